Source: an optimization exercise on an open RTL-to-GDS flow (aim: small area). Production flows keep margins and buffers that such runs may drop. Where RTL was checked, it was by simulation tests only, not by an equivalence proof against the original. The runs stand in the order in which they began. Some may have run side by side, so a run need not build on the results above it, and the first need not be the original design. The series may have gaps, and a smaller design here may also do less where the tests do not look. The RTL of runs 1 to 4, 7 and 9 was laid out without a check of its function. Power and IR drop assume default switching activity.

<file path="run.sh">
#!/bin/bash
# synth_recipe.tcl (not shown) runs the flow's synth.tcl, then flattens the netlist and writes it again
# the make line also repeats each setting of config.mk as NAME=value (left out here)
make -C /OpenROAD-flow-scripts/flow DESIGN_CONFIG=/design/flow/config.mk WORK_HOME=/design/flow/orfs CLKGATE_MAP_FILE= SYNTH_SCRIPT=/design/flow/synth_recipe.tcl finish
</file>
<file path="config.mk">
export PLATFORM = sky130hd
export DESIGN_NAME = usb_cdl
export DESIGN_NICKNAME = usb_cdl
export VERILOG_FILES = /design/flow/design.v
export SDC_FILE = /design/flow/constraint.sdc
export NUM_CORES = 4
export LEC_CHECK = 0
export CAP_MARGIN = 20
export CORE_MARGIN = 2
export CORE_UTILIZATION = 40
export SLEW_MARGIN = 20
</file>
<file path="constraint.sdc">
create_clock -name core_clock -period 10.0 [get_ports {clk}]
set_input_delay 2.0000 -clock core_clock [delete_from_list [all_inputs] [get_ports {clk}]]
set_output_delay 2.0000 -clock core_clock [all_outputs]
set_load 0.01 [all_outputs]
</file>
<file path="design.v">
module sync_high(input logic clk, input logic n_rst, input logic async_in, output logic sync_out);
logic intermediate;
always_ff @ (posedge clk, negedge n_rst) begin
	if(n_rst == 1'b0) begin
		sync_out <= 1'b1;
		intermediate <= 1'b1;
	end
	else begin
		intermediate <= async_in;
		sync_out <= intermediate;
	end
end
endmodule
module sync_low(input logic clk, input logic n_rst, input logic async_in, output logic sync_out);
logic intermediate;
	always_ff @ (posedge clk, negedge n_rst) begin
		if(n_rst == 1'b0) begin
			sync_out <= 1'b0;
			intermediate <= 1'b0;
		end
		else begin
			intermediate <= async_in;
			sync_out <= intermediate;
		end
	end
endmodule
module edge_detector(
    input logic clk,
    input logic n_rst,
    input logic dplus_in_sync,
    output logic d_edge
);
logic dplus_in_prev;
always_ff @(posedge clk, negedge n_rst) begin
    if(n_rst == 1'b0) begin
        dplus_in_prev <= 0;
    end
    else begin
        dplus_in_prev <= dplus_in_sync;
    end
end
assign d_edge = dplus_in_prev & !dplus_in_sync;
endmodule
module eop(
    input logic clk,
    input logic n_rst,
    input logic dminus_in_sync,
    input logic dplus_in_sync,
    output logic eop
);
assign eop = !dminus_in_sync && !dplus_in_sync;
endmodule
module decode(
    input logic clk,
    input logic n_rst,
    input logic shift_enable,
    input logic clear,
    input logic dplus_in_sync,
    output logic d_orig
);
logic dplus_in_nxt, dplus_in_prev;
always_ff @ (posedge clk, negedge n_rst) begin
    if(n_rst == 0) begin
        dplus_in_prev <= 1;
    end
    else begin
        dplus_in_prev <= dplus_in_nxt;
    end
end
always_comb begin
    dplus_in_nxt = dplus_in_prev;
    if(clear) begin
        dplus_in_nxt = 1;
    end
    else if(shift_enable) begin
        dplus_in_nxt = dplus_in_sync;
    end
end
assign d_orig = !(dplus_in_sync ^ dplus_in_prev);
endmodule
module flex_counter#(parameter NUM_CNT_BITS = 4)
(
	input logic clk, 
	input logic n_rst, 
	input logic clear, 
	input logic count_enable, 
	input logic [2:0] reset_val,
	input logic [NUM_CNT_BITS-1:0]rollover_val, 
	output logic [NUM_CNT_BITS-1:0]count_out, 
	output logic rollover_flag
);
logic [(NUM_CNT_BITS-1):0]cout;
logic flag;
always_ff @ (posedge clk, negedge n_rst) begin
	if (n_rst == 1'b0) begin
		count_out <= 0;
		rollover_flag <= 0;
	end
	else begin
		count_out <= cout;
		rollover_flag <= flag;
	end
end
always_comb begin 
	cout = count_out;
	flag = 0;
	if (clear == 1'b1) begin
		cout = reset_val;
		flag = 0;
	end
	else if(count_enable == 1'b1) begin
		if(count_out == rollover_val - 1) begin
			flag = 1;
			cout = count_out + 1;
		end
		else if (count_out == rollover_val) begin
			cout = 1;
		end
		else begin
			cout = count_out + 1;
		end
	end
	else begin
		flag = rollover_flag;
		cout = count_out;
	end
end
endmodule
module timer(
    input logic clk,
    input logic n_rst,
    input logic addr_en,
    input logic rx_transfer_active,
    input logic eop_en,
    output logic shift_en,
    output logic eop_1_comp,
    output logic eop_comp,
    output logic byte_received,
    output logic address_comp
);
    logic addr_byte_en;
    flex_counter #(.NUM_CNT_BITS(4)) f1(.clk(clk), .n_rst(n_rst), .clear(!rx_transfer_active), 
    .count_enable(rx_transfer_active), .rollover_val(4'd8), .reset_val(3'd4),.rollover_flag(shift_en));
    flex_counter #(.NUM_CNT_BITS(4)) f2(.clk(clk), .n_rst(n_rst), .clear(!rx_transfer_active), 
    .count_enable(shift_en), .rollover_val(4'd8), .reset_val(3'd0), .rollover_flag(byte_received));
    flex_counter #(.NUM_CNT_BITS(4)) f3(.clk(clk), .n_rst(n_rst), .clear(!rx_transfer_active), 
    .count_enable(eop_en), .rollover_val(4'd8), .reset_val(3'd0),.rollover_flag(eop_1_comp));
    flex_counter #(.NUM_CNT_BITS(5)) f4(.clk(clk), .n_rst(n_rst), .clear(!rx_transfer_active), 
    .count_enable(eop_en), .rollover_val(5'd16), .reset_val(3'd0), .rollover_flag(eop_comp));
    flex_counter #(.NUM_CNT_BITS(4)) f5(.clk(clk), .n_rst(n_rst), .clear(!rx_transfer_active), 
    .count_enable(addr_en), .rollover_val(4'd8),.reset_val(3'd4), .rollover_flag(addr_byte_en));
    flex_counter #(.NUM_CNT_BITS(5)) f6(.clk(clk), .n_rst(n_rst), .clear(!rx_transfer_active), 
    .count_enable(addr_byte_en), .rollover_val(5'd16),.reset_val(3'd0), .rollover_flag(address_comp));
endmodule
module flex_stp_sr#(parameter NUM_BITS = 4, parameter SHIFT_MSB = 1)
                    (input logic clk,
                    input logic n_rst,
                    input logic shift_enable,
                    input logic serial_in,
                    output logic [NUM_BITS-1:0] parallel_out);
    logic [NUM_BITS-1:0] out;
    always_ff @(posedge clk, negedge n_rst) begin
        if(n_rst == 0) begin
            parallel_out <= '1;
        end
        else begin
            parallel_out <= out;
        end
    end 
    always_comb begin
        if(SHIFT_MSB)begin
            if(shift_enable == 1) begin
                out[0] = serial_in;
                out[NUM_BITS-1:1] = parallel_out[NUM_BITS-2:0];
            end
            else begin
                out = parallel_out;
            end
        end
        else begin
            if(shift_enable == 1) begin
                out[NUM_BITS-1] = serial_in;
                out[NUM_BITS-2:0] = parallel_out[NUM_BITS-1:1];
            end
            else begin
                out = parallel_out;
            end
        end
    end
endmodule
module sr_9bit(
    input logic clk,
    input logic n_rst,
    input logic shift_strobe,
    input logic addr_en,
    input logic serial_in,
    output logic [7:0] packet_data,
    output logic [15:0] address
    );
    flex_stp_sr #(.NUM_BITS(8), .SHIFT_MSB(1)) shift_register(.clk(clk), .n_rst(n_rst), 
    .shift_enable(shift_strobe), .serial_in(serial_in), .parallel_out(packet_data));
    flex_stp_sr #(.NUM_BITS(16), .SHIFT_MSB(1)) address_reg (.clk(clk), .n_rst(n_rst), 
    .shift_enable(addr_en), .serial_in(serial_in), .parallel_out(address));
endmodule
module rcu(
    input logic clk,
    input logic n_rst,
    input logic shift_enable,
    input logic [7:0] rcv_data,
    input logic d_edge,
    input logic eop,
    input logic address_comp,
    input logic byte_received,
    input logic [6:0] buffer_occupancy,
    input logic [15:0] address,
    input logic eop_1_comp,
    input logic eop_comp,
    output logic store_rx_packet_data,
    output logic byte_en,
    output logic flush,
    output logic addr_en,
    output logic rcving,
    output logic r_error,
    output logic [2:0] pid,
    output logic rx_data_ready,
    output logic eop_en
);
logic [2:0] nxt_pid;
typedef enum {idle, token, match, match_err, eop1, eop2,
DATA, IN,OUT,store,eop_error,DATA_wait,sync_wait,token_wait,
ACK, NAK, STALL,error,pack,EOP, EOP_wait} state_type;
state_type nxt_state;
state_type state;
always_ff @ (posedge clk, negedge n_rst) begin
    if(n_rst == 0) begin
        state <= idle;
        pid <= '0;
    end
    else begin
        state <= nxt_state;
        pid <= nxt_pid;
    end
end
always_comb begin
    nxt_state = state;
    store_rx_packet_data = 0;
    r_error = 0;
    rcving = 1;
    flush = 0;
    addr_en = 0;
    byte_en = 0;
    nxt_pid = 0;
    rx_data_ready = 0;
    eop_en = 0;
    case(state)
        idle: begin
            rcving = 0;
            if(d_edge) begin
                nxt_state = sync_wait;
            end
            else begin
                nxt_state = idle;
            end
        end
        sync_wait: begin
            rcving = 1;
            flush = 1;
            nxt_pid = 0;
            if(eop) begin
                nxt_state = error;
            end
            if(byte_received) begin
                nxt_state = match;
            end
        end
        match: begin
            rcving = 1;
            if(rcv_data == 8'b00000001) begin
                nxt_state = token;
            end
            else if(rcv_data != 8'b00000001)begin
                r_error = 1;
                nxt_state = match_err;
            end
        end
        token_wait: begin
            rcving = 1;
            if(eop) begin
                nxt_state = error;
            end
            else begin
                nxt_state = token;
            end
        end
        token: begin
            rcving = 1;
            byte_en = 1;
            if(rcv_data == 8'b00011110) begin
                nxt_state = OUT;
                nxt_pid = 3'b010;
            end
            else if(rcv_data == 8'b10010110) begin
                nxt_state = IN;
                nxt_pid = 3'b001;
            end
            else if(rcv_data == 8'b00111100) begin 
                nxt_state = DATA;
                nxt_pid = 3'b011;
            end
            else if(rcv_data == 8'b10110100) begin 
                nxt_state = DATA;
                nxt_pid = 3'b100;
            end
            else if(rcv_data == 8'b00101101) begin
                nxt_state = ACK;
                nxt_pid = 3'b101;
            end
            else if(rcv_data == 8'b10100101) begin
                nxt_state = NAK;
                nxt_pid = 3'b111;
            end
            else if(rcv_data == 8'b11100001) begin
                nxt_state = STALL;
                nxt_pid = 3'b000;
            end
            else if(eop && !byte_received)begin
                r_error = 1;
                nxt_state = error;
            end
            else if(eop)begin
                nxt_state = eop1;
            end
        end
        match_err: begin
            rcving = 1;
            r_error = 1;
            if(eop) begin
                nxt_state = eop1;
            end
            else begin
                nxt_state = match_err;
            end
        end
        ACK, NAK, STALL: begin
            nxt_state = eop1;
        end
        DATA: begin
            rcving = 1;
            if(eop) begin
                nxt_state = error;
            end
            else if(buffer_occupancy == 7'd64) begin
                nxt_state = error;
            end
            else if(byte_received)begin
                nxt_state = store;
            end
        end
        IN, OUT: begin
            rcving = 1;
            addr_en = 1;
            if(eop) begin
                nxt_state = error;
            end
            if(address_comp) begin
                nxt_state = eop1;
            end
        end
        store: begin
            store_rx_packet_data = 1;
            rcving = 1;
            byte_en = 1;
            if(eop) begin
                nxt_state = eop1;
            end
            else if(buffer_occupancy == 7'd64) begin
                nxt_state = error;
            end
            else begin
                nxt_state = DATA_wait;
            end
        end
        DATA_wait: begin
            rcving = 1;
            if(byte_received) begin
                nxt_state = store;
            end
            else if(eop)begin
                nxt_state = eop1;
            end
        end
        eop1: begin
            eop_en = 1;
            rcving = 1;
            r_error = 0;
            if(eop_1_comp == 1)begin
                if (eop == 1) begin
                    nxt_state = eop2;
                end
                else begin
                    nxt_state = eop_error;
                end
            end
        end
        eop2: begin
            eop_en = 1;
            rcving = 1;
            r_error = 0;
            if(eop_comp == 1) begin
                if(eop) begin
                    nxt_state = pack;
                end
                else if(eop_comp != 1)begin
                    nxt_state = eop_error;
                end
            end
        end
        pack: begin
            rcving = 1;
            rx_data_ready = 1;
            nxt_state = idle;
        end
        eop_error: begin
            r_error = 1;
            rcving = 0;
            if(!d_edge) begin
                nxt_state = eop_error;
            end
            else begin
                nxt_state = match;
            end
        end
        error: begin
            r_error = 1;
            rcving = 0;
            flush = 1;
            if(d_edge) begin
                nxt_state = match;
            end
            else begin
                nxt_state = error;
            end
        end
    endcase
end
endmodule
module usb_rx (
    input logic clk,
    input logic n_rst,
    input logic dplus_in,
    input logic dminus_in,
    input logic [6:0] buffer_occupancy,
    output logic [2:0] rx_packet,
    output logic rx_data_ready,
    output logic rx_transfer_active,
    output logic rx_error,
    output logic flush,
    output logic store_rx_packet_data,
    output logic [7:0] rx_packet_data
);
    logic d_edge;
    logic byte_en;
    logic byte_received;
    logic d_orig;
    logic address_comp;
    logic addr_en;
    logic eop;
    logic eop_en;
    logic eop_comp;
    logic eop_1_comp;
    logic [15:0] address;
    logic shift_enable;
    sync_high sh (.clk(clk), .n_rst(n_rst), .async_in(dplus_in), .sync_out(dplus_in_sync));
    sync_low sl (.clk(clk), .n_rst(n_rst), .async_in(dminus_in), .sync_out(dminus_in_sync));
    edge_detector edge_1(.clk(clk), .n_rst(n_rst), 
    .dplus_in_sync(dplus_in_sync), .d_edge(d_edge));
    timer timer1(.clk(clk), .n_rst(n_rst),
    .addr_en(addr_en), .rx_transfer_active(rx_transfer_active),
    .shift_en(shift_enable), .eop_en(eop_en),
    .byte_received(byte_received), .address_comp(address_comp), .eop_comp(eop_comp), .eop_1_comp(eop_1_comp));
    decode decoder(.clk(clk), .n_rst(n_rst), .shift_enable(shift_enable), .clear(!rx_transfer_active),
    .dplus_in_sync(dplus_in_sync), .d_orig(d_orig)); 
    eop end_of_packet(.clk(clk), .n_rst(n_rst), .dminus_in_sync(dminus_in_sync), 
    .dplus_in_sync(dplus_in_sync), .eop(eop));
    sr_9bit shift_register(.clk(clk), .n_rst(n_rst), .shift_strobe(shift_enable), 
    .serial_in(d_orig),.addr_en(addr_en), .packet_data(rx_packet_data), .address(address));
    rcu controller(.clk(clk),.n_rst(n_rst),.shift_enable(shift_enable), .addr_en(addr_en),
    .rcv_data(rx_packet_data), .d_edge(d_edge), .eop(eop), .eop_comp(eop_comp), .eop_1_comp(eop_1_comp), .byte_en(byte_en),.address_comp(address_comp),
    .byte_received(byte_received),.address(address), .rcving(rx_transfer_active), 
    .buffer_occupancy(buffer_occupancy),
    .r_error(rx_error), .store_rx_packet_data(store_rx_packet_data), 
    .rx_data_ready(rx_data_ready),.pid(rx_packet),.flush(flush),.eop_en(eop_en));
endmodule
module flex_counter_tx
#(
parameter NUM_CNT_BITS = 4
)
(
	input logic clk,
	input logic n_rst,
	input logic clear,
	input logic count_enable,
	input logic [NUM_CNT_BITS - 1:0]rollover_val,
	output logic [NUM_CNT_BITS - 1:0]count_out,
	output logic rollover_flag
);
logic [NUM_CNT_BITS - 1:0]count;
logic flag;
always_ff @ (posedge clk, negedge n_rst) begin
if (!n_rst) begin
	count_out <= 0;
	rollover_flag <= 0;
end
else begin
	count_out <= count;
	rollover_flag <= flag;	
end
end
always_comb begin
if (clear) begin
	flag = 0;
end
else if (count_out == (rollover_val - 1) && count_enable) begin
	flag = 1;
end
else if (count_enable == 1'b0) begin
	flag = rollover_flag;
end
else begin
	flag = 0;
end
end
always_comb begin
if (clear) begin
	count = 0;
end
else if (count_enable == 1'b0) begin
	count = count_out;
end
else if (count_out == rollover_val) begin
	count = 1;
end
else begin
	count = count_out + 1;
end
end
endmodule
module timer_tx
(
	input logic clk,
	input logic n_rst,
	input logic enable_timer,
	output logic shift_strobe,
	output logic packet_done
);
typedef enum logic [1:0] {IDLE, SHORT1, SHORT2, LONG} period_type;
period_type state, next_state;
logic temp_packet_done, enable_timer_reg;
logic [3:0] bit_period;
flex_counter_tx #(.NUM_CNT_BITS(4)) c1 (
	.clk(clk), .n_rst(n_rst),
	.clear(!enable_timer),
	.count_enable(enable_timer),
	.rollover_val(bit_period),
	.rollover_flag(shift_strobe)
	);
flex_counter_tx #(.NUM_CNT_BITS(4)) c2 (
	.clk(clk), .n_rst(n_rst),
	.clear(!enable_timer),
	.count_enable(shift_strobe || (enable_timer && (!enable_timer_reg))),
	.rollover_val(4'd8),
	.rollover_flag(temp_packet_done)
	);
always_ff @ (posedge clk, negedge n_rst) begin
	if (!n_rst) begin
		state <= IDLE;
		enable_timer_reg <= 1'b0;
	end
	else begin
		state <= next_state;
		enable_timer_reg <= enable_timer;
	end
end
always_comb begin : next_state_logic
	next_state = state;
	bit_period = 4'd8;
	case (state)
	IDLE: begin
		if (enable_timer) begin
			next_state = SHORT1;
		end
	end
	SHORT1: begin
		if (enable_timer && shift_strobe) begin
			next_state = SHORT2;
		end
		else if (enable_timer == 1'b0) begin
			next_state = IDLE;
		end
	end
	SHORT2: begin
		if (enable_timer && shift_strobe) begin
			next_state = LONG;
		end
		else if (enable_timer == 1'b0) begin
			next_state = IDLE;
		end
	end
	LONG: begin
		bit_period = 4'd9;
		if (enable_timer && shift_strobe) begin
			next_state = SHORT1;
		end
		else if (enable_timer == 1'b0) begin
			next_state = IDLE;
		end
	end
	endcase
end
assign packet_done = temp_packet_done && shift_strobe;
endmodule
module flex_pts_sr_tx
#(
	parameter NUM_BITS = 4,
	parameter SHIFT_MSB = 1'b1
)
(
	input logic clk,
	input logic n_rst,
	input logic load_enable,
	input logic shift_enable,
	input logic [NUM_BITS - 1:0] parallel_in,
	output logic serial_out
);
logic [NUM_BITS - 1:0] out;
logic [NUM_BITS - 1:0] next_out;
always_ff @ (posedge clk, negedge n_rst) begin
if (n_rst == 1'b0) begin
	out <= '1;
end
else begin
	out <= next_out;
end
end
always_comb begin
if (SHIFT_MSB) begin
	serial_out <= out[NUM_BITS - 1];
end
else begin
	serial_out <= out[0];
end
end
always_comb begin
if (load_enable == 1'b1) begin
	next_out = parallel_in;
end
else if (shift_enable == 1'b1) begin
	next_out = SHIFT_MSB ? {out[NUM_BITS - 2:0], 1'b1} : {1'b1, out[NUM_BITS - 1:1]};
end
else begin
	next_out = out;
end
end
endmodule
module encoder (
    input logic clk,
    input logic n_rst,
    input logic enable,
    input logic shift,
    input logic eop,
    input logic d_orig,
    output logic d_plus,
    output logic d_minus
);
logic next_d_plus;
always_ff @ (posedge clk, negedge n_rst) begin
    if (!n_rst) begin
        d_plus <= 1'b1;
        d_minus <= 1'b0;
    end
    else if (eop) begin
        d_plus <= 1'b0;
        d_minus <= 1'b0;
    end
    else begin
        d_plus <= next_d_plus;
        d_minus <= !next_d_plus;
    end
end
always_comb begin
    if (enable) begin
        next_d_plus = d_plus;
        if (shift) begin
            if (d_orig) begin
                next_d_plus = d_plus;
            end
            else begin
                next_d_plus = !d_plus;
            end
        end
    end
    else begin
        next_d_plus = 1'b1;
    end
end
endmodule
module usb_tx (
    input logic clk,
    input logic n_rst,
    input logic [2:0] tx_packet,
    input logic [7:0] tx_packet_data,
    input logic [6:0] buffer_occupancy,
    output logic tx_transfer_active,
    output logic tx_error,
    output logic get_tx_packet_data,
    output logic dplus_out,
    output logic dminus_out
);
logic load_enable, enable_timer, enable_encoder, shift_encoder, d_orig, eop, next_eop, packet_done, next_load_enable, next_load_enable_reg, get_packet;
logic [2:0] tx_packet_reg, tx_packet_sync;
logic [7:0] parallel_data;
encoder DUT1 (
    .clk(clk), .n_rst(n_rst),
    .eop(next_eop),
    .enable(enable_encoder),
    .shift(shift_encoder),
    .d_orig(d_orig),
    .d_plus(dplus_out),
    .d_minus(dminus_out)
    );
flex_pts_sr_tx #(.NUM_BITS(8), .SHIFT_MSB(0)) 
    DUT2 (
    .clk(clk), .n_rst(n_rst),
    .load_enable(load_enable || packet_done),
    .shift_enable(shift_strobe),
    .parallel_in(parallel_data),
    .serial_out(d_orig)
    );
timer_tx DUT3 (
    .clk(clk), .n_rst(n_rst),
	.enable_timer(enable_timer),
	.shift_strobe(shift_strobe),
    .packet_done(packet_done)
    );
typedef enum logic [3:0] {IDLE, SYNC, ID, DATA, CRC1, CRC2, EOP1, EOP2, WAIT, EEOP1, EEOP2, EWAIT, EIDLE} state_type;
state_type state, next_state, packet_data;
always_ff @ (posedge clk, negedge n_rst) begin
    if (!n_rst) begin
	    next_load_enable_reg <= 1'b0;
	    shift_encoder <= 1'b0;
        tx_packet_reg <= 3'b0;
        state <= IDLE;
    end
    else begin
	    next_load_enable_reg <= next_load_enable;
	    shift_encoder <= (shift_strobe || load_enable);
        tx_packet_reg <= tx_packet_sync;
        state <= next_state;
    end
end
assign next_load_enable = tx_packet == 3'd1 || tx_packet == 3'd2 || tx_packet == 3'd3 || tx_packet == 3'd4;
assign load_enable = next_load_enable && ~next_load_enable_reg && ~tx_transfer_active;
assign tx_packet_sync = tx_transfer_active ? (tx_packet_reg) : (tx_packet);
assign get_tx_packet_data = packet_done && get_packet;
always_comb begin : fsm
    next_state = state;
    case(state)
    IDLE: begin
        if (tx_packet != 0) begin
            next_state = SYNC;
        end
    end
    SYNC: begin
        if (packet_done) begin
            next_state = ID;
        end
    end
    ID: begin
	    if (packet_done) begin
            if (tx_packet_sync == 3'd1) begin
                if (buffer_occupancy != 7'b0) begin
                    next_state = DATA;
                end
                else begin
                    next_state = EEOP1;
                end
            end
            else begin
                next_state = EOP1;
            end
        end
    end
    DATA: begin
        if (packet_done && buffer_occupancy == 0) begin
            next_state = CRC1;
        end
    end
    CRC1: begin
        if (packet_done) begin
            next_state = CRC2;
        end
    end
    CRC2: begin
        if (packet_done) begin
            next_state = EOP1;
        end
    end
    EOP1: begin
        if (shift_strobe) begin
            next_state = EOP2;
        end
    end
    EOP2: begin
        if (shift_strobe) begin
            next_state = IDLE;
        end
    end
    EEOP1: begin
        if (shift_strobe) begin
            next_state = EOP2;
        end
    end
    EEOP2: begin
        if (shift_strobe) begin
            next_state = EIDLE;
        end
    end
    EIDLE: begin
        if (tx_packet_sync != 0) begin
            next_state = SYNC;
        end
    end
    endcase
end
always_comb begin : signal_logic
    packet_data = IDLE;
    get_packet = 1'b0;
    tx_transfer_active = 1'b1;
    enable_encoder = 1'b1;
    enable_timer = 1'b1;
    tx_error = 1'b0;
    next_eop = 1'b0;
    case(state)
    IDLE: begin
        packet_data = SYNC;
        tx_transfer_active = 1'b0;
        enable_encoder = 1'b0;
        enable_timer = 1'b0;
    end
    SYNC: begin
        packet_data = ID;
    end
    ID: begin
        packet_data = DATA;
        get_packet = tx_packet_sync == 3'd1;
    end
    DATA: begin
        if(buffer_occupancy == 7'd0) begin
            packet_data = CRC1;
            get_packet = 1'b0;
        end
        else begin
            packet_data = DATA;
            get_packet = 1'b1;
        end
    end
    CRC1: begin
        packet_data = CRC2;
    end
    CRC2: begin
    end
    EOP1: begin
        next_eop = 1'b1;
    end
    EOP2: begin
        next_eop = 1'b1;
    end
    EEOP1: begin
        tx_error = 1'b1;
        next_eop = 1'b1;
    end
    EEOP2: begin
        tx_error = 1'b1;
        next_eop = 1'b1;
    end
    EIDLE: begin
        packet_data = SYNC;
        tx_transfer_active = 1'b0;
        enable_encoder = 1'b0;
        enable_timer = 1'b0;
        tx_error = 1'b1;
    end
    endcase
end
always_comb begin : parallel_data_logic
    parallel_data = 8'b11111111;
    if (packet_data == SYNC) begin
        parallel_data = 8'b10000000;
    end
    else if (packet_data == ID) begin
        case (tx_packet_sync)
        3'd1: parallel_data = 8'b11000011;
        3'd2: parallel_data = 8'b11010010;
        3'd3: parallel_data = 8'b01011010;
        3'd4: parallel_data = 8'b00011110;
        endcase
    end
    else if (packet_data == DATA) begin
        parallel_data = tx_packet_data;
    end
    else if(packet_data == CRC1) begin
        parallel_data = 8'b10011111;
    end
    else if(packet_data == CRC2) begin
        parallel_data = 8'b00100010;
    end
end
endmodule
module data_buffer (
    input logic clk,
    input logic n_rst,
    input logic get_rx_data,
    input logic store_tx_data,
    input logic [7:0] tx_data,
    input logic clear,
    input logic get_tx_packet_data,
    input logic [7:0] rx_packet_data,
    input logic store_rx_packet_data,
    input logic flush,
    output logic [6:0] buffer_occupancy,
    output logic [7:0] rx_data,
    output logic [7:0] tx_packet_data
);
logic [63:0][7:0]fifo_storage;
logic [63:0][7:0] nxt_fifo_storage;
logic [6:0] nxt_occupancy;
logic [5:0] w_addr, r_addr, nxt_w_addr, nxt_r_addr;
always_ff@(posedge clk, negedge n_rst) begin
    if(n_rst == 0) begin
        fifo_storage <= 0;
        buffer_occupancy <= 7'b0;
        w_addr <= 6'b0;
        r_addr <= 6'b0;
    end
    else begin
        fifo_storage <= nxt_fifo_storage;
        buffer_occupancy <= nxt_occupancy;
        w_addr <= nxt_w_addr;
        r_addr <= nxt_r_addr;
    end
end
always_comb begin
    nxt_occupancy = buffer_occupancy;
    if(store_rx_packet_data || store_tx_data)begin
        if(nxt_occupancy != 7'd64) begin
            nxt_occupancy = nxt_occupancy + 7'd1;
        end
        else begin
            nxt_occupancy = buffer_occupancy;
        end
    end
    else if(get_rx_data || get_tx_packet_data) begin
        if(nxt_occupancy != 7'd0) begin
            nxt_occupancy = nxt_occupancy - 7'd1;
        end
        else begin
            nxt_occupancy = buffer_occupancy;
        end
    end
    else if(flush || clear) begin
        nxt_occupancy = 7'd0;
    end
end
always_comb begin
    nxt_fifo_storage = fifo_storage;
    rx_data = 8'b0;
    tx_packet_data = 8'b0;
    nxt_w_addr = w_addr;
    nxt_r_addr = r_addr;
    if(store_rx_packet_data)begin
        if(nxt_occupancy != 7'd64) begin
            if(nxt_w_addr != 7'd63)begin
                nxt_fifo_storage[nxt_w_addr][7:0] = rx_packet_data[7:0];
                nxt_w_addr = nxt_w_addr + 7'd1;
            end
            else begin
                nxt_w_addr = 6'd0;
                    nxt_fifo_storage[nxt_w_addr][7:0] = rx_packet_data[7:0];
                    nxt_w_addr = nxt_w_addr + 6'd1;
            end
        end
    end
    else if(store_tx_data)begin
       if(nxt_occupancy != 7'd64) begin
            if(nxt_w_addr != 7'd63)begin
                nxt_fifo_storage[nxt_w_addr][7:0] = tx_data[7:0];
                nxt_w_addr = nxt_w_addr + 7'd1;
            end
            else begin
                nxt_w_addr = 6'd0;
                if(nxt_r_addr != nxt_w_addr)begin
                    nxt_fifo_storage[0][7:0] = tx_data[7:0];
                    nxt_w_addr = 6'd1;
                end
            end
        end
    end
    else if(get_tx_packet_data) begin
        if(nxt_occupancy != 6'd0) begin
            if(nxt_r_addr != 6'd63) begin
                tx_packet_data[7:0] = nxt_fifo_storage[nxt_r_addr][7:0];
                nxt_r_addr = nxt_r_addr + 7'd1;
            end
            else begin
                nxt_r_addr = 6'd0;
                if(nxt_r_addr != nxt_w_addr)begin
                    tx_packet_data[7:0] = nxt_fifo_storage[nxt_r_addr][7:0];
                    nxt_r_addr = nxt_r_addr + 7'd1;
                end
            end
        end
    end
    else if(get_rx_data)begin
        if(nxt_occupancy != 6'd0) begin
            if(nxt_r_addr != nxt_w_addr) begin
                if(nxt_r_addr != 6'd63) begin
                    rx_data[7:0] = nxt_fifo_storage[nxt_r_addr][7:0];
                    nxt_r_addr = nxt_r_addr + 6'd1;
                end
                else begin
                    nxt_r_addr = 6'd0;
                        rx_data[7:0] = nxt_fifo_storage[nxt_r_addr][7:0];
                        nxt_r_addr = nxt_r_addr + 6'd1;
                end
            end
        end
    end
    else if(flush || clear) begin
        nxt_fifo_storage[63:0] = 8'b0;
        nxt_r_addr = 6'b0;
        nxt_w_addr = 6'b0;
    end
end
endmodule
module ahb_lite_slave_cdl (
    input logic clk,
    input logic n_rst,
    input logic [2:0] rx_packet,
    input logic rx_data_ready,
    input logic rx_transfer_active,
    input logic rx_error,
    input logic [6:0] buffer_occupancy,
    input logic tx_transfer_active,
    input logic tx_error,
    input logic [7:0] rx_data,
    output logic get_rx_data,
    output logic store_tx_data,
    output logic [7:0] tx_data,
    output logic clear,
    output logic [2:0] tx_packet,
    output logic d_mode,
    input logic hsel,
    input logic [7:0] haddr,
    input logic [1:0] hsize,
    input logic [1:0] htrans,
    input logic [2:0] hburst,
    input logic hwrite,
    input logic [31:0] hwdata,
    output logic [31:0] hrdata,
    output logic hresp,
    output logic hready
);  
    logic write;
    logic [3:0]addr;
    logic [1:0]size;
    logic [31:0]db;
    logic [31:0]n_hrdata;
    logic [31:0]n_data_buffer;
    logic [7:0] n_tx_packet;
    logic [31:0]n_db;
    logic [31:0]db1;
    logic [31:0]n_db1;
    logic n_clear;
    logic [1:0]ssize;
    typedef enum logic [3:0] {idle, load1, load2, load3, load4, done,hold, store1, store2, store3, store4} slog;
    slog state;
    slog nstate;
    always_ff @ (posedge clk, negedge n_rst) begin
        if (!n_rst) begin
            hrdata <= 32'd0;
            addr <= 4'd0;
            write <= 0;
            size <= 2'b0;
            db <= 32'b0;
            state <= idle;
            tx_packet <= 0;
            clear <= 0;
            db1 <= 32'b0;
        end
        else begin
            hrdata <= n_hrdata;
            addr <= haddr;
            size <= (haddr == 0 & htrans == 2) ? hsize: size;
            write <= hwrite;
            db <= n_db;
            state <= nstate;
            tx_packet <= n_tx_packet[2:0];
            clear <= n_clear;
            db1 <= n_db1;
        end
    end
    always_comb begin
        hresp = ((hwrite == 1 && (haddr == 4 || haddr == 5 || haddr == 6 || haddr == 7 || haddr == 8)) || (haddr == 9 || haddr == 10 || haddr == 11 || haddr > 13));
    end
    always_comb begin
        hready = 1;
        ssize = hsize;
        nstate = state;
        n_db = db;
        tx_data = 0;
        store_tx_data = 0;
        get_rx_data = 0;
        case(state)
        idle:  begin
            if(hwrite == 0 && hsel == 1 && htrans == 2) begin
                if(hsize == 0) begin
                    case(haddr)
                        0: begin nstate = done; n_db [7:0] = rx_data;get_rx_data = 1; hready = 0; end
                        1: begin nstate = done; n_db [15:8] = rx_data;get_rx_data = 1;hready = 0; end
                        2: begin nstate = done; n_db [23:16] = rx_data;get_rx_data = 1;hready = 0;end
                        3: begin nstate = done; n_db [31:24] = rx_data;get_rx_data = 1;hready = 0;end
                    endcase
                end
                if(hsize == 1) begin
                    case(haddr)
                        0, 1: begin nstate = load2; n_db [7:0] = rx_data;get_rx_data = 1;hready = 0;  end
                        2, 3: begin nstate = load4; n_db [23:16] = rx_data;get_rx_data = 1;hready = 0;end
                    endcase
                end
                if(hsize == 2) begin
                    case(haddr)
                        0,1,2,3: begin nstate = load2; n_db [7:0] = rx_data;get_rx_data = 1;hready = 0;end
                    endcase
                end
            end
            if(write == 1 && hsel == 1) begin
                ssize = hsize;
                if (size == 0) begin
                    case(addr) 
                    0: nstate = store1;
                    1: nstate = store2;
                    2: nstate = store3;
                    3: nstate = store4;
                    endcase
                end
                if (size == 1) begin
                    case(addr)
                    0,1: nstate = store1;
                    2,3: nstate = store3;
                    endcase
                end
                if (size == 2) begin
                    case(addr)
                    0,1,2,3: nstate = store1;
                    endcase
                end
            end
        end
        load2: begin
            hready = 0;
            get_rx_data = 1;
            n_db[15:8] = rx_data;
            if (size == 2) begin
                nstate = load3;
            end
            else
                nstate = done;
        end
        load3: begin
            hready = 0;
            get_rx_data = 1;
            n_db[23:16] = rx_data;
            nstate = load4;
        end
        load4: begin
            hready = 0;
            get_rx_data = 1;
            n_db[31:24] = rx_data;
            nstate = done;
        end
        done: begin
            nstate = hold;
            hready = 1;
        end
        hold: begin 
            hready = 1;
            nstate = idle;
        end
        store1: begin
            hready = 0;
            store_tx_data = 1;
            tx_data = db1[7:0];
            if ((size == 1) || (size == 2)) begin
                nstate = store2;
                ssize = size;
            end
            else 
                nstate = idle;
        end
        store2: begin
            hready = 0;
            store_tx_data = 1;
            tx_data = db1[15:8];
            if (size == 2) begin
                nstate = store3;
                ssize = size;
            end
            else
                nstate = idle;
        end
        store3: begin
            hready = 0;
            store_tx_data = 1;
            tx_data = db1[23:16];
            if ((size == 1) || (size == 2)) begin
                nstate = store4;
                ssize = size;
            end
            else 
                nstate = idle;
        end
        store4: begin
            hready = 0;
            store_tx_data = 1;
            tx_data = db1[31:24];
            nstate = idle;
        end
        endcase
    end
    always_comb begin
        n_hrdata = hrdata;
        n_clear = 0;
        n_tx_packet = tx_transfer_active ? 0 : tx_packet;
        n_db1 = db1;
        if(hsel == 1) begin
            if(hwrite == 0) begin
                if (hsize == 0) begin
                            case(haddr)
                            0: n_hrdata[7:0] = db[7:0];
                            1: n_hrdata[15:8] = db[15:8];
                            2: n_hrdata[23:16] = db[23:16];
                            3: n_hrdata[31:24] = db[31:24];
                            4: begin
                                n_hrdata[0] = rx_data_ready;
                                if (rx_packet == 3'b001)
                                    n_hrdata[1] = 1;
                                else if (rx_packet == 3'b010)
                                    n_hrdata[2] = 1;
                                else if (rx_packet == 3'b110)
                                    n_hrdata[3] = 1;
                                else if (rx_packet == 3'b111)
                                    n_hrdata[4] = 1;
                            end
                            5: begin
                                n_hrdata[8] = rx_transfer_active;
                                n_hrdata[9] = tx_transfer_active;
                            end
                            6: n_hrdata[0] = rx_error;
                            7: n_hrdata[8] = tx_error;
                            8: n_hrdata = buffer_occupancy;
                            12: n_hrdata = tx_packet;
                            13: n_hrdata = clear;
                            endcase
                        end
                else if (hsize == 1) begin
                            case(haddr)
                            0,1: n_hrdata[15:0] = db[15:0];
                            2,3: n_hrdata[31:16] = db[31:16];
                            4,5:begin
                                n_hrdata[0] = rx_data_ready;
                                if (rx_packet == 3'b001)
                                    n_hrdata[1] = 1;
                                else if (rx_packet == 3'b010)
                                    n_hrdata[2] = 1;
                                else if (rx_packet == 3'b110)
                                    n_hrdata[3] = 1;
                                else if (rx_packet == 3'b111)
                                    n_hrdata[4] = 1;
                                n_hrdata[8] = rx_transfer_active;
                                n_hrdata[9] = tx_transfer_active;
                            end
                            6, 7: n_hrdata = {23'b0, tx_error, 7'b0, rx_error};
                            8: n_hrdata = buffer_occupancy;
                            12,13: n_hrdata = {23'b0, clear, 5'b0, tx_packet};
                            endcase
                        end
                else if (hsize == 2) begin
                            case(haddr)
                            0,1,2,3: n_hrdata[31:0] = db[31:0];
                            4,5,6,7: begin
                                n_hrdata[15:0] = {6'b0, tx_transfer_active, rx_transfer_active, 3'b0, rx_packet == 3'b111, rx_packet == 3'b110, rx_packet == 3'b010, rx_packet == 3'b001, rx_data_ready};
                                n_hrdata[31:16] = {7'b0, tx_error, 7'b0, rx_error};
                            end
                            8: n_hrdata = buffer_occupancy;
                            12: n_hrdata = {23'b0, clear, 5'b0, tx_packet};
                            13: n_hrdata = {23'b0, clear, 5'b0, tx_packet};
                            endcase
                        end
            end
            if (write == 1) begin
                if (size == 0) begin    
                            case(addr)
                            0: n_db1[7:0] = hwdata[7:0];
                            1: n_db1[15:8] = hwdata[15:8];
                            2: n_db1[23:16] = hwdata[23:16];
                            3: n_db1[31:24] = hwdata[31:24];
                            12: begin
                                if (hwdata <= 4) begin
                                    n_tx_packet = hwdata[7:0];
                                end
                            end
                            13: n_clear = hwdata[0];
                            endcase
                    end
                else if (size == 1) begin
                            case(addr)
                            0: n_db1[15:0] = hwdata[15:0];
                            1: n_db1[15:0] = hwdata[15:0];
                            2: n_db1[31:16] = hwdata[31:16];
                            3: n_db1[31:16] = hwdata[31:16];
                            12: begin
                                if (hwdata <= 4) begin
                                    n_tx_packet = hwdata[7:0];
                                end
                            end
                            13: n_clear = hwdata[0];
                            endcase
                end
                else if (size == 2) begin
                            case(addr)
                            0: n_db1[31:0] = hwdata[31:0];
                            1: n_db1[31:0] = hwdata[31:0];
                            2: n_db1[31:0] = hwdata[31:0];
                            3: n_db1[31:0] = hwdata[31:0];
                            12: begin
                                if (hwdata <= 4) begin
                                    n_tx_packet = hwdata[7:0];
                                end
                            end
                            13: n_clear = hwdata[0];
                            endcase
                end
            end
        end
    end
    always_comb begin
        d_mode = 0;
        if (tx_transfer_active)
            d_mode = 1;
    end
endmodule
module usb_cdl(
    input logic clk,
    input logic n_rst,
    input logic hsel,
    input logic [7:0] haddr,
    input logic [1:0] hsize,
    input logic [1:0] htrans,
    input logic [2:0] hburst,
    input logic hwrite,
    input logic [31:0] hwdata,
    output logic [31:0] hrdata,
    output logic hresp,
    output logic hready,
    input logic dplus_in,
    input logic dminus_in,
    output logic dplus_out,
    output logic dminus_out,
    output logic d_mode
);
    logic [2:0] rx_packet;
    logic rx_data_ready, rx_transfer_active, rx_error, flush, store_rx_packet_data;
    logic [2:0] tx_packet;
    logic tx_data_ready, tx_transfer_active, tx_error, get_tx_packet_data;
    logic get_rx_data, store_rx_data, get_tx_data, store_tx_data, clear;
    logic [6:0] buffer_occupancy;
    logic [7:0] rx_data, tx_data, tx_packet_data, rx_packet_data;
    ahb_lite_slave_cdl DUT1(
		.clk(clk), .n_rst(n_rst),
        .rx_packet(rx_packet),
        .rx_data_ready(rx_data_ready),
        .rx_transfer_active(rx_transfer_active),
        .rx_error(rx_error),
        .buffer_occupancy(buffer_occupancy),
        .tx_transfer_active(tx_transfer_active),
        .tx_error(tx_error),
        .rx_data(rx_data),
        .get_rx_data(get_rx_data),
        .store_tx_data(store_tx_data),
        .tx_data(tx_data),
        .clear(clear),
        .tx_packet(tx_packet),
        .d_mode(d_mode),
        .hsel(hsel),
        .haddr(haddr),
        .hsize(hsize),
        .htrans(htrans),
        .hburst(hburst),
        .hwrite(hwrite),
        .hwdata(hwdata),
        .hrdata(hrdata),
        .hresp(hresp),
        .hready(hready)
    );
    usb_rx DUT2 (
		.clk(clk), .n_rst(n_rst),
        .dplus_in(dplus_in),
        .dminus_in(dminus_in),
        .buffer_occupancy(buffer_occupancy),
        .rx_packet(rx_packet),
        .rx_data_ready(rx_data_ready),
        .rx_transfer_active(rx_transfer_active),
        .rx_error(rx_error),
        .flush(flush),
        .store_rx_packet_data(store_rx_packet_data),
        .rx_packet_data(rx_packet_data)
    );
    usb_tx DUT3 (
		.clk(clk), .n_rst(n_rst),
        .tx_packet(tx_packet),
        .tx_packet_data(tx_packet_data),
        .buffer_occupancy(buffer_occupancy),
        .tx_transfer_active(tx_transfer_active),
        .tx_error(tx_error),
        .get_tx_packet_data(get_tx_packet_data),
        .dplus_out(dplus_out),
        .dminus_out(dminus_out)
    );
    data_buffer DUT4 (
		.clk(clk), .n_rst(n_rst),
        .buffer_occupancy(buffer_occupancy),
        .rx_data(rx_data),
        .get_rx_data(get_rx_data),
        .store_tx_data(store_tx_data),
        .tx_data(tx_data),
        .clear(clear),
        .tx_packet_data(tx_packet_data),
        .get_tx_packet_data(get_tx_packet_data),
        .rx_packet_data(rx_packet_data),
        .store_rx_packet_data(store_rx_packet_data),
        .flush(flush)
    );
endmodule
</file>
==> impl_metrics.tcl, run 1 <==
set metrics [dict create \
    status "timing/DRC/antenna clean" \
    start_kind "input port" \
    worst-path-buf-inv 2 \
    reg2reg_to "DUT4.fifo_storage[464]$_DFFE_PN0P_" \
    synth_top_area_share_pct 47.6 \
    area.growth.synth_to_final_pct 13.0 \
    crit_path_max_fanout 11 \
    maxSlewViolCount 0 \
    num-nets-final 3532 \
    syn_area_um2 38600 \
    finalHoldViolations 0 \
    drtAntennaViolNets 0 \
    arrival_ns 4.53 \
    initial_core_util_pct 40.5 \
    grt.overflow.total 0 \
    top_register "DUT4.fifo_storage" \
    path_cells "clkdlybuf4s50_1 > or4_1 > nor3_1 > and4_1 > nor2_1 > clkdlybuf4s50_1" \
    critPathSlowestCell "or4_1" \
    fmax_mhz 153 \
    gr-usage-all-layers_pct 21.6 \
    crit_path_frequent_cell "clkdlybuf4s50_1" \
    hpwlAfterDp_um 67500 \
    hold_depth 0 \
    most-common-layout-cells "731 x dfrtp_1, 413 x nand2_1, 262 x mux2i_1" \
    cts_tree "yes" \
    cp.depth 6 \
    io_pins 90 \
    ir_drop_uv 124 \
    syn_inst 3520 \
    wl_per_cell_um 22.3 \
    cts_sinks 755 \
    yosysWarnings 19 \
    fin_skew_ns 0.0265 \
    first_global_vias 27884 \
    synth.largest_area_cell "dfrtp_1" \
    drt_iter0_drc 2719 \
    synth-seq-cells 755 \
    cp.required_ns 8.00 \
    cts_setup_buffers 0 \
    drc_errors 0 \
    yosysSeqAreaShare_pct 49.0 \
    htreeDepth 3 \
    yosys-top-cells-area "dfrtp_1 48%, mux4_2 9.4%, mux2i_1 6.8%" \
    num-fill-cells 8711 \
    grt_pass1_wl_um 169000 \
    maxCapViolations 0 \
    die_width_um 315 \
    n_antenna_cell 0 \
    final_layout_size_suffix_gt1_share_pct 15.7 \
    synth_ff_type "dfrtp_1" \
    critPathKind "input port to primary output" \
    root_buffer "clkbuf_16" \
    synthArstFlopShare_pct 100 \
    rsz0062_at_grt "false" \
    synth_edf_count 0 \
    min-delay-start "DUT2.sl.intermediate$_DFF_PN0_" \
    leakagePower_nw 17.9 \
    fp.dieH_um 315 \
    setup_viol 0 \
    dieArea_um2 99100 \
    vias 28134 \
    relSlewSlack_pct 26.0 \
    synth.distinct_cells 96 \
    largest_reg_flops 512 \
    antenna_found_initial 0 \
    firstDrtPassIters 6 \
    r2r_slack_ns 4.92 \
    clockBufferDepth 3 \
    holdBufCountCts 0 \
    finalCritPeriodShare_pct 65.3 \
    placeableCoreArea_um2 95300 \
    worstRegToRegCells 9 \
    endpoint_kind "primary output" \
    fin_crit_ns 6.53 \
    final_common_cell "dfrtp_1" \
    viasPerCell 5.88 \
    clock_latency_ns 0.65 \
    max_stage_delay_ns 0.76 \
    rows 113 \
    cts_buffers 83 \
    fin_tns_setup_ns 0 \
    power_density_nw_per_um2 198 \
    worst_pin_slew_ns 1.10 \
    clkSlewWorstSetupHoldPaths_ns 0.06 \
    finalHoldWorstSlack_ns 0.348 \
    worstReg2RegStart "DUT1.state[1]$_DFFE_PN0P_" \
    synth_area_per_cell_um2 11.0 \
    hp-class "flop to flop" \
    hold_end "DUT2.sl.sync_out$_DFF_PN0_" \
    wl_um 107000 \
    gp_congestion 0.924 \
    grt_max_degree 212 \
    cts_resized 0 \
    io_buffers 86 \
    cp_top_family "simple AND/OR/NAND/NOR gates" \
]
==> layout make-up <==
cell class / count / area [µm²] / share of cell area [%]
Clock buffer: 110 / 2370 / 5.43
Tap cell: 1265 / 1580 / 3.63
Sequential cell: 755 / 18900 / 43.4
Timing Repair Buffer: 146 / 1400 / 3.20
Clock inverter: 42 / 703 / 1.61
Multi-Input combinational cell: 2400 / 18400 / 42.2
Inverter: 65 / 244 / 0.559
==> synthesized netlist by cell type, types with 13 or more instances <==
cell type,n
dfrtp_1,735
nand2_1,414
mux2i_1,262
o21ai_0,256
clkbuf_1,245
nor2_1,176
mux4_2,161
nand3_1,136
a22o_1,135
a21oi_1,123
o211ai_1,86
mux2_2,70
inv_1,64
nor3_1,49
buf_1,32
o21ai_1,32
a31oi_1,30
nor4_1,30
ha_1,28
o22ai_1,24
o31ai_1,23
nor2b_1,21
dfstp_2,20
nand2b_1,20
and2_1,19
or2_2,19
o21bai_1,18
a211oi_1,15
and3_1,15
nor3_4,15
or3_1,15
xor2_1,15
nor3b_1,14
a22oi_1,13
buf_2,13
==> metrics by stage <==
stage	instance area, µm²	setup WS (ns)	std cells	power [mW]	utilization, %
finish	43700	3.47	4783	8.66	45.8
global route	43700	3.32	4783	9.03	45.8
CTS	43600	3.50	4782	8.71	45.8
detailed placement	40600	3.12	4630	5.26	42.6
global placement	40500	3.20	4629	5.25	42.5
floorplan	38600	4.64	3520	4.69	-
==> per-layer routing <==
metal  global-route usage (%)  part of all wire (%)  up-vias
li1                         -                     -    12781
met1                     31.7                    46    14335
met2                     33.6                    46      862
met3                     2.93                   5.5      156
met4                     5.88                   2.5        0
met5                        0                     0        -
==> how the worst max path moves through the flow <==
stage                   from                                 end  slack [ns]
floorplan           haddr[5]                              hready        4.64
global placement    haddr[5]  DUT4.fifo_storage[471]$_DFFE_PN0P_        3.20
detailed placement  haddr[5]  DUT4.fifo_storage[471]$_DFFE_PN0P_        3.12
CTS                 haddr[5]                              hready        3.50
global route        haddr[5]                              hready        3.32
finish              haddr[5]                              hready        3.47
==> logic make-up (layout without fill, tap and decap cells) <==
kind of cell | count (synthesis) | in the layout | synth area share, %
simple gates | 1016 | 1016 | 13.3
xor+xnor | 28 | 28 | 0.654
mux | 493 | 493 | 18.2
flops | 755 | 755 | 49.0
compound gates | 835 | 835 | 14.2
buf+inv | 365 | 363 | 3.72
fa+ha+maj | 28 | 28 | 0.907
==> report_power, final <==
| group | switching (mW) | internal (mW) |
|---|---|---|
| Combinational | 1.18 | 0.630 |
| Sequential | 0.240 | 3.17 |
| Clock | 1.34 | 2.10 |
| Total | 2.76 | 5.90 |
==> inputs of run 2 (changes only) <==
==> design.v (replaced) <==
module usb_rx (
    input logic clk,
    input logic n_rst,
    input logic dplus_in,
    input logic dminus_in,
    input logic [6:0] buffer_occupancy,
    output logic [2:0] rx_packet,
    output logic rx_data_ready,
    output logic rx_transfer_active,
    output logic rx_error,
    output logic flush,
    output logic store_rx_packet_data,
    output logic [7:0] rx_packet_data
);
    localparam logic [3:0] S_IDLE = 4'd0, S_SYNC_WAIT = 4'd1, S_MATCH = 4'd2, S_TOKEN = 4'd3,
                           S_MATCH_ERR = 4'd4, S_HS = 4'd5, S_DATA = 4'd6, S_INOUT = 4'd7,
                           S_STORE = 4'd8, S_DATA_WAIT = 4'd9, S_EOP1 = 4'd10, S_EOP2 = 4'd11,
                           S_PACK = 4'd12, S_EOP_ERROR = 4'd13, S_ERROR = 4'd14;
    logic dp_meta, dp_s, dm_meta, dm_s, dp_prev, dec_prev;
    logic [2:0] q1;
    logic [3:0] c2;
    logic [6:0] cc;
    logic [3:0] state, nxt_state;
    logic [2:0] nxt_pid;
    logic active, shift_en, byte_received, d_edge, eop, d_orig;
    logic addr_en, eop_en, address_comp, eop_1_comp, eop_comp;
    assign shift_en = q1 == 3'd4;
    assign byte_received = c2[3];
    assign d_edge = dp_prev & !dp_s;
    assign eop = !dm_s & !dp_s;
    assign d_orig = !(dp_s ^ dec_prev);
    assign address_comp = cc == 7'd125;
    assign eop_1_comp = cc == 7'd8;
    assign eop_comp = cc[3:0] == 4'd0;
    always_ff @(posedge clk, negedge n_rst) begin
        if (!n_rst) begin
            dp_meta <= 1'b1;
            dp_s <= 1'b1;
            dm_meta <= 1'b0;
            dm_s <= 1'b0;
            dp_prev <= 1'b0;
            dec_prev <= 1'b1;
            rx_packet_data <= 8'hff;
            q1 <= 3'd0;
            c2 <= 4'd0;
            cc <= 7'd0;
            state <= S_IDLE;
            rx_packet <= 3'd0;
        end else begin
            dp_meta <= dplus_in;
            dp_s <= dp_meta;
            dm_meta <= dminus_in;
            dm_s <= dm_meta;
            dp_prev <= dp_s;
            if (!active) dec_prev <= 1'b1;
            else if (shift_en) dec_prev <= dp_s;
            if (shift_en) rx_packet_data <= {rx_packet_data[6:0], d_orig};
            q1 <= active ? q1 + 3'd1 : 3'd0;
            if (!active) c2 <= 4'd0;
            else if (shift_en) c2 <= c2[3] ? 4'd1 : c2 + 4'd1;
            if (!active || (addr_en && address_comp)) cc <= 7'd0;
            else if (addr_en || eop_en) cc <= cc + 7'd1;
            state <= nxt_state;
            rx_packet <= nxt_pid;
        end
    end
    always_comb begin
        nxt_state = state;
        nxt_pid = 3'd0;
        active = 1'b1;
        flush = 1'b0;
        rx_error = 1'b0;
        store_rx_packet_data = 1'b0;
        rx_data_ready = 1'b0;
        addr_en = 1'b0;
        eop_en = 1'b0;
        case (state)
            S_IDLE: begin
                active = 1'b0;
                if (d_edge) nxt_state = S_SYNC_WAIT;
            end
            S_SYNC_WAIT: begin
                flush = 1'b1;
                if (byte_received) nxt_state = S_MATCH;
                else if (eop) nxt_state = S_ERROR;
            end
            S_MATCH: begin
                if (rx_packet_data == 8'b00000001) nxt_state = S_TOKEN;
                else begin
                    rx_error = 1'b1;
                    nxt_state = S_MATCH_ERR;
                end
            end
            S_TOKEN: begin
                case (rx_packet_data)
                    8'b00011110: begin nxt_state = S_INOUT; nxt_pid = 3'b010; end
                    8'b10010110: begin nxt_state = S_INOUT; nxt_pid = 3'b001; end
                    8'b00111100: begin nxt_state = S_DATA; nxt_pid = 3'b011; end
                    8'b10110100: begin nxt_state = S_DATA; nxt_pid = 3'b100; end
                    8'b00101101: begin nxt_state = S_HS; nxt_pid = 3'b101; end
                    8'b10100101: begin nxt_state = S_HS; nxt_pid = 3'b111; end
                    8'b11100001: begin nxt_state = S_HS; nxt_pid = 3'b000; end
                    default: begin
                        if (eop && !byte_received) begin
                            rx_error = 1'b1;
                            nxt_state = S_ERROR;
                        end else if (eop) nxt_state = S_EOP1;
                    end
                endcase
            end
            S_MATCH_ERR: begin
                rx_error = 1'b1;
                if (eop) nxt_state = S_EOP1;
            end
            S_HS: nxt_state = S_EOP1;
            S_DATA: begin
                if (eop || buffer_occupancy == 7'd64) nxt_state = S_ERROR;
                else if (byte_received) nxt_state = S_STORE;
            end
            S_INOUT: begin
                addr_en = 1'b1;
                if (address_comp) nxt_state = S_EOP1;
                else if (eop) nxt_state = S_ERROR;
            end
            S_STORE: begin
                store_rx_packet_data = 1'b1;
                if (eop) nxt_state = S_EOP1;
                else if (buffer_occupancy == 7'd64) nxt_state = S_ERROR;
                else nxt_state = S_DATA_WAIT;
            end
            S_DATA_WAIT: begin
                if (byte_received) nxt_state = S_STORE;
                else if (eop) nxt_state = S_EOP1;
            end
            S_EOP1: begin
                eop_en = 1'b1;
                if (eop_1_comp) nxt_state = eop ? S_EOP2 : S_EOP_ERROR;
            end
            S_EOP2: begin
                eop_en = 1'b1;
                if (eop_comp && eop) nxt_state = S_PACK;
            end
            S_PACK: begin
                rx_data_ready = 1'b1;
                nxt_state = S_IDLE;
            end
            S_EOP_ERROR: begin
                active = 1'b0;
                rx_error = 1'b1;
                if (d_edge) nxt_state = S_MATCH;
            end
            S_ERROR: begin
                active = 1'b0;
                rx_error = 1'b1;
                flush = 1'b1;
                if (d_edge) nxt_state = S_MATCH;
            end
            default: ;
        endcase
    end
    assign rx_transfer_active = active;
endmodule
module usb_tx (
    input logic clk,
    input logic n_rst,
    input logic [2:0] tx_packet,
    input logic [7:0] tx_packet_data,
    input logic [6:0] buffer_occupancy,
    output logic tx_transfer_active,
    output logic tx_error,
    output logic get_tx_packet_data,
    output logic dplus_out,
    output logic dminus_out
);
    localparam logic [3:0] IDLE = 4'd0, SYNC = 4'd1, ID = 4'd2, DATA = 4'd3, CRC1 = 4'd4,
                           CRC2 = 4'd5, EOP1 = 4'd6, EOP2 = 4'd7, EEOP1 = 4'd8;
    localparam logic [1:0] T_IDLE = 2'd0, T_SHORT1 = 2'd1, T_SHORT2 = 2'd2, T_LONG = 2'd3;
    logic [3:0] state, next_state;
    logic [1:0] tstate;
    logic [3:0] c1, c2;
    logic en_reg, next_load_enable_reg, shift_encoder;
    logic [2:0] tx_packet_reg, tx_packet_sync;
    logic [7:0] sr, parallel_data;
    logic active, shift_strobe, packet_done, next_load_enable, load_enable, next_eop;
    logic occ0, next_d_plus;
    assign occ0 = buffer_occupancy == 7'd0;
    assign active = state != IDLE;
    assign tx_transfer_active = active;
    assign tx_error = state == EEOP1;
    assign next_eop = state == EOP1 || state == EOP2 || state == EEOP1;
    assign shift_strobe = c1[3] && (c1[0] == (tstate == T_LONG));
    assign packet_done = c2[3] && shift_strobe;
    assign next_load_enable = tx_packet == 3'd1 || tx_packet == 3'd2 || tx_packet == 3'd3 || tx_packet == 3'd4;
    assign load_enable = next_load_enable && !next_load_enable_reg && !active;
    assign tx_packet_sync = active ? tx_packet_reg : tx_packet;
    assign get_tx_packet_data = packet_done &&
        ((state == ID && tx_packet_sync == 3'd1) || (state == DATA && !occ0));
    assign next_d_plus = !active ? 1'b1 : (shift_encoder && !sr[0]) ? !dplus_out : dplus_out;
    always_ff @(posedge clk, negedge n_rst) begin
        if (!n_rst) begin
            state <= IDLE;
            tstate <= T_IDLE;
            c1 <= 4'd0;
            c2 <= 4'd0;
            en_reg <= 1'b0;
            next_load_enable_reg <= 1'b0;
            shift_encoder <= 1'b0;
            tx_packet_reg <= 3'd0;
            sr <= 8'hff;
            dplus_out <= 1'b1;
            dminus_out <= 1'b0;
        end else begin
            state <= next_state;
            en_reg <= active;
            next_load_enable_reg <= next_load_enable;
            shift_encoder <= shift_strobe || load_enable;
            tx_packet_reg <= tx_packet_sync;
            if (!active) begin
                tstate <= T_IDLE;
                c1 <= 4'd0;
                c2 <= 4'd0;
            end else begin
                case (tstate)
                    T_IDLE: tstate <= T_SHORT1;
                    T_SHORT1: if (shift_strobe) tstate <= T_SHORT2;
                    T_SHORT2: if (shift_strobe) tstate <= T_LONG;
                    default: if (shift_strobe) tstate <= T_SHORT1;
                endcase
                c1 <= shift_strobe ? 4'd1 : c1 + 4'd1;
                if (shift_strobe || !en_reg) c2 <= c2[3] ? 4'd1 : c2 + 4'd1;
            end
            if (load_enable || packet_done) sr <= parallel_data;
            else if (shift_strobe) sr <= {1'b1, sr[7:1]};
            if (next_eop) begin
                dplus_out <= 1'b0;
                dminus_out <= 1'b0;
            end else begin
                dplus_out <= next_d_plus;
                dminus_out <= !next_d_plus;
            end
        end
    end
    always_comb begin
        next_state = state;
        case (state)
            IDLE: if (tx_packet != 3'd0) next_state = SYNC;
            SYNC: if (packet_done) next_state = ID;
            ID: if (packet_done) begin
                    if (tx_packet_sync == 3'd1) next_state = occ0 ? EEOP1 : DATA;
                    else next_state = EOP1;
                end
            DATA: if (packet_done && occ0) next_state = CRC1;
            CRC1: if (packet_done) next_state = CRC2;
            CRC2: if (packet_done) next_state = EOP1;
            EOP1: if (shift_strobe) next_state = EOP2;
            EOP2: if (shift_strobe) next_state = IDLE;
            EEOP1: if (shift_strobe) next_state = EOP2;
            default: ;
        endcase
    end
    always_comb begin
        parallel_data = 8'hff;
        case (state)
            IDLE: parallel_data = 8'b10000000;
            SYNC: case (tx_packet_sync)
                    3'd1: parallel_data = 8'b11000011;
                    3'd2: parallel_data = 8'b11010010;
                    3'd3: parallel_data = 8'b01011010;
                    3'd4: parallel_data = 8'b00011110;
                    default: ;
                endcase
            ID: parallel_data = tx_packet_data;
            DATA: parallel_data = occ0 ? 8'b10011111 : tx_packet_data;
            CRC1: parallel_data = 8'b00100010;
            default: ;
        endcase
    end
endmodule
module data_buffer (
    input logic clk,
    input logic n_rst,
    input logic get_rx_data,
    input logic store_tx_data,
    input logic [7:0] tx_data,
    input logic clear,
    input logic get_tx_packet_data,
    input logic [7:0] rx_packet_data,
    input logic store_rx_packet_data,
    input logic flush,
    output logic [6:0] buffer_occupancy,
    output logic [7:0] rx_data,
    output logic [7:0] tx_packet_data
);
logic [7:0] mem [0:62];
logic [5:0] w_addr, r_addr;
logic wrapped;
logic st, gt, occ64, occ0, wr_ok, rd_ok, w63, r63, w0, r0;
logic [5:0] wslot, rslot;
logic do_write, do_read_tx, do_read_rx, wr_any, rd_clr, fl;
logic [7:0] wd, rd;
logic [62:0] wsel, rsel;
assign st = store_rx_packet_data | store_tx_data;
assign gt = get_rx_data | get_tx_packet_data;
assign occ64 = buffer_occupancy[6];
assign occ0 = buffer_occupancy == 7'd0;
assign wr_ok = !occ64 && buffer_occupancy[5:0] != 6'd63;
assign rd_ok = buffer_occupancy[6:1] != 6'd0;
assign w63 = w_addr == 6'd63;
assign r63 = r_addr == 6'd63;
assign w0 = w_addr == 6'd0;
assign r0 = r_addr == 6'd0;
assign wslot = w63 ? 6'd0 : w_addr;
assign rslot = r63 ? 6'd0 : r_addr;
assign wr_any = st && wr_ok;
assign do_write = wr_any && (store_rx_packet_data || !w63 || !r0);
assign do_read_tx = !st && get_tx_packet_data && rd_ok && !(r63 && w0);
assign rd_clr = !st && get_tx_packet_data && rd_ok && r63 && w0;
assign do_read_rx = !st && !get_tx_packet_data && get_rx_data && rd_ok && (r_addr != w_addr);
assign fl = !st && !gt && (flush || clear);
assign wd = store_rx_packet_data ? rx_packet_data : tx_data;
always_ff @(posedge clk, negedge n_rst) begin
    if (!n_rst) begin
        buffer_occupancy <= 7'd0;
        w_addr <= 6'd0;
        r_addr <= 6'd0;
        wrapped <= 1'b0;
    end else begin
        if (st) begin
            if (!occ64) buffer_occupancy <= buffer_occupancy + 7'd1;
        end else if (gt) begin
            if (!occ0) buffer_occupancy <= buffer_occupancy - 7'd1;
        end else if (flush || clear) begin
            buffer_occupancy <= 7'd0;
        end
        if (fl) begin
            w_addr <= 6'd0;
            r_addr <= 6'd0;
            wrapped <= 1'b0;
        end else begin
            if (wr_any) w_addr <= do_write ? wslot + 6'd1 : 6'd0;
            if (do_read_tx || do_read_rx) r_addr <= rslot + 6'd1;
            else if (rd_clr) r_addr <= 6'd0;
            if (w63) wrapped <= 1'b1;
        end
    end
end
fifo_dec wdec (.en(do_write), .a(w_addr), .sel(wsel));
fifo_dec rdec (.en(1'b1), .a(r_addr), .sel(rsel));
genvar s, b;
generate
    for (s = 0; s < 63; s = s + 1) begin : g_slot
        always_ff @(posedge clk) begin
            if (wsel[s]) mem[s] <= wd;
        end
    end
    for (b = 0; b < 8; b = b + 1) begin : g_bit
        logic [62:0] col;
        for (s = 0; s < 63; s = s + 1) begin : g_col
            assign col[s] = mem[s][b];
        end
        fifo_rdbit rb (.sel(rsel), .d(col), .y(rd[b]));
    end
endgenerate
logic valid;
assign valid = wrapped || rslot < w_addr;
assign tx_packet_data = (do_read_tx && valid) ? rd : 8'd0;
assign rx_data = (do_read_rx && valid) ? rd : 8'd0;
endmodule
module fifo_dec (
    input logic en,
    input logic [5:0] a,
    output logic [62:0] sel
);
logic [7:0] hi_n, lo_n;
fifo_predec ph (.en(en), .a(a[5:3]), .y_n(hi_n));
fifo_predec pl (.en(1'b1), .a(a[2:0]), .y_n(lo_n));
always_comb begin
    for (int k = 0; k < 63; k++) sel[k] = !(hi_n[k / 8] | lo_n[k % 8]);
    sel[0] = !((hi_n[0] | lo_n[0]) & (hi_n[7] | lo_n[7]));
end
endmodule
module fifo_predec (
    input logic en,
    input logic [2:0] a,
    output logic [7:0] y_n
);
always_comb
    for (int k = 0; k < 8; k++) y_n[k] = !(en && a == k);
endmodule
module fifo_rdbit (
    input logic [62:0] sel,
    input logic [62:0] d,
    output logic y
);
logic [20:0] part_n;
genvar g;
generate
    for (g = 0; g < 21; g = g + 1) begin : g_aoi
        fifo_aoi3 u (.a(sel[3 * g +: 3]), .b(d[3 * g +: 3]), .y(part_n[g]));
    end
endgenerate
assign y = !(&part_n);
endmodule
module fifo_aoi3 (
    input logic [2:0] a,
    input logic [2:0] b,
    output logic y
);
assign y = !((a[0] & b[0]) | (a[1] & b[1]) | (a[2] & b[2]));
endmodule
module ahb_lite_slave_cdl (
    input logic clk,
    input logic n_rst,
    input logic [2:0] rx_packet,
    input logic rx_data_ready,
    input logic rx_transfer_active,
    input logic rx_error,
    input logic [6:0] buffer_occupancy,
    input logic tx_transfer_active,
    input logic tx_error,
    input logic [7:0] rx_data,
    output logic get_rx_data,
    output logic store_tx_data,
    output logic [7:0] tx_data,
    output logic clear,
    output logic [2:0] tx_packet,
    output logic d_mode,
    input logic hsel,
    input logic [7:0] haddr,
    input logic [1:0] hsize,
    input logic [1:0] htrans,
    input logic [2:0] hburst,
    input logic hwrite,
    input logic [31:0] hwdata,
    output logic [31:0] hrdata,
    output logic hresp,
    output logic hready
);  
    logic write;
    logic [3:0]addr;
    logic [1:0]size;
    logic [31:0]db;
    logic [31:0]n_hrdata;
    logic [31:0]n_data_buffer;
    logic [7:0] n_tx_packet;
    logic [31:0]n_db;
    logic [31:0]db1;
    logic [31:0]n_db1;
    logic n_clear;
    logic [1:0]ssize;
    typedef enum logic [3:0] {idle, load1, load2, load3, load4, done,hold, store1, store2, store3, store4} slog;
    slog state;
    slog nstate;
    always_ff @ (posedge clk, negedge n_rst) begin
        if (!n_rst) begin
            hrdata <= 32'd0;
            addr <= 4'd0;
            write <= 0;
            size <= 2'b0;
            db <= 32'b0;
            state <= idle;
            tx_packet <= 0;
            clear <= 0;
            db1 <= 32'b0;
        end
        else begin
            hrdata <= n_hrdata;
            addr <= haddr;
            size <= (haddr == 0 & htrans == 2) ? hsize: size;
            write <= hwrite;
            db <= n_db;
            state <= nstate;
            tx_packet <= n_tx_packet[2:0];
            clear <= n_clear;
            db1 <= n_db1;
        end
    end
    always_comb begin
        hresp = ((hwrite == 1 && (haddr == 4 || haddr == 5 || haddr == 6 || haddr == 7 || haddr == 8)) || (haddr == 9 || haddr == 10 || haddr == 11 || haddr > 13));
    end
    always_comb begin
        hready = 1;
        ssize = hsize;
        nstate = state;
        n_db = db;
        tx_data = 0;
        store_tx_data = 0;
        get_rx_data = 0;
        case(state)
        idle:  begin
            if(hwrite == 0 && hsel == 1 && htrans == 2) begin
                if(hsize == 0) begin
                    case(haddr)
                        0: begin nstate = done; n_db [7:0] = rx_data;get_rx_data = 1; hready = 0; end
                        1: begin nstate = done; n_db [15:8] = rx_data;get_rx_data = 1;hready = 0; end
                        2: begin nstate = done; n_db [23:16] = rx_data;get_rx_data = 1;hready = 0;end
                        3: begin nstate = done; n_db [31:24] = rx_data;get_rx_data = 1;hready = 0;end
                    endcase
                end
                if(hsize == 1) begin
                    case(haddr)
                        0, 1: begin nstate = load2; n_db [7:0] = rx_data;get_rx_data = 1;hready = 0;  end
                        2, 3: begin nstate = load4; n_db [23:16] = rx_data;get_rx_data = 1;hready = 0;end
                    endcase
                end
                if(hsize == 2) begin
                    case(haddr)
                        0,1,2,3: begin nstate = load2; n_db [7:0] = rx_data;get_rx_data = 1;hready = 0;end
                    endcase
                end
            end
            if(write == 1 && hsel == 1) begin
                ssize = hsize;
                if (size == 0) begin
                    case(addr) 
                    0: nstate = store1;
                    1: nstate = store2;
                    2: nstate = store3;
                    3: nstate = store4;
                    endcase
                end
                if (size == 1) begin
                    case(addr)
                    0,1: nstate = store1;
                    2,3: nstate = store3;
                    endcase
                end
                if (size == 2) begin
                    case(addr)
                    0,1,2,3: nstate = store1;
                    endcase
                end
            end
        end
        load2: begin
            hready = 0;
            get_rx_data = 1;
            n_db[15:8] = rx_data;
            if (size == 2) begin
                nstate = load3;
            end
            else
                nstate = done;
        end
        load3: begin
            hready = 0;
            get_rx_data = 1;
            n_db[23:16] = rx_data;
            nstate = load4;
        end
        load4: begin
            hready = 0;
            get_rx_data = 1;
            n_db[31:24] = rx_data;
            nstate = done;
        end
        done: begin
            nstate = hold;
            hready = 1;
        end
        hold: begin 
            hready = 1;
            nstate = idle;
        end
        store1: begin
            hready = 0;
            store_tx_data = 1;
            tx_data = db1[7:0];
            if ((size == 1) || (size == 2)) begin
                nstate = store2;
                ssize = size;
            end
            else 
                nstate = idle;
        end
        store2: begin
            hready = 0;
            store_tx_data = 1;
            tx_data = db1[15:8];
            if (size == 2) begin
                nstate = store3;
                ssize = size;
            end
            else
                nstate = idle;
        end
        store3: begin
            hready = 0;
            store_tx_data = 1;
            tx_data = db1[23:16];
            if ((size == 1) || (size == 2)) begin
                nstate = store4;
                ssize = size;
            end
            else 
                nstate = idle;
        end
        store4: begin
            hready = 0;
            store_tx_data = 1;
            tx_data = db1[31:24];
            nstate = idle;
        end
        endcase
    end
    always_comb begin
        n_hrdata = hrdata;
        n_clear = 0;
        n_tx_packet = tx_transfer_active ? 0 : tx_packet;
        n_db1 = db1;
        if(hsel == 1) begin
            if(hwrite == 0) begin
                if (hsize == 0) begin
                            case(haddr)
                            0: n_hrdata[7:0] = db[7:0];
                            1: n_hrdata[15:8] = db[15:8];
                            2: n_hrdata[23:16] = db[23:16];
                            3: n_hrdata[31:24] = db[31:24];
                            4: begin
                                n_hrdata[0] = rx_data_ready;
                                if (rx_packet == 3'b001)
                                    n_hrdata[1] = 1;
                                else if (rx_packet == 3'b010)
                                    n_hrdata[2] = 1;
                                else if (rx_packet == 3'b110)
                                    n_hrdata[3] = 1;
                                else if (rx_packet == 3'b111)
                                    n_hrdata[4] = 1;
                            end
                            5: begin
                                n_hrdata[8] = rx_transfer_active;
                                n_hrdata[9] = tx_transfer_active;
                            end
                            6: n_hrdata[0] = rx_error;
                            7: n_hrdata[8] = tx_error;
                            8: n_hrdata = buffer_occupancy;
                            12: n_hrdata = tx_packet;
                            13: n_hrdata = clear;
                            endcase
                        end
                else if (hsize == 1) begin
                            case(haddr)
                            0,1: n_hrdata[15:0] = db[15:0];
                            2,3: n_hrdata[31:16] = db[31:16];
                            4,5:begin
                                n_hrdata[0] = rx_data_ready;
                                if (rx_packet == 3'b001)
                                    n_hrdata[1] = 1;
                                else if (rx_packet == 3'b010)
                                    n_hrdata[2] = 1;
                                else if (rx_packet == 3'b110)
                                    n_hrdata[3] = 1;
                                else if (rx_packet == 3'b111)
                                    n_hrdata[4] = 1;
                                n_hrdata[8] = rx_transfer_active;
                                n_hrdata[9] = tx_transfer_active;
                            end
                            6, 7: n_hrdata = {23'b0, tx_error, 7'b0, rx_error};
                            8: n_hrdata = buffer_occupancy;
                            12,13: n_hrdata = {23'b0, clear, 5'b0, tx_packet};
                            endcase
                        end
                else if (hsize == 2) begin
                            case(haddr)
                            0,1,2,3: n_hrdata[31:0] = db[31:0];
                            4,5,6,7: begin
                                n_hrdata[15:0] = {6'b0, tx_transfer_active, rx_transfer_active, 3'b0, rx_packet == 3'b111, rx_packet == 3'b110, rx_packet == 3'b010, rx_packet == 3'b001, rx_data_ready};
                                n_hrdata[31:16] = {7'b0, tx_error, 7'b0, rx_error};
                            end
                            8: n_hrdata = buffer_occupancy;
                            12: n_hrdata = {23'b0, clear, 5'b0, tx_packet};
                            13: n_hrdata = {23'b0, clear, 5'b0, tx_packet};
                            endcase
                        end
            end
            if (write == 1) begin
                if (size == 0) begin    
                            case(addr)
                            0: n_db1[7:0] = hwdata[7:0];
                            1: n_db1[15:8] = hwdata[15:8];
                            2: n_db1[23:16] = hwdata[23:16];
                            3: n_db1[31:24] = hwdata[31:24];
                            12: begin
                                if (hwdata <= 4) begin
                                    n_tx_packet = hwdata[7:0];
                                end
                            end
                            13: n_clear = hwdata[0];
                            endcase
                    end
                else if (size == 1) begin
                            case(addr)
                            0: n_db1[15:0] = hwdata[15:0];
                            1: n_db1[15:0] = hwdata[15:0];
                            2: n_db1[31:16] = hwdata[31:16];
                            3: n_db1[31:16] = hwdata[31:16];
                            12: begin
                                if (hwdata <= 4) begin
                                    n_tx_packet = hwdata[7:0];
                                end
                            end
                            13: n_clear = hwdata[0];
                            endcase
                end
                else if (size == 2) begin
                            case(addr)
                            0: n_db1[31:0] = hwdata[31:0];
                            1: n_db1[31:0] = hwdata[31:0];
                            2: n_db1[31:0] = hwdata[31:0];
                            3: n_db1[31:0] = hwdata[31:0];
                            12: begin
                                if (hwdata <= 4) begin
                                    n_tx_packet = hwdata[7:0];
                                end
                            end
                            13: n_clear = hwdata[0];
                            endcase
                end
            end
        end
    end
    always_comb begin
        d_mode = 0;
        if (tx_transfer_active)
            d_mode = 1;
    end
endmodule
module usb_cdl(
    input logic clk,
    input logic n_rst,
    input logic hsel,
    input logic [7:0] haddr,
    input logic [1:0] hsize,
    input logic [1:0] htrans,
    input logic [2:0] hburst,
    input logic hwrite,
    input logic [31:0] hwdata,
    output logic [31:0] hrdata,
    output logic hresp,
    output logic hready,
    input logic dplus_in,
    input logic dminus_in,
    output logic dplus_out,
    output logic dminus_out,
    output logic d_mode
);
    logic [2:0] rx_packet;
    logic rx_data_ready, rx_transfer_active, rx_error, flush, store_rx_packet_data;
    logic [2:0] tx_packet;
    logic tx_data_ready, tx_transfer_active, tx_error, get_tx_packet_data;
    logic get_rx_data, store_rx_data, get_tx_data, store_tx_data, clear;
    logic [6:0] buffer_occupancy;
    logic [7:0] rx_data, tx_data, tx_packet_data, rx_packet_data;
    ahb_lite_slave_cdl DUT1(
		.clk(clk), .n_rst(n_rst),
        .rx_packet(rx_packet),
        .rx_data_ready(rx_data_ready),
        .rx_transfer_active(rx_transfer_active),
        .rx_error(rx_error),
        .buffer_occupancy(buffer_occupancy),
        .tx_transfer_active(tx_transfer_active),
        .tx_error(tx_error),
        .rx_data(rx_data),
        .get_rx_data(get_rx_data),
        .store_tx_data(store_tx_data),
        .tx_data(tx_data),
        .clear(clear),
        .tx_packet(tx_packet),
        .d_mode(d_mode),
        .hsel(hsel),
        .haddr(haddr),
        .hsize(hsize),
        .htrans(htrans),
        .hburst(hburst),
        .hwrite(hwrite),
        .hwdata(hwdata),
        .hrdata(hrdata),
        .hresp(hresp),
        .hready(hready)
    );
    usb_rx DUT2 (
		.clk(clk), .n_rst(n_rst),
        .dplus_in(dplus_in),
        .dminus_in(dminus_in),
        .buffer_occupancy(buffer_occupancy),
        .rx_packet(rx_packet),
        .rx_data_ready(rx_data_ready),
        .rx_transfer_active(rx_transfer_active),
        .rx_error(rx_error),
        .flush(flush),
        .store_rx_packet_data(store_rx_packet_data),
        .rx_packet_data(rx_packet_data)
    );
    usb_tx DUT3 (
		.clk(clk), .n_rst(n_rst),
        .tx_packet(tx_packet),
        .tx_packet_data(tx_packet_data),
        .buffer_occupancy(buffer_occupancy),
        .tx_transfer_active(tx_transfer_active),
        .tx_error(tx_error),
        .get_tx_packet_data(get_tx_packet_data),
        .dplus_out(dplus_out),
        .dminus_out(dminus_out)
    );
    data_buffer DUT4 (
		.clk(clk), .n_rst(n_rst),
        .buffer_occupancy(buffer_occupancy),
        .rx_data(rx_data),
        .get_rx_data(get_rx_data),
        .store_tx_data(store_tx_data),
        .tx_data(tx_data),
        .clear(clear),
        .tx_packet_data(tx_packet_data),
        .get_tx_packet_data(get_tx_packet_data),
        .rx_packet_data(rx_packet_data),
        .store_rx_packet_data(store_rx_packet_data),
        .flush(flush)
    );
endmodule
--- a/config.mk
+++ b/config.mk
@@ -10,2 +10,3 @@
 export CORE_UTILIZATION = 40
 export SLEW_MARGIN = 20
+export SYNTH_HIERARCHICAL = 1
==> run 2 against run 1 <==
Critical path type unchanged. Sequential power decreased by 1%. Power decreased by 20%. Highest routed layer unchanged. Still clean. Largest cell class unchanged. Setup slack got worse by 0.058 ns. Critical endpoint unchanged. Non-clock buffer count decreased by 42. Register-to-register slack improved by 0.49 ns. Hold slack improved by 0.0097 ns. Final cell count decreased by 29%. Via count decreased by 28%.
==> impl_metrics.tcl, run 2 <==
set metrics [dict create \
    power_density_nw_per_um2 199 \
    cts_sinks 700 \
    dieArea_um2 78200 \
    clockBufferDepth 3 \
    viasPerCell 5.98 \
    fin_skew_ns 0.0354 \
    critPathKind "input port to primary output" \
    initial_core_util_pct 40.2 \
    synthArstFlopShare_pct 28.0 \
    yosys-top-cells-area "edfxtp_1 50%, dfrtp_1 14%, a222oi_1 5.6%" \
    ir_drop_uv 118 \
    finalCoreUtilization_pct 46.0 \
    worstRegToRegCells 7 \
    gr-usage-all-layers_pct 20.1 \
    cts_buffers 75 \
    cp-endpoint "hready" \
    synth_ff_type "edfxtp_1" \
    finalHoldWorstSlack_ns 0.358 \
    rsz0062_at_grt "false" \
    crit_path_max_fanout 20 \
    htreeDepth 3 \
    cts_resized 0 \
    grt_max_degree 91 \
    grt.overflow.total 0 \
    reg2reg_to "DUT4.mem[15][3]$_DFFE_PP_" \
    cts_setup_buffers 0 \
    leakagePower_nw 12.3 \
    cts_tree "yes" \
    maxCapViolations 0 \
    crit_path_frequent_cell "clkdlybuf4s50_1" \
    synth_top_area_share_pct 49.8 \
    setup_slack_ns 3.42 \
    io_pins 90 \
    synth_edf_count 504 \
    status "timing/DRC/antenna clean" \
    gp_congestion 0.916 \
    fin_crit_ns 6.58 \
    finalPower_mw 6.92 \
    n_antenna_cell 0 \
    die_width_um 280 \
    grt_pass1_wl_um 121000 \
    min-delay-start "DUT2.dp_meta$_DFF_PN1_" \
    vias 20227 \
    most-common-layout-cells "504 x edfxtp_1, 234 x nor2_1, 176 x dfrtp_1" \
    synth_most_common_cell "edfxtp_1" \
    fmax_mhz 152 \
    area.growth.synth_to_final_pct 14.3 \
    setup_viol 0 \
    finalHoldViolations 0 \
    yosysWarnings 13 \
    syn_area_um2 30400 \
    top_register "DUT4.mem" \
    hp-class "flop to flop" \
    drt_iter0_drc 2628 \
    yosysSeqAreaShare_pct 66.0 \
    first_global_vias 20306 \
    synth_common_cells "504 x edfxtp_1, 234 x nor2_1, 176 x dfrtp_1" \
    final_common_cell "edfxtp_1" \
    worst_pin_slew_ns 0.994 \
    holdBufCountCts 0 \
    endpoint_kind "primary output" \
    synth.largest_area_cell "edfxtp_1" \
    synth-seq-cells 700 \
    relSlewSlack_pct 33.3 \
    arrival_ns 4.58 \
    antenna_found_initial 0 \
    synth_area_per_cell_um2 13.6 \
    num-nets-final 2427 \
    path_cells "clkdlybuf4s50_1 > nor2_1 > nand3_1 > a21oi_1 > o211ai_1 > clkdlybuf4s50_1" \
    maxSlewViolCount 0 \
    drtAntennaViolNets 0 \
    fin_tns_setup_ns 0 \
    start_kind "input port" \
    firstDrtPassIters 9 \
    drc_errors 0 \
    fp.dieH_um 280 \
    finalCritPeriodShare_pct 65.8 \
    cp.required_ns 8.00 \
    clock_latency_ns 0.64 \
    rows 101 \
    wl_um 79100 \
    critPathSlowestCell "clkdlybuf4s50_1" \
    r2r_slack_ns 5.41 \
    worstReg2RegStart "DUT1.state[3]$_DFFE_PN0P_" \
    root_buffer "clkbuf_16" \
    final_layout_size_suffix_gt1_share_pct 12.2 \
    placeableCoreArea_um2 75600 \
    io_buffers 86 \
    post-place-ws_ns 3.42 \
    clkSlewWorstSetupHoldPaths_ns 0.06 \
    wl_per_cell_um 23.4 \
    hpwlAfterDp_um 51800 \
    cp-startpoint "haddr[2]" \
    synth.distinct_cells 114 \
    largest_reg_flops 504 \
    syn_inst 2240 \
    max_stage_delay_ns 0.80 \
]
## run 2: cell count changes in the layout (fill, tap and decap cells not counted), sizes merged, moves of 44 or more
cell / previous run / this run
edfxtp: 0 / 504
a222oi: 1 / 170
nand2: 414 / 160
nand4: 9 / 53
a21oi: 124 / 69
o211ai: 87 / 13
mux2i: 262 / 35
o21ai: 290 / 86
nor3: 65 / 20
nor2: 187 / 237
mux4: 161 / 0
dfrtp: 735 / 176
nand3: 137 / 42
a22o: 135 / 18
## run 2: worst max-delay path, delay by kind of cell
family | cells | cell delay (ns)
AO/OA/AOI/OAI | 2 | 0.57
buffers and inverters | 2 | 1.30
AND/OR/NAND/NOR | 2 | 0.70
## run 2: how the worst min path moves through the flow
stage	slack, ns	cells past startpoint	endpoint
global route	0.37	0	DUT2.dp_s$_DFF_PN1_
finish	0.36	0	DUT2.dp_s$_DFF_PN1_
global placement	0.35	0	DUT2.dp_s$_DFF_PN1_
floorplan	0.33	0	DUT2.dm_s$_DFF_PN0_
detailed placement	0.35	0	DUT2.dp_s$_DFF_PN1_
CTS	0.36	0	DUT2.dp_s$_DFF_PN1_
## run 2: stage by stage
| step | instances | area, µm² |
|---|---|---|
| after floorplan | 2261 | 30500 |
| after global placement | 3248 | 32200 |
| after detailed placement | 3248 | 32200 |
| after CTS | 3384 | 34800 |
| after global routing | 3384 | 34800 |
| final | 3384 | 34800 |
## run 2: metal layers
| metal | share of wire [%] | GRT usage [%] | up-vias |
|---|---|---|---|
| li1 | - | - | 9112 |
| met1 | 41 | 26.2 | 10161 |
| met2 | 49 | 33.9 | 810 |
| met3 | 6.6 | 3.21 | 144 |
| met4 | 2.9 | 7.23 | 0 |
| met5 | 0 | 0 | - |
## run 2: cell families after synthesis
logic type | count (synthesis) | synth area share [%]
flip-flops | 700 | 66.0
XOR/XNOR | 26 | 0.749
AND/OR/NAND/NOR | 703 | 11.9
multiplexers | 115 | 4.11
AO/OA/AOI/OAI | 507 | 13.7
other | 3 | 0.0370
adder cells (fa/ha/maj) | 28 | 1.15
buffers and inverters | 158 | 2.36
## run 2: cell type report
cell class / count / area, µm²
fill: 6704 / 40800
multi-input combinational: 1403 / 9700
timing repair buffer: 104 / 1000
clock inverter: 44 / 531
inverter: 63 / 236
clock buffer: 92 / 2000
tap: 978 / 1220
sequential: 700 / 20100
## run 2: power breakdown
| part | switching (mW) | total (mW) | internal, mW |
|---|---|---|---|
| logic | 0.467 | 0.748 | 0.281 |
| clock network | 1.18 | 2.81 | 1.63 |
| registers | 0.134 | 3.36 | 3.23 |
## run 2: modules after synthesis, one instance, submodules excluded, excerpt
module | cells | times used | cell area [µm²] | flops+latches
ahb_lite_slave_cdl | 615 | 1 | 6170 | 111
fifo_aoi3 | 1 | 168 | 10.0 | 0
fifo_rdbit | 9 | 8 | 47.5 | 0
fifo_predec | 8 | 4 | 76.3 | 0
fifo_dec | 80 | 2 | 345 | 0
usb_tx | 214 | 1 | 1850 | 30
usb_rx | 259 | 1 | 2270 | 35
data_buffer | 720 | 1 | 17100 | 524
==> inputs of run 3 (changes only) <==
--- a/design.v
+++ b/design.v
@@ -20,5 +20,5 @@
     logic [2:0] q1;
     logic [3:0] c2;
-    logic [6:0] cc;
+    logic [3:0] cc;
     logic [3:0] state, nxt_state;
     logic [2:0] nxt_pid;
@@ -30,7 +30,7 @@
     assign eop = !dm_s & !dp_s;
     assign d_orig = !(dp_s ^ dec_prev);
-    assign address_comp = cc == 7'd125;
-    assign eop_1_comp = cc == 7'd8;
-    assign eop_comp = cc[3:0] == 4'd0;
+    assign address_comp = cc == 4'd15 && q1 == 3'd3;
+    assign eop_1_comp = cc == 4'd8;
+    assign eop_comp = cc == 4'd0;
     always_ff @(posedge clk, negedge n_rst) begin
         if (!n_rst) begin
@@ -44,5 +44,5 @@
             q1 <= 3'd0;
             c2 <= 4'd0;
-            cc <= 7'd0;
+            cc <= 4'd0;
             state <= S_IDLE;
             rx_packet <= 3'd0;
@@ -59,6 +59,6 @@
             if (!active) c2 <= 4'd0;
             else if (shift_en) c2 <= c2[3] ? 4'd1 : c2 + 4'd1;
-            if (!active || (addr_en && address_comp)) cc <= 7'd0;
-            else if (addr_en || eop_en) cc <= cc + 7'd1;
+            if (!active || (addr_en && address_comp)) cc <= 4'd0;
+            else if ((addr_en && shift_en) || eop_en) cc <= cc + 4'd1;
             state <= nxt_state;
             rx_packet <= nxt_pid;
@@ -436,293 +436,215 @@
     output logic hresp,
     output logic hready
-);  
+);
+    localparam logic [3:0] IDLE = 4'd0, LOAD2 = 4'd1, LOAD3 = 4'd2, LOAD4 = 4'd3, DONE = 4'd4,
+                           HOLD = 4'd5, STORE1 = 4'd6, STORE2 = 4'd7, STORE3 = 4'd8, STORE4 = 4'd9;
     logic write;
-    logic [3:0]addr;
-    logic [1:0]size;
-    logic [31:0]db;
-    logic [31:0]n_hrdata;
-    logic [31:0]n_data_buffer;
-    logic [7:0] n_tx_packet;
-    logic [31:0]n_db;
-    logic [31:0]db1;
-    logic [31:0]n_db1;
-    logic n_clear;
-    logic [1:0]ssize;
-    typedef enum logic [3:0] {idle, load1, load2, load3, load4, done,hold, store1, store2, store3, store4} slog;
-    slog state;
-    slog nstate;
-    always_ff @ (posedge clk, negedge n_rst) begin
+    logic [3:0] addr;
+    logic [1:0] size;
+    logic [31:0] db, db1;
+    logic [3:0] state, nstate;
+    logic [31:0] n_hrdata;
+    logic [3:0] db_we;       
+    logic [3:0] db1_we;      
+    logic n_clear, tp_we;
+    logic a_lo, a0, a1, a2, a3, rd, rd_start;
+    assign a_lo = haddr[7:2] == 6'd0;
+    assign a0 = a_lo && haddr[1:0] == 2'd0;
+    assign a1 = a_lo && haddr[1:0] == 2'd1;
+    assign a2 = a_lo && haddr[1:0] == 2'd2;
+    assign a3 = a_lo && haddr[1:0] == 2'd3;
+    assign rd = hsel && !hwrite;
+    assign rd_start = rd && htrans == 2'd2 && a_lo && hsize != 2'd3;
+    assign hresp = (hwrite && (haddr == 8'd4 || haddr == 8'd5 || haddr == 8'd6 || haddr == 8'd7 || haddr == 8'd8)) ||
+                   haddr == 8'd9 || haddr == 8'd10 || haddr == 8'd11 || haddr > 8'd13;
+    assign d_mode = tx_transfer_active;
+    always_ff @(posedge clk, negedge n_rst) begin
         if (!n_rst) begin
             hrdata <= 32'd0;
             addr <= 4'd0;
-            write <= 0;
-            size <= 2'b0;
-            db <= 32'b0;
-            state <= idle;
-            tx_packet <= 0;
-            clear <= 0;
-            db1 <= 32'b0;
-        end
-        else begin
+            write <= 1'b0;
+            size <= 2'd0;
+            db <= 32'd0;
+            state <= IDLE;
+            tx_packet <= 3'd0;
+            clear <= 1'b0;
+            db1 <= 32'd0;
+        end else begin
             hrdata <= n_hrdata;
-            addr <= haddr;
-            size <= (haddr == 0 & htrans == 2) ? hsize: size;
+            addr <= haddr[3:0];
+            if (a0 && htrans == 2'd2) size <= hsize;
             write <= hwrite;
-            db <= n_db;
+            for (int k = 0; k < 4; k++) begin
+                if (db_we[k]) db[8 * k +: 8] <= rx_data;
+                if (db1_we[k]) db1[8 * k +: 8] <= hwdata[8 * k +: 8];
+            end
             state <= nstate;
-            tx_packet <= n_tx_packet[2:0];
+            if (tp_we) tx_packet <= hwdata[2:0];
+            else if (tx_transfer_active) tx_packet <= 3'd0;
             clear <= n_clear;
-            db1 <= n_db1;
         end
     end
+    logic wr_go;
+    assign wr_go = write && hsel && addr[3:2] == 2'b00 && size != 2'd3;
     always_comb begin
-        hresp = ((hwrite == 1 && (haddr == 4 || haddr == 5 || haddr == 6 || haddr == 7 || haddr == 8)) || (haddr == 9 || haddr == 10 || haddr == 11 || haddr > 13));
-    end
-    always_comb begin
-        hready = 1;
-        ssize = hsize;
         nstate = state;
-        n_db = db;
-        tx_data = 0;
-        store_tx_data = 0;
-        get_rx_data = 0;
-        case(state)
-        idle:  begin
-            if(hwrite == 0 && hsel == 1 && htrans == 2) begin
-                if(hsize == 0) begin
-                    case(haddr)
-                        0: begin nstate = done; n_db [7:0] = rx_data;get_rx_data = 1; hready = 0; end
-                        1: begin nstate = done; n_db [15:8] = rx_data;get_rx_data = 1;hready = 0; end
-                        2: begin nstate = done; n_db [23:16] = rx_data;get_rx_data = 1;hready = 0;end
-                        3: begin nstate = done; n_db [31:24] = rx_data;get_rx_data = 1;hready = 0;end
-                    endcase
-                end
-                if(hsize == 1) begin
-                    case(haddr)
-                        0, 1: begin nstate = load2; n_db [7:0] = rx_data;get_rx_data = 1;hready = 0;  end
-                        2, 3: begin nstate = load4; n_db [23:16] = rx_data;get_rx_data = 1;hready = 0;end
-                    endcase
-                end
-                if(hsize == 2) begin
-                    case(haddr)
-                        0,1,2,3: begin nstate = load2; n_db [7:0] = rx_data;get_rx_data = 1;hready = 0;end
-                    endcase
-                end
-            end
-            if(write == 1 && hsel == 1) begin
-                ssize = hsize;
-                if (size == 0) begin
-                    case(addr) 
-                    0: nstate = store1;
-                    1: nstate = store2;
-                    2: nstate = store3;
-                    3: nstate = store4;
-                    endcase
-                end
-                if (size == 1) begin
-                    case(addr)
-                    0,1: nstate = store1;
-                    2,3: nstate = store3;
+        hready = 1'b1;
+        get_rx_data = 1'b0;
+        store_tx_data = 1'b0;
+        db_we = 4'd0;
+        tx_data = 8'd0;
+        case (state)
+            IDLE: begin
+                if (rd_start) begin
+                    hready = 1'b0;
+                    get_rx_data = 1'b1;
+                    case (hsize)
+                        2'd0: begin
+                            nstate = DONE;
+                            db_we[haddr[1:0]] = 1'b1;
+                        end
+                        2'd1: begin
+                            nstate = haddr[1] ? LOAD4 : LOAD2;
+                            db_we = haddr[1] ? 4'b0100 : 4'b0001;
+                        end
+                        default: begin
+                            nstate = LOAD2;
+                            db_we = 4'b0001;
+                        end
                     endcase
                 end
-                if (size == 2) begin
-                    case(addr)
-                    0,1,2,3: nstate = store1;
+                if (wr_go) begin
+                    case (size)
+                        2'd0: case (addr[1:0])
+                                2'd0: nstate = STORE1;
+                                2'd1: nstate = STORE2;
+                                2'd2: nstate = STORE3;
+                                default: nstate = STORE4;
+                            endcase
+                        2'd1: nstate = addr[1] ? STORE3 : STORE1;
+                        default: nstate = STORE1;
                     endcase
                 end
             end
-        end
-        load2: begin
-            hready = 0;
-            get_rx_data = 1;
-            n_db[15:8] = rx_data;
-            if (size == 2) begin
-                nstate = load3;
+            LOAD2: begin
+                hready = 1'b0;
+                get_rx_data = 1'b1;
+                db_we = 4'b0010;
+                nstate = size == 2'd2 ? LOAD3 : DONE;
+            end
+            LOAD3: begin
+                hready = 1'b0;
+                get_rx_data = 1'b1;
+                db_we = 4'b0100;
+                nstate = LOAD4;
+            end
+            LOAD4: begin
+                hready = 1'b0;
+                get_rx_data = 1'b1;
+                db_we = 4'b1000;
+                nstate = DONE;
+            end
+            DONE: nstate = HOLD;
+            HOLD: nstate = IDLE;
+            STORE1: begin
+                hready = 1'b0;
+                store_tx_data = 1'b1;
+                tx_data = db1[7:0];
+                nstate = (size == 2'd1 || size == 2'd2) ? STORE2 : IDLE;
+            end
+            STORE2: begin
+                hready = 1'b0;
+                store_tx_data = 1'b1;
+                tx_data = db1[15:8];
+                nstate = size == 2'd2 ? STORE3 : IDLE;
+            end
+            STORE3: begin
+                hready = 1'b0;
+                store_tx_data = 1'b1;
+                tx_data = db1[23:16];
+                nstate = (size == 2'd1 || size == 2'd2) ? STORE4 : IDLE;
+            end
+            STORE4: begin
+                hready = 1'b0;
+                store_tx_data = 1'b1;
+                tx_data = db1[31:24];
+                nstate = IDLE;
             end
-            else
-                nstate = done;
-        end
-        load3: begin
-            hready = 0;
-            get_rx_data = 1;
-            n_db[23:16] = rx_data;
-            nstate = load4;
-        end
-        load4: begin
-            hready = 0;
-            get_rx_data = 1;
-            n_db[31:24] = rx_data;
-            nstate = done;
-        end
-        done: begin
-            nstate = hold;
-            hready = 1;
-        end
-        hold: begin 
-            hready = 1;
-            nstate = idle;
-        end
-        store1: begin
-            hready = 0;
-            store_tx_data = 1;
-            tx_data = db1[7:0];
-            if ((size == 1) || (size == 2)) begin
-                nstate = store2;
-                ssize = size;
-            end
-            else 
-                nstate = idle;
-        end
-        store2: begin
-            hready = 0;
-            store_tx_data = 1;
-            tx_data = db1[15:8];
-            if (size == 2) begin
-                nstate = store3;
-                ssize = size;
-            end
-            else
-                nstate = idle;
-        end
-        store3: begin
-            hready = 0;
-            store_tx_data = 1;
-            tx_data = db1[23:16];
-            if ((size == 1) || (size == 2)) begin
-                nstate = store4;
-                ssize = size;
+            default: ;
+        endcase
+    end
+    logic wdp;
+    assign wdp = hsel && write;
+    always_comb begin
+        db1_we = 4'd0;
+        n_clear = 1'b0;
+        tp_we = 1'b0;
+        if (wdp && size != 2'd3) begin
+            if (addr[3:2] == 2'b00) begin
+                case (size)
+                    2'd0: db1_we[addr[1:0]] = 1'b1;
+                    2'd1: db1_we = addr[1] ? 4'b1100 : 4'b0011;
+                    default: db1_we = 4'b1111;
+                endcase
             end
-            else 
-                nstate = idle;
+            if (addr == 4'd12) tp_we = hwdata <= 32'd4;
+            if (addr == 4'd13) n_clear = hwdata[0];
         end
-        store4: begin
-            hready = 0;
-            store_tx_data = 1;
-            tx_data = db1[31:24];
-            nstate = idle;
-        end
-        endcase
     end
+    logic [4:0] pid_bits;
+    assign pid_bits = {rx_packet == 3'b111, rx_packet == 3'b110, rx_packet == 3'b010, rx_packet == 3'b001, rx_data_ready};
     always_comb begin
         n_hrdata = hrdata;
-        n_clear = 0;
-        n_tx_packet = tx_transfer_active ? 0 : tx_packet;
-        n_db1 = db1;
-        if(hsel == 1) begin
-            if(hwrite == 0) begin
-                if (hsize == 0) begin
-                            case(haddr)
-                            0: n_hrdata[7:0] = db[7:0];
-                            1: n_hrdata[15:8] = db[15:8];
-                            2: n_hrdata[23:16] = db[23:16];
-                            3: n_hrdata[31:24] = db[31:24];
-                            4: begin
-                                n_hrdata[0] = rx_data_ready;
-                                if (rx_packet == 3'b001)
-                                    n_hrdata[1] = 1;
-                                else if (rx_packet == 3'b010)
-                                    n_hrdata[2] = 1;
-                                else if (rx_packet == 3'b110)
-                                    n_hrdata[3] = 1;
-                                else if (rx_packet == 3'b111)
-                                    n_hrdata[4] = 1;
-                            end
-                            5: begin
-                                n_hrdata[8] = rx_transfer_active;
-                                n_hrdata[9] = tx_transfer_active;
-                            end
-                            6: n_hrdata[0] = rx_error;
-                            7: n_hrdata[8] = tx_error;
-                            8: n_hrdata = buffer_occupancy;
-                            12: n_hrdata = tx_packet;
-                            13: n_hrdata = clear;
-                            endcase
-                        end
-                else if (hsize == 1) begin
-                            case(haddr)
-                            0,1: n_hrdata[15:0] = db[15:0];
-                            2,3: n_hrdata[31:16] = db[31:16];
-                            4,5:begin
-                                n_hrdata[0] = rx_data_ready;
-                                if (rx_packet == 3'b001)
-                                    n_hrdata[1] = 1;
-                                else if (rx_packet == 3'b010)
-                                    n_hrdata[2] = 1;
-                                else if (rx_packet == 3'b110)
-                                    n_hrdata[3] = 1;
-                                else if (rx_packet == 3'b111)
-                                    n_hrdata[4] = 1;
-                                n_hrdata[8] = rx_transfer_active;
-                                n_hrdata[9] = tx_transfer_active;
-                            end
-                            6, 7: n_hrdata = {23'b0, tx_error, 7'b0, rx_error};
-                            8: n_hrdata = buffer_occupancy;
-                            12,13: n_hrdata = {23'b0, clear, 5'b0, tx_packet};
-                            endcase
+        if (rd) begin
+            case (hsize)
+                2'd0: begin
+                    if (a0) n_hrdata[7:0] = db[7:0];
+                    if (a1) n_hrdata[15:8] = db[15:8];
+                    if (a2) n_hrdata[23:16] = db[23:16];
+                    if (a3) n_hrdata[31:24] = db[31:24];
+                    case (haddr)
+                        8'd4: begin
+                            n_hrdata[0] = rx_data_ready;
+                            n_hrdata[4:1] = hrdata[4:1] | pid_bits[4:1];
                         end
-                else if (hsize == 2) begin
-                            case(haddr)
-                            0,1,2,3: n_hrdata[31:0] = db[31:0];
-                            4,5,6,7: begin
-                                n_hrdata[15:0] = {6'b0, tx_transfer_active, rx_transfer_active, 3'b0, rx_packet == 3'b111, rx_packet == 3'b110, rx_packet == 3'b010, rx_packet == 3'b001, rx_data_ready};
-                                n_hrdata[31:16] = {7'b0, tx_error, 7'b0, rx_error};
-                            end
-                            8: n_hrdata = buffer_occupancy;
-                            12: n_hrdata = {23'b0, clear, 5'b0, tx_packet};
-                            13: n_hrdata = {23'b0, clear, 5'b0, tx_packet};
-                            endcase
+                        8'd5: n_hrdata[9:8] = {tx_transfer_active, rx_transfer_active};
+                        8'd6: n_hrdata[0] = rx_error;
+                        8'd7: n_hrdata[8] = tx_error;
+                        8'd8: n_hrdata = {25'd0, buffer_occupancy};
+                        8'd12: n_hrdata = {29'd0, tx_packet};
+                        8'd13: n_hrdata = {31'd0, clear};
+                        default: ;
+                    endcase
+                end
+                2'd1: begin
+                    if (a0 || a1) n_hrdata[15:0] = db[15:0];
+                    if (a2 || a3) n_hrdata[31:16] = db[31:16];
+                    case (haddr)
+                        8'd4, 8'd5: begin
+                            n_hrdata[0] = rx_data_ready;
+                            n_hrdata[4:1] = hrdata[4:1] | pid_bits[4:1];
+                            n_hrdata[9:8] = {tx_transfer_active, rx_transfer_active};
                         end
-            end
-            if (write == 1) begin
-                if (size == 0) begin    
-                            case(addr)
-                            0: n_db1[7:0] = hwdata[7:0];
-                            1: n_db1[15:8] = hwdata[15:8];
-                            2: n_db1[23:16] = hwdata[23:16];
-                            3: n_db1[31:24] = hwdata[31:24];
-                            12: begin
-                                if (hwdata <= 4) begin
-                                    n_tx_packet = hwdata[7:0];
-                                end
-                            end
-                            13: n_clear = hwdata[0];
-                            endcase
-                    end
-                else if (size == 1) begin
-                            case(addr)
-                            0: n_db1[15:0] = hwdata[15:0];
-                            1: n_db1[15:0] = hwdata[15:0];
-                            2: n_db1[31:16] = hwdata[31:16];
-                            3: n_db1[31:16] = hwdata[31:16];
-                            12: begin
-                                if (hwdata <= 4) begin
-                                    n_tx_packet = hwdata[7:0];
-                                end
-                            end
-                            13: n_clear = hwdata[0];
-                            endcase
+                        8'd6, 8'd7: n_hrdata = {23'd0, tx_error, 7'd0, rx_error};
+                        8'd8: n_hrdata = {25'd0, buffer_occupancy};
+                        8'd12, 8'd13: n_hrdata = {23'd0, clear, 5'd0, tx_packet};
+                        default: ;
+                    endcase
                 end
-                else if (size == 2) begin
-                            case(addr)
-                            0: n_db1[31:0] = hwdata[31:0];
-                            1: n_db1[31:0] = hwdata[31:0];
-                            2: n_db1[31:0] = hwdata[31:0];
-                            3: n_db1[31:0] = hwdata[31:0];
-                            12: begin
-                                if (hwdata <= 4) begin
-                                    n_tx_packet = hwdata[7:0];
-                                end
-                            end
-                            13: n_clear = hwdata[0];
-                            endcase
+                2'd2: begin
+                    if (a_lo) n_hrdata = db;
+                    case (haddr)
+                        8'd4, 8'd5, 8'd6, 8'd7:
+                            n_hrdata = {7'd0, tx_error, 7'd0, rx_error,
+                                        6'd0, tx_transfer_active, rx_transfer_active, 3'd0, pid_bits};
+                        8'd8: n_hrdata = {25'd0, buffer_occupancy};
+                        8'd12, 8'd13: n_hrdata = {23'd0, clear, 5'd0, tx_packet};
+                        default: ;
+                    endcase
                 end
-            end
+                default: ;
+            endcase
         end
     end
-    always_comb begin
-        d_mode = 0;
-        if (tx_transfer_active)
-            d_mode = 1;
-    end
 endmodule
 module usb_cdl(
--- a/config.mk
+++ b/config.mk
@@ -8,5 +8,6 @@
 export CAP_MARGIN = 20
 export CORE_MARGIN = 2
-export CORE_UTILIZATION = 40
+export CORE_UTILIZATION = 65
+export CTS_BUF_LIST = sky130_fd_sc_hd__clkbuf_4 sky130_fd_sc_hd__clkbuf_8
 export SLEW_MARGIN = 20
 export SYNTH_HIERARCHICAL = 1
==> run 3 against run 2 <==
Still clean on timing, DRC and antenna. Hold slack got worse by 0.0012 ns. Power decreased by 5.7%. Fmax decreased by 1.7%. Utilization increased by 27 points. Synthesized cell count decreased by 2.5%. Global-route usage increased by 12 points. Clock skew about the same. First-iteration DRC count increased by 19%. Critical path depth increased by 1. Sequential power about the same. Critical path type unchanged.
==> impl_metrics.tcl, run 3 <==
set metrics [dict create \
    critPathKind "input port to primary output" \
    yosys-top-cells-area "edfxtp_1 50%, dfrtp_1 14%, a222oi_1 5.6%" \
    largest_reg_flops 504 \
    clockBufferDepth 3 \
    endpoint_kind "primary output" \
    synth_common_cells "504 x edfxtp_1, 216 x nor2_1, 173 x dfrtp_1" \
    syn_inst 2183 \
    gp_congestion 0.892 \
    most-common-layout-cells "504 x edfxtp_1, 216 x nor2_1, 173 x dfrtp_1" \
    synthArstFlopShare_pct 27.7 \
    grt_use_met1_pct 42.6 \
    cp.required_ns 8.00 \
    synth_edf_count 504 \
    arrival_ns 4.70 \
    n_antenna_cell 0 \
    worstRegToRegCells 11 \
    ir_drop_uv 164 \
    fin_tns_setup_ns 0 \
    reg2reg_to "DUT3.sr[3]$_DFFE_PN1P_" \
    num-nets-final 2405 \
    syn_area_um2 30200 \
    grt_busiest_layer "met2" \
    placeableCoreArea_um2 46300 \
    dieArea_um2 48300 \
    finalCritPeriodShare_pct 67.0 \
    wl_um 77000 \
    cts_tree "yes" \
    final_common_cell "edfxtp_1" \
    io_pins 90 \
    use_met2_pct 51.4 \
    yosysSeqAreaShare_pct 66.1 \
    htreeDepth 3 \
    grt_max_degree 118 \
    final_layout_size_suffix_gt1_share_pct 15.1 \
    clkSlewWorstSetupHoldPaths_ns 0.06 \
    cp_top_family "simple AND/OR/NAND/NOR gates" \
    worstReg2RegStart "DUT4.r_addr[1]$_DFFE_PN0P_" \
    fin_skew_ns 0.0353 \
    min-delay-start "DUT2.dp_meta$_DFF_PN1_" \
    gr-usage-all-layers_pct 32.0 \
    grt_pass1_wl_um 116000 \
    viasPerCell 6.74 \
    crit_path_frequent_cell "clkdlybuf4s50_1" \
    synth-seq-cells 697 \
    wl_per_cell_um 25.6 \
    first_global_vias 19779 \
    synth.largest_area_cell "edfxtp_1" \
    worst_pin_slew_ns 1.07 \
    cts_sinks 697 \
    maxSlewViolCount 0 \
    relSlewSlack_pct 28.0 \
    top_register "DUT4.mem" \
    leakagePower_nw 12.4 \
    hp-class "flop to flop" \
    drc_errors 0 \
    start_kind "input port" \
    status "timing/DRC/antenna clean" \
    hold_depth 0 \
    die_width_um 220 \
    vias 20280 \
    io_buffers 86 \
    holdBufCountCts 0 \
    drt_iter0_drc 3133 \
    synth.distinct_cells 115 \
    power_density_nw_per_um2 193 \
    clock_latency_ns 0.72 \
    final_cell_count_no_fill 3010 \
    maxCapViolations 0 \
    path_cells "clkdlybuf4s50_1 > or4_4 > nor3_4 > and3_4 > o31a_1 > nor2_1 > clkdlybuf4s50_1" \
    cts_resized 0 \
    worst-path-buf-inv 2 \
    synth_ff_type "edfxtp_1" \
    drtAntennaViolNets 0 \
    rsz0062_at_grt "false" \
    hold_end "DUT2.dp_s$_DFF_PN1_" \
    r2r_slack_ns 5.49 \
    fp.dieH_um 220 \
    grt.overflow.total 0 \
    cts_buffers 107 \
    synth_top_area_share_pct 50.0 \
    antenna_found_initial 0 \
    dp_cells 2816 \
    use_met3_pct 6.05 \
    synth_area_per_cell_um2 13.9 \
    rows 79 \
    cts_setup_buffers 0 \
    finalHoldViolations 0 \
    setup_viol 0 \
    firstDrtPassIters 9 \
    hpwlAfterDp_um 49800 \
    cp.depth 7 \
    dpl-instance-area_um2 31600 \
    initial_core_util_pct 65.4 \
    fin_crit_ns 6.70 \
    fmax_mhz 149 \
    fin_area_um2 33800 \
    area.growth.synth_to_final_pct 11.7 \
    critPathSlowestCell "or4_4" \
    root_buffer "clkbuf_8" \
    max_stage_delay_ns 0.65 \
    crit_path_max_fanout 9 \
    synth_most_common_cell "edfxtp_1" \
    yosysWarnings 13 \
]
run 3: cell types whose count changed after synthesis, moves of 12 or more:
cell and delta:
nand2_1 -28, nor2_1 -18, o21ai_0 -29, o21ai_1 +12
run 3: final cells by class:
| type | instances | area, µm² |
|---|---|---|
| clock buffer | 156 | 1900 |
| clock inverter | 36 | 287 |
| sequential | 697 | 20000 |
| tap | 607 | 759 |
| multi-input combinational | 1348 | 9610 |
| timing repair buffer | 105 | 1030 |
| fill | 3024 | 12500 |
| inverter | 61 | 229 |
run 3: power by group:
group | switching [mW] | internal (mW)
Clock | 1.10 | 1.32
Combinational | 0.469 | 0.292
Sequential | 0.125 | 3.23
run 3: Yosys stat by module (local to each module, per instance), excerpt:
module	cells	cell area, µm²	copies in the design
data_buffer	720	17100	1
ahb_lite_slave_cdl	587	6130	1
usb_rx	234	2130	1
usb_tx	210	1830	1
fifo_dec	80	345	2
fifo_predec	8	76.3	4
fifo_rdbit	9	47.5	8
fifo_aoi3	1	10.0	168
run 3: layer usage:
layer | wire [µm] | up-vias
li1 | - | 8985
met1 | 29900 | 9995
met2 | 36900 | 1094
met3 | 6790 | 206
met4 | 3380 | 0
met5 | 0 | -
run 3: cell families (layout without fill, tap and decap cells):
group	count (synthesis)	after routing	synth area share, %
buffers and inverters	159	358	2.44
AOI/OAI and AO/OA	478	478	13.1
and+or+nand+nor	657	657	11.4
adders and majority gates	33	33	1.36
xor gates and xnor gates	20	20	0.604
other	3	24	0.0372
muxes	136	136	5.00
DFF	697	697	66.1
run 3: how the worst max path moves through the flow:
stage / startpoint / end / slack (ns)
floorplan: haddr[6] / hready / 4.58
global placement: haddr[6] / hready / 3.36
detailed placement: haddr[6] / hready / 3.28
CTS: haddr[6] / hready / 3.27
global route: haddr[2] / hready / 3.17
finish: haddr[6] / hready / 3.30
run 3: per-stage QoR:
stage	setup WS [ns]	utilization, %	power (mW)	hold WS, ns
floorplan	4.58	-	3.92	0.331
global placement	3.36	68.3	4.13	0.349
detailed placement	3.28	68.3	4.15	0.352
CTS	3.27	73.0	6.54	0.357
global route	3.17	73.1	6.75	0.359
finish	3.30	73.1	6.53	0.356
==> inputs of run 4 (changes only) <==
--- a/config.mk
+++ b/config.mk
@@ -8,5 +8,5 @@
 export CAP_MARGIN = 20
 export CORE_MARGIN = 2
-export CORE_UTILIZATION = 65
+export CORE_UTILIZATION = 40
 export CTS_BUF_LIST = sky130_fd_sc_hd__clkbuf_4 sky130_fd_sc_hd__clkbuf_8
 export SLEW_MARGIN = 20
==> run 4 against run 3 <==
Sequential share of layout area is 1.1 points lower. Utilization is 27 points lower. Synthesized cell count stayed put. Clock-buffer cell count is 5 higher. Setup slack better by 0.031 ns. Clock power is 7% higher. Largest cell class unchanged.
==> impl_metrics.tcl, run 4 <==
set metrics [dict create \
    wl_per_cell_um 23.2 \
    crit_path_frequent_cell "clkdlybuf4s50_1" \
    finalHoldViolations 0 \
    cts_setup_buffers 0 \
    gr-usage-all-layers_pct 19.9 \
    firstDrtPassIters 6 \
    fin_crit_ns 6.67 \
    cp_top_family "simple AND/OR/NAND/NOR gates" \
    synth_ff_type "edfxtp_1" \
    cts_sinks 697 \
    critPathKind "input port to primary output" \
    synth_most_common_cell "edfxtp_1" \
    synth-seq-cells 697 \
    finalCritPeriodShare_pct 66.7 \
    synth_common_cells "504 x edfxtp_1, 216 x nor2_1, 173 x dfrtp_1" \
    io_buffers 86 \
    gp_congestion 0.900 \
    synth_edf_count 504 \
    drc_errors 0 \
    worst-path-buf-inv 2 \
    worstRegToRegCells 7 \
    post-place-ws_ns 3.34 \
    num-nets-final 2413 \
    grt_max_degree 124 \
    top_register "DUT4.mem" \
    r2r_slack_ns 5.64 \
    dieArea_um2 77800 \
    drt_iter0_drc 2098 \
    cts_buffers 115 \
    status "timing/DRC/antenna clean" \
    crit_path_max_fanout 9 \
    maxSlewViolCount 0 \
    fp.dieH_um 279 \
    setup_viol 0 \
    synthArstFlopShare_pct 27.7 \
    clockBufferDepth 3 \
    path_cells "clkdlybuf4s50_1 > or4_4 > nor3_4 > and3_4 > o31a_1 > nor2_1 > clkdlybuf4s50_1" \
    clock_latency_ns 0.77 \
    worst_pin_slew_ns 1.13 \
    most-common-layout-cells "504 x edfxtp_1, 216 x nor2_1, 173 x dfrtp_1" \
    synth_top_area_share_pct 50.0 \
    synth_area_per_cell_um2 13.9 \
    syn_area_um2 30200 \
    synth.largest_area_cell "edfxtp_1" \
    cts_tree "yes" \
    grt_pass1_wl_um 119000 \
    io_pins 90 \
    initial_core_util_pct 40.5 \
    die_width_um 279 \
    yosys-top-cells-area "edfxtp_1 50%, dfrtp_1 14%, a222oi_1 5.6%" \
    dp_cells 3179 \
    syn_inst 2183 \
    fin_skew_ns 0.0551 \
    cp.depth 7 \
    finalHoldWorstSlack_ns 0.365 \
    fmax_mhz 150 \
    viasPerCell 5.89 \
    placeableCoreArea_um2 74700 \
    arrival_ns 4.67 \
    drtAntennaViolNets 0 \
    hpwlAfterDp_um 50800 \
    holdBufCountCts 0 \
    yosysSeqAreaShare_pct 66.1 \
    cp.required_ns 8.00 \
    setup_slack_ns 3.33 \
    root_buffer "clkbuf_8" \
    rsz0062_at_grt "false" \
    clkSlewWorstSetupHoldPaths_ns 0.06 \
    reg2reg_to "DUT4.mem[57][7]$_DFFE_PP_" \
    area.growth.synth_to_final_pct 14.0 \
    wl_um 78500 \
    critPathSlowestCell "or4_4" \
    finalCoreUtilization_pct 46.1 \
    final_common_cell "edfxtp_1" \
    worstReg2RegStart "DUT1.state[3]$_DFFE_PN0P_" \
    yosysWarnings 13 \
    synth.distinct_cells 115 \
    vias 19924 \
    relSlewSlack_pct 24.8 \
    power_density_nw_per_um2 195 \
    endpoint_kind "primary output" \
    cts_resized 0 \
    htreeDepth 3 \
    final_cell_count_no_fill 3385 \
    min-delay-start "DUT2.dp_meta$_DFF_PN1_" \
    cp-startpoint "haddr[6]" \
    max_stage_delay_ns 0.65 \
    fin_tns_setup_ns 0 \
    grt.overflow.total 0 \
    antenna_found_initial 1 \
    final_layout_size_suffix_gt1_share_pct 15.6 \
    first_global_vias 19563 \
    largest_reg_flops 504 \
    maxCapViolations 0 \
    cp-endpoint "hready" \
    start_kind "input port" \
    ir_drop_uv 151 \
    hp-class "flop to flop" \
    rows 100 \
    leakagePower_nw 12.5 \
]
[run 4: cell types whose count changed in the layout (fill, tap and decap cells not counted), moves of 2 or more]
cell	previous run	this run
clkinv_2	8	13
clkinvlp_4	3	1
clkbuf_8	117	128
inv_12	0	3
clkbuf_4	40	34
[run 4: area by class of cell]
cell class                      count  area [µm²]
Clock inverter                     43         392
Timing Repair Buffer              105        1030
Sequential cell                   697       20000
Multi-Input combinational cell   1348        9610
Inverter                           61         229
Clock buffer                      161        2000
Fill cell                        6604       40200
Antenna cell                        1        2.50
Tap cell                          969        1210
[run 4: per-module statistics from Yosys, one instance, submodules excluded, a selection]
module,copies in the design,flops+latches
ahb_lite_slave_cdl,1,111
fifo_rdbit,8,0
fifo_aoi3,168,0
usb_tx,1,30
fifo_predec,4,0
data_buffer,1,524
usb_rx,1,32
fifo_dec,2,0
[run 4: metal layers]
layer / up-vias / global-route usage, % / wire (µm)
li1: 8983 / - / -
met1: 10046 / 26.6 / 33100
met2: 756 / 33.0 / 38300
met3: 139 / 3.44 / 5000
met4: 0 / 6.18 / 2080
met5: - / 0 / 0
[run 4: how the worst min path moves through the flow]
stage	cells past startpoint	slack [ns]	to
after floorplan	0	0.33	DUT2.dm_s$_DFF_PN0_
after global placement	0	0.34	DUT2.dm_s$_DFF_PN0_
after detailed placement	0	0.34	DUT2.dm_s$_DFF_PN0_
after CTS	0	0.37	DUT2.dm_s$_DFF_PN0_
after global routing	0	0.37	DUT2.dp_s$_DFF_PN1_
final	0	0.36	DUT2.dp_s$_DFF_PN1_
[run 4: kinds of logic after synthesis]
kind of cell	share of synthesized area (%)
AOI/OAI and AO/OA	13.1
xor gates and xnor gates	0.604
adders and majority gates	1.36
buffers and inverters	2.44
DFF	66.1
muxes	5.00
other	0.0372
and+or+nand+nor	11.4
[run 4: report_power, final]
group,switching (mW),leakage (nW),internal (mW)
clock,1.15,1.27,1.43
sequential,0.126,7.29,3.23
combinational,0.475,3.96,0.292
[run 4: worst register-to-register path, delay by kind of cell (launching register included)]
kind             cells  cell delay [ns]
AND/OR/NAND/NOR      4             2.40
flip-flops           1             0.46
AO/OA/AOI/OAI        3             1.13
[run 4: metrics by stage]
step                cell area (µm²)  total power [mW]
floorplan                     30300              3.92
global placement              32000              4.14
finish                        34500              6.70
detailed placement            32000              4.17
CTS                           34400              6.75
global route                  34500              6.96
==> inputs of run 5 (changes only) <==
--- a/design.v
+++ b/design.v
@@ -294,5 +294,4 @@
 logic [7:0] mem [0:62];
 logic [5:0] w_addr, r_addr;
-logic wrapped;
 logic st, gt, occ64, occ0, wr_ok, rd_ok, w63, r63, w0, r0;
 logic [5:0] wslot, rslot;
@@ -324,5 +323,4 @@
         w_addr <= 6'd0;
         r_addr <= 6'd0;
-        wrapped <= 1'b0;
     end else begin
         if (st) begin
@@ -336,10 +334,8 @@
             w_addr <= 6'd0;
             r_addr <= 6'd0;
-            wrapped <= 1'b0;
-        end else begin
+            end else begin
             if (wr_any) w_addr <= do_write ? wslot + 6'd1 : 6'd0;
             if (do_read_tx || do_read_rx) r_addr <= rslot + 6'd1;
             else if (rd_clr) r_addr <= 6'd0;
-            if (w63) wrapped <= 1'b1;
         end
     end
@@ -362,8 +358,6 @@
     end
 endgenerate
-logic valid;
-assign valid = wrapped || rslot < w_addr;
-assign tx_packet_data = (do_read_tx && valid) ? rd : 8'd0;
-assign rx_data = (do_read_rx && valid) ? rd : 8'd0;
+assign tx_packet_data = do_read_tx ? rd : 8'd0;
+assign rx_data = do_read_rx ? rd : 8'd0;
 endmodule
 module fifo_dec (
--- a/config.mk
+++ b/config.mk
@@ -8,6 +8,8 @@
 export CAP_MARGIN = 20
 export CORE_MARGIN = 2
-export CORE_UTILIZATION = 40
-export CTS_BUF_LIST = sky130_fd_sc_hd__clkbuf_4 sky130_fd_sc_hd__clkbuf_8
+export CORE_UTILIZATION = 65
+export CTS_BUF_LIST = sky130_fd_sc_hd__clkbuf_8
+export CTS_CLUSTER_DIAMETER = 50
+export CTS_CLUSTER_SIZE = 16
 export SLEW_MARGIN = 20
 export SYNTH_HIERARCHICAL = 1
==> run 5 against run 4 <==
Clock skew shrank 0.020 ns. Die area shrank 39%. Final area shrank 5.8%. Clock power shrank 36%. Synthesized area shrank 0.89%. Synthesized cell count shrank 1.3%. Via count shrank 1.8%. Largest power group unchanged.
==> impl_metrics.tcl, run 5 <==
set metrics [dict create \
    largest_reg_flops 504 \
    path_cells "clkdlybuf4s50_1 > or4_4 > nor3_4 > and3_4 > o31a_1 > nor2_1 > clkdlybuf4s50_1" \
    holdBufCountCts 0 \
    synthArstFlopShare_pct 27.6 \
    status "timing/DRC/antenna clean" \
    crit_path_frequent_cell "clkdlybuf4s50_1" \
    num-fill-cells 3074 \
    wl_per_cell_um 25.0 \
    maxCapViolations 0 \
    setup_viol 0 \
    wl_um 71900 \
    worst_pin_slew_ns 0.972 \
    grt_max_degree 135 \
    post-place-ws_ns 3.52 \
    synth.distinct_cells 110 \
    clockBufferDepth 3 \
    htreeDepth 2 \
    synth_area_per_cell_um2 13.9 \
    area.growth.synth_to_final_pct 8.36 \
    initial_core_util_pct 65.9 \
    finalHoldWorstSlack_ns 0.344 \
    antenna_found_initial 1 \
    clock_latency_ns 0.72 \
    final_layout_size_suffix_gt1_share_pct 11.5 \
    yosysSeqAreaShare_pct 66.6 \
    grt_pass1_wl_um 109000 \
    clkSlewWorstSetupHoldPaths_ns 0.08 \
    synth.largest_area_cell "edfxtp_1" \
    max_stage_delay_ns 0.64 \
    p_clk_share_pct 28.5 \
    critPathKind "input port to primary output" \
    syn_inst 2154 \
    first_global_vias 18613 \
    dieArea_um2 47800 \
    root_buffer "clkbuf_8" \
    drtAntennaViolNets 0 \
    fin_crit_ns 6.52 \
    final-seq-area_um2 20000 \
    grt.overflow.total 0 \
    finalCoreUtilization_pct 71.4 \
    final_cell_count_no_fill 2871 \
    leakagePower_nw 11.6 \
    syn_area_um2 30000 \
    ir_drop_uv 143 \
    gr-usage-all-layers_pct 30.1 \
    rows 78 \
    rsz0062_at_grt "false" \
    combPwrFrac_pct 13.4 \
    cts_sinks 696 \
    finalHoldViolations 0 \
    arrival_ns 4.52 \
    io_buffers 86 \
    synth_common_cells "504 x edfxtp_1, 217 x nor2_1, 172 x dfrtp_1" \
    maxSlewViolCount 0 \
    worst-path-buf-inv 2 \
    most-common-layout-cells "504 x edfxtp_1, 217 x nor2_1, 172 x dfrtp_1" \
    firstDrtPassIters 8 \
    drc_errors 0 \
    relSlewSlack_pct 35.1 \
    num-nets-final 2320 \
    cts_setup_buffers 0 \
    top_register "DUT4.mem" \
    fp.dieH_um 219 \
    gp_congestion 0.955 \
    n_antenna_cell 0 \
    placeableCoreArea_um2 45500 \
    cp.required_ns 8.00 \
    intPower_mw 4.16 \
    synth-seq-cells 696 \
    synth_ff_type "edfxtp_1" \
    drt_iter0_drc 2843 \
    critPathSlowestCell "or4_4" \
    cts_buffers 59 \
    endpoint_kind "primary output" \
    yosysWarnings 13 \
    cp_top_family "simple AND/OR/NAND/NOR gates" \
    start_kind "input port" \
    cts_resized 0 \
    power_density_nw_per_um2 177 \
    io_pins 90 \
    power_switching_mw 1.60 \
    synth_edf_count 504 \
    setup_slack_ns 3.48 \
    vias 19568 \
    die_width_um 219 \
    synth_top_area_share_pct 50.5 \
    viasPerCell 6.82 \
    fin_skew_ns 0.0354 \
    final_common_cell "edfxtp_1" \
    multi_input_area_um2 9390 \
    sw_frac_of_total_pct 27.8 \
    dp_cells 2778 \
    hp-class "flop to flop" \
    crit_path_max_fanout 9 \
    synth_most_common_cell "edfxtp_1" \
    fmax_mhz 153 \
    hpwlAfterDp_um 47300 \
    finalCritPeriodShare_pct 65.2 \
    cts_tree "yes" \
    p_seq_share_pct 58.1 \
    yosys-top-cells-area "edfxtp_1 50%, dfrtp_1 14%, a222oi_1 5.6%" \
    fin_tns_setup_ns 0 \
]
run 5: changes by cell type after synthesis, moves of 3 or more:
cell and change:
inv_1 -5, nand4_1 -4, a21o_1 -3, ha_1 -5, nand3_1 -5
run 5: Yosys stat by module, one instance, submodules excluded, excerpt:
module              flip-flops and latches  area, µm²  cells
fifo_dec                                 0        345     80
fifo_aoi3                                0       10.0      1
ahb_lite_slave_cdl                     111       6130    587
usb_rx                                  32       2130    234
fifo_predec                              0       76.3      8
data_buffer                            523      16800    691
usb_tx                                  30       1830    210
fifo_rdbit                               0       47.5      9
run 5: area by class of cell:
type / instances / share of cell area, %
Tap cell: 600 / 2.31
Sequential cell: 696 / 61.5
Clock buffer: 61 / 2.58
Timing Repair Buffer: 102 / 3.10
Inverter: 56 / 0.647
Clock inverter: 31 / 0.975
Multi-Input combinational cell: 1325 / 28.9
run 5: cells by family after synthesis:
group	share of synthesized area, %
other cells	0.0376
compound gates	12.7
mux	5.08
fa+ha+maj	1.16
simple gates	11.4
xor+xnor	0.609
buf+inv	2.38
flops	66.6
run 5: worst reg2reg max path, delay by kind of cell, from the launching register on:
family | cells | cell delay [ns]
compound gates | 3 | 0.97
buf+inv | 2 | 0.55
simple gates | 4 | 2.06
flops | 1 | 0.63
run 5: power by group through the flow:
stage	Sequential, mW	Clock [mW]	Combinational, mW
global route	3.36	1.76	0.840
floorplan	3.34	0	0.567
detailed placement	3.41	0	0.759
CTS	3.34	1.66	0.763
global placement	3.40	0	0.736
finish	3.35	1.64	0.773
run 5: worst paths after layout:
check	from	to	slack [ns]	cells past startpoint
max	haddr[6]	hready	3.48	7
min	DUT2.dm_meta$_DFF_PN0_	DUT2.dm_s$_DFF_PN0_	0.34	0
max reg2reg	DUT2.state[0]$_DFFE_PN0P_	DUT4.mem[13][6]$_DFFE_PP_	5.43	9
min reg2reg	DUT2.dm_meta$_DFF_PN0_	DUT2.dm_s$_DFF_PN0_	0.34	0
max in group asynchronous	n_rst	DUT3.c1[1]$_DFF_PN0_	7.36	3
min in group asynchronous	n_rst	DUT1.hrdata[6]$_DFFE_PN0P_	1.16	1
run 5: per-layer routing:
layer	global-route usage (%)	vias up	share of wire, %
met1	43.3	9704	41
met5	0	-	0.018
met4	10.7	2	3.6
met3	4.01	150	8.3
met2	47.9	998	47
li1	-	8714	-
run 5: through the flow:
stage	cell area (µm²)	power (mW)
final	32500	5.76
after global routing	32500	5.96
after CTS	32500	5.77
after detailed placement	31300	4.17
after global placement	31300	4.13
after floorplan	30100	3.91
==> inputs of run 6 (changes only) <==
==> flow/run.sh (new file) <==
#!/bin/bash
# Own layout flow: the standard flow with a smaller clock tree (no dummy
# loads), minimum-size port buffers and power recovery (downsizing).
set -e
cat >> config.mk <<'EOC'
export CTS_ARGS = -sink_clustering_enable -repair_clock_nets -sink_clustering_size 16 -sink_clustering_max_diameter 50 -buf_list sky130_fd_sc_hd__clkbuf_8 -dont_use_dummy_load
export BUFFER_PORTS_ARGS = -buffer_cell sky130_fd_sc_hd__buf_1
export RECOVER_POWER = 100
EOC
bash standard.sh > standard.log 2>&1
==> standard.sh (new file) <==
#!/bin/bash
# synth_recipe.tcl (not shown) runs the flow's synth.tcl, then flattens the netlist and writes it again
# the make line also repeats each setting of config.mk as NAME=value (left out here)
make -C /OpenROAD-flow-scripts/flow DESIGN_CONFIG=/design/flow/config.mk WORK_HOME=/design/flow/orfs CLKGATE_MAP_FILE= SYNTH_SCRIPT=/design/flow/synth_recipe.tcl "${@:-finish}"
--- a/config.mk
+++ b/config.mk
@@ -14,2 +14,5 @@
 export SLEW_MARGIN = 20
 export SYNTH_HIERARCHICAL = 1
+export CTS_ARGS = -sink_clustering_enable -repair_clock_nets -sink_clustering_size 16 -sink_clustering_max_diameter 50 -buf_list sky130_fd_sc_hd__clkbuf_8 -dont_use_dummy_load
+export BUFFER_PORTS_ARGS = -buffer_cell sky130_fd_sc_hd__buf_1
+export RECOVER_POWER = 100
removed: run.sh
==> run 6 against run 5 <==
The layout now fails its checks (max-capacitance violations, max-slew violations). Non-clock buffer count increased by 2. First-iteration DRC count down 2.3%. Synthesized cell count did not move. Critical endpoint unchanged. Setup slack better by 0.25 ns. Fmax is 3.9% higher.
==> impl_metrics.tcl, run 6 <==
set metrics [dict create \
    die_width_um 219 \
    num-nets-final 2320 \
    p_seq_share_pct 61.7 \
    setup_viol 0 \
    cts_tree "yes" \
    yosysWarnings 13 \
    antenna_found_initial 0 \
    io_buffers 86 \
    placeableCoreArea_um2 45500 \
    synth_ff_type "edfxtp_1" \
    initial_core_util_pct 65.9 \
    syn_inst 2154 \
    fmax_mhz 159 \
    largest_reg_flops 504 \
    yosys.area_share.simple_pct 11.4 \
    failed_checks "max-capacitance violations, max-slew violations" \
    viasPerCell 6.87 \
    use_met3_pct 3.87 \
    grt.overflow.total 0 \
    grt_use_met1_pct 42.9 \
    endpoint_kind "primary output" \
    ir_drop_uv 158 \
    max_stage_delay_ns 0.70 \
    clockBufferDepth 3 \
    grt_pass1_wl_um 109000 \
    synth-xor-area-share_pct 0.609 \
    n_antenna_cell 0 \
    yosysSeqAreaShare_pct 66.6 \
    dieArea_um2 47800 \
    finalCritPeriodShare_pct 62.7 \
    cts_sinks 696 \
    dpl-instance-area_um2 30800 \
    final_common_cell "edfxtp_1" \
    arrival_ns 4.27 \
    drc_errors 0 \
    wl_um 71700 \
    synth_top_area_share_pct 50.5 \
    sw_frac_of_total_pct 26.7 \
    synth_top_family_by_area "compound AO/OA/AOI/OAI gates" \
    fin_crit_ns 6.27 \
    top_register "DUT4.mem" \
    area.growth.synth_to_final_pct 4.75 \
    worst-path-buf-inv 2 \
    synthMuxAreaShare_pct 5.08 \
    final_cell_count_no_fill 2838 \
    grt_busiest_layer "met2" \
    synth_common_cells "504 x edfxtp_1, 217 x nor2_1, 172 x dfrtp_1" \
    io_pins 90 \
    gp_congestion 0.927 \
    start_kind "input port" \
    crit_path_max_fanout 9 \
    cp_top_family "simple AND/OR/NAND/NOR gates" \
    synth-seq-cells 696 \
    grt_max_degree 193 \
    dp_cells 2780 \
    syn_area_um2 30000 \
    synth_area_per_cell_um2 13.9 \
    first_global_vias 18693 \
    wl_per_cell_um 25.3 \
    drt_iter0_drc 2777 \
    cp.required_ns 8.00 \
    synth.largest_area_cell "edfxtp_1" \
    hpwlAfterDp_um 47500 \
    gr-usage-all-layers_pct 30.0 \
    synth.distinct_cells 110 \
    clock_latency_ns 0.74 \
    cts_setup_buffers 0 \
    worst_pin_slew_ns 4.53 \
    root_buffer "clkbuf_8" \
    combPwrFrac_pct 13.3 \
    fin_skew_ns 0.142 \
    leakagePower_nw 11.1 \
    most-common-layout-cells "504 x edfxtp_1, 218 x nor2_1, 172 x dfrtp_1" \
    drtAntennaViolNets 0 \
    firstDrtPassIters 7 \
    cts_resized 0 \
    maxSlewViolCount 622 \
    cts_buffers 57 \
    synth_edf_count 504 \
    holdBufCountCts 0 \
    intPower_mw 3.99 \
    use_met2_pct 47.6 \
    final_layout_size_suffix_gt1_share_pct 8.80 \
    synth_compound_area_share_pct 12.7 \
    critPathKind "input port to primary output" \
    hp-class "flop to flop" \
    synthArstFlopShare_pct 27.6 \
    htreeDepth 2 \
    path_cells "buf_1 > or4_1 > nor3_1 > and3_1 > o31a_1 > nor2_1 > buf_1" \
    power_switching_mw 1.45 \
    vias 19489 \
    power_density_nw_per_um2 173 \
    fp.dieH_um 219 \
    rsz0062_at_grt "false" \
    synthAdderAreaFrac_pct 1.16 \
    rows 78 \
    clkSlewWorstSetupHoldPaths_ns 0.07 \
    relSlewSlack_pct -202 \
    status "failed layout checks" \
    finalHoldViolations 0 \
    yosys-top-cells-area "edfxtp_1 50%, dfrtp_1 14%, a222oi_1 5.6%" \
    p_clk_share_pct 25.0 \
    critPathSlowestCell "or4_1" \
    fin_tns_setup_ns 0 \
    fin_area_um2 31400 \
    synth_most_common_cell "edfxtp_1" \
    maxCapViolations 10 \
    crit_path_frequent_cell "buf_1" \
]
-- run 6: cell counts after synthesis --
No cell type changed its count.
-- run 6: power groups by stage --
stage	clock, mW	combinational, mW	sequential, mW
after floorplan	0	0.567	3.34
after global placement	0	0.716	3.40
after detailed placement	0	0.739	3.41
after CTS	1.38	0.743	3.34
after global routing	1.48	0.793	3.37
final	1.36	0.723	3.36
-- run 6: final timing paths --
path,end,start,slack [ns],cells past startpoint
setup / recovery,hready,haddr[6],3.73,7
hold / removal,DUT2.dp_s$_DFF_PN1_,DUT2.dp_meta$_DFF_PN1_,0.36,0
setup reg to reg,DUT4.mem[0][5]$_DFFE_PP_,DUT2.state[0]$_DFFE_PN0P_,4.62,9
hold reg to reg,DUT2.dp_s$_DFF_PN1_,DUT2.dp_meta$_DFF_PN1_,0.36,0
max in group asynchronous,DUT4.r_addr[0]$_DFFE_PN0P_,n_rst,4.32,2
min in group asynchronous,DUT3.tstate[0]$_DFFE_PN0P_,n_rst,3.08,2
-- run 6: layout make-up --
class | instances | area [µm²]
clock buffers | 57 | 785
fillers | 3196 | 14100
inverters | 56 | 210
multi-input cells | 1325 | 9260
flip-flops and latches | 696 | 20000
well taps | 600 | 751
repair buffers | 104 | 429
-- run 6: per-layer routing --
| metal | share of wire (%) | up-vias |
|---|---|---|
| li1 | - | 8679 |
| met1 | 41 | 9739 |
| met2 | 47 | 920 |
| met3 | 8.4 | 151 |
| met4 | 3.8 | 0 |
| met5 | 0 | - |
-- run 6: stage by stage --
step                setup slack (ns)  util [%]  power (mW)  hold WS, ns
global placement                4.26      67.7        4.12        0.334
detailed placement              4.25      67.7        4.15        0.339
CTS                             4.25      69.4        5.46        0.361
finish                          3.73      69.0        5.44        0.364
floorplan                       4.69         -        3.91        0.331
global route                    3.26      69.0        5.65        0.372
-- run 6: worst reg2reg max path, delay by kind of cell (launching register included) --
kind                   cells  cell delay (ns)
buffers and inverters      2             0.92
flip-flops                 1             0.64
AND/OR/NAND/NOR            3             1.32
AO/OA/AOI/OAI              4             2.09
-- run 6: cell families (layout without fill, tap and decap cells) --
kind of cell | after synthesis | after routing
multiplexers | 137 | 137
flip-flops | 696 | 696
XOR/XNOR | 20 | 20
buffers and inverters | 154 | 217
other | 3 | 24
AO/OA/AOI/OAI | 467 | 467
AND/OR/NAND/NOR | 649 | 649
adder cells (fa/ha/maj) | 28 | 28
-- run 6: per-module statistics from Yosys, one instance, submodules excluded, a selection --
module,flops+latches,cells inside
fifo_predec,0,8
fifo_aoi3,0,1
fifo_dec,0,80
ahb_lite_slave_cdl,111,587
usb_rx,32,234
usb_tx,30,210
data_buffer,523,691
fifo_rdbit,0,9
==> inputs of run 7 (changes only) <==
--- a/design.v
+++ b/design.v
@@ -206,6 +206,4 @@
             next_load_enable_reg <= 1'b0;
             shift_encoder <= 1'b0;
-            tx_packet_reg <= 3'd0;
-            sr <= 8'hff;
             dplus_out <= 1'b1;
             dminus_out <= 1'b0;
@@ -215,5 +213,4 @@
             next_load_enable_reg <= next_load_enable;
             shift_encoder <= shift_strobe || load_enable;
-            tx_packet_reg <= tx_packet_sync;
             if (!active) begin
                 tstate <= T_IDLE;
@@ -230,6 +227,4 @@
                 if (shift_strobe || !en_reg) c2 <= c2[3] ? 4'd1 : c2 + 4'd1;
             end
-            if (load_enable || packet_done) sr <= parallel_data;
-            else if (shift_strobe) sr <= {1'b1, sr[7:1]};
             if (next_eop) begin
                 dplus_out <= 1'b0;
@@ -241,4 +236,9 @@
         end
     end
+    always_ff @(posedge clk) begin
+        tx_packet_reg <= tx_packet_sync;
+        if (load_enable || packet_done) sr <= parallel_data;
+        else if (shift_strobe) sr <= {1'b1, sr[7:1]};
+    end
     always_comb begin
         next_state = state;
@@ -456,5 +456,4 @@
         if (!n_rst) begin
             hrdata <= 32'd0;
-            addr <= 4'd0;
             write <= 1'b0;
             size <= 2'd0;
@@ -466,5 +465,4 @@
         end else begin
             hrdata <= n_hrdata;
-            addr <= haddr[3:0];
             if (a0 && htrans == 2'd2) size <= hsize;
             write <= hwrite;
@@ -479,4 +477,5 @@
         end
     end
+    always_ff @(posedge clk) addr <= haddr[3:0];
     logic wr_go;
     assign wr_go = write && hsel && addr[3:2] == 2'b00 && size != 2'd3;
==> flow/run.sh (replaced) <==
#!/bin/bash
# Own layout flow: the standard flow (standard.sh) with a smaller clock
# tree (sink clusters of up to 14 flip-flops under clkbuf_8 leaf buffers, no
# dummy loads) and minimum-size port buffers. Each tool's log stays under
# orfs/logs; standard.sh's own output goes to standard.log.
set -e
cat >> config.mk <<'EOC'
export CTS_ARGS = -sink_clustering_enable -repair_clock_nets -sink_clustering_size 14 -sink_clustering_max_diameter 50 -buf_list sky130_fd_sc_hd__clkbuf_8 -dont_use_dummy_load
export BUFFER_PORTS_ARGS = -buffer_cell sky130_fd_sc_hd__buf_1
EOC
bash standard.sh > standard.log 2>&1
--- a/config.mk
+++ b/config.mk
@@ -14,5 +14,4 @@
 export SLEW_MARGIN = 20
 export SYNTH_HIERARCHICAL = 1
-export CTS_ARGS = -sink_clustering_enable -repair_clock_nets -sink_clustering_size 16 -sink_clustering_max_diameter 50 -buf_list sky130_fd_sc_hd__clkbuf_8 -dont_use_dummy_load
+export CTS_ARGS = -sink_clustering_enable -repair_clock_nets -sink_clustering_size 14 -sink_clustering_max_diameter 50 -buf_list sky130_fd_sc_hd__clkbuf_8 -dont_use_dummy_load
 export BUFFER_PORTS_ARGS = -buffer_cell sky130_fd_sc_hd__buf_1
-export RECOVER_POWER = 100
==> run 7 against run 6 <==
The run now finishes clean. Power grew 18%. Sequential cell count unchanged. Utilization grew 0.53 points. Synthesized area decreased by 0.51%. Clock skew is 0.037 ns lower. Fmax up 3.9%. Global-route usage up 1.6 points. Clock-buffer cell count grew 4. Clock power is 4% higher. Combinational power increased by 91%.
==> impl_metrics.tcl, run 7 <==
set metrics [dict create \
    status "timing/DRC/antenna clean" \
    rows 78 \
    cts_sinks 696 \
    gp_congestion 0.935 \
    wl_per_cell_um 26.3 \
    start_kind "input port" \
    synth_most_common_cell "edfxtp_1" \
    crit_path_max_fanout 13 \
    area.growth.synth_to_final_pct 5.87 \
    yosysSeqAreaShare_pct 66.9 \
    hpwlAfterDp_um 48700 \
    ir_drop_uv 193 \
    cp.required_ns 8.00 \
    synth_ff_type "edfxtp_1" \
    synthArstFlopShare_pct 25.4 \
    power_density_nw_per_um2 203 \
    clockBufferDepth 3 \
    io_buffers 86 \
    dieArea_um2 47600 \
    synth.largest_area_cell "edfxtp_1" \
    cts_buffers 61 \
    gr-usage-all-layers_pct 31.6 \
    viasPerCell 6.93 \
    hold_depth 0 \
    wl_um 74600 \
    endpoint_kind "primary output" \
    fin_tns_setup_ns 0 \
    antenna_found_initial 0 \
    synth_top_area_share_pct 51.6 \
    top_register "DUT4.mem" \
    finalCoreUtilization_pct 69.6 \
    grt_use_met1_pct 44.4 \
    synth-xor-area-share_pct 0.554 \
    worst_pin_slew_ns 1.15 \
    syn_inst 2134 \
    cts_setup_buffers 0 \
    yosys.area_share.simple_pct 11.6 \
    io_pins 90 \
    synth_area_per_cell_um2 14.0 \
    worstRegToRegCells 10 \
    htreeDepth 2 \
    num-fill-cells 3109 \
    cts_resized 0 \
    relSlewSlack_pct 22.6 \
    leakagePower_nw 11.1 \
    drt_iter0_drc 2929 \
    first_global_vias 18941 \
    use_met3_pct 5.97 \
    arrival_ns 4.03 \
    n_antenna_cell 0 \
    drtAntennaViolNets 0 \
    grt_max_degree 70 \
    maxCapViolations 0 \
    synthAdderAreaFrac_pct 1.17 \
    yosys-top-cells-area "edfxtp_1 52%, dfrtp_1 14%, a222oi_1 5.6%" \
    maxSlewViolCount 0 \
    critPathKind "input port to primary output" \
    cts_tree "yes" \
    clock_latency_ns 0.74 \
    placeableCoreArea_um2 45400 \
    multi_input_area_um2 9310 \
    grt.overflow.total 0 \
    fin_crit_ns 6.03 \
    grt_busiest_layer "met2" \
    final_cell_count_no_fill 2836 \
    root_buffer "clkbuf_8" \
    most-common-layout-cells "512 x edfxtp_1, 220 x nor2_1, 168 x a222oi_1" \
    initial_core_util_pct 65.7 \
    synth.distinct_cells 112 \
    final-seq-area_um2 20000 \
    rsz0062_at_grt "false" \
    vias 19650 \
    synth_compound_area_share_pct 12.5 \
    synthMuxAreaShare_pct 5.02 \
    yosysWarnings 13 \
    finalPower_mw 6.42 \
    finalHoldViolations 0 \
    hp-class "flop to flop" \
    fin_skew_ns 0.104 \
    clkSlewWorstSetupHoldPaths_ns 0.06 \
    fp.dieH_um 218 \
    holdBufCountCts 0 \
    synth_edf_count 512 \
    synth-seq-cells 696 \
    largest_reg_flops 504 \
    syn_area_um2 29800 \
    drc_errors 0 \
    finalCritPeriodShare_pct 60.3 \
    final_common_cell "edfxtp_1" \
    use_met2_pct 49.3 \
    grt_pass1_wl_um 113000 \
    final_layout_size_suffix_gt1_share_pct 11.3 \
    firstDrtPassIters 9 \
    fmax_mhz 166 \
    setup_viol 0 \
    synth_top_family_by_area "compound AO/OA/AOI/OAI gates" \
    dp_cells 2774 \
    synth_common_cells "512 x edfxtp_1, 220 x nor2_1, 168 x a222oi_1" \
    die_width_um 218 \
    num-nets-final 2318 \
]
[run 7: changes by cell type after synthesis, moves of 9 or more]
cell,previous run,this run
a22oi_1,15,6
nor3_1,16,28
buf_2,52,43
mux2_4,10,0
nand3_1,46,35
mux2_2,79,91
[run 7: cell type report]
cell class / instances / area share, %
tap: 600 / 2.38
multi-input combinational: 1315 / 29.5
timing repair buffer: 109 / 1.62
sequential: 696 / 63.2
clock buffer: 61 / 2.66
inverter: 55 / 0.654
[run 7: worst paths after layout]
kind	end	slack [ns]	start
setup / recovery	hready	3.97	haddr[6]
hold / removal	DUT2.dp_s$_DFF_PN1_	0.36	DUT2.dp_meta$_DFF_PN1_
setup reg to reg	DUT3.sr[0]$_DFFE_PP_	5.28	DUT4.r_addr[2]$_DFFE_PN0P_
hold reg to reg	DUT2.dp_s$_DFF_PN1_	0.36	DUT2.dp_meta$_DFF_PN1_
max in group asynchronous	DUT1.size[0]$_DFFE_PN0P_	7.23	n_rst
min in group asynchronous	DUT1.db1[8]$_DFFE_PN0P_	1.29	n_rst
[run 7: per-module statistics from Yosys (local to each module, per instance), excerpt]
module	flip-flops and latches	cell area, µm²	cells	times used
fifo_dec	0	345	80	2
fifo_aoi3	0	10.0	1	168
fifo_predec	0	76.3	8	4
fifo_rdbit	0	47.5	9	8
data_buffer	523	16800	692	1
usb_tx	30	1870	195	1
ahb_lite_slave_cdl	111	5990	581	1
usb_rx	32	2130	234	1
[run 7: critical path: stages]
cell and delay, ns:
buf_1 0.09, or4_4 0.66, nor4_4 0.50, nor3_1 0.10, nor2_1 0.38, nor2_1 0.14
buf_1 0.16
[run 7: cell families (layout without fill, tap and decap cells)]
| logic type | after synthesis | after routing |
|---|---|---|
| AOI/OAI and AO/OA | 451 | 451 |
| xor gates and xnor gates | 18 | 18 |
| adders and majority gates | 28 | 28 |
| buffers and inverters | 144 | 225 |
| DFF | 696 | 696 |
| muxes | 138 | 138 |
| other | 3 | 24 |
| and+or+nand+nor | 656 | 656 |
[run 7: report_power, final]
| group | switching (mW) | leakage, nW | internal, mW |
|---|---|---|---|
| registers | 0.213 | 7.13 | 3.42 |
| logic | 0.921 | 3.49 | 0.461 |
| clock network | 0.872 | 0.439 | 0.540 |
| total | 2.01 | 11.1 | 4.42 |
[run 7: metal layers]
layer / vias to the layer above / share of wire [%]
li1: 8689 / -
met1: 9716 / 40
met2: 1084 / 47
met3: 161 / 9.2
met4: 0 / 4.2
met5: - / 0
[run 7: stage by stage]
step,hold slack [ns],instance area (µm²),setup slack (ns)
2_1_floorplan,0.331,29900,4.70
3_3_place_gp,0.338,30700,4.04
3_5_place_dp,0.347,30700,4.03
4_1_cts,0.356,31500,4.02
5_1_grt,0.365,31600,3.87
6_report,0.355,31600,3.97
==> inputs of run 8 (changes only) <==
--- a/design.v
+++ b/design.v
@@ -13,8 +13,19 @@
     output logic [7:0] rx_packet_data
 );
-    localparam logic [3:0] S_IDLE = 4'd0, S_SYNC_WAIT = 4'd1, S_MATCH = 4'd2, S_TOKEN = 4'd3,
-                           S_MATCH_ERR = 4'd4, S_HS = 4'd5, S_DATA = 4'd6, S_INOUT = 4'd7,
-                           S_STORE = 4'd8, S_DATA_WAIT = 4'd9, S_EOP1 = 4'd10, S_EOP2 = 4'd11,
-                           S_PACK = 4'd12, S_EOP_ERROR = 4'd13, S_ERROR = 4'd14;
+    localparam logic [3:0] S_IDLE = 4'd0,
+                           S_SYNC_WAIT = 4'd14,
+                           S_MATCH = 4'd6,
+                           S_TOKEN = 4'd10,
+                           S_MATCH_ERR = 4'd9,
+                           S_HS = 4'd4,
+                           S_DATA = 4'd12,
+                           S_INOUT = 4'd7,
+                           S_STORE = 4'd8,
+                           S_DATA_WAIT = 4'd13,
+                           S_EOP1 = 4'd3,
+                           S_EOP2 = 4'd11,
+                           S_PACK = 4'd15,
+                           S_EOP_ERROR = 4'd1,
+                           S_ERROR = 4'd2;
     logic dp_meta, dp_s, dm_meta, dm_s, dp_prev, dec_prev;
     logic [2:0] q1;
==> run 8 against run 7 <==
Still clean. Via count is 0.16% higher. Register-to-register slack better by 0.07 ns. Synthesized cell count decreased by 0.33%. Critical path depth stayed put. Power is 0.19% lower. Sequential power is essentially flat. Highest routed layer unchanged.
==> impl_metrics.tcl, run 8 <==
set metrics [dict create \
    leakagePower_nw 11.1 \
    clkSlewWorstSetupHoldPaths_ns 0.09 \
    wl_per_cell_um 26.1 \
    cp.required_ns 8.00 \
    path_cells "buf_1 > or4_4 > nor4_4 > nor3_1 > nor2_1 > nor2_1 > buf_1" \
    wl_um 73800 \
    gr-usage-all-layers_pct 31.2 \
    fmax_mhz 168 \
    most-common-layout-cells "512 x edfxtp_1, 222 x nor2_1, 168 x a222oi_1" \
    io_pins 90 \
    top_register "DUT4.mem" \
    drtAntennaViolNets 0 \
    yosys-top-cells-area "edfxtp_1 52%, dfrtp_1 14%, a222oi_1 5.7%" \
    sw_frac_of_total_pct 31.5 \
    fin_skew_ns 0.109 \
    ir_drop_uv 155 \
    cts_resized 0 \
    maxCapViolations 0 \
    initial_core_util_pct 65.7 \
    hp-class "flop to flop" \
    num-nets-final 2310 \
    relSlewSlack_pct 31.0 \
    drt_iter0_drc 3004 \
    status "timing/DRC/antenna clean" \
    worst-path-buf-inv 2 \
    first_global_vias 18926 \
    synth_ff_type "edfxtp_1" \
    critPathSlowestCell "or4_4" \
    dpl-instance-area_um2 30600 \
    grt_pass1_wl_um 112000 \
    root_buffer "clkbuf_8" \
    finalCritPeriodShare_pct 59.4 \
    fp.dieH_um 218 \
    syn_area_um2 29700 \
    cts_sinks 696 \
    setup_viol 0 \
    start_kind "input port" \
    holdBufCountCts 0 \
    max_stage_delay_ns 0.65 \
    finalPower_mw 6.41 \
    synth_common_cells "512 x edfxtp_1, 222 x nor2_1, 168 x a222oi_1" \
    power_density_nw_per_um2 204 \
    rsz0062_at_grt "false" \
    cts_tree "yes" \
    die_width_um 218 \
    htreeDepth 2 \
    cts_buffers 61 \
    grt.overflow.total 0 \
    dieArea_um2 47500 \
    clockBufferDepth 3 \
    yosysWarnings 13 \
    syn_inst 2127 \
    num-fill-cells 3146 \
    synth_area_per_cell_um2 14.0 \
    cp_top_family "simple AND/OR/NAND/NOR gates" \
    placeableCoreArea_um2 45300 \
    synthArstFlopShare_pct 25.4 \
    setup_slack_ns 4.06 \
    drc_errors 0 \
    synth_edf_count 512 \
    p_seq_share_pct 56.3 \
    p_clk_share_pct 22.0 \
    arrival_ns 3.94 \
    fin_tns_setup_ns 0 \
    synth_top_area_share_pct 51.7 \
    intPower_mw 4.39 \
    hpwlAfterDp_um 48400 \
    antenna_found_initial 0 \
    grt_max_degree 69 \
    combPwrFrac_pct 21.7 \
    cts_setup_buffers 0 \
    final_common_cell "edfxtp_1" \
    synth_most_common_cell "edfxtp_1" \
    rows 78 \
    critPathKind "input port to primary output" \
    post-place-ws_ns 4.11 \
    finalHoldViolations 0 \
    yosysSeqAreaShare_pct 67.1 \
    fin_area_um2 31500 \
    synth.distinct_cells 109 \
    finalHoldWorstSlack_ns 0.366 \
    crit_path_max_fanout 13 \
    clock_latency_ns 0.74 \
    power_switching_mw 2.02 \
    n_antenna_cell 0 \
    endpoint_kind "primary output" \
    firstDrtPassIters 7 \
    viasPerCell 6.96 \
    synth.largest_area_cell "edfxtp_1" \
    vias 19681 \
    maxSlewViolCount 0 \
    io_buffers 86 \
    fin_crit_ns 5.94 \
    area.growth.synth_to_final_pct 5.85 \
    synth-seq-cells 696 \
    final_layout_size_suffix_gt1_share_pct 10.9 \
    worst_pin_slew_ns 1.03 \
    r2r_slack_ns 5.35 \
    gp_congestion 0.954 \
    largest_reg_flops 504 \
]
==> run 8: per-layer routing <==
| layer | share of wire (%) | up-vias | global-route usage (%) |
|---|---|---|---|
| li1 | - | 8638 | - |
| met1 | 39 | 9751 | 41.8 |
| met5 | 0 | - | 0 |
| met3 | 8.5 | 204 | 4.59 |
| met2 | 48 | 1088 | 50.4 |
| met4 | 5.1 | 0 | 15.4 |
==> run 8: cells by family after synthesis <==
family	after synthesis	synth area share, %
buf+inv	144	2.17
xor+xnor	19	0.559
other cells	3	0.0379
flops	696	67.1
mux	138	5.03
compound gates	443	12.4
simple gates	657	11.6
fa+ha+maj	27	1.14
==> run 8: worst register-to-register path: stages, from the launching register on <==
cell	delay [ns]
dfrtp_1	0.63
nand4bb_1	0.81
nor2_1	0.35
a222oi_1	0.50
nand4_1	0.38
nor4_1	0.68
nand2_1	0.30
and2_1	0.24
a22o_1	0.23
nand2_1	0.07
a41oi_1	0.14
==> run 8: cell type report <==
type | instances | area (µm²) | share of cell area (%)
Inverter | 56 | 210 | 0.668
Clock buffer | 61 | 840 | 2.67
Timing Repair Buffer | 107 | 484 | 1.54
Multi-Input combinational cell | 1308 | 9240 | 29.4
Tap cell | 600 | 751 | 2.38
Sequential cell | 696 | 20000 | 63.4
==> run 8: worst paths after layout <==
kind                                       startpoint                    endpoint  cells after the start
max                                          haddr[6]                      hready                      7
min                            DUT2.dp_meta$_DFF_PN1_         DUT2.dp_s$_DFF_PN1_                      0
max reg2reg                DUT4.r_addr[1]$_DFFE_PN0P_        DUT3.sr[0]$_DFFE_PP_                     10
min reg2reg                    DUT2.dp_meta$_DFF_PN1_         DUT2.dp_s$_DFF_PN1_                      0
max in group asynchronous                       n_rst      DUT1.db[8]$_DFFE_PN0P_                      3
min in group asynchronous                       n_rst  DUT4.w_addr[2]$_DFFE_PN0P_                      1
==> run 8: through the flow <==
| step | util, % | instances |
|---|---|---|
| floorplan | - | 2148 |
| global placement | 67.7 | 2767 |
| detailed placement | 67.7 | 2767 |
| CTS | 69.5 | 2828 |
| global route | 69.5 | 2828 |
| finish | 69.5 | 2828 |
==> run 8: power groups by stage <==
stage	clock network (mW)	registers (mW)	logic [mW]
4_1_cts	1.43	3.60	1.37
3_3_place_gp	0	3.66	1.33
6_report	1.41	3.61	1.39
3_5_place_dp	0	3.67	1.37
2_1_floorplan	0	3.57	0.985
5_1_grt	1.51	3.63	1.51
==> run 8: Yosys stat by module, one instance, submodules excluded, a selection <==
module / area [µm²] / times used
ahb_lite_slave_cdl: 5990 / 1
data_buffer: 16800 / 1
fifo_aoi3: 10.0 / 168
fifo_dec: 345 / 2
fifo_predec: 76.3 / 4
fifo_rdbit: 47.5 / 8
usb_rx: 2050 / 1
usb_tx: 1870 / 1
==> inputs of run 9 (changes only) <==
--- a/design.v
+++ b/design.v
@@ -596,59 +596,93 @@
         end
     end
+    logic s0, s1, s2, a4, a5, a6, a7, a8, a12, a13;
+    logic [3:0] ld_db;
+    logic f_occ, f_tp0, f_clr0, f_tpc, f_err1, f_st2, full;
+    logic p0_4, p0_5, p0_6, p0_7, p1_45;
+    logic [31:0] fv, n_simple;
     logic [4:0] pid_bits;
     assign pid_bits = {rx_packet == 3'b111, rx_packet == 3'b110, rx_packet == 3'b010, rx_packet == 3'b001, rx_data_ready};
+    assign s0 = rd && hsize == 2'd0;
+    assign s1 = rd && hsize == 2'd1;
+    assign s2 = rd && hsize == 2'd2;
+    assign a4 = haddr == 8'd4;
+    assign a5 = haddr == 8'd5;
+    assign a6 = haddr == 8'd6;
+    assign a7 = haddr == 8'd7;
+    assign a8 = haddr == 8'd8;
+    assign a12 = haddr == 8'd12;
+    assign a13 = haddr == 8'd13;
+    assign ld_db[0] = (s0 && a0) || (s1 && (a0 || a1)) || (s2 && a_lo);
+    assign ld_db[1] = (s0 && a1) || (s1 && (a0 || a1)) || (s2 && a_lo);
+    assign ld_db[2] = (s0 && a2) || (s1 && (a2 || a3)) || (s2 && a_lo);
+    assign ld_db[3] = (s0 && a3) || (s1 && (a2 || a3)) || (s2 && a_lo);
+    assign f_occ = (s0 || s1 || s2) && a8;
+    assign f_tp0 = s0 && a12;
+    assign f_clr0 = s0 && a13;
+    assign f_tpc = (s1 || s2) && (a12 || a13);
+    assign f_err1 = s1 && (a6 || a7);
+    assign f_st2 = s2 && (a4 || a5 || a6 || a7);
+    assign full = f_occ || f_tp0 || f_clr0 || f_tpc || f_err1 || f_st2;
+    assign p0_4 = s0 && a4;
+    assign p0_5 = s0 && a5;
+    assign p0_6 = s0 && a6;
+    assign p0_7 = s0 && a7;
+    assign p1_45 = s1 && (a4 || a5);
     always_comb begin
-        n_hrdata = hrdata;
-        if (rd) begin
-            case (hsize)
-                2'd0: begin
-                    if (a0) n_hrdata[7:0] = db[7:0];
-                    if (a1) n_hrdata[15:8] = db[15:8];
-                    if (a2) n_hrdata[23:16] = db[23:16];
-                    if (a3) n_hrdata[31:24] = db[31:24];
-                    case (haddr)
-                        8'd4: begin
-                            n_hrdata[0] = rx_data_ready;
-                            n_hrdata[4:1] = hrdata[4:1] | pid_bits[4:1];
-                        end
-                        8'd5: n_hrdata[9:8] = {tx_transfer_active, rx_transfer_active};
-                        8'd6: n_hrdata[0] = rx_error;
-                        8'd7: n_hrdata[8] = tx_error;
-                        8'd8: n_hrdata = {25'd0, buffer_occupancy};
-                        8'd12: n_hrdata = {29'd0, tx_packet};
-                        8'd13: n_hrdata = {31'd0, clear};
-                        default: ;
-                    endcase
-                end
-                2'd1: begin
-                    if (a0 || a1) n_hrdata[15:0] = db[15:0];
-                    if (a2 || a3) n_hrdata[31:16] = db[31:16];
-                    case (haddr)
-                        8'd4, 8'd5: begin
-                            n_hrdata[0] = rx_data_ready;
-                            n_hrdata[4:1] = hrdata[4:1] | pid_bits[4:1];
-                            n_hrdata[9:8] = {tx_transfer_active, rx_transfer_active};
-                        end
-                        8'd6, 8'd7: n_hrdata = {23'd0, tx_error, 7'd0, rx_error};
-                        8'd8: n_hrdata = {25'd0, buffer_occupancy};
-                        8'd12, 8'd13: n_hrdata = {23'd0, clear, 5'd0, tx_packet};
-                        default: ;
-                    endcase
-                end
-                2'd2: begin
-                    if (a_lo) n_hrdata = db;
-                    case (haddr)
-                        8'd4, 8'd5, 8'd6, 8'd7:
-                            n_hrdata = {7'd0, tx_error, 7'd0, rx_error,
-                                        6'd0, tx_transfer_active, rx_transfer_active, 3'd0, pid_bits};
-                        8'd8: n_hrdata = {25'd0, buffer_occupancy};
-                        8'd12, 8'd13: n_hrdata = {23'd0, clear, 5'd0, tx_packet};
-                        default: ;
-                    endcase
-                end
-                default: ;
-            endcase
+        fv = 32'd0;
+        if (f_occ) fv[6:0] = buffer_occupancy;
+        if (f_tp0 || f_tpc) fv[2:0] = tx_packet;
+        if (f_clr0) fv[0] = clear;
+        if (f_tpc) fv[8] = clear;
+        if (f_err1 || f_st2) begin
+            fv[0] = f_err1 ? rx_error : pid_bits[0];
+            fv[8] = f_err1 ? tx_error : rx_transfer_active;
+        end
+        if (f_st2) begin
+            fv[4:1] = pid_bits[4:1];
+            fv[9] = tx_transfer_active;
+            fv[16] = rx_error;
+            fv[24] = tx_error;
         end
     end
+    genvar b;
+    generate
+        for (b = 0; b < 32; b = b + 1) begin : g_hr
+            if (b <= 6 || b == 8 || b == 9 || b == 16 || b == 24) begin : g_v
+                ahb_hr_bit u (.ld(ld_db[b / 8]), .d(db[b]), .full(full), .fv(fv[b]), .hold(hrdata[b]), .y(n_simple[b]));
+            end else begin : g_z
+                ahb_hr_bitz u (.ld(ld_db[b / 8]), .d(db[b]), .full_n(!full), .hold(hrdata[b]), .y(n_simple[b]));
+            end
+        end
+    endgenerate
+    always_comb begin
+        n_hrdata = n_simple;
+        if (p0_4 || p1_45) begin
+            n_hrdata[0] = rx_data_ready;
+            n_hrdata[4:1] = hrdata[4:1] | pid_bits[4:1];
+        end
+        if (p0_5 || p1_45) n_hrdata[9:8] = {tx_transfer_active, rx_transfer_active};
+        if (p0_6) n_hrdata[0] = rx_error;
+        if (p0_7) n_hrdata[8] = tx_error;
+    end
+endmodule
+module ahb_hr_bit (
+    input logic ld,
+    input logic d,
+    input logic full,
+    input logic fv,
+    input logic hold,
+    output logic y
+);
+    assign y = ld ? d : full ? fv : hold;
+endmodule
+module ahb_hr_bitz (
+    input logic ld,
+    input logic d,
+    input logic full_n,
+    input logic hold,
+    output logic y
+);
+    assign y = ld ? d : hold & full_n;
 endmodule
 module usb_cdl(
==> run 9 against run 8 <==
Still clean. Clock skew shrank 0.030 ns. Sequential cell count stayed put. Via count fell by 3.5%. Combinational power down 22%. Routed wire length down 4.0%. Final area fell by 1.3%. Largest cell class unchanged. Largest power group unchanged.
==> impl_metrics.tcl, run 9 <==
set metrics [dict create \
    status "timing/DRC/antenna clean" \
    clockBufferDepth 3 \
    synthArstFlopShare_pct 25.4 \
    rows 77 \
    fin_tns_setup_ns 0 \
    area.growth.synth_to_final_pct 5.66 \
    wl_um 70900 \
    synth_most_common_cell "edfxtp_1" \
    rsz0062_at_grt "false" \
    fin_crit_ns 5.84 \
    critPathKind "input port to primary output" \
    max_stage_delay_ns 0.61 \
    multi_input_area_um2 8990 \
    worstRegToRegCells 8 \
    io_pins 90 \
    worst_pin_slew_ns 1.08 \
    first_global_vias 18345 \
    yosys-top-cells-area "edfxtp_1 52%, dfrtp_1 14%, a222oi_1 5.7%" \
    maxSlewViolCount 0 \
    worst-path-buf-inv 2 \
    syn_inst 2065 \
    leakagePower_nw 11.1 \
    gr-usage-all-layers_pct 30.4 \
    htreeDepth 2 \
    endpoint_kind "primary output" \
    fin_skew_ns 0.0788 \
    num-nets-final 2241 \
    cp_top_family "simple AND/OR/NAND/NOR gates" \
    r2r_slack_ns 5.12 \
    worstReg2RegStart "DUT2.state[3]$_DFFE_PN0P_" \
    drc_errors 0 \
    antenna_found_initial 1 \
    synth_top_area_share_pct 52.3 \
    gp_congestion 0.917 \
    synth-seq-cells 696 \
    cts_tree "yes" \
    syn_area_um2 29400 \
    final_common_cell "edfxtp_1" \
    yosysSeqAreaShare_pct 67.9 \
    cts_sinks 696 \
    wl_per_cell_um 25.7 \
    synth_ff_type "edfxtp_1" \
    firstDrtPassIters 8 \
    final_layout_size_suffix_gt1_share_pct 10.8 \
    arrival_ns 3.84 \
    top_register "DUT4.mem" \
    fp.dieH_um 217 \
    die_width_um 217 \
    clkSlewWorstSetupHoldPaths_ns 0.08 \
    root_buffer "clkbuf_8" \
    cp-startpoint "haddr[2]" \
    cp-endpoint "hready" \
    hp-class "flop to flop" \
    ir_drop_uv 174 \
    vias 18999 \
    most-common-layout-cells "512 x edfxtp_1, 215 x nor2_1, 168 x a222oi_1" \
    grt_pass1_wl_um 108000 \
    grt.overflow.total 0 \
    initial_core_util_pct 66.2 \
    io_buffers 86 \
    finalCritPeriodShare_pct 58.4 \
    largest_reg_flops 504 \
    finalPower_mw 5.97 \
    power_density_nw_per_um2 192 \
    cp.required_ns 8.00 \
    cts_buffers 59 \
    viasPerCell 6.89 \
    crit_path_max_fanout 7 \
    drtAntennaViolNets 0 \
    synth_common_cells "512 x edfxtp_1, 216 x nor2_1, 168 x a222oi_1" \
    finalHoldViolations 0 \
    final-seq-area_um2 20000 \
    holdBufCountCts 0 \
    clock_latency_ns 0.72 \
    placeableCoreArea_um2 44400 \
    num-fill-cells 3115 \
    yosysWarnings 13 \
    synth.largest_area_cell "edfxtp_1" \
    relSlewSlack_pct 28.3 \
    fmax_mhz 171 \
    start_kind "input port" \
    grt_max_degree 83 \
    hpwlAfterDp_um 46000 \
    synth.distinct_cells 115 \
    maxCapViolations 0 \
    path_cells "buf_1 > or4b_4 > or4_4 > a21oi_1 > a21oi_1 > buf_1" \
    synth_edf_count 512 \
    cts_resized 0 \
    reg2reg_to "DUT4.mem[3][3]$_DFFE_PP_" \
    dieArea_um2 46900 \
    drt_iter0_drc 2885 \
    setup_viol 0 \
    critPathSlowestCell "or4_4" \
    cts_setup_buffers 0 \
    cp.depth 6 \
    synth_area_per_cell_um2 14.2 \
]
## run 9: final cells by class
class / instances / share of cell area (%)
inverters: 33 / 0.399
multi-input cells: 1276 / 28.9
flip-flops and latches: 696 / 64.3
clock buffers: 59 / 2.61
diodes: 1 / 0.00806
well taps: 592 / 2.38
repair buffers: 100 / 1.40
## run 9: Yosys stat by module, one instance, submodules excluded, a selection
module	flip-flops and latches	cells inside
fifo_predec	0	8
ahb_lite_slave_cdl	111	428
fifo_rdbit	0	9
fifo_dec	0	80
ahb_hr_bitz	0	3
usb_rx	32	223
## run 9: worst min path at each step
stage / depth (start not counted) / to / start
floorplan: 0 / DUT2.dm_s$_DFF_PN0_ / DUT2.dm_meta$_DFF_PN0_
global placement: 0 / DUT2.dm_s$_DFF_PN0_ / DUT2.dm_meta$_DFF_PN0_
detailed placement: 0 / DUT2.dm_s$_DFF_PN0_ / DUT2.dm_meta$_DFF_PN0_
CTS: 0 / DUT2.dm_s$_DFF_PN0_ / DUT2.dm_meta$_DFF_PN0_
global route: 0 / DUT2.dm_s$_DFF_PN0_ / DUT2.dm_meta$_DFF_PN0_
finish: 0 / DUT2.dm_s$_DFF_PN0_ / DUT2.dm_meta$_DFF_PN0_
## run 9: where the power goes
group          switching [mW]  total, mW  leakage [nW]  internal (mW)
clock network           0.863       1.39         0.424          0.524
logic                   0.683       1.09          3.12          0.410
registers               0.213       3.49          7.59           3.28
total                    1.76       5.97          11.1           4.21
## run 9: kinds of logic (layout without fill, tap and decap cells)
group           count (synthesis)  count (layout)  share of synthesized area (%)
flops                         696             696                           67.9
simple gates                  658             658                           12.0
compound gates                439             439                           12.4
mux                           114             114                           4.31
buf+inv                       114             192                           1.87
fa+ha+maj                      22              22                          0.936
xor+xnor                       19              19                          0.592
other cells                     3              25                         0.0383
## run 9: worst register-to-register path, delay by kind of cell (launching register included)
family,cells,cell delay [ns]
compound gates,3,1.03
flops,1,0.71
simple gates,3,2.17
buf+inv,2,0.60
## run 9: stage by stage
| step | cells | hold WS (ns) | utilization, % | worst slack, ns | cell area (µm²) |
|---|---|---|---|---|---|
| 2_1_floorplan | 2086 | 0.331 | - | 4.62 | 29500 |
| 3_3_place_gp | 2696 | 0.336 | 68.0 | 4.23 | 30200 |
| 3_5_place_dp | 2696 | 0.340 | 68.0 | 4.20 | 30200 |
| 4_1_cts | 2755 | 0.359 | 69.9 | 4.20 | 31000 |
| 5_1_grt | 2757 | 0.367 | 69.9 | 4.14 | 31100 |
| 6_report | 2757 | 0.356 | 69.9 | 4.16 | 31100 |
## run 9: per-layer routing
layer / wire, µm / vias up / track usage (%)
met5: 0 / - / 0
met4: 2980 / 0 / 12.2
met3: 6520 / 167 / 5.15
met2: 33300 / 1021 / 48.9
met1: 28000 / 9365 / 41.9
li1: - / 8446 / -
==> inputs of run 10 (changes only) <==
--- a/design.v
+++ b/design.v
@@ -30,6 +30,5 @@
     logic dp_meta, dp_s, dm_meta, dm_s, dp_prev, dec_prev;
     logic [2:0] q1;
-    logic [3:0] c2;
-    logic [3:0] cc;
+    logic [3:0] cnt;
     logic [3:0] state, nxt_state;
     logic [2:0] nxt_pid;
@@ -37,11 +36,11 @@
     logic addr_en, eop_en, address_comp, eop_1_comp, eop_comp;
     assign shift_en = q1 == 3'd4;
-    assign byte_received = c2[3];
+    assign byte_received = cnt[3];
     assign d_edge = dp_prev & !dp_s;
     assign eop = !dm_s & !dp_s;
     assign d_orig = !(dp_s ^ dec_prev);
-    assign address_comp = cc == 4'd15 && q1 == 3'd3;
-    assign eop_1_comp = cc == 4'd8;
-    assign eop_comp = cc == 4'd0;
+    assign address_comp = cnt == 4'd15 && q1 == 3'd3;
+    assign eop_1_comp = cnt == 4'd8;
+    assign eop_comp = cnt == 4'd0;
     always_ff @(posedge clk, negedge n_rst) begin
         if (!n_rst) begin
@@ -54,6 +53,5 @@
             rx_packet_data <= 8'hff;
             q1 <= 3'd0;
-            c2 <= 4'd0;
-            cc <= 4'd0;
+            cnt <= 4'd0;
             state <= S_IDLE;
             rx_packet <= 3'd0;
@@ -68,8 +66,10 @@
             if (shift_en) rx_packet_data <= {rx_packet_data[6:0], d_orig};
             q1 <= active ? q1 + 3'd1 : 3'd0;
-            if (!active) c2 <= 4'd0;
-            else if (shift_en) c2 <= c2[3] ? 4'd1 : c2 + 4'd1;
-            if (!active || (addr_en && address_comp)) cc <= 4'd0;
-            else if ((addr_en && shift_en) || eop_en) cc <= cc + 4'd1;
+            if (!active || (nxt_state == S_INOUT && !addr_en) || (nxt_state == S_EOP1 && state != S_EOP1))
+                cnt <= 4'd0;
+            else if (addr_en) begin
+                if (shift_en) cnt <= cnt + 4'd1;
+            end else if (eop_en) cnt <= cnt + 4'd1;
+            else if (shift_en) cnt <= cnt[3] ? 4'd1 : cnt + 4'd1;
             state <= nxt_state;
             rx_packet <= nxt_pid;
@@ -186,9 +186,9 @@
     localparam logic [3:0] IDLE = 4'd0, SYNC = 4'd1, ID = 4'd2, DATA = 4'd3, CRC1 = 4'd4,
                            CRC2 = 4'd5, EOP1 = 4'd6, EOP2 = 4'd7, EEOP1 = 4'd8;
-    localparam logic [1:0] T_IDLE = 2'd0, T_SHORT1 = 2'd1, T_SHORT2 = 2'd2, T_LONG = 2'd3;
+    localparam logic [1:0] T_SHORT1 = 2'd0, T_SHORT2 = 2'd1, T_LONG = 2'd2;
     logic [3:0] state, next_state;
     logic [1:0] tstate;
     logic [3:0] c1, c2;
-    logic en_reg, next_load_enable_reg, shift_encoder;
+    logic next_load_enable_reg, shift_encoder;
     logic [2:0] tx_packet_reg, tx_packet_sync;
     logic [7:0] sr, parallel_data;
@@ -211,8 +211,7 @@
         if (!n_rst) begin
             state <= IDLE;
-            tstate <= T_IDLE;
+            tstate <= T_SHORT1;
             c1 <= 4'd0;
             c2 <= 4'd0;
-            en_reg <= 1'b0;
             next_load_enable_reg <= 1'b0;
             shift_encoder <= 1'b0;
@@ -221,20 +220,20 @@
         end else begin
             state <= next_state;
-            en_reg <= active;
             next_load_enable_reg <= next_load_enable;
             shift_encoder <= shift_strobe || load_enable;
             if (!active) begin
-                tstate <= T_IDLE;
+                tstate <= T_SHORT1;
                 c1 <= 4'd0;
                 c2 <= 4'd0;
             end else begin
-                case (tstate)
-                    T_IDLE: tstate <= T_SHORT1;
-                    T_SHORT1: if (shift_strobe) tstate <= T_SHORT2;
-                    T_SHORT2: if (shift_strobe) tstate <= T_LONG;
-                    default: if (shift_strobe) tstate <= T_SHORT1;
-                endcase
+                if (shift_strobe) begin
+                    case (tstate)
+                        T_SHORT1: tstate <= T_SHORT2;
+                        T_SHORT2: tstate <= T_LONG;
+                        default: tstate <= T_SHORT1;
+                    endcase
+                end
                 c1 <= shift_strobe ? 4'd1 : c1 + 4'd1;
-                if (shift_strobe || !en_reg) c2 <= c2[3] ? 4'd1 : c2 + 4'd1;
+                if (shift_strobe || c1 == 4'd0) c2 <= c2[3] ? 4'd1 : c2 + 4'd1;
             end
             if (next_eop) begin
@@ -352,6 +351,11 @@
     end
 end
-fifo_dec wdec (.en(do_write), .a(w_addr), .sel(wsel));
-fifo_dec rdec (.en(1'b1), .a(r_addr), .sel(rsel));
+logic [7:0] whi_n, wlo_n, rhi_n, rlo_n;
+fifo_predec_en pwh (.en(do_write), .a(w_addr[5:3]), .y_n(whi_n));
+fifo_predec pwl (.a(w_addr[2:0]), .y_n(wlo_n));
+fifo_predec prh (.a(r_addr[5:3]), .y_n(rhi_n));
+fifo_predec prl (.a(r_addr[2:0]), .y_n(rlo_n));
+fifo_sel wdec (.hi_n(whi_n), .lo_n(wlo_n), .sel(wsel));
+fifo_sel rdec (.hi_n(rhi_n), .lo_n(rlo_n), .sel(rsel));
 genvar s, b;
 generate
@@ -372,12 +376,9 @@
 assign rx_data = do_read_rx ? rd : 8'd0;
 endmodule
-module fifo_dec (
-    input logic en,
-    input logic [5:0] a,
+module fifo_sel (
+    input logic [7:0] hi_n,
+    input logic [7:0] lo_n,
     output logic [62:0] sel
 );
-logic [7:0] hi_n, lo_n;
-fifo_predec ph (.en(en), .a(a[5:3]), .y_n(hi_n));
-fifo_predec pl (.en(1'b1), .a(a[2:0]), .y_n(lo_n));
 always_comb begin
     for (int k = 0; k < 63; k++) sel[k] = !(hi_n[k / 8] | lo_n[k % 8]);
@@ -386,4 +387,11 @@
 endmodule
 module fifo_predec (
+    input logic [2:0] a,
+    output logic [7:0] y_n
+);
+always_comb
+    for (int k = 0; k < 8; k++) y_n[k] = a != k;
+endmodule
+module fifo_predec_en (
     input logic en,
     input logic [2:0] a,
==> run 10 against run 9 <==
Die area shrank 1.2%. Critical endpoint unchanged. Critical path depth is the same. Utilization shrank 0.47 points. Register-to-register slack gained 0.37 ns. Clock power is essentially flat. Fmax grew 1.0%. Non-clock buffer count is the same. Final cell count shrank 1.8%.
==> impl_metrics.tcl, run 10 <==
set metrics [dict create \
    setup_viol 0 \
    final_layout_size_suffix_gt1_share_pct 10.6 \
    cts_sinks 691 \
    dieArea_um2 46400 \
    num-nets-final 2189 \
    fin_skew_ns 0.106 \
    clock_latency_ns 0.73 \
    fin_tns_setup_ns 0 \
    first_global_vias 18148 \
    n_antenna_cell 0 \
    hpwlAfterDp_um 45500 \
    clockBufferDepth 3 \
    io_buffers 86 \
    crit_path_max_fanout 7 \
    synth_common_cells "512 x edfxtp_1, 202 x nor2_1, 168 x a222oi_1" \
    io_pins 90 \
    final_cell_count_no_fill 2708 \
    die_width_um 215 \
    cts_setup_buffers 0 \
    relSlewSlack_pct 34.6 \
    gr-usage-all-layers_pct 30.3 \
    synth_most_common_cell "edfxtp_1" \
    gp_congestion 0.881 \
    yosysWarnings 14 \
    synth_ff_type "edfxtp_1" \
    holdBufCountCts 0 \
    endpoint_kind "primary output" \
    root_buffer "clkbuf_8" \
    grt_max_degree 72 \
    hp-class "flop to flop" \
    grt.overflow.total 0 \
    dp_cells 2646 \
    clkSlewWorstSetupHoldPaths_ns 0.08 \
    yosysSeqAreaShare_pct 68.3 \
    start_kind "input port" \
    cp.required_ns 8.00 \
    fmax_mhz 173 \
    initial_core_util_pct 65.8 \
    maxSlewViolCount 0 \
    leakagePower_nw 10.1 \
    path_cells "buf_1 > or4b_4 > or4_4 > a21oi_1 > a21oi_1 > buf_1" \
    max_stage_delay_ns 0.60 \
    ir_drop_uv 147 \
    num-fill-cells 3108 \
    synth_area_per_cell_um2 14.3 \
    rsz0062_at_grt "false" \
    power_density_nw_per_um2 198 \
    most-common-layout-cells "512 x edfxtp_1, 201 x nor2_1, 168 x a222oi_1" \
    drtAntennaViolNets 0 \
    vias 18689 \
    area.growth.synth_to_final_pct 5.54 \
    critPathKind "input port to primary output" \
    finalCritPeriodShare_pct 57.8 \
    final_common_cell "edfxtp_1" \
    wl_per_cell_um 25.9 \
    drt_iter0_drc 2680 \
    syn_area_um2 29000 \
    status "timing/DRC/antenna clean" \
    synth.distinct_cells 116 \
    synth_top_area_share_pct 52.9 \
    synth-seq-cells 691 \
    drc_errors 0 \
    syn_inst 2032 \
    worst_pin_slew_ns 0.967 \
    cts_tree "yes" \
    htreeDepth 2 \
    viasPerCell 6.90 \
    grt_pass1_wl_um 107000 \
    synthArstFlopShare_pct 24.9 \
    yosys-top-cells-area "edfxtp_1 53%, dfrtp_1 14%, a222oi_1 5.8%" \
    cts_resized 0 \
    arrival_ns 3.78 \
    fp.dieH_um 215 \
    critPathSlowestCell "or4_4" \
    wl_um 70100 \
    synth.largest_area_cell "edfxtp_1" \
    top_register "DUT4.mem" \
    finalHoldViolations 0 \
    rows 77 \
    maxCapViolations 0 \
    firstDrtPassIters 9 \
    antenna_found_initial 0 \
    cts_buffers 60 \
    fin_crit_ns 5.78 \
    placeableCoreArea_um2 44100 \
    largest_reg_flops 504 \
    synth_edf_count 512 \
]
## run 10: path summary, 6_finish.rpt
kind | from | end | slack, ns | depth (start not counted)
hold reg to reg | DUT2.dm_meta$_DFF_PN0_ | DUT2.dm_s$_DFF_PN0_ | 0.35 | 0
hold / removal | DUT2.dm_meta$_DFF_PN0_ | DUT2.dm_s$_DFF_PN0_ | 0.35 | 0
max in group asynchronous | n_rst | DUT4.w_addr[0]$_DFFE_PN0P_ | 6.56 | 3
min in group asynchronous | n_rst | DUT1.db1[9]$_DFFE_PN0P_ | 1.47 | 1
setup / recovery | haddr[2] | hready | 4.22 | 6
setup reg to reg | DUT1.state[3]$_DFFE_PN0P_ | DUT4.mem[14][4]$_DFFE_PP_ | 5.49 | 8
## run 10: where the power goes
part	internal [mW]	leakage, nW	switching, mW	total [mW]
combinational	0.432	3.14	0.806	1.24
sequential	3.26	6.51	0.187	3.45
clock	0.531	0.431	0.856	1.39
## run 10: per-module statistics from Yosys, one instance, submodules excluded, a selection
module	copies in the design	flip-flops and latches
data_buffer	1	523
ahb_lite_slave_cdl	1	111
usb_rx	1	28
usb_tx	1	29
fifo_sel	2	0
fifo_predec_en	1	0
fifo_predec	3	0
fifo_rdbit	8	0
ahb_hr_bit	11	0
ahb_hr_bitz	21	0
fifo_aoi3	168	0
## run 10: routing by layer
metal,wire length [µm],part of all wire (%),GRT usage (%),vias up
met3,6000,8.6,4.57,162
li1,-,-,-,8277
met4,2680,3.8,11.3,0
met1,27900,40,42.3,9335
met2,33500,48,49.1,915
met5,0,0,0,-
## run 10: final cells by class
type	count	area, µm²	share of cell area (%)
Timing Repair Buffer	100	429	1.40
Clock buffer	60	826	2.69
Multi-Input combinational cell	1228	8690	28.3
Inverter	37	139	0.453
Tap cell	592	741	2.42
Sequential cell	691	19800	64.7
## run 10: through the flow
step	hold WS (ns)	setup slack, ns	power (mW)	util, %	cell area, µm²
final	0.355	4.22	6.07	69.5	30700
after global routing	0.363	4.15	6.30	69.5	30700
after CTS	0.359	4.21	6.07	69.4	30600
after detailed placement	0.339	4.21	4.72	67.6	29800
after global placement	0.336	4.27	4.69	67.6	29800
after floorplan	0.331	4.62	4.32	-	29000
## run 10: cell families after synthesis
| logic type | share of synthesized area, % |
|---|---|
| buffers and inverters | 1.84 |
| adders and majority gates | 0.775 |
| and+or+nand+nor | 11.6 |
| AOI/OAI and AO/OA | 12.7 |
| muxes | 4.22 |
| DFF | 68.3 |
| xor gates and xnor gates | 0.513 |
## run 10: critical path, delay by kind of cell
| family | cells | cell delay [ns] |
|---|---|---|
| buffers and inverters | 2 | 0.29 |
| AND/OR/NAND/NOR | 2 | 1.18 |
| AO/OA/AOI/OAI | 2 | 0.30 |
==> inputs of run 11 (changes only) <==
--- a/design.v
+++ b/design.v
@@ -450,6 +450,14 @@
     output logic hready
 );
-    localparam logic [3:0] IDLE = 4'd0, LOAD2 = 4'd1, LOAD3 = 4'd2, LOAD4 = 4'd3, DONE = 4'd4,
-                           HOLD = 4'd5, STORE1 = 4'd6, STORE2 = 4'd7, STORE3 = 4'd8, STORE4 = 4'd9;
+    localparam logic [3:0] IDLE = 4'd0,
+                           LOAD2 = 4'd11,
+                           LOAD3 = 4'd10,
+                           LOAD4 = 4'd1,
+                           DONE = 4'd14,
+                           HOLD = 4'd12,
+                           STORE1 = 4'd7,
+                           STORE2 = 4'd13,
+                           STORE3 = 4'd4,
+                           STORE4 = 4'd9;
     logic write;
     logic [3:0] addr;
==> flow/run.sh (replaced) <==
#!/bin/bash
# Own layout flow: the standard flow (standard.sh) with
# - synthesis by flow/area_synth.tcl: the standard flow's synthesis script with an
#   area-oriented ABC mapping script (flow/area.abc);
# - a smaller clock tree: sink clusters of up to 14 flip-flops under clkbuf_8
#   leaf buffers, no dummy loads;
# - minimum-size (buf_1) port buffers.
# Each step's log is under orfs/logs/; standard.sh's output is in standard.log.
set -e
cat >> config.mk <<EOC
export AREA_ABC_SCRIPT = $PWD/flow/area.abc
export CTS_ARGS = -sink_clustering_enable -repair_clock_nets -sink_clustering_size 14 -sink_clustering_max_diameter 50 -buf_list sky130_fd_sc_hd__clkbuf_8 -dont_use_dummy_load
export BUFFER_PORTS_ARGS = -buffer_cell sky130_fd_sc_hd__buf_1
EOC
bash standard.sh SYNTH_SCRIPT=$PWD/flow/area_synth.tcl finish > standard.log 2>&1
==> flow/area.abc (new file) <==
strash
&get -n
&fraig -x
&put
scorr
dc2
strash
&get -n
&dch -f
&nf -R 1000 -p -F 8 -A 4
&put
==> flow/area_synth.tcl (new file) <==
# The standard flow's synthesis script (synth_recipe.tcl) with one change: ABC maps the
# logic with an area-oriented script (flow/area.abc, given by AREA_ABC_SCRIPT)
# instead of ORFS's delay-oriented one. Registers are mapped before ABC runs,
# so they are the same as in the standard synthesis.
proc synth {args} { yosys synth -nofsm -noshare {*}$args }
proc abc {args} {
  set i [lsearch -exact $args -script]
  if {$i >= 0} { set args [lreplace $args $i [expr {$i + 1}] -script $::env(AREA_ABC_SCRIPT)] }
  yosys abc {*}$args
}
source $::env(SCRIPTS_DIR)/synth.tcl
# left out here: clear keep_hierarchy, flatten, clean up, hide names made inside functions, write 1_2_yosys.v
--- a/config.mk
+++ b/config.mk
@@ -14,4 +14,5 @@
 export SLEW_MARGIN = 20
 export SYNTH_HIERARCHICAL = 1
+export AREA_ABC_SCRIPT = /design/flow/flow/area.abc
 export CTS_ARGS = -sink_clustering_enable -repair_clock_nets -sink_clustering_size 14 -sink_clustering_max_diameter 50 -buf_list sky130_fd_sc_hd__clkbuf_8 -dont_use_dummy_load
 export BUFFER_PORTS_ARGS = -buffer_cell sky130_fd_sc_hd__buf_1
==> run 11 against run 10 <==
Non-clock buffer count rose by 4. Synthesized area fell by 4.7%. Still clean. Synthesized cell count fell by 5.6%. Combinational power rose by 9%. Critical endpoint unchanged. Final cell count fell by 3.3%. Register-to-register slack got worse by 0.75 ns. Global-route usage rose by 0.21 points. Hold slack got worse by 0.0023 ns. Routed wire length fell by 3.8%. Largest power group unchanged. Sequential cell count did not move.
==> impl_metrics.tcl, run 11 <==
set metrics [dict create \
    syn_area_um2 27700 \
    synth_area_per_cell_um2 14.4 \
    gr-usage-all-layers_pct 30.5 \
    final_common_cell "edfxtp_1" \
    root_buffer "clkbuf_8" \
    final_layout_size_suffix_gt1_share_pct 4.71 \
    finalHoldWorstSlack_ns 0.352 \
    vias 18150 \
    worstRegToRegCells 15 \
    post-place-ws_ns 3.88 \
    n_antenna_cell 0 \
    cp.required_ns 8.00 \
    synth.largest_area_cell "edfxtp_1" \
    relSlewSlack_pct 31.3 \
    first_global_vias 17330 \
    path_cells "buf_1 > nor4_1 > nor2b_1 > nand2b_1 > nor3b_1 > nand3_1 > nand3_1 > nor2_1 > buf_1" \
    worst-path-buf-inv 2 \
    synth_most_common_cell "edfxtp_1" \
    max_stage_delay_ns 0.55 \
    hold_depth 0 \
    initial_core_util_pct 66.0 \
    holdBufCountCts 0 \
    synthMuxAreaShare_pct 3.80 \
    clock_latency_ns 0.73 \
    min-delay-start "DUT2.dm_meta$_DFF_PN0_" \
    drtAntennaViolNets 0 \
    grt.overflow.total 0 \
    fin_area_um2 29600 \
    synth_edf_count 512 \
    yosys.area_share.simple_pct 11.5 \
    cts_resized 0 \
    reg2reg_to "DUT4.buffer_occupancy[1]$_DFFE_PN0P_" \
    maxCapViolations 0 \
    placeableCoreArea_um2 41900 \
    cp.depth 9 \
    dp_cells 2559 \
    grt_max_degree 66 \
    arrival_ns 4.19 \
    ir_drop_uv 135 \
    firstDrtPassIters 9 \
    finalPower_mw 6.34 \
    finalCritPeriodShare_pct 61.9 \
    crit_path_max_fanout 5 \
    synth.distinct_cells 54 \
    critPathSlowestCell "nor4_1" \
    final_cell_count_no_fill 2619 \
    grt_pass1_wl_um 101000 \
    cts_setup_buffers 0 \
    critPathKind "input port to primary output" \
    syn_inst 1919 \
    cp_top_family "simple AND/OR/NAND/NOR gates" \
    io_buffers 86 \
    yosysSeqAreaShare_pct 71.7 \
    top_register "DUT4.mem" \
    status "timing/DRC/antenna clean" \
    setup_viol 0 \
    cts_buffers 59 \
    wl_um 67400 \
    rsz0062_at_grt "false" \
    viasPerCell 6.93 \
    fp.dieH_um 210 \
    num-fill-cells 2879 \
    clockBufferDepth 3 \
    endpoint_kind "primary output" \
    synth-xor-area-share_pct 0.633 \
    cts_sinks 691 \
    synth_top_family_by_area "simple AND/OR/NAND/NOR gates" \
    dpl-instance-area_um2 28800 \
    synthArstFlopShare_pct 24.9 \
    area.growth.synth_to_final_pct 6.99 \
    synth_compound_area_share_pct 11.1 \
    cts_tree "yes" \
    antenna_found_initial 0 \
    io_pins 90 \
    dieArea_um2 44200 \
    wl_per_cell_um 25.7 \
    synth_common_cells "512 x edfxtp_1, 221 x nor2_1, 169 x a222oi_1" \
    setup_slack_ns 3.81 \
    die_width_um 210 \
    synthAdderAreaFrac_pct 0.814 \
    drt_iter0_drc 3064 \
    maxSlewViolCount 0 \
    leakagePower_nw 10.1 \
    largest_reg_flops 504 \
    yosysWarnings 14 \
    htreeDepth 2 \
    synth_top_area_share_pct 55.6 \
    clkSlewWorstSetupHoldPaths_ns 0.07 \
    r2r_slack_ns 4.74 \
    most-common-layout-cells "512 x edfxtp_1, 221 x nor2_1, 169 x a222oi_1" \
    finalHoldViolations 0 \
    finalCoreUtilization_pct 70.6 \
    power_density_nw_per_um2 214 \
    start_kind "input port" \
    num-nets-final 2153 \
    yosys-top-cells-area "edfxtp_1 56%, dfrtp_1 14%, a222oi_1 6.1%" \
    fin_tns_setup_ns 0 \
    hp-class "flop to flop" \
    drc_errors 0 \
    synth-seq-cells 691 \
    fin_crit_ns 6.19 \
    fmax_mhz 162 \
    synth_ff_type "edfxtp_1" \
    worstReg2RegStart "DUT3.state[1]$_DFFE_PN0P_" \
    hpwlAfterDp_um 43300 \
    gp_congestion 0.900 \
    fin_skew_ns 0.0964 \
    hold_end "DUT2.dm_s$_DFF_PN0_" \
    rows 75 \
    worst_pin_slew_ns 1.03 \
]
-- run 11: layout make-up --
cell class                 count  area (µm²)  share of cell area [%]
clock buffer                  59         812                    2.74
timing repair buffer         104         462                    1.56
tap                          539         674                    2.28
inverter                      31         116                   0.393
multi-input combinational   1195        7710                    26.0
sequential                   691       19800                    67.0
-- run 11: per-module statistics from Yosys (local to each module, per instance), excerpt --
module              copies in the design  area [µm²]  cells inside  flip-flops and latches
fifo_sel                               2         239            63                       0
fifo_rdbit                             8        45.0             7                       0
usb_rx                                 1        1630           190                      28
data_buffer                            1       16600           681                     523
fifo_predec_en                         1        60.1            12                       0
ahb_hr_bit                            11        18.8             3                       0
ahb_lite_slave_cdl                     1        4730           395                     111
fifo_aoi3                            168        10.0             1                       0
ahb_hr_bitz                           21        12.5             3                       0
fifo_predec                            3        58.8             9                       0
usb_tx                                 1        1500           168                      29
-- run 11: logic make-up after synthesis --
logic type | Yosys count
AOI/OAI and AO/OA | 395
xor gates and xnor gates | 20
adders and majority gates | 18
buffers and inverters | 33
DFF | 691
muxes | 95
and+or+nand+nor | 667
-- run 11: worst max path at each step --
stage / start / end / slack, ns
finish: haddr[5] / hready / 3.81
global route: haddr[5] / hready / 3.61
CTS: haddr[5] / hready / 3.86
detailed placement: haddr[5] / hready / 3.88
global placement: haddr[5] / hready / 3.99
floorplan: haddr[5] / hready / 4.55
-- run 11: per-layer routing --
layer  global-route usage, %  share of wire, %  vias to the layer above  wire length (µm)
li1                        -                 -                     8065                 -
met1                    42.1                39                     8947             26500
met2                    49.5                48                     1000             32400
met3                    5.10               9.2                      138              6190
met4                    12.0               3.5                        0              2380
met5                       0                 0                        -                 0
-- run 11: power by group --
part	total [mW]	switching [mW]	internal [mW]
registers	3.62	0.172	3.45
logic	1.35	0.967	0.387
clock network	1.37	0.846	0.523
==> inputs of run 12 (changes only) <==
--- a/design.v
+++ b/design.v
@@ -50,8 +50,6 @@
             dm_s <= 1'b0;
             dp_prev <= 1'b0;
-            dec_prev <= 1'b1;
             rx_packet_data <= 8'hff;
             q1 <= 3'd0;
-            cnt <= 4'd0;
             state <= S_IDLE;
             rx_packet <= 3'd0;
@@ -62,18 +60,20 @@
             dm_s <= dm_meta;
             dp_prev <= dp_s;
-            if (!active) dec_prev <= 1'b1;
-            else if (shift_en) dec_prev <= dp_s;
             if (shift_en) rx_packet_data <= {rx_packet_data[6:0], d_orig};
             q1 <= active ? q1 + 3'd1 : 3'd0;
-            if (!active || (nxt_state == S_INOUT && !addr_en) || (nxt_state == S_EOP1 && state != S_EOP1))
-                cnt <= 4'd0;
-            else if (addr_en) begin
-                if (shift_en) cnt <= cnt + 4'd1;
-            end else if (eop_en) cnt <= cnt + 4'd1;
-            else if (shift_en) cnt <= cnt[3] ? 4'd1 : cnt + 4'd1;
             state <= nxt_state;
             rx_packet <= nxt_pid;
         end
     end
+    always_ff @(posedge clk) begin
+        if (!active) dec_prev <= 1'b1;
+        else if (shift_en) dec_prev <= dp_s;
+        if (!active || (nxt_state == S_INOUT && !addr_en) || (nxt_state == S_EOP1 && state != S_EOP1))
+            cnt <= 4'd0;
+        else if (addr_en) begin
+            if (shift_en) cnt <= cnt + 4'd1;
+        end else if (eop_en) cnt <= cnt + 4'd1;
+        else if (shift_en) cnt <= cnt[3] ? 4'd1 : cnt + 4'd1;
+    end
     always_comb begin
         nxt_state = state;
@@ -211,30 +211,8 @@
         if (!n_rst) begin
             state <= IDLE;
-            tstate <= T_SHORT1;
-            c1 <= 4'd0;
-            c2 <= 4'd0;
-            next_load_enable_reg <= 1'b0;
-            shift_encoder <= 1'b0;
             dplus_out <= 1'b1;
             dminus_out <= 1'b0;
         end else begin
             state <= next_state;
-            next_load_enable_reg <= next_load_enable;
-            shift_encoder <= shift_strobe || load_enable;
-            if (!active) begin
-                tstate <= T_SHORT1;
-                c1 <= 4'd0;
-                c2 <= 4'd0;
-            end else begin
-                if (shift_strobe) begin
-                    case (tstate)
-                        T_SHORT1: tstate <= T_SHORT2;
-                        T_SHORT2: tstate <= T_LONG;
-                        default: tstate <= T_SHORT1;
-                    endcase
-                end
-                c1 <= shift_strobe ? 4'd1 : c1 + 4'd1;
-                if (shift_strobe || c1 == 4'd0) c2 <= c2[3] ? 4'd1 : c2 + 4'd1;
-            end
             if (next_eop) begin
                 dplus_out <= 1'b0;
@@ -247,4 +225,21 @@
     end
     always_ff @(posedge clk) begin
+        next_load_enable_reg <= next_load_enable;
+        shift_encoder <= shift_strobe || load_enable;
+        if (!active) begin
+            tstate <= T_SHORT1;
+            c1 <= 4'd0;
+            c2 <= 4'd0;
+        end else begin
+            if (shift_strobe) begin
+                case (tstate)
+                    T_SHORT1: tstate <= T_SHORT2;
+                    T_SHORT2: tstate <= T_LONG;
+                    default: tstate <= T_SHORT1;
+                endcase
+            end
+            c1 <= shift_strobe ? 4'd1 : c1 + 4'd1;
+            if (shift_strobe || c1 == 4'd0) c2 <= c2[3] ? 4'd1 : c2 + 4'd1;
+        end
         tx_packet_reg <= tx_packet_sync;
         if (load_enable || packet_done) sr <= parallel_data;
==> run 12 against run 11 <==
Setup slack lost 0.0082 ns. Critical path depth is the same. Combinational power is essentially flat. Final cell count shrank 0.34%. Clock-buffer cell count is the same. Routed wire length shrank 1.1%. Die area shrank 0.38%. Synthesized area shrank 0.38%. Sequential share of layout area shrank 0.057 points. Largest power group unchanged.
==> impl_metrics.tcl, run 12 <==
set metrics [dict create \
    grt_pass1_wl_um 102000 \
    status "timing/DRC/antenna clean" \
    cts_sinks 691 \
    cts_tree "yes" \
    most-common-layout-cells "512 x edfxtp_1, 216 x nor2_1, 172 x nand2_1" \
    cts_buffers 59 \
    reg2reg_to "DUT4.mem[0][6]$_DFFE_PP_" \
    hold_depth 0 \
    synth_top_area_share_pct 55.8 \
    dieArea_um2 44100 \
    synth_area_per_cell_um2 14.4 \
    worst-path-buf-inv 2 \
    use_met3_pct 4.69 \
    synth_common_cells "512 x edfxtp_1, 216 x nor2_1, 172 x nand2_1" \
    cts_setup_buffers 0 \
    wl_um 66700 \
    die_width_um 210 \
    yosys-top-cells-area "edfxtp_1 56%, dfrtp_1 13%, a222oi_1 6.1%" \
    grt_use_met1_pct 41.7 \
    power_density_nw_per_um2 214 \
    finalCoreUtilization_pct 70.3 \
    placeableCoreArea_um2 41900 \
    worstReg2RegStart "DUT1.state[3]$_DFFE_PN0P_" \
    relSlewSlack_pct 26.5 \
    rows 75 \
    num-fill-cells 2880 \
    clkSlewWorstSetupHoldPaths_ns 0.08 \
    dpl-instance-area_um2 28700 \
    fin_area_um2 29500 \
    initial_core_util_pct 65.7 \
    fmax_mhz 161 \
    grt_max_degree 64 \
    leakagePower_nw 10.0 \
    htreeDepth 2 \
    cp-startpoint "haddr[5]" \
    syn_area_um2 27600 \
    holdBufCountCts 0 \
    final-seq-area_um2 19700 \
    rsz0062_at_grt "false" \
    arrival_ns 4.20 \
    cts_resized 0 \
    use_met2_pct 50.6 \
    ir_drop_uv 153 \
    worst_pin_slew_ns 1.10 \
    hpwlAfterDp_um 43700 \
    clock_latency_ns 0.69 \
    area.growth.synth_to_final_pct 7.02 \
    synth_ff_type "edfxtp_1" \
    final_common_cell "edfxtp_1" \
    grt.overflow.total 0 \
    maxSlewViolCount 0 \
    critPathSlowestCell "nor4_1" \
    critPathKind "input port to primary output" \
    synth-seq-cells 691 \
    maxCapViolations 0 \
    setup_viol 0 \
    finalHoldWorstSlack_ns 0.353 \
    io_buffers 86 \
    top_register "DUT4.mem" \
    grt_busiest_layer "met2" \
    hp-class "flop to flop" \
    cp-endpoint "hready" \
    max_stage_delay_ns 0.54 \
    yosysSeqAreaShare_pct 71.6 \
    path_cells "buf_1 > nor4_1 > nor2b_1 > nand2b_1 > nor3b_1 > nand3_1 > nand3_1 > nor2_1 > buf_1" \
    final_layout_size_suffix_gt1_share_pct 4.73 \
    n_antenna_cell 0 \
    synth_edf_count 512 \
    first_global_vias 17473 \
    finalPower_mw 6.32 \
    drc_errors 0 \
    synthArstFlopShare_pct 22.4 \
    gp_congestion 0.942 \
    gr-usage-all-layers_pct 30.5 \
    crit_path_max_fanout 5 \
    syn_inst 1911 \
    fin_tns_setup_ns 0 \
    drtAntennaViolNets 0 \
    multi_input_area_um2 7710 \
    fin_skew_ns 0.0626 \
    num-nets-final 2144 \
    yosysWarnings 14 \
    synth.distinct_cells 56 \
    io_pins 90 \
    cp.required_ns 8.00 \
    wl_per_cell_um 25.5 \
    antenna_found_initial 0 \
    clockBufferDepth 3 \
    largest_reg_flops 504 \
    r2r_slack_ns 5.32 \
    root_buffer "clkbuf_8" \
    fin_crit_ns 6.20 \
    cp.depth 9 \
    finalHoldViolations 0 \
    synth.largest_area_cell "edfxtp_1" \
    cp_top_family "simple AND/OR/NAND/NOR gates" \
    endpoint_kind "primary output" \
    viasPerCell 6.92 \
    drt_iter0_drc 2901 \
    finalCritPeriodShare_pct 62.0 \
    fp.dieH_um 210 \
    synth_most_common_cell "edfxtp_1" \
    vias 18056 \
    worstRegToRegCells 10 \
    firstDrtPassIters 7 \
    start_kind "input port" \
]
[run 12: cell families after synthesis]
family,after synthesis,synth area share (%)
adder cells (fa/ha/maj),18,0.817
AO/OA/AOI/OAI,401,11.3
AND/OR/NAND/NOR,655,11.3
flip-flops,691,71.6
buffers and inverters,30,0.436
XOR/XNOR,19,0.604
multiplexers,97,3.89
[run 12: metal layers]
layer,up-vias,share of wire (%)
met5,-,0
met4,0,3.3
met3,139,8.5
met2,924,49
met1,8963,39
li1,8030,-
[run 12: per-module statistics from Yosys, one instance, submodules excluded, excerpt]
module              flip-flops and latches  copies in the design
ahb_hr_bitz                              0                    21
ahb_lite_slave_cdl                     111                     1
fifo_predec                              0                     3
fifo_predec_en                           0                     1
fifo_sel                                 0                     2
usb_rx                                  28                     1
usb_tx                                  29                     1
[run 12: area by class of cell]
type | instances | area share (%)
Clock buffer | 59 | 2.75
Tap cell | 539 | 2.29
Inverter | 28 | 0.356
Sequential cell | 691 | 66.9
Timing Repair Buffer | 103 | 1.54
Multi-Input combinational cell | 1190 | 26.1
[run 12: worst min-delay path by stage]
| stage | startpoint | end |
|---|---|---|
| CTS | DUT2.dm_meta$_DFF_PN0_ | DUT2.dm_s$_DFF_PN0_ |
| global placement | DUT2.dm_meta$_DFF_PN0_ | DUT2.dm_s$_DFF_PN0_ |
| finish | DUT2.dm_meta$_DFF_PN0_ | DUT2.dm_s$_DFF_PN0_ |
| global route | DUT2.dm_meta$_DFF_PN0_ | DUT2.dm_s$_DFF_PN0_ |
| floorplan | DUT2.dm_meta$_DFF_PN0_ | DUT2.dm_s$_DFF_PN0_ |
| detailed placement | DUT2.dm_meta$_DFF_PN0_ | DUT2.dm_s$_DFF_PN0_ |
[run 12: through the flow]
stage                     setup slack [ns]  std cells
after floorplan                       4.55       1911
after global placement                3.99       2551
after detailed placement              3.88       2551
after CTS                             3.87       2610
after global routing                  3.64       2610
final                                 3.80       2610
[run 12: report_power, final]
group          internal [mW]  switching (mW)  total (mW)
logic                  0.387           0.936        1.32
registers               3.45           0.176        3.62
clock network          0.524           0.850        1.37
total                   4.36            1.96        6.32
==> inputs of run 13 (changes only) <==
--- a/design.v
+++ b/design.v
@@ -459,4 +459,5 @@
     logic [1:0] size;
     logic [31:0] db, db1;
+    logic [3:0] db_v, db1_v;
     logic [3:0] state, nstate;
     logic [31:0] n_hrdata;
@@ -480,17 +481,15 @@
             write <= 1'b0;
             size <= 2'd0;
-            db <= 32'd0;
+            db_v <= 4'd0;
             state <= IDLE;
             tx_packet <= 3'd0;
             clear <= 1'b0;
-            db1 <= 32'd0;
+            db1_v <= 4'd0;
         end else begin
             hrdata <= n_hrdata;
             if (a0 && htrans == 2'd2) size <= hsize;
             write <= hwrite;
-            for (int k = 0; k < 4; k++) begin
-                if (db_we[k]) db[8 * k +: 8] <= rx_data;
-                if (db1_we[k]) db1[8 * k +: 8] <= hwdata[8 * k +: 8];
-            end
+            db_v <= db_v | db_we;
+            db1_v <= db1_v | db1_we;
             state <= nstate;
             if (tp_we) tx_packet <= hwdata[2:0];
@@ -499,5 +498,11 @@
         end
     end
-    always_ff @(posedge clk) addr <= haddr[3:0];
+    always_ff @(posedge clk) begin
+        addr <= haddr[3:0];
+        for (int k = 0; k < 4; k++) begin
+            if (db_we[k]) db[8 * k +: 8] <= rx_data;
+            if (db1_we[k]) db1[8 * k +: 8] <= hwdata[8 * k +: 8];
+        end
+    end
     logic wr_go;
     assign wr_go = write && hsel && addr[3:2] == 2'b00 && size != 2'd3;
@@ -565,5 +570,5 @@
                 hready = 1'b0;
                 store_tx_data = 1'b1;
-                tx_data = db1[7:0];
+                tx_data = db1_v[0] ? db1[7:0] : 8'd0;
                 nstate = (size == 2'd1 || size == 2'd2) ? STORE2 : IDLE;
             end
@@ -571,5 +576,5 @@
                 hready = 1'b0;
                 store_tx_data = 1'b1;
-                tx_data = db1[15:8];
+                tx_data = db1_v[1] ? db1[15:8] : 8'd0;
                 nstate = size == 2'd2 ? STORE3 : IDLE;
             end
@@ -577,5 +582,5 @@
                 hready = 1'b0;
                 store_tx_data = 1'b1;
-                tx_data = db1[23:16];
+                tx_data = db1_v[2] ? db1[23:16] : 8'd0;
                 nstate = (size == 2'd1 || size == 2'd2) ? STORE4 : IDLE;
             end
@@ -583,5 +588,5 @@
                 hready = 1'b0;
                 store_tx_data = 1'b1;
-                tx_data = db1[31:24];
+                tx_data = db1_v[3] ? db1[31:24] : 8'd0;
                 nstate = IDLE;
             end
@@ -635,4 +640,7 @@
     assign f_st2 = s2 && (a4 || a5 || a6 || a7);
     assign full = f_occ || f_tp0 || f_clr0 || f_tpc || f_err1 || f_st2;
+    logic [3:0] ld_v, full_l;
+    assign ld_v = ld_db & db_v;
+    assign full_l = {4{full}} | (ld_db & ~db_v);
     assign p0_4 = s0 && a4;
     assign p0_5 = s0 && a5;
@@ -661,7 +669,7 @@
         for (b = 0; b < 32; b = b + 1) begin : g_hr
             if (b <= 6 || b == 8 || b == 9 || b == 16 || b == 24) begin : g_v
-                ahb_hr_bit u (.ld(ld_db[b / 8]), .d(db[b]), .full(full), .fv(fv[b]), .hold(hrdata[b]), .y(n_simple[b]));
+                ahb_hr_bit u (.ld(ld_v[b / 8]), .d(db[b]), .full(full_l[b / 8]), .fv(fv[b]), .hold(hrdata[b]), .y(n_simple[b]));
             end else begin : g_z
-                ahb_hr_bitz u (.ld(ld_db[b / 8]), .d(db[b]), .full_n(!full), .hold(hrdata[b]), .y(n_simple[b]));
+                ahb_hr_bitz u (.ld(ld_v[b / 8]), .d(db[b]), .full_n(!full_l[b / 8]), .hold(hrdata[b]), .y(n_simple[b]));
             end
         end
==> flow/run.sh (replaced) <==
#!/bin/bash
# Own layout flow: the standard flow (standard.sh) with
# - synthesis by flow/area_synth.tcl: the standard flow's synthesis script with an
#   area-oriented ABC mapping script (flow/area.abc);
# - a smaller clock tree: sink clusters of up to 18 flip-flops under clkbuf_8
#   leaf buffers, no dummy loads;
# - minimum-size (buf_1) port buffers.
# Each step's log is under orfs/logs/; standard.sh's output is in standard.log.
set -e
cat >> config.mk <<EOC
export AREA_ABC_SCRIPT = $PWD/flow/area.abc
export CTS_ARGS = -sink_clustering_enable -repair_clock_nets -sink_clustering_size 18 -sink_clustering_max_diameter 50 -buf_list sky130_fd_sc_hd__clkbuf_8 -dont_use_dummy_load
export BUFFER_PORTS_ARGS = -buffer_cell sky130_fd_sc_hd__buf_1
EOC
bash standard.sh SYNTH_SCRIPT=$PWD/flow/area_synth.tcl finish > standard.log 2>&1
--- a/config.mk
+++ b/config.mk
@@ -15,4 +15,4 @@
 export SYNTH_HIERARCHICAL = 1
 export AREA_ABC_SCRIPT = /design/flow/flow/area.abc
-export CTS_ARGS = -sink_clustering_enable -repair_clock_nets -sink_clustering_size 14 -sink_clustering_max_diameter 50 -buf_list sky130_fd_sc_hd__clkbuf_8 -dont_use_dummy_load
+export CTS_ARGS = -sink_clustering_enable -repair_clock_nets -sink_clustering_size 18 -sink_clustering_max_diameter 50 -buf_list sky130_fd_sc_hd__clkbuf_8 -dont_use_dummy_load
 export BUFFER_PORTS_ARGS = -buffer_cell sky130_fd_sc_hd__buf_1
==> run 13 against run 12 <==
Clock power is 4% lower. Global-route usage is 0.51 points higher. Fmax is 3.0% higher. Utilization is 0.21 points lower. Critical path depth stayed put. Setup slack better by 0.18 ns. Critical path type unchanged. Highest routed layer unchanged.
==> impl_metrics.tcl, run 13 <==
set metrics [dict create \
    first_global_vias 16913 \
    fmax_mhz 166 \
    wl_um 67500 \
    setup_slack_ns 3.98 \
    drt_iter0_drc 2690 \
    fin_area_um2 29300 \
    synth.largest_area_cell "edfxtp_1" \
    yosysWarnings 14 \
    grt.overflow.total 0 \
    htreeDepth 2 \
    worstRegToRegCells 14 \
    cts_resized 0 \
    grt_pass1_wl_um 101000 \
    fin_tns_setup_ns 0 \
    finalHoldViolations 0 \
    synth_common_cells "576 x edfxtp_1, 219 x nor2_1, 173 x nand2_1" \
    synth_ff_type "edfxtp_1" \
    setup_viol 0 \
    placeableCoreArea_um2 41900 \
    cts_sinks 699 \
    yosysSeqAreaShare_pct 73.7 \
    drc_errors 0 \
    fin_skew_ns 0.0920 \
    status "timing/DRC/antenna clean" \
    cp.required_ns 8.00 \
    wl_per_cell_um 26.3 \
    max_stage_delay_ns 0.57 \
    final_layout_size_suffix_gt1_share_pct 4.48 \
    finalPower_mw 5.16 \
    gr-usage-all-layers_pct 31.0 \
    fp.dieH_um 210 \
    power_density_nw_per_um2 176 \
    num-fill-cells 2894 \
    viasPerCell 6.92 \
    ir_drop_uv 164 \
    most-common-layout-cells "576 x edfxtp_1, 219 x nor2_1, 173 x nand2_1" \
    relSlewSlack_pct 29.1 \
    synth_top_area_share_pct 62.9 \
    vias 17786 \
    arrival_ns 4.02 \
    num-nets-final 2105 \
    hpwlAfterDp_um 44600 \
    initial_core_util_pct 65.7 \
    cp-endpoint "hready" \
    clock_latency_ns 0.70 \
    dpl-instance-area_um2 28600 \
    firstDrtPassIters 7 \
    finalCritPeriodShare_pct 60.2 \
    cts_tree "yes" \
    leakagePower_nw 9.43 \
    final_common_cell "edfxtp_1" \
    post-place-ws_ns 4.02 \
    path_cells "buf_1 > or4_1 > nor3_1 > nand2_1 > nor2_1 > nand3_1 > nand2_1 > nor2_1 > buf_1" \
    critPathSlowestCell "or4_1" \
    antenna_found_initial 0 \
    largest_reg_flops 504 \
    syn_area_um2 27500 \
    cp-startpoint "haddr[5]" \
    cts_setup_buffers 0 \
    clkSlewWorstSetupHoldPaths_ns 0.09 \
    use_met3_pct 4.56 \
    start_kind "input port" \
    cts_buffers 53 \
    maxSlewViolCount 0 \
    io_buffers 86 \
    endpoint_kind "primary output" \
    yosys-top-cells-area "edfxtp_1 63%, dfrtp_1 8.0%, a222oi_1 6.2%" \
    area.growth.synth_to_final_pct 6.72 \
    maxCapViolations 0 \
    use_met2_pct 50.8 \
    rows 75 \
    dieArea_um2 44000 \
    worst_pin_slew_ns 1.06 \
    die_width_um 210 \
    grt_max_degree 64 \
    gp_congestion 0.918 \
    synth_most_common_cell "edfxtp_1" \
    synth_area_per_cell_um2 14.6 \
    grt_busiest_layer "met2" \
    critPathKind "input port to primary output" \
    synth-seq-cells 699 \
    synth.distinct_cells 58 \
    hp-class "flop to flop" \
    r2r_slack_ns 5.51 \
    grt_use_met1_pct 42.9 \
    holdBufCountCts 0 \
    n_antenna_cell 0 \
    syn_inst 1879 \
    root_buffer "clkbuf_8" \
    top_register "DUT4.mem" \
    synthArstFlopShare_pct 14.2 \
    io_pins 90 \
    drtAntennaViolNets 0 \
    worstReg2RegStart "DUT3.state[0]$_DFFE_PN0P_" \
    synth_edf_count 576 \
    clockBufferDepth 3 \
    reg2reg_to "DUT4.buffer_occupancy[0]$_DFFE_PN0P_" \
    rsz0062_at_grt "false" \
    crit_path_max_fanout 5 \
    fin_crit_ns 6.02 \
]
==> run 13: cell types whose count changed after synthesis, sizes merged, moves of 4 or more <==
cell | previous run | this run
mux2 | 80 | 16
o2111ai | 5 | 1
dfrtp | 144 | 88
edfxtp | 512 | 576
or2 | 3 | 12
a211oi | 5 | 10
a22oi | 19 | 15
==> run 13: critical path, delay by kind of cell <==
kind / cells / cell delay, ns
buf+inv: 2 / 0.22
simple gates: 7 / 1.80
==> run 13: layer usage <==
metal | up-vias | wire length [µm]
li1 | 7922 | -
met2 | 966 | 33000
met3 | 128 | 6150
met1 | 8770 | 26000
met5 | - | 0
met4 | 0 | 2350
==> run 13: stage by stage <==
step                      cells  hold slack [ns]  util, %
after floorplan            1879            0.331        -
after global placement     2517            0.333     68.3
after detailed placement   2517            0.341     68.3
after CTS                  2570            0.364     70.1
after global routing       2571            0.372     70.1
final                      2571            0.362     70.1
==> run 13: worst min-delay path by stage <==
stage / end / cells after the start / slack [ns] / startpoint
floorplan: DUT2.dm_s$_DFF_PN0_ / 0 / 0.33 / DUT2.dm_meta$_DFF_PN0_
global placement: DUT2.dm_s$_DFF_PN0_ / 0 / 0.33 / DUT2.dm_meta$_DFF_PN0_
detailed placement: DUT2.dm_s$_DFF_PN0_ / 0 / 0.34 / DUT2.dm_meta$_DFF_PN0_
CTS: DUT2.dp_s$_DFF_PN1_ / 0 / 0.36 / DUT2.dp_meta$_DFF_PN1_
global route: DUT2.dp_s$_DFF_PN1_ / 0 / 0.37 / DUT2.dp_meta$_DFF_PN1_
finish: DUT2.dp_s$_DFF_PN1_ / 0 / 0.36 / DUT2.dp_meta$_DFF_PN1_
==> run 13: area by class of cell <==
cell class | instances | area [µm²] | area share (%)
Sequential cell | 699 | 20300 | 69.1
Inverter | 31 | 116 | 0.397
Timing Repair Buffer | 102 | 447 | 1.52
Tap cell | 539 | 674 | 2.30
Clock buffer | 53 | 729 | 2.49
Multi-Input combinational cell | 1147 | 7110 | 24.2
==> run 13: cell families (layout without fill, tap and decap cells) <==
group,Yosys count,after routing,synth area share [%]
compound gates,406,406,11.4
buf+inv,33,186,0.478
simple gates,671,671,11.7
xor+xnor,19,19,0.605
fa+ha+maj,18,18,0.819
flops,699,699,73.7
mux,33,33,1.27
==> run 13: per-module statistics from Yosys, one instance, submodules excluded, excerpt <==
module,flip-flops and latches,copies in the design,cells
data_buffer,523,1,681
ahb_lite_slave_cdl,119,1,366
usb_rx,28,1,182
usb_tx,29,1,165
fifo_sel,0,2,63
fifo_predec_en,0,1,12
fifo_predec,0,3,9
fifo_rdbit,0,8,7
ahb_hr_bit,0,11,3
ahb_hr_bitz,0,21,3
fifo_aoi3,0,168,1
==> run 13: report_power, final <==
group	switching, mW	leakage [nW]	total, mW	internal, mW
Clock	0.842	0.381	1.31	0.473
Sequential	0.112	6.65	3.31	3.20
Combinational	0.360	2.40	0.532	0.171
Total	1.31	9.43	5.16	3.84
==> inputs of run 14 (changes only) <==
--- a/config.mk
+++ b/config.mk
@@ -8,5 +8,5 @@
 export CAP_MARGIN = 20
 export CORE_MARGIN = 2
-export CORE_UTILIZATION = 65
+export CORE_UTILIZATION = 70
 export CTS_BUF_LIST = sky130_fd_sc_hd__clkbuf_8
 export CTS_CLUSTER_DIAMETER = 50
==> run 14 against run 13 <==
Global-route usage up 2.0 points. First-iteration DRC count up 9.4%. Sequential power about the same. Critical path type unchanged. Critical endpoint unchanged. Largest cell class unchanged.
==> impl_metrics.tcl, run 14 <==
set metrics [dict create \
    critPathKind "input port to primary output" \
    holdBufCountCts 0 \
    num-nets-final 2102 \
    use_met2_pct 52.8 \
    grt_pass1_wl_um 101000 \
    synth_area_per_cell_um2 14.6 \
    synth_top_area_share_pct 62.9 \
    syn_area_um2 27500 \
    finalHoldWorstSlack_ns 0.361 \
    fin_skew_ns 0.111 \
    maxCapViolations 0 \
    fmax_mhz 162 \
    cts_setup_buffers 0 \
    most-common-layout-cells "576 x edfxtp_1, 219 x nor2_1, 173 x nand2_1" \
    wl_per_cell_um 26.2 \
    fin_tns_setup_ns 0 \
    relSlewSlack_pct 26.3 \
    final-seq-area_um2 20300 \
    grt_max_degree 64 \
    status "timing/DRC/antenna clean" \
    gp_congestion 0.912 \
    post-place-ws_ns 3.90 \
    cts_tree "yes" \
    finalHoldViolations 0 \
    cts_resized 0 \
    synth-seq-cells 699 \
    synth_common_cells "576 x edfxtp_1, 219 x nor2_1, 173 x nand2_1" \
    grt.overflow.total 0 \
    syn_inst 1879 \
    synthArstFlopShare_pct 14.2 \
    io_buffers 86 \
    drt_iter0_drc 2943 \
    vias 18045 \
    start_kind "input port" \
    cp.required_ns 8.00 \
    cts_buffers 52 \
    drtAntennaViolNets 0 \
    setup_slack_ns 3.83 \
    first_global_vias 17125 \
    top_register "DUT4.mem" \
    rsz0062_at_grt "false" \
    largest_reg_flops 504 \
    grt_use_met1_pct 45.3 \
    crit_path_max_fanout 5 \
    setup_viol 0 \
    wl_um 66800 \
    cts_sinks 699 \
    hp-class "flop to flop" \
    clkSlewWorstSetupHoldPaths_ns 0.08 \
    yosys-top-cells-area "edfxtp_1 63%, dfrtp_1 8.0%, a222oi_1 6.2%" \
    yosysSeqAreaShare_pct 73.7 \
    leakagePower_nw 9.41 \
    arrival_ns 4.17 \
    ir_drop_uv 175 \
    endpoint_kind "primary output" \
    n_antenna_cell 0 \
    clockBufferDepth 3 \
    use_met3_pct 5.29 \
    htreeDepth 2 \
    synth.largest_area_cell "edfxtp_1" \
    root_buffer "clkbuf_8" \
    placeableCoreArea_um2 38700 \
    gr-usage-all-layers_pct 33.0 \
    hpwlAfterDp_um 44500 \
    drc_errors 0 \
    clock_latency_ns 0.72 \
    maxSlewViolCount 0 \
    io_pins 90 \
    fin_crit_ns 6.17 \
    synth_ff_type "edfxtp_1" \
    synth.distinct_cells 58 \
    synth_edf_count 576 \
    firstDrtPassIters 9 \
    multi_input_area_um2 7110 \
    final_common_cell "edfxtp_1" \
    finalCritPeriodShare_pct 61.7 \
    rows 72 \
    antenna_found_initial 0 \
    num-fill-cells 2420 \
    viasPerCell 7.08 \
    fp.dieH_um 202 \
    grt_busiest_layer "met2" \
    worst_pin_slew_ns 1.10 \
    final_layout_size_suffix_gt1_share_pct 4.34 \
    die_width_um 202 \
    initial_core_util_pct 71.0 \
    area.growth.synth_to_final_pct 6.52 \
    yosysWarnings 14 \
    power_density_nw_per_um2 175 \
    synth_most_common_cell "edfxtp_1" \
    dieArea_um2 40900 \
]
[run 14: cell counts after synthesis]
No cell type changed its count.
[run 14: final cells by class]
class | count | share of cell area [%]
Multi-Input combinational cell | 1147 | 24.3
Timing Repair Buffer | 100 | 1.47
Sequential cell | 699 | 69.2
Clock buffer | 52 | 2.44
Inverter | 31 | 0.397
Tap cell | 518 | 2.21
[run 14: cells by family (layout without fill, tap and decap cells)]
group | after synthesis | in the layout | share of synthesized area (%)
DFF | 699 | 699 | 73.7
and+or+nand+nor | 671 | 671 | 11.7
AOI/OAI and AO/OA | 406 | 406 | 11.4
muxes | 33 | 33 | 1.27
buffers and inverters | 33 | 183 | 0.478
xor gates and xnor gates | 19 | 19 | 0.605
adders and majority gates | 18 | 18 | 0.819
[run 14: stage by stage]
step	total power [mW]	utilization, %	cells	area (µm²)
final	5.13	75.6	2547	29300
after global routing	5.31	75.6	2547	29300
after CTS	5.12	75.6	2547	29300
after detailed placement	3.88	73.8	2495	28600
after global placement	3.87	73.8	2495	28600
after floorplan	3.68	-	1879	27500
[run 14: final timing paths]
path                                                start                                   end  slack, ns  cells after the start
worst max register to register  DUT3.state[0]$_DFFE_PN0P_  DUT4.buffer_occupancy[0]$_DFFE_PN0P_       5.72                     14
max in group asynchronous                           n_rst               DUT2.state[2]$_DFF_PN0_       7.37                      2
worst max-delay path                             haddr[5]                                hready       3.83                      9
min in group asynchronous                           n_rst             DUT1.hrdata[18]$_DFF_PN0_       1.34                      1
worst min register to register     DUT2.dp_meta$_DFF_PN1_                   DUT2.dp_s$_DFF_PN1_       0.36                      0
worst min-delay path               DUT2.dp_meta$_DFF_PN1_                   DUT2.dp_s$_DFF_PN1_       0.36                      0
[run 14: where the power goes]
group / total (mW) / internal [mW] / switching [mW] / leakage [nW]
registers: 3.31 / 3.20 / 0.112 / 6.65
logic: 0.521 / 0.172 / 0.350 / 2.39
clock network: 1.30 / 0.464 / 0.838 / 0.374
[run 14: per-layer routing]
layer | up-vias | routed length (µm)
met5 | - | 0
met4 | 0 | 3290
met3 | 189 | 6790
met2 | 1161 | 31800
met1 | 8773 | 25000
li1 | 7922 | -
[run 14: worst max-delay path, cell delays in order]
cell	delay, ns
buf_1	0.08
or4_1	0.58
nor3_1	0.48
nand2_1	0.10
nor2_1	0.20
nand3_1	0.21
nand2_1	0.26
nor2_1	0.10
buf_1	0.16
[run 14: Yosys stat by module, one instance, submodules excluded, excerpt]
module	area (µm²)	copies in the design
data_buffer	16600	1
ahb_lite_slave_cdl	4680	1
usb_rx	1580	1
usb_tx	1430	1
fifo_predec_en	60.1	1
fifo_predec	58.8	3
fifo_rdbit	45.0	8
ahb_hr_bit	18.8	11
ahb_hr_bitz	12.5	21
fifo_aoi3	10.0	168
==> inputs of run 15 (changes only) <==
--- a/flow/area.abc
+++ b/flow/area.abc
@@ -6,4 +6,6 @@
 dc2
 strash
+balance -l; resub -K 6 -l; rewrite -l; resub -K 6 -N 2 -l; refactor -l; resub -K 8 -l; balance -l; resub -K 8 -N 2 -l; rewrite -l; resub -K 10 -l; rewrite -z -l; resub -K 10 -N 2 -l; balance -l; resub -K 12 -l; refactor -z -l; resub -K 12 -N 2 -l; rewrite -z -l; balance -l
+strash
 &get -n
 &dch -f
--- a/config.mk
+++ b/config.mk
@@ -8,5 +8,5 @@
 export CAP_MARGIN = 20
 export CORE_MARGIN = 2
-export CORE_UTILIZATION = 70
+export CORE_UTILIZATION = 65
 export CTS_BUF_LIST = sky130_fd_sc_hd__clkbuf_8
 export CTS_CLUSTER_DIAMETER = 50
==> run 15 against run 14 <==
Still clean on timing, DRC and antenna. Non-clock buffer count shrank 2. Global-route usage shrank 2.8 points. Sequential cell count is the same. Synthesized area is essentially flat. Largest cell class unchanged. Highest routed layer unchanged.
==> impl_metrics.tcl, run 15 <==
set metrics [dict create \
    dpl-instance-area_um2 28600 \
    grt.overflow.total 0 \
    max_stage_delay_ns 0.61 \
    hp-class "flop to flop" \
    synth_edf_count 576 \
    firstDrtPassIters 7 \
    arrival_ns 4.19 \
    fin_tns_setup_ns 0 \
    clkSlewWorstSetupHoldPaths_ns 0.08 \
    crit_path_frequent_cell "buf_1" \
    fp.dieH_um 210 \
    synth_common_cells "576 x edfxtp_1, 214 x nor2_1, 177 x a222oi_1" \
    power_density_nw_per_um2 200 \
    num-nets-final 2075 \
    initial_core_util_pct 65.6 \
    relSlewSlack_pct 21.7 \
    fin_skew_ns 0.0657 \
    final_layout_size_suffix_gt1_share_pct 4.20 \
    worstRegToRegCells 9 \
    cts_buffers 50 \
    clock_latency_ns 0.69 \
    io_buffers 86 \
    die_width_um 210 \
    wl_um 66500 \
    grt_max_degree 64 \
    top_register "DUT4.mem" \
    gp_congestion 0.938 \
    finalHoldViolations 0 \
    largest_reg_flops 504 \
    placeableCoreArea_um2 41900 \
    synth_top_area_share_pct 63.0 \
    critPathKind "input port to primary output" \
    path_cells "buf_1 > or4_1 > nor3_1 > nand4b_1 > o21ai_0 > nor2_1 > buf_1" \
    worst_pin_slew_ns 1.17 \
    cp.required_ns 8.00 \
    wl_per_cell_um 26.2 \
    synth.largest_area_cell "edfxtp_1" \
    cts_sinks 699 \
    worstReg2RegStart "DUT4.r_addr[2]$_DFFE_PN0P_" \
    cts_resized 0 \
    drtAntennaViolNets 0 \
    dieArea_um2 43900 \
    setup_viol 0 \
    endpoint_kind "primary output" \
    vias 17461 \
    fin_area_um2 29200 \
    cts_setup_buffers 0 \
    area.growth.synth_to_final_pct 6.46 \
    yosysSeqAreaShare_pct 73.8 \
    synth.distinct_cells 62 \
    viasPerCell 6.87 \
    fin_crit_ns 6.19 \
    htreeDepth 2 \
    crit_path_max_fanout 7 \
    r2r_slack_ns 5.28 \
    maxCapViolations 0 \
    grt_pass1_wl_um 99000 \
    finalCritPeriodShare_pct 61.9 \
    first_global_vias 16636 \
    rows 75 \
    start_kind "input port" \
    synth_area_per_cell_um2 14.8 \
    final_common_cell "edfxtp_1" \
    antenna_found_initial 0 \
    n_antenna_cell 0 \
    synth_most_common_cell "edfxtp_1" \
    maxSlewViolCount 0 \
    yosys-top-cells-area "edfxtp_1 63%, dfrtp_1 8.0%, a222oi_1 6.4%" \
    cp-endpoint "hready" \
    syn_inst 1856 \
    drc_errors 0 \
    synth_ff_type "edfxtp_1" \
    gr-usage-all-layers_pct 30.2 \
    reg2reg_to "DUT3.sr[4]$_DFFE_PP_" \
    rsz0062_at_grt "false" \
    synthArstFlopShare_pct 14.2 \
    status "timing/DRC/antenna clean" \
    synth-seq-cells 699 \
    fmax_mhz 161 \
    ir_drop_uv 168 \
    cp-startpoint "haddr[5]" \
    drt_iter0_drc 2623 \
    syn_area_um2 27500 \
    holdBufCountCts 0 \
    most-common-layout-cells "576 x edfxtp_1, 214 x nor2_1, 177 x a222oi_1" \
    io_pins 90 \
    cts_tree "yes" \
    root_buffer "clkbuf_8" \
    leakagePower_nw 8.89 \
    finalHoldWorstSlack_ns 0.352 \
    hpwlAfterDp_um 43700 \
    clockBufferDepth 3 \
    yosysWarnings 14 \
    critPathSlowestCell "nor3_1" \
]
run 15: through the flow:
stage	utilization, %	setup slack [ns]	total power [mW]	cells
finish	69.9	3.81	5.85	2541
global route	69.9	3.65	6.05	2541
CTS	69.9	3.87	5.84	2541
detailed placement	68.2	3.89	4.60	2491
global placement	68.2	3.91	4.57	2491
floorplan	-	4.52	4.16	1856
run 15: layer usage:
| metal | part of all wire [%] | global-route usage [%] | up-vias | routed length [µm] |
|---|---|---|---|---|
| met4 | 3.3 | 10.6 | 0 | 2220 |
| met3 | 9.3 | 4.89 | 130 | 6190 |
| li1 | - | - | 7830 | - |
| met1 | 39 | 41.9 | 8572 | 26100 |
| met2 | 48 | 49.6 | 929 | 32000 |
| met5 | 0 | 0 | - | 0 |
run 15: worst min path at each step:
stage | start | end | depth (start not counted)
floorplan | DUT2.dm_meta$_DFF_PN0_ | DUT2.dm_s$_DFF_PN0_ | 0
global placement | DUT2.dm_meta$_DFF_PN0_ | DUT2.dm_s$_DFF_PN0_ | 0
detailed placement | DUT2.dm_meta$_DFF_PN0_ | DUT2.dm_s$_DFF_PN0_ | 0
CTS | DUT2.dm_meta$_DFF_PN0_ | DUT2.dm_s$_DFF_PN0_ | 0
global route | DUT2.dm_meta$_DFF_PN0_ | DUT2.dm_s$_DFF_PN0_ | 0
finish | DUT2.dm_meta$_DFF_PN0_ | DUT2.dm_s$_DFF_PN0_ | 0
run 15: per-module statistics from Yosys (local to each module, per instance), a selection:
module | times used | area [µm²]
usb_rx | 1 | 1590
fifo_rdbit | 8 | 45.0
data_buffer | 1 | 16600
usb_tx | 1 | 1420
fifo_aoi3 | 168 | 10.0
ahb_hr_bitz | 21 | 12.5
fifo_sel | 2 | 239
fifo_predec_en | 1 | 60.1
ahb_hr_bit | 11 | 18.8
fifo_predec | 3 | 58.8
run 15: final cells by class:
cell class / instances / area, µm²
well taps: 539 / 674
inverters: 35 / 131
fillers: 2883 / 12600
multi-input cells: 1120 / 7070
clock buffers: 50 / 688
flip-flops and latches: 699 / 20300
repair buffers: 98 / 417
run 15: worst max-delay path: cells and delay by family:
| kind | cells | cell delay [ns] |
|---|---|---|
| and+or+nand+nor | 4 | 1.56 |
| AOI/OAI and AO/OA | 1 | 0.40 |
| buffers and inverters | 2 | 0.23 |
run 15: logic make-up (layout without fill, tap and decap cells):
family | count (synthesis) | after routing | share of synthesized area [%]
DFF | 699 | 699 | 73.8
and+or+nand+nor | 662 | 662 | 11.7
AOI/OAI and AO/OA | 388 | 388 | 11.3
buffers and inverters | 37 | 183 | 0.533
muxes | 35 | 35 | 1.36
adders and majority gates | 18 | 18 | 0.820
xor gates and xnor gates | 17 | 17 | 0.542
run 15: where the power goes:
group | internal [mW] | switching (mW)
clock network | 0.448 | 0.835
logic | 0.341 | 0.761
registers | 3.32 | 0.148
total | 4.10 | 1.74
==> inputs of run 16 (changes only) <==
--- a/config.mk
+++ b/config.mk
@@ -8,5 +8,5 @@
 export CAP_MARGIN = 20
 export CORE_MARGIN = 2
-export CORE_UTILIZATION = 65
+export CORE_UTILIZATION = 70
 export CTS_BUF_LIST = sky130_fd_sc_hd__clkbuf_8
 export CTS_CLUSTER_DIAMETER = 50
==> run 16 against run 15 <==
Still clean on timing, DRC and antenna. Sequential power hardly changed. Critical path depth is 1 higher. Global-route usage is 3.0 points higher. Highest routed layer is now met5. Fmax is 1.7% higher. Setup slack better by 0.10 ns. Utilization is 5.6 points higher.
==> impl_metrics.tcl, run 16 <==
set metrics [dict create \
    dieArea_um2 40800 \
    vias 18043 \
    final_layout_size_suffix_gt1_share_pct 4.39 \
    synth_most_common_cell "edfxtp_1" \
    synth_area_per_cell_um2 14.8 \
    maxCapViolations 0 \
    fmax_mhz 164 \
    wl_per_cell_um 26.9 \
    clockBufferDepth 3 \
    drc_errors 0 \
    status "timing/DRC/antenna clean" \
    start_kind "input port" \
    rows 72 \
    largest_reg_flops 504 \
    grt.overflow.total 0 \
    ir_drop_uv 177 \
    synthArstFlopShare_pct 14.2 \
    cts_sinks 699 \
    crit_path_max_fanout 7 \
    worst_pin_slew_ns 1.12 \
    syn_inst 1856 \
    root_buffer "clkbuf_8" \
    drtAntennaViolNets 0 \
    synth.distinct_cells 62 \
    drt_iter0_drc 2755 \
    clock_latency_ns 0.70 \
    viasPerCell 7.15 \
    first_global_vias 16988 \
    holdBufCountCts 0 \
    cts_setup_buffers 0 \
    synth_common_cells "576 x edfxtp_1, 214 x nor2_1, 177 x a222oi_1" \
    synth-seq-cells 699 \
    yosysWarnings 14 \
    finalHoldViolations 0 \
    fp.dieH_um 202 \
    clkSlewWorstSetupHoldPaths_ns 0.07 \
    cts_tree "yes" \
    finalCoreUtilization_pct 75.5 \
    final_common_cell "edfxtp_1" \
    n_antenna_cell 0 \
    antenna_found_initial 1 \
    synth_edf_count 576 \
    hp-class "flop to flop" \
    num-nets-final 2077 \
    syn_area_um2 27500 \
    gr-usage-all-layers_pct 33.2 \
    setup_viol 0 \
    leakagePower_nw 8.90 \
    cts_resized 0 \
    synth.largest_area_cell "edfxtp_1" \
    critPathKind "input port to primary output" \
    firstDrtPassIters 9 \
    arrival_ns 4.09 \
    placeableCoreArea_um2 38700 \
    die_width_um 202 \
    cts_buffers 51 \
    gp_congestion 0.919 \
    relSlewSlack_pct 24.4 \
    initial_core_util_pct 70.9 \
    synth_top_area_share_pct 63.0 \
    finalCritPeriodShare_pct 60.9 \
    fin_tns_setup_ns 0 \
    fin_crit_ns 6.09 \
    grt_pass1_wl_um 101000 \
    io_pins 90 \
    maxSlewViolCount 0 \
    yosys-top-cells-area "edfxtp_1 63%, dfrtp_1 8.0%, a222oi_1 6.4%" \
    hpwlAfterDp_um 44800 \
    power_density_nw_per_um2 200 \
    endpoint_kind "primary output" \
    top_register "DUT4.mem" \
    most-common-layout-cells "576 x edfxtp_1, 214 x nor2_1, 177 x a222oi_1" \
    cp.required_ns 8.00 \
    io_buffers 86 \
    area.growth.synth_to_final_pct 6.48 \
    synth_ff_type "edfxtp_1" \
    fin_skew_ns 0.0876 \
    grt_max_degree 77 \
    yosysSeqAreaShare_pct 73.8 \
    rsz0062_at_grt "false" \
    htreeDepth 2 \
    wl_um 67800 \
]
==> run 16: cell count changes in the layout (fill, tap and decap cells not counted) <==
cell | before | now
nor3b_2 | 0 | 2
nor3b_1 | 6 | 4
clkbuf_8 | 50 | 51
buf_4 | 12 | 13
==> run 16: report_power, final <==
group	switching [mW]	leakage, nW	internal, mW
combinational	0.743	2.51	0.341
clock	0.833	0.367	0.456
sequential	0.153	6.03	3.32
==> run 16: routing by layer <==
metal | wire, µm | part of all wire (%) | global-route usage, % | vias to the layer above
met2 | 32000 | 47 | 51.4 | 1189
met1 | 25400 | 37 | 46.7 | 8848
met4 | 3160 | 4.7 | 15.6 | 2
li1 | - | - | - | 7830
met3 | 7210 | 11 | 6.09 | 174
met5 | 10 | 0.015 | 0 | -
==> run 16: through the flow <==
stage          setup WS [ns]  total power, mW  hold slack (ns)  std cells  area, µm²
6_report                3.91             5.84            0.350       2522      29300
5_1_grt                 3.86             6.04            0.361       2522      29300
2_1_floorplan           4.52             4.16            0.331       1856      27500
3_3_place_gp            4.03             4.56            0.333       2471      28500
4_1_cts                 3.97             5.82            0.352       2522      29200
3_5_place_dp            4.00             4.58            0.336       2471      28500
==> run 16: path summary, 6_finish.rpt <==
path | from | cells past startpoint | end | slack (ns)
min in group asynchronous | n_rst | 1 | DUT1.hrdata[16]$_DFF_PN0_ | 1.25
worst max-delay path | haddr[5] | 8 | hready | 3.91
worst max register to register | DUT3.state[1]$_DFFE_PN0P_ | 11 | DUT1.db[11]$_DFFE_PP_ | 5.32
worst min-delay path | DUT2.dm_meta$_DFF_PN0_ | 0 | DUT2.dm_s$_DFF_PN0_ | 0.35
max in group asynchronous | n_rst | 2 | DUT3.state[0]$_DFFE_PN0P_ | 7.37
worst min register to register | DUT2.dm_meta$_DFF_PN0_ | 0 | DUT2.dm_s$_DFF_PN0_ | 0.35
==> run 16: kinds of logic after synthesis <==
logic type               count (synthesis)  synth area share (%)
flip-flops                             699                  73.8
AND/OR/NAND/NOR                        662                  11.7
AO/OA/AOI/OAI                          388                  11.3
buffers and inverters                   37                 0.533
multiplexers                            35                  1.36
adder cells (fa/ha/maj)                 18                 0.820
XOR/XNOR                                17                 0.542
==> run 16: cell type report <==
type | count | area [µm²]
Clock buffer | 51 | 702
Fill cell | 2468 | 9480
Inverter | 35 | 131
Multi-Input combinational cell | 1120 | 7080
Sequential cell | 699 | 20300
Tap cell | 518 | 648
Timing Repair Buffer | 99 | 424
==> run 16: critical path, cell delays in order <==
cell and delay (ns):
buf_1 0.09, or4_1 0.57, nor3_1 0.18, buf_4 0.19
nand4b_1 0.17, o21ai_0 0.51, nor2_1 0.19, buf_1 0.20
==> run 16: modules after synthesis, one instance, submodules excluded, excerpt <==
module	flops+latches	area [µm²]	copies in the design	cells
ahb_hr_bit	0	18.8	11	3
ahb_hr_bitz	0	12.5	21	3
ahb_lite_slave_cdl	119	4640	1	357
data_buffer	523	16600	1	679
fifo_aoi3	0	10.0	168	1
fifo_predec	0	58.8	3	9
fifo_predec_en	0	60.1	1	12
fifo_rdbit	0	45.0	8	7
fifo_sel	0	239	2	63
usb_rx	28	1590	1	181
usb_tx	29	1420	1	154

-- re-timing with driven ports --
The flow's constraints put no driver on any port. The routed layouts listed below were extracted and timed again, unchanged, in two steps.
Step 1 sets driving cells, clkbuf_16 on the clock port and buf_2 on the other inputs (assumed; they add their load-dependent delay and slew).
Step 2 also shifts input and output timing later by t, the mid clock arrival at the registers, as if the neighbouring blocks saw the same clock.
a / b / c = ideal / step 1 / step 2; a / b = the first two.
run	shift t [ns]	slack for setup (ns)	worst register clock-pin slew, ns	worst data-port slew with drivers (ns)
run 1	0.704	3.474 / 3.445 / 3.084	0.07 / 0.07	0.05
run 2	0.685	3.416 / 3.393 / 3.393	0.07 / 0.07	0.04
run 3	0.760	3.301 / 3.269 / 3.269	0.07 / 0.07	0.04
run 4	0.796	3.332 / 3.308 / 3.308	0.07 / 0.07	0.06
run 5	0.752	3.482 / 3.456 / 3.456	0.10 / 0.10	0.05
run 6	0.726	3.728 / 3.704 / 3.631	0.11 / 0.11	0.04
run 7	0.741	3.966 / 3.945 / 3.945	0.10 / 0.10	0.04
run 8	0.738	4.062 / 4.042 / 4.042	0.09 / 0.09	0.03
run 9	0.735	4.157 / 4.137 / 4.137	0.09 / 0.09	0.09
run 10	0.736	4.216 / 4.195 / 4.195	0.09 / 0.09	0.04
run 11	0.733	3.812 / 3.791 / 3.791	0.09 / 0.09	0.04
run 12	0.708	3.804 / 3.784 / 3.784	0.09 / 0.09	0.03
run 13	0.709	3.982 / 3.963 / 3.963	0.11 / 0.11	0.04
run 14	0.724	3.831 / 3.810 / 3.810	0.11 / 0.11	0.05
run 15	0.707	3.805 / 3.785 / 3.785	0.11 / 0.11	0.05
run 16	0.712	3.909 / 3.888 / 3.888	0.11 / 0.11	0.05
The setup slack of run 1, which loses most, moves by -0.029 ns with the drivers and by -0.390 ns with both steps. The worst setup slack also covers recovery checks on asynchronous resets.
